This design comes from an exercise in tuning for small area on the open sky130 flow, not from production work. Where RTL was checked, it was by simulation tests only, not by an equivalence proof against the original. The runs stand in the order in which they began. Some may have run side by side, so a run need not build on the results above it, and the first need not be the original design. Some runs may be left out. An edit can pass the tests and still lose a function that they never use. Only the layout flow was run in runs 1, 3 and 4; the RTL was not checked for function there. No driver is modelled on the clock port, so clocking that relies on it looks cheaper here than on a real chip. Power figures rest on the tool's default switching activity, not on a simulated workload.

[flow/config.mk]
export PLATFORM = sky130hd
export DESIGN_NAME = pong
export DESIGN_NICKNAME = pong
export VERILOG_FILES = /design/flow/design.v
export SDC_FILE = /design/flow/constraint.sdc
export NUM_CORES = 4
export LEC_CHECK = 0
export CAP_MARGIN = 20
export CORE_MARGIN = 2
export CORE_UTILIZATION = 40
export SLEW_MARGIN = 20
[flow/constraint.sdc]
create_clock -name core_clock -period 10.0 [get_ports {i_Clk}]
set_input_delay 2.0000 -clock core_clock [delete_from_list [all_inputs] [get_ports {i_Clk}]]
set_output_delay 2.0000 -clock core_clock [all_outputs]
set_load 0.01 [all_outputs]
[flow/design.v]
module bin_to_7seg
  (
    input  [7:0] i_bin,
    output o_Segment1_A,
    output o_Segment1_B,
    output o_Segment1_C,
    output o_Segment1_D,
    output o_Segment1_E,
    output o_Segment1_F,
    output o_Segment1_G,
    output o_Segment2_A,
    output o_Segment2_B,
    output o_Segment2_C,
    output o_Segment2_D,
    output o_Segment2_E,
    output o_Segment2_F,
    output o_Segment2_G
  );
  wire [6:0] w_Segment1;
  wire [6:0] w_Segment2;
  assign o_Segment1_A = w_Segment1[6];
  assign o_Segment1_B = w_Segment1[5];
  assign o_Segment1_C = w_Segment1[4];
  assign o_Segment1_D = w_Segment1[3];
  assign o_Segment1_E = w_Segment1[2];
  assign o_Segment1_F = w_Segment1[1];
  assign o_Segment1_G = w_Segment1[0];
  assign o_Segment2_A = w_Segment2[6];
  assign o_Segment2_B = w_Segment2[5];
  assign o_Segment2_C = w_Segment2[4];
  assign o_Segment2_D = w_Segment2[3];
  assign o_Segment2_E = w_Segment2[2];
  assign o_Segment2_F = w_Segment2[1];
  assign o_Segment2_G = w_Segment2[0];
  assign w_Segment1 = encode(i_bin[7:4]);
  assign w_Segment2 = encode(i_bin[3:0]);
	function [6:0] encode;
		input [3:0] i_bin_val;
		encode =	(i_bin_val[3:0] == 4'b0000) ? ~7'b1111110 :
					(i_bin_val[3:0] == 4'b0001) ? ~7'b0110000 :
					(i_bin_val[3:0] == 4'b0010) ? ~7'b1101101 :
					(i_bin_val[3:0] == 4'b0011) ? ~7'b1111001 :
					(i_bin_val[3:0] == 4'b0100) ? ~7'b0110011 :
					(i_bin_val[3:0] == 4'b0101) ? ~7'b1011011 :
					(i_bin_val[3:0] == 4'b0110) ? ~7'b1011111 :
					(i_bin_val[3:0] == 4'b0111) ? ~7'b1110000 :
					(i_bin_val[3:0] == 4'b1000) ? ~7'b1111111 :
					(i_bin_val[3:0] == 4'b1001) ? ~7'b1111011 :
					(i_bin_val[3:0] == 4'b1010) ? ~7'b1110111 :
					(i_bin_val[3:0] == 4'b1011) ? ~7'b0011111 :
					(i_bin_val[3:0] == 4'b1100) ? ~7'b1001110 :
					(i_bin_val[3:0] == 4'b1101) ? ~7'b0111101 :
					(i_bin_val[3:0] == 4'b1110) ? ~7'b1001111 :
					(i_bin_val[3:0] == 4'b1111) ? ~7'b1000111 :
											      ~7'b0000000;
	endfunction
endmodule
module LFSR (
	input i_Clk,
	input i_Rst,
	input [1:0] i_state,
	output [8:0] o_reg
);
	parameter seed =	9'b1_0110_1001;
	parameter DELAY_COUNT = 10000000;
	parameter INITIAL_VAL = 9'b1_1010_1110;
	reg	[8:0] r_reg;
	reg [31:0] delay_counter;
	assign o_reg = r_reg;
	always @(posedge i_Clk) begin
		if (i_Rst) begin
			r_reg <= INITIAL_VAL;
			delay_counter <= DELAY_COUNT;
		end else if (i_state == 0) begin
			r_reg <= INITIAL_VAL;
		end else begin
			if (delay_counter == 0) begin
				delay_counter <= DELAY_COUNT;
				r_reg[0] <= r_reg[8];
				r_reg[1] <= seed[7] ? r_reg[0] ^ r_reg[8] : r_reg[0];
				r_reg[2] <= seed[6] ? r_reg[1] ^ r_reg[8] : r_reg[1];
				r_reg[3] <= seed[5] ? r_reg[2] ^ r_reg[8] : r_reg[2];
				r_reg[4] <= seed[4] ? r_reg[3] ^ r_reg[8] : r_reg[3];
				r_reg[5] <= seed[3] ? r_reg[4] ^ r_reg[8] : r_reg[4];
				r_reg[6] <= seed[2] ? r_reg[5] ^ r_reg[8] : r_reg[5];
				r_reg[7] <= seed[1] ? r_reg[6] ^ r_reg[8] : r_reg[6];
				r_reg[8] <= seed[0] ? r_reg[7] ^ r_reg[8] : r_reg[7];
			end else begin
				delay_counter <= delay_counter - 1;
			end
		end
	end
endmodule
module paddle 
	#( parameter
	SCREEN_HEIGHT = 480,
	SCREEN_WIDTH = 640,
	PADDLE_HEIGHT = 80,
	PADDLE_WIDTH = 10,
	SW_STEP_COUNT = 52000,	 
	X_center = SCREEN_HEIGHT/2
	)
	(
	input i_Clk,
	input i_Rst,
	input i_up,
	input i_down,
	input i_enable,
	output reg o1,
	output reg o2,
	output [9:0] o_left,
	output [9:0] o_right,
	output [9:0] o_top,
	output [9:0] o_bottom
	);
	reg [31:0] r_up_sw_counter;	 
	reg [31:0] r_down_sw_counter;
	wire [9:0] X_START = X_center - PADDLE_WIDTH/2;
	wire [9:0] X_END   = X_center + PADDLE_WIDTH/2;
	reg [9:0] Y_start;
	reg [9:0] Y_end;
	assign o_left	= X_START;
	assign o_right	= X_END;
	assign o_top	= Y_start;
	assign o_bottom	= Y_end;
	always @(posedge i_Clk) begin
		if (i_Rst) begin
			r_up_sw_counter <= 0;
			r_down_sw_counter <= 0;
			o1 <= 1'b0;
			o2 <= 1'b0;
			Y_start <= (SCREEN_HEIGHT - PADDLE_HEIGHT)/2;
			Y_end	<= (SCREEN_HEIGHT + PADDLE_HEIGHT)/2;
		end else if (i_enable == 1) begin
			if (i_up == 1'b1 && i_down == 1'b0) begin
				r_up_sw_counter <= r_up_sw_counter + 1;
				if (r_up_sw_counter == SW_STEP_COUNT) begin
					r_up_sw_counter <= 0;
					if (Y_start != 0) begin
						Y_start <= Y_start - 1;
						Y_end	<= Y_end - 1;
					end
				end else begin
					o1 <= 1'b1;
				end
			end else if (i_up == 1'b0 && i_down == 1'b1) begin
				r_down_sw_counter <= r_down_sw_counter + 1;
				if (r_down_sw_counter == SW_STEP_COUNT) begin
					r_down_sw_counter <= 0;
					if (Y_end != SCREEN_HEIGHT - 1) begin
						Y_start <= Y_start + 1;
						Y_end	<= Y_end + 1;
					end
				end else begin
					o2 <= 1'b1;
				end
			end else begin
				r_up_sw_counter <= 0;
				r_down_sw_counter <= 0;
				o1 <= 1'b0;
				o2 <= 1'b0;
				Y_start <= Y_start;
				Y_end	<= Y_end;
			end	
		end else begin
			Y_start <= (SCREEN_HEIGHT - PADDLE_HEIGHT)/2;
			Y_end	<= (SCREEN_HEIGHT + PADDLE_HEIGHT)/2;
		end
	end
endmodule
module ball 
	#( parameter
		SIZE = 10,
		DEFAULT_SPEED = 100000,
		SCREEN_HEIGHT = 480,
		SCREEN_WIDTH = 640,
		BALL_SPEED_UP = 2000
	)
	(
	input i_Clk,
	input i_Rst,
	input i_enable,
	input i_P1_sw_up,
	input i_P1_sw_down,
	input i_P2_sw_up,
	input i_P2_sw_down,
	input [9:0] i_P1_top,
	input [9:0] i_P1_right,
	input [9:0] i_P1_bottom,
	input [9:0] i_P2_top,
	input [9:0] i_P2_left,
	input [9:0] i_P2_bottom,
	output [9:0] o_left,
	output [9:0] o_right,
	output [9:0] o_top,
	output [9:0] o_bottom,
	output reg [1:0] o_game_result  
    );
	parameter 	DEFAULT_TOP		= (SCREEN_HEIGHT - SIZE)/2,
				DEFAULT_BOTTOM	= (SCREEN_HEIGHT + SIZE)/2,
				DEFAULT_LEFT	= (SCREEN_WIDTH - SIZE)/2,
				DEFAULT_RIGHT	= (SCREEN_WIDTH + SIZE)/2;
	reg [31:0] ball_X_speed_count;
	reg [31:0] ball_X_speed;
	reg ball_X_direction;  
	reg [1:0]  ball_Y_direction;  
	reg last_win;  
	reg [9:0] ball_top;
	reg [9:0] ball_bottom;
	reg [9:0] ball_left;
	reg [9:0] ball_right;
	assign o_left	= ball_left;
	assign o_right	= ball_right;
	assign o_top	= ball_top;
	assign o_bottom	= ball_bottom;
	always @(posedge i_Clk) begin
		if (i_Rst) begin
			ball_top	<= DEFAULT_TOP;
			ball_bottom	<= DEFAULT_BOTTOM;
			ball_left	<= DEFAULT_LEFT;
			ball_right	<= DEFAULT_RIGHT;
			ball_X_speed_count 	<= DEFAULT_SPEED;
			ball_X_speed		<= DEFAULT_SPEED;
			ball_X_direction	<= 0;
			ball_Y_direction	<= 0;
			last_win			<= 0;
			o_game_result		<= 0;
		end else if (i_enable == 1) begin
			ball_X_speed_count <= ball_X_speed_count - 1;
			if (ball_X_speed_count == 0) begin
				ball_X_speed_count <= ball_X_speed;
				if (ball_X_direction == 0) begin
					ball_left <= ball_left - 1;
					ball_right <= ball_right - 1;
					if (ball_left == i_P1_right && (ball_top < i_P1_bottom) && (ball_bottom > i_P1_top)) begin	 
						if (i_P1_sw_up ^ i_P1_sw_down) begin
							if (i_P1_sw_up) begin
								if (ball_Y_direction == 0) begin
									ball_Y_direction <= 1;
								end else if (ball_Y_direction == 2) begin
									ball_Y_direction <= 0;
								end
							end else begin
								if (ball_Y_direction == 0) begin
									ball_Y_direction <= 2;
								end else if (ball_Y_direction == 1) begin
									ball_Y_direction <= 0;
								end					
							end
						end
						ball_X_direction <= 1;
						if (ball_X_speed > BALL_SPEED_UP) ball_X_speed <= ball_X_speed - BALL_SPEED_UP;
					end
					if (ball_left == 0) begin
						last_win <= 1;
						o_game_result <= 2;
					end
				end else begin
					ball_left <= ball_left + 1;
					ball_right <= ball_right + 1;
					if (ball_right == i_P2_left && (ball_top < i_P2_bottom) && (ball_bottom > i_P2_top)) begin	 
						if (i_P2_sw_up ^ i_P2_sw_down) begin
							if (i_P2_sw_up) begin
								if (ball_Y_direction == 0) begin
									ball_Y_direction <= 1;
								end else if (ball_Y_direction == 2) begin
									ball_Y_direction <= 0;
								end
							end else begin
								if (ball_Y_direction == 0) begin
									ball_Y_direction <= 2;
								end else if (ball_Y_direction == 1) begin
									ball_Y_direction <= 0;
								end					
							end
						end
						ball_X_direction <= 0;
						if (ball_X_speed > BALL_SPEED_UP) ball_X_speed <= ball_X_speed - BALL_SPEED_UP;
					end
					if (ball_right == SCREEN_WIDTH - 1) begin
						last_win <= 0;
						o_game_result <= 1;
					end
				end
				if (ball_Y_direction == 1) begin
					ball_top <= ball_top - 1;
					ball_bottom <= ball_bottom- 1;
					if (ball_top == 0) begin	 
						ball_Y_direction <= 2;  
					end
				end else if (ball_Y_direction == 2) begin
					ball_top <= ball_top + 1;
					ball_bottom <= ball_bottom + 1;
					if (ball_bottom == SCREEN_HEIGHT - 1) begin	 
						ball_Y_direction <= 1;
					end
				end else begin
					ball_top <= ball_top;
					ball_bottom <= ball_bottom;
				end
			end
		end else begin
			ball_top	<= DEFAULT_TOP;
			ball_bottom	<= DEFAULT_BOTTOM;
			ball_left	<= DEFAULT_LEFT;
			ball_right	<= DEFAULT_RIGHT;
			ball_X_speed_count 	<= DEFAULT_SPEED;
			ball_X_speed		<= DEFAULT_SPEED;
			ball_Y_direction	<= 0;
			if (last_win == 1)
				ball_X_direction <= 0;
			else
				ball_X_direction <= 1;
			o_game_result <= 0;
		end
	end
endmodule
module sync_pulse_generator
 #(parameter total_col = 800,
             total_row = 525,
             active_col = 640,
             active_row = 480)
  (input i_Clk,
   input i_Rst,
   output o_H_Sync,
   output o_V_Sync,
   output [9:0] o_X_Cursor,
   output [9:0] o_Y_Cursor
  );
  reg [9:0] r_X_Cursor;
  reg [9:0] r_Y_Cursor;
  always @ (posedge i_Clk) begin
   if (i_Rst) begin
    r_X_Cursor <= 0;
    r_Y_Cursor <= 0;
   end else begin
    r_X_Cursor <= r_X_Cursor + 1;
    if (r_X_Cursor == total_col - 1) begin
      r_X_Cursor <= 0;
      r_Y_Cursor <= r_Y_Cursor + 1;
    end
    if (r_Y_Cursor == total_row - 1 && r_X_Cursor == total_col - 1) begin
      r_Y_Cursor <= 0;
    end
   end
  end
  assign o_H_Sync = (r_X_Cursor < active_col) ? 1 : 0;
  assign o_V_Sync = (r_Y_Cursor < active_row) ? 1 : 0;
  assign o_X_Cursor = r_X_Cursor;
  assign o_Y_Cursor = r_Y_Cursor;
endmodule
module vga_sync_porch
 #(parameter total_col = 800,
             total_row = 525,
             active_col = 640,
             active_row = 480,
             H_F_Porch = 18,
             H_B_Porch = 50,
             V_F_Porch = 10,
             V_B_Porch = 33
  )
  (
   input [9:0] i_X_Cursor,
   input [9:0] i_Y_Cursor,
   output o_H_Sync,
   output o_V_Sync
  );
  assign o_H_Sync = (i_X_Cursor < active_col + H_F_Porch || i_X_Cursor > total_col - H_B_Porch) ? 1 : 0;
  assign o_V_Sync = (i_Y_Cursor < active_row + V_F_Porch || i_Y_Cursor > total_row - V_B_Porch) ? 1 : 0;
endmodule
module display_to_screen #(parameter LFSR_DELAY = 10000000) (
	input i_Clk,
	input i_Rst,
	input [1:0] i_device_state,
	input [5:0] i_p1_score,
	input [5:0] i_p2_score,
	input [9:0] i_P1_left,
	input [9:0] i_P1_right,
	input [9:0] i_P1_top,
	input [9:0] i_P1_bottom,
	input [9:0] i_P2_left,
	input [9:0] i_P2_right,
	input [9:0] i_P2_top,
	input [9:0] i_P2_bottom,
	input [9:0] i_B_left,
	input [9:0] i_B_right,
	input [9:0] i_B_top,
	input [9:0] i_B_bottom,
	input [9:0] i_X_cursor,
	input [9:0] i_Y_cursor,
	output [2:0] o_VGA_Red,
	output [2:0] o_VGA_Grn,
	output [2:0] o_VGA_Blu
);
	parameter 	w_w = 46, 	 
				s_w = 4,	 
				u_h = 46,	 
				b_h = 23,	 
				ste = 8,	 
				X_OFFSET = (640-(5*w_w+4*s_w))/2,
				Y_OFFSET = (480-(2*u_h+b_h))/2;
	wire [8:0] start_output;
	reg start_output_flag;
	assign start_output = (start_output_flag == 1) ? 9'b111111111 : 9'b000000000;  
	wire [8:0] game_output;
	wire [8:0] score_output;
	wire [8:0] p1_score;
	wire [8:0] p2_score;
	wire [8:0] finish_output;
	reg finish_output_flag;
	wire [8:0] w_rand_RGB;
	LFSR #(.DELAY_COUNT(LFSR_DELAY)) rand_RGB (.i_Clk(i_Clk), .i_Rst(i_Rst), .i_state(i_device_state), .o_reg(w_rand_RGB));
	assign finish_output = (finish_output_flag == 1) ? w_rand_RGB : 9'b000000000;
	assign {o_VGA_Red, o_VGA_Grn, o_VGA_Blu} = 	
		(i_device_state == 0) ? start_output :
		(i_device_state == 1) ? game_output :
		(i_device_state == 2) ? score_output :
		(i_device_state == 3) ? finish_output :
		0;
	always @(posedge i_Clk) begin  
		if (i_Rst)
			start_output_flag <= 0;
		else if (
			(i_Y_cursor>Y_OFFSET+0 && i_Y_cursor<=Y_OFFSET+u_h) && (i_X_cursor == X_OFFSET+4*w_w+3*s_w-ste || i_X_cursor == X_OFFSET+4*w_w+3*s_w)			 
			||(i_Y_cursor>Y_OFFSET+u_h/2 && i_Y_cursor<=Y_OFFSET+u_h/2+ste) && (i_X_cursor == X_OFFSET+2*w_w+2*s_w+ste || i_X_cursor == X_OFFSET+3*w_w+2*s_w)	 
			||(i_Y_cursor>Y_OFFSET+u_h/2+ste && i_Y_cursor<=Y_OFFSET+u_h) && (i_X_cursor == X_OFFSET+3*w_w+2*s_w-ste || i_X_cursor == X_OFFSET+3*w_w+2*s_w)
			||(i_Y_cursor>Y_OFFSET+u_h && i_Y_cursor<=Y_OFFSET+u_h+ste) && (i_X_cursor == X_OFFSET+0 || i_X_cursor == X_OFFSET+w_w || i_X_cursor == X_OFFSET+w_w+s_w || 			 
				i_X_cursor == X_OFFSET+2*w_w+s_w || i_X_cursor == X_OFFSET+2*w_w+2*s_w || i_X_cursor == X_OFFSET+3*w_w+2*s_w || i_X_cursor == X_OFFSET+3*w_w+3*s_w || 
				i_X_cursor == X_OFFSET+4*w_w+3*s_w || i_X_cursor == X_OFFSET+4*w_w+4*s_w || i_X_cursor == X_OFFSET+4*w_w+4*s_w+ste || i_X_cursor == X_OFFSET+5*w_w+4*s_w-ste ||
				i_X_cursor == X_OFFSET+5*w_w+4*s_w )
			||(i_Y_cursor>Y_OFFSET+u_h+ste && i_Y_cursor<=Y_OFFSET+u_h+b_h-ste/2) && (i_X_cursor == X_OFFSET+0 || i_X_cursor == X_OFFSET+ste || i_X_cursor == X_OFFSET+w_w+s_w || 
				i_X_cursor == X_OFFSET+w_w+s_w+ste || i_X_cursor == X_OFFSET+2*w_w+s_w-ste || i_X_cursor == X_OFFSET+2*w_w+s_w || i_X_cursor == X_OFFSET+2*w_w+2*s_w || 
				i_X_cursor == X_OFFSET+2*w_w+2*s_w+ste || i_X_cursor == X_OFFSET+3*w_w+2*s_w-ste || i_X_cursor == X_OFFSET+3*w_w+2*s_w || i_X_cursor == X_OFFSET+3*w_w+3*s_w || 
				i_X_cursor == X_OFFSET+3*w_w+3*s_w+ste || i_X_cursor == X_OFFSET+4*w_w+3*s_w-ste || i_X_cursor == X_OFFSET+4*w_w+3*s_w || i_X_cursor == X_OFFSET+4*w_w+4*s_w || 
				i_X_cursor == X_OFFSET+4*w_w+4*s_w+ste || i_X_cursor == X_OFFSET+5*w_w+4*s_w-ste || i_X_cursor == X_OFFSET+5*w_w+4*s_w )
			||(i_Y_cursor>Y_OFFSET+u_h+b_h-ste/2 && i_Y_cursor<=Y_OFFSET+u_h+b_h+ste/2) && (i_X_cursor == X_OFFSET+0 || i_X_cursor == X_OFFSET+ste || i_X_cursor == X_OFFSET+w_w+s_w || 
				i_X_cursor == X_OFFSET+2*w_w+s_w || i_X_cursor == X_OFFSET+2*w_w+2*s_w || i_X_cursor == X_OFFSET+2*w_w+2*s_w+ste || i_X_cursor == X_OFFSET+3*w_w+2*s_w-ste || 
				i_X_cursor == X_OFFSET+3*w_w+2*s_w || i_X_cursor == X_OFFSET+3*w_w+3*s_w || i_X_cursor == X_OFFSET+3*w_w+3*s_w+ste || i_X_cursor == X_OFFSET+4*w_w+3*s_w-ste || 
				i_X_cursor == X_OFFSET+4*w_w+3*s_w || i_X_cursor == X_OFFSET+4*w_w+4*s_w || i_X_cursor == X_OFFSET+4*w_w+4*s_w+ste || i_X_cursor == X_OFFSET+5*w_w+4*s_w-ste || 
				i_X_cursor == X_OFFSET+5*w_w+4*s_w )
			||(i_Y_cursor>Y_OFFSET+u_h+b_h+ste/2 && i_Y_cursor<=Y_OFFSET+2*u_h-ste) && (i_X_cursor == X_OFFSET+0 || i_X_cursor == X_OFFSET+ste || i_X_cursor == X_OFFSET+w_w+s_w || 
				i_X_cursor == X_OFFSET+w_w+s_w+ste || i_X_cursor == X_OFFSET+2*w_w+2*s_w || 
				i_X_cursor == X_OFFSET+2*w_w+2*s_w+ste || i_X_cursor == X_OFFSET+3*w_w+2*s_w-ste || i_X_cursor == X_OFFSET+3*w_w+2*s_w || i_X_cursor == X_OFFSET+3*w_w+3*s_w || 
				i_X_cursor == X_OFFSET+3*w_w+3*s_w+ste || i_X_cursor == X_OFFSET+4*w_w+3*s_w-ste || i_X_cursor == X_OFFSET+4*w_w+3*s_w || i_X_cursor == X_OFFSET+4*w_w+4*s_w || 
				i_X_cursor == X_OFFSET+4*w_w+4*s_w+ste || i_X_cursor == X_OFFSET+5*w_w+4*s_w-ste || i_X_cursor == X_OFFSET+5*w_w+4*s_w )								
			||(i_Y_cursor>Y_OFFSET+2*u_h-ste && i_Y_cursor<=Y_OFFSET+2*u_h) && (i_X_cursor == X_OFFSET+0 || i_X_cursor == X_OFFSET+ste || i_X_cursor == X_OFFSET+w_w+s_w || 
				i_X_cursor == X_OFFSET+2*w_w+s_w || i_X_cursor == X_OFFSET+2*w_w+2*s_w || i_X_cursor == X_OFFSET+3*w_w+2*s_w || i_X_cursor == X_OFFSET+3*w_w+3*s_w || 
				i_X_cursor == X_OFFSET+4*w_w+3*s_w || i_X_cursor == X_OFFSET+4*w_w+4*s_w || i_X_cursor == X_OFFSET+5*w_w+4*s_w )
			||(i_Y_cursor>Y_OFFSET+2*u_h && i_Y_cursor<=Y_OFFSET+2*u_h+b_h-ste) && (i_X_cursor == X_OFFSET+5*w_w+4*s_w-ste || i_X_cursor == X_OFFSET+5*w_w+4*s_w)	 
			||(i_Y_cursor>Y_OFFSET+2*u_h+b_h-ste && i_Y_cursor<=Y_OFFSET+2*u_h+b_h) && (i_X_cursor == X_OFFSET+4*w_w+4*s_w || i_X_cursor == X_OFFSET+5*w_w+4*s_w) 	
		) 
			start_output_flag <= ~start_output_flag;
		else
			start_output_flag <= start_output_flag;
	    end
	assign game_output = ((i_X_cursor > i_P1_left && i_X_cursor < i_P1_right && i_Y_cursor > i_P1_top && i_Y_cursor < i_P1_bottom) ||
						  (i_X_cursor > i_P2_left && i_X_cursor < i_P2_right && i_Y_cursor > i_P2_top && i_Y_cursor < i_P2_bottom) ||
						  (i_X_cursor > i_B_left && i_X_cursor < i_B_right && i_Y_cursor > i_B_top && i_Y_cursor < i_B_bottom)
							) ? 9'b111111111 : 9'b000000000;
	assign score_output = game_output | p1_score | p2_score;
	print_score #(.X_OFFSET((640-(3*w_w+2*s_w))/2), .Y_OFFSET((480-(2*u_h))/2)) player_1 
		(.i_Clk(i_Clk), .i_Rst(i_Rst), .i_score_val(i_p1_score), .i_X_cursor(i_X_cursor), .i_Y_cursor(i_Y_cursor), .o_score_RGB(p1_score));
	print_score #(.X_OFFSET((640-(3*w_w+2*s_w))/2+2*w_w+2*s_w), .Y_OFFSET((480-(2*u_h))/2)) player_2
		(.i_Clk(i_Clk), .i_Rst(i_Rst), .i_score_val(i_p2_score), .i_X_cursor(i_X_cursor), .i_Y_cursor(i_Y_cursor), .o_score_RGB(p2_score));
	always @(posedge i_Clk) begin  
		if (i_Rst)
		finish_output_flag <= 0;
	else if (
			(i_Y_cursor>Y_OFFSET+0 && i_Y_cursor<=Y_OFFSET+ste) && (i_X_cursor == X_OFFSET+0 || i_X_cursor == X_OFFSET+w_w)			 
			||(i_Y_cursor>Y_OFFSET+ste && i_Y_cursor<=Y_OFFSET+u_h) && (i_X_cursor == X_OFFSET+0 || i_X_cursor == X_OFFSET+ste || i_X_cursor == X_OFFSET+w_w-ste || i_X_cursor == X_OFFSET+w_w)
			||(i_Y_cursor>Y_OFFSET+u_h && i_Y_cursor<=Y_OFFSET+u_h+ste) && (i_X_cursor == X_OFFSET+0 || i_X_cursor == X_OFFSET+w_w || 
				i_X_cursor == X_OFFSET+3*w_w+3*s_w || i_X_cursor == X_OFFSET+3*w_w+3*s_w+ste || i_X_cursor == X_OFFSET+3*w_w+3*s_w+w_w/2-ste/2 || i_X_cursor == X_OFFSET+3*w_w+3*s_w+w_w/2+ste/2 ||
				i_X_cursor == X_OFFSET+4*w_w+3*s_w-ste || i_X_cursor == X_OFFSET+4*w_w+3*s_w || i_X_cursor == X_OFFSET+4*w_w+4*s_w || i_X_cursor == X_OFFSET+5*w_w+4*s_w ||
				i_X_cursor == X_OFFSET+5*w_w+5*s_w || i_X_cursor == X_OFFSET+6*w_w+5*s_w)
			||(i_Y_cursor>Y_OFFSET+u_h+ste && i_Y_cursor<=Y_OFFSET+2*u_h-ste) && (i_X_cursor == X_OFFSET+0 || i_X_cursor == X_OFFSET+ste || 
				i_X_cursor == X_OFFSET+3*w_w+3*s_w || i_X_cursor == X_OFFSET+3*w_w+3*s_w+ste || i_X_cursor == X_OFFSET+3*w_w+3*s_w+w_w/2-ste/2 || i_X_cursor == X_OFFSET+3*w_w+3*s_w+w_w/2+ste/2 ||
				i_X_cursor == X_OFFSET+4*w_w+3*s_w-ste || i_X_cursor == X_OFFSET+4*w_w+3*s_w || i_X_cursor == X_OFFSET+4*w_w+4*s_w || i_X_cursor == X_OFFSET+4*w_w+4*s_w+ste ||
				i_X_cursor == X_OFFSET+5*w_w+4*s_w-ste ||i_X_cursor == X_OFFSET+5*w_w+4*s_w || i_X_cursor == X_OFFSET+5*w_w+5*s_w || i_X_cursor == X_OFFSET+5*w_w+5*s_w+ste || 
				i_X_cursor == X_OFFSET+6*w_w+5*s_w-ste || i_X_cursor == X_OFFSET+6*w_w+5*s_w)
			||(i_Y_cursor>Y_OFFSET+2*u_h-ste && i_Y_cursor<=Y_OFFSET+2*u_h) && (i_X_cursor == X_OFFSET+0 || i_X_cursor == X_OFFSET+ste || 
				i_X_cursor == X_OFFSET+3*w_w+3*s_w || i_X_cursor == X_OFFSET+4*w_w+3*s_w || i_X_cursor == X_OFFSET+4*w_w+4*s_w || i_X_cursor == X_OFFSET+5*w_w+4*s_w || 
				i_X_cursor == X_OFFSET+5*w_w+5*s_w || i_X_cursor == X_OFFSET+5*w_w+5*s_w+ste || i_X_cursor == X_OFFSET+6*w_w+5*s_w-ste || i_X_cursor == X_OFFSET+6*w_w+5*s_w)
			|| ((i_p1_score > i_p2_score) && ((i_Y_cursor>Y_OFFSET+0 && i_Y_cursor<=Y_OFFSET+2*u_h) && (i_X_cursor==X_OFFSET+2*w_w+s_w-ste || i_X_cursor==X_OFFSET+2*w_w+s_w)))	 
			|| ((i_p1_score < i_p2_score) && ((i_Y_cursor>Y_OFFSET+0 && i_Y_cursor<=Y_OFFSET+ste) && (i_X_cursor==X_OFFSET+w_w+s_w+0 || i_X_cursor==X_OFFSET+w_w+s_w+w_w)		 
				|| (i_Y_cursor>Y_OFFSET+ste && i_Y_cursor<=Y_OFFSET+u_h-ste/2) && (i_X_cursor==X_OFFSET+w_w+s_w+w_w-ste || i_X_cursor==X_OFFSET+w_w+s_w+w_w)
				|| (i_Y_cursor>Y_OFFSET+u_h-ste/2 && i_Y_cursor<=Y_OFFSET+u_h+ste/2) && (i_X_cursor==X_OFFSET+w_w+s_w+0 || i_X_cursor==X_OFFSET+w_w+s_w+w_w)
				|| (i_Y_cursor>Y_OFFSET+u_h+ste/2 && i_Y_cursor<=Y_OFFSET+2*u_h-ste) && (i_X_cursor==X_OFFSET+w_w+s_w+0 || i_X_cursor==X_OFFSET+w_w+s_w+ste)
				|| (i_Y_cursor>Y_OFFSET+2*u_h-ste && i_Y_cursor<=Y_OFFSET+2*u_h) && (i_X_cursor==X_OFFSET+w_w+s_w+0 || i_X_cursor==X_OFFSET+w_w+s_w+w_w)))
		) 
		finish_output_flag <= ~finish_output_flag;
	else
		finish_output_flag <= finish_output_flag;
	end
endmodule
module print_score #(
	parameter	X_OFFSET = 0,
				Y_OFFSET = 0,
				w_w = 46, 	 
				s_w = 4,	 
				u_h = 46,	 
				b_h = 23,	 
				ste = 8	 
	)
	(
	input i_Clk,
	input i_Rst,
	input [5:0] i_score_val,
	input [9:0] i_X_cursor,
	input [9:0] i_Y_cursor,
	output [8:0] o_score_RGB
	);
	reg score_flag;
	assign o_score_RGB = (score_flag == 1) ? 9'b111111111 : 9'b000000000;
	always @(posedge i_Clk) begin
		if (i_Rst) score_flag <= 0;
		else
		case(i_score_val)
			0: score_flag <= ((i_Y_cursor>Y_OFFSET+0 && i_Y_cursor<=Y_OFFSET+ste) && (i_X_cursor==X_OFFSET+0 || i_X_cursor==X_OFFSET+w_w)
	|| (i_Y_cursor>Y_OFFSET+ste && i_Y_cursor<=Y_OFFSET+2*u_h-ste) && (i_X_cursor==X_OFFSET+0 || i_X_cursor==X_OFFSET+ste || i_X_cursor==X_OFFSET+w_w-ste || i_X_cursor==X_OFFSET+w_w)
	|| (i_Y_cursor>Y_OFFSET+2*u_h-ste && i_Y_cursor<=Y_OFFSET+2*u_h) && (i_X_cursor==X_OFFSET+0 || i_X_cursor==X_OFFSET+w_w)) ? ~score_flag : score_flag;
			1: score_flag <= ((i_Y_cursor>Y_OFFSET+0 && i_Y_cursor<=Y_OFFSET+2*u_h) && (i_X_cursor==X_OFFSET+w_w-ste || i_X_cursor==X_OFFSET+w_w)) ? ~score_flag : score_flag;
			2: score_flag <= ((i_Y_cursor>Y_OFFSET+0 && i_Y_cursor<=Y_OFFSET+ste) && (i_X_cursor==X_OFFSET+0 || i_X_cursor==X_OFFSET+w_w)
	|| (i_Y_cursor>Y_OFFSET+ste && i_Y_cursor<=Y_OFFSET+u_h-ste/2) && (i_X_cursor==X_OFFSET+w_w-ste || i_X_cursor==X_OFFSET+w_w)
	|| (i_Y_cursor>Y_OFFSET+u_h-ste/2 && i_Y_cursor<=Y_OFFSET+u_h+ste/2) && (i_X_cursor==X_OFFSET+0 || i_X_cursor==X_OFFSET+w_w)
	|| (i_Y_cursor>Y_OFFSET+u_h+ste/2 && i_Y_cursor<=Y_OFFSET+2*u_h-ste) && (i_X_cursor==X_OFFSET+0 || i_X_cursor==X_OFFSET+ste)
	|| (i_Y_cursor>Y_OFFSET+2*u_h-ste && i_Y_cursor<=Y_OFFSET+2*u_h) && (i_X_cursor==X_OFFSET+0 || i_X_cursor==X_OFFSET+w_w)) ? ~score_flag : score_flag;
			3: score_flag <= ((i_Y_cursor>Y_OFFSET+0 && i_Y_cursor<=Y_OFFSET+ste) && (i_X_cursor==X_OFFSET+0 || i_X_cursor==X_OFFSET+w_w)
	|| (i_Y_cursor>Y_OFFSET+ste && i_Y_cursor<=Y_OFFSET+u_h-ste/2) && (i_X_cursor==X_OFFSET+w_w-ste || i_X_cursor==X_OFFSET+w_w)
	|| (i_Y_cursor>Y_OFFSET+u_h-ste/2 && i_Y_cursor<=Y_OFFSET+u_h+ste/2) && (i_X_cursor==X_OFFSET+0 || i_X_cursor==X_OFFSET+w_w)
	|| (i_Y_cursor>Y_OFFSET+u_h+ste/2 && i_Y_cursor<=Y_OFFSET+2*u_h-ste) && (i_X_cursor==X_OFFSET+w_w-ste || i_X_cursor==X_OFFSET+w_w)
	|| (i_Y_cursor>Y_OFFSET+2*u_h-ste && i_Y_cursor<=Y_OFFSET+2*u_h) && (i_X_cursor==X_OFFSET+0 || i_X_cursor==X_OFFSET+w_w)) ? ~score_flag : score_flag; 
			4: score_flag <= ((i_Y_cursor>Y_OFFSET+0 && i_Y_cursor<=Y_OFFSET+u_h-ste/2) && (i_X_cursor==X_OFFSET+0 || i_X_cursor==X_OFFSET+ste || i_X_cursor==X_OFFSET+w_w-ste || i_X_cursor==X_OFFSET+w_w)
	|| (i_Y_cursor>Y_OFFSET+u_h-ste/2 && i_Y_cursor<=Y_OFFSET+u_h+ste/2) && (i_X_cursor==X_OFFSET+0 || i_X_cursor==X_OFFSET+w_w)
	|| (i_Y_cursor>Y_OFFSET+u_h+ste/2 && i_Y_cursor<=Y_OFFSET+2*u_h) && (i_X_cursor==X_OFFSET+w_w-ste || i_X_cursor==X_OFFSET+w_w)) ? ~score_flag : score_flag;
			5: score_flag <= ((i_Y_cursor>Y_OFFSET+0 && i_Y_cursor<=Y_OFFSET+ste) && (i_X_cursor==X_OFFSET+0 || i_X_cursor==X_OFFSET+w_w)
	|| (i_Y_cursor>Y_OFFSET+ste && i_Y_cursor<=Y_OFFSET+u_h-ste/2) && (i_X_cursor==X_OFFSET+0 || i_X_cursor==X_OFFSET+ste)
	|| (i_Y_cursor>Y_OFFSET+u_h-ste/2 && i_Y_cursor<=Y_OFFSET+u_h+ste/2) && (i_X_cursor==X_OFFSET+0 || i_X_cursor==X_OFFSET+w_w)
	|| (i_Y_cursor>Y_OFFSET+u_h+ste/2 && i_Y_cursor<=Y_OFFSET+2*u_h-ste) && (i_X_cursor==X_OFFSET+w_w-ste || i_X_cursor==X_OFFSET+w_w)
	|| (i_Y_cursor>Y_OFFSET+2*u_h-ste && i_Y_cursor<=Y_OFFSET+2*u_h) && (i_X_cursor==X_OFFSET+0 || i_X_cursor==X_OFFSET+w_w)) ? ~score_flag : score_flag;
			6: score_flag <= ((i_Y_cursor>Y_OFFSET+0 && i_Y_cursor<=Y_OFFSET+ste) && (i_X_cursor==X_OFFSET+0 || i_X_cursor==X_OFFSET+w_w)
	|| (i_Y_cursor>Y_OFFSET+ste && i_Y_cursor<=Y_OFFSET+u_h-ste/2) && (i_X_cursor==X_OFFSET+0 || i_X_cursor==X_OFFSET+ste)
	|| (i_Y_cursor>Y_OFFSET+u_h-ste/2 && i_Y_cursor<=Y_OFFSET+u_h+ste/2) && (i_X_cursor==X_OFFSET+0 || i_X_cursor==X_OFFSET+w_w)
	|| (i_Y_cursor>Y_OFFSET+u_h+ste/2 && i_Y_cursor<=Y_OFFSET+2*u_h-ste) && (i_X_cursor==X_OFFSET+0 || i_X_cursor==X_OFFSET+ste || i_X_cursor==X_OFFSET+w_w-ste || i_X_cursor==X_OFFSET+w_w)
	|| (i_Y_cursor>Y_OFFSET+2*u_h-ste && i_Y_cursor<=Y_OFFSET+2*u_h) && (i_X_cursor==X_OFFSET+0 || i_X_cursor==X_OFFSET+w_w)) ? ~score_flag : score_flag;
			7: score_flag <= ((i_Y_cursor>Y_OFFSET+0 && i_Y_cursor<=Y_OFFSET+ste) && (i_X_cursor==X_OFFSET+0 || i_X_cursor==X_OFFSET+w_w)
	|| (i_Y_cursor>Y_OFFSET+ste && i_Y_cursor<=Y_OFFSET+2*u_h) && (i_X_cursor==X_OFFSET+w_w-ste || i_X_cursor==X_OFFSET+w_w)) ? ~score_flag : score_flag;
			8: score_flag <= ((i_Y_cursor>Y_OFFSET+0 && i_Y_cursor<=Y_OFFSET+ste) && (i_X_cursor==X_OFFSET+0 || i_X_cursor==X_OFFSET+w_w)
	|| (i_Y_cursor>Y_OFFSET+ste && i_Y_cursor<=Y_OFFSET+u_h-ste/2) && (i_X_cursor==X_OFFSET+0 || i_X_cursor==X_OFFSET+ste || i_X_cursor==X_OFFSET+w_w-ste || i_X_cursor==X_OFFSET+w_w)
	|| (i_Y_cursor>Y_OFFSET+u_h-ste/2 && i_Y_cursor<=Y_OFFSET+u_h+ste/2) && (i_X_cursor==X_OFFSET+0 || i_X_cursor==X_OFFSET+w_w)
	|| (i_Y_cursor>Y_OFFSET+u_h+ste/2 && i_Y_cursor<=Y_OFFSET+2*u_h-ste) && (i_X_cursor==X_OFFSET+0 || i_X_cursor==X_OFFSET+ste || i_X_cursor==X_OFFSET+w_w-ste || i_X_cursor==X_OFFSET+w_w)
	|| (i_Y_cursor>Y_OFFSET+2*u_h-ste && i_Y_cursor<=Y_OFFSET+2*u_h) && (i_X_cursor==X_OFFSET+0 || i_X_cursor==X_OFFSET+w_w)) ? ~score_flag : score_flag;
			9: score_flag <= ((i_Y_cursor>Y_OFFSET+0 && i_Y_cursor<=Y_OFFSET+ste) && (i_X_cursor==X_OFFSET+0 || i_X_cursor==X_OFFSET+w_w)
	|| (i_Y_cursor>Y_OFFSET+ste && i_Y_cursor<=Y_OFFSET+u_h-ste/2) && (i_X_cursor==X_OFFSET+0 || i_X_cursor==X_OFFSET+ste || i_X_cursor==X_OFFSET+w_w-ste || i_X_cursor==X_OFFSET+w_w)
	|| (i_Y_cursor>Y_OFFSET+u_h-ste/2 && i_Y_cursor<=Y_OFFSET+u_h+ste/2) && (i_X_cursor==X_OFFSET+0 || i_X_cursor==X_OFFSET+w_w)
	|| (i_Y_cursor>Y_OFFSET+u_h+ste/2 && i_Y_cursor<=Y_OFFSET+2*u_h-ste) && (i_X_cursor==X_OFFSET+w_w-ste || i_X_cursor==X_OFFSET+w_w)
	|| (i_Y_cursor>Y_OFFSET+2*u_h-ste && i_Y_cursor<=Y_OFFSET+2*u_h) && (i_X_cursor==X_OFFSET+0 || i_X_cursor==X_OFFSET+w_w)) ? ~score_flag : score_flag;
			default: score_flag <= score_flag;
		endcase
	end
endmodule
module pong (
  input i_Clk,
  input i_Rst,
  input i_Switch_1,
  input i_Switch_2,
  input i_Switch_3,
  input i_Switch_4,
  output o_LED_1,
  output o_LED_2,
  output o_LED_3,
  output o_LED_4,
  output o_Segment1_A,
  output o_Segment1_B,
  output o_Segment1_C,
  output o_Segment1_D,
  output o_Segment1_E,
  output o_Segment1_F,
  output o_Segment1_G,
  output o_Segment2_A,
  output o_Segment2_B,
  output o_Segment2_C,
  output o_Segment2_D,
  output o_Segment2_E,
  output o_Segment2_F,
  output o_Segment2_G,
  output o_VGA_Red_0,
  output o_VGA_Red_1,
  output o_VGA_Red_2,
  output o_VGA_Grn_0,
  output o_VGA_Grn_1,
  output o_VGA_Grn_2,
  output o_VGA_Blu_0,
  output o_VGA_Blu_1,
  output o_VGA_Blu_2,
  output o_VGA_HSync,
  output o_VGA_VSync
  );
  parameter total_col = 800,
            total_row = 525,
            active_col = 640,
            active_row = 480;
  wire [9:0] w_X_Cursor;
  wire [9:0] w_Y_Cursor;
  wire [9:0] w_P1_left;
  wire [9:0] w_P1_right;
  wire [9:0] w_P1_top;
  wire [9:0] w_P1_bottom;
  wire [9:0] w_P2_left;
  wire [9:0] w_P2_right;
  wire [9:0] w_P2_top;
  wire [9:0] w_P2_bottom;
  wire [9:0] w_B_left;
  wire [9:0] w_B_right;
  wire [9:0] w_B_top;
  wire [9:0] w_B_bottom;
  wire [1:0] game_result;
  localparam BALL_DEFAULT_SPEED = 200,
             BALL_SPEED_STEP    = 10,
             PADDLE_STEP_COUNT  = 16,
             LFSR_DELAY         = 100000;
  reg [1:0] device_state;	 
  reg r_en;
  reg [5:0] r_p1_score;
  reg [5:0] r_p2_score;
	always @(posedge i_Clk) begin
		if (i_Rst) begin
			device_state <= 0;
			r_en <= 0;
			r_p1_score <= 0;
			r_p2_score <= 0;
		end else if (device_state == 0) begin
			if (i_Switch_1 == 1 || i_Switch_2 == 1 || i_Switch_3 == 1 || i_Switch_4 == 1 || r_en == 1)begin
				device_state <= 1;
				r_en <= 1;
			end
		end else if (device_state == 1) begin
			if (game_result != 0) begin
				if (game_result == 1) begin
					r_p1_score <= r_p1_score + 1;
				end else if (game_result == 2) begin
					r_p2_score <= r_p2_score + 1;
				end
				if (r_p1_score == 9 || r_p2_score == 9) begin
					device_state <= 3;
				end else begin
					device_state <= 2;
				end
				r_en <= 0;
			end
		end else if (device_state == 2) begin
			if (i_Switch_1 == 1 || i_Switch_2 == 1 || i_Switch_3 == 1 || i_Switch_4 == 1 || r_en == 1)begin
				device_state <= 1;
				r_en <= 1;
			end
		end else begin
			if (i_Switch_1 == 1 || i_Switch_2 == 1 || i_Switch_3 == 1 || i_Switch_4 == 1 || r_en == 1)begin
				r_p1_score <= 0;
				r_p2_score <= 0;
				device_state <= 1;
				r_en <= 1;
			end
		end
	end
  bin_to_7seg U_BIN2SEG(
    .i_bin({r_p1_score[3:0], r_p2_score[3:0]}),
    .o_Segment1_A(o_Segment1_A),
    .o_Segment1_B(o_Segment1_B),
    .o_Segment1_C(o_Segment1_C),
    .o_Segment1_D(o_Segment1_D),
    .o_Segment1_E(o_Segment1_E),
    .o_Segment1_F(o_Segment1_F),
    .o_Segment1_G(o_Segment1_G),
    .o_Segment2_A(o_Segment2_A),
    .o_Segment2_B(o_Segment2_B),
    .o_Segment2_C(o_Segment2_C),
    .o_Segment2_D(o_Segment2_D),
    .o_Segment2_E(o_Segment2_E),
    .o_Segment2_F(o_Segment2_F),
    .o_Segment2_G(o_Segment2_G)
    );
  paddle #(.X_center(49), .SW_STEP_COUNT(PADDLE_STEP_COUNT)) Paddle1 (
		.i_Clk(i_Clk),
		.i_Rst(i_Rst),
		.i_up(i_Switch_1),
		.i_down(i_Switch_2),
		.i_enable(r_en),
		.o1(o_LED_1),
		.o2(o_LED_2),
		.o_left(w_P1_left),
		.o_right(w_P1_right),
		.o_top(w_P1_top),
		.o_bottom(w_P1_bottom)
    );
  paddle #(.X_center(active_col-49), .SW_STEP_COUNT(PADDLE_STEP_COUNT)) Paddle2 (
		.i_Clk(i_Clk),
		.i_Rst(i_Rst),
		.i_up(i_Switch_3),
		.i_down(i_Switch_4),
		.i_enable(r_en),
		.o1(o_LED_3),
		.o2(o_LED_4),
		.o_left(w_P2_left),
		.o_right(w_P2_right),
		.o_top(w_P2_top),
		.o_bottom(w_P2_bottom)
    );
  ball #(.DEFAULT_SPEED(BALL_DEFAULT_SPEED), .BALL_SPEED_UP(BALL_SPEED_STEP)) Ball_Unit (
	.i_Clk(i_Clk),
	.i_Rst(i_Rst),
	.i_P1_sw_up(i_Switch_1),
	.i_P1_sw_down(i_Switch_2),
	.i_P2_sw_up(i_Switch_3),
	.i_P2_sw_down(i_Switch_4),
	.i_P1_top(w_P1_top),
	.i_P1_right(w_P1_right),
	.i_P1_bottom(w_P1_bottom),
	.i_P2_top(w_P2_top),
	.i_P2_left(w_P2_left),
	.i_P2_bottom(w_P2_bottom),
	.i_enable(r_en),
	.o_game_result(game_result),
	.o_left(w_B_left),
	.o_right(w_B_right),
	.o_top(w_B_top),
	.o_bottom(w_B_bottom)
  );
  sync_pulse_generator SPG1 (
    .i_Clk(i_Clk),
    .i_Rst(i_Rst),
    .o_H_Sync(),
    .o_V_Sync(),
    .o_X_Cursor(w_X_Cursor),
    .o_Y_Cursor(w_Y_Cursor)
  );
  vga_sync_porch VSP1 (
    .i_X_Cursor(w_X_Cursor),
    .i_Y_Cursor(w_Y_Cursor),
    .o_H_Sync(o_VGA_HSync),
    .o_V_Sync(o_VGA_VSync)
  );
	display_to_screen #(.LFSR_DELAY(LFSR_DELAY)) Display1 (
		.i_Clk(i_Clk),
		.i_Rst(i_Rst),
		.i_device_state(device_state),
		.i_p1_score(r_p1_score),
		.i_p2_score(r_p2_score),
	  .i_P1_left(w_P1_left),
	  .i_P1_right(w_P1_right),
	  .i_P1_top(w_P1_top),
	  .i_P1_bottom(w_P1_bottom),
	  .i_P2_left(w_P2_left),
	  .i_P2_right(w_P2_right),
	  .i_P2_top(w_P2_top),
	  .i_P2_bottom(w_P2_bottom),	  
	  .i_B_left(w_B_left),
	  .i_B_right(w_B_right),
	  .i_B_top(w_B_top),
	  .i_B_bottom(w_B_bottom),
	  .i_X_cursor(w_X_Cursor),
	  .i_Y_cursor(w_Y_Cursor),
	  .o_VGA_Red({o_VGA_Red_2, o_VGA_Red_1, o_VGA_Red_0}),
	  .o_VGA_Grn({o_VGA_Grn_2, o_VGA_Grn_1, o_VGA_Grn_0}),
	  .o_VGA_Blu({o_VGA_Blu_2, o_VGA_Blu_1, o_VGA_Blu_0})
	);
endmodule
[flow/run.sh]
#!/bin/bash
# synth_recipe.tcl (not shown) runs the flow's synth.tcl, then flattens the netlist and writes it again
# the make line also repeats each setting of config.mk as NAME=value (left out here)
make -C /OpenROAD-flow-scripts/flow DESIGN_CONFIG=/design/flow/config.mk WORK_HOME=/design/flow/orfs CLKGATE_MAP_FILE= SYNTH_SCRIPT=/design/flow/synth_recipe.tcl finish
==> results of run 1 <==
[area by class of cell]
type	instances	area, um2
Sequential cell	361	7230
Clock buffer	62	1250
Timing Repair Buffer	56	503
Inverter	172	646
Clock inverter	12	128
Multi-Input combinational cell	2530	16500
Fill cell	6198	34300
Tap cell	837	1050
[where the power goes]
group / leakage (nW) / internal (mW) / switching, mW / total [mW]
Combinational: 6.85 / 0.0747 / 0.130 / 0.205
Sequential: 2.91 / 1.45 / 0.0160 / 1.47
Clock: 0.677 / 0.893 / 0.650 / 1.54
[cells in the mapped netlist (73+ instances only)]
cell	number
nor3_1	113
a21oi_1	225
xor2_1	87
xnor2_1	93
nor4_1	73
nand2_1	296
inv_1	170
nor2_1	380
dfxtp_1	361
clkbuf_1	132
nand3_1	105
o21ai_0	142
ha_1	219
[stage by stage]
step                      hold WS [ns]  utilization
after floorplan                  0.419            -
after global placement           0.438        0.420
after detailed placement         0.442        0.420
after CTS                        0.458        0.442
after global routing             0.473        0.442
final                            0.457        0.442
[worst register-to-register path: cells and delay by family (launching register included)]
kind                     cells  cell delay [ns]
buffers and inverters        1             0.06
AO/OA/AOI/OAI                1             0.14
adder cells (fa/ha/maj)      1             0.19
AND/OR/NAND/NOR              6             3.05
flip-flops                   1             0.32
[per-layer routing]
layer / vias to the layer above / routed length [um]
li1: 11567 / -
met1: 10588 / 32600
met2: 465 / 28600
met3: 75 / 2980
met4: 0 / 1440
met5: - / 0
[logic make-up after synthesis]
family | share of synthesized area
AND/OR/NAND/NOR | 0.266
flip-flops | 0.291
multiplexers | 0.0145
adder cells (fa/ha/maj) | 0.117
buffers and inverters | 0.0487
XOR/XNOR | 0.0635
AO/OA/AOI/OAI | 0.200
[worst paths after layout]
check	start	endpoint	slack, ns
max	SPG1.r_Y_Cursor[9]	o_VGA_Blu_2	3.27
min	Paddle1.Y_end[9]	Paddle1.Y_end[9]	0.46
max reg2reg	Ball_Unit.ball_X_speed_count[0]	Ball_Unit.ball_X_speed[17]	6.18
min reg2reg	Paddle1.Y_end[9]	Paddle1.Y_end[9]	0.46
==> run notes, run 1 <==
Hold Path Class register to register; max_slew headroom 0.232; asr flop ratio synth 0; area delta synth->final 9.69%; root buffer cell clkbuf_16; total power 3.21 mW; core area around 60000 um2; number of cells on the critical path 10; synth warn 10; largest net degree at the start of global routing 70; total number of vias about 23000; via/cell ratio 5.63; Setup CP Type register to primary output; Crit path largest cell delay about 0.75 ns; CTS tree done; synthesized area between 20000 and 25000 um2; LEAKAGE 10.4 nW; ys flop type dfxtp_1; hold path cells 2; Cell variety after synth 90; number of port buffers 34; total track usage 0.201; routing usage on met2 0.319; commonest non-fill, non-tap cell in the layout nor2_1; Sink Count between 300 and 400; Slew Limit Fails 0; worst skew pair latency roughly 0.58 ns; nets about 3400; Max Freq 0.149 GHz; worst vdd ir 108 uV; layout cells sized above 1 0.0435; DIE WIDTH 253 um; Critical Path Slowest Stage Cell dfxtp_1; sequential area share after synthesis 0.291; met1 Usage GRT 0.288; unrepaired setup endpoints after global routing no; I/O pins 35; CP dominant cell by count o211ai_1; total gr overflow 0; die footprint 64100 um2; DRT Pass-1 Iters 6; CP max FO 18; number of instances in the placed design 3956; Final WS setup roughly 3.3 ns; data arrival time of the critical path 4.73 ns; crit share post-route 0.673; n_diodes 0; Setup-failing EPs final 0; fin crit period 6.73 ns; worst-case clock buffer depth 3; clock slew at reported path FFs around 0.060 ns; initial antenna violation count 0; EDFF count, synth 0; routability cong. a little over 0.9; CP Launch Type register; #FFs+latches synth 361; Hold Vio Cnt, Final 0; cell area after layout approximately 27000 um2; Die Ht 253 um; most frequent cells in the layout nor2_1, dfxtp_1, nand2_1; DP HPWL 46300 um; top-area cell type share of the netlist area 0.291; R2R depth 9; CP cell instances ha_1 > a211oi_1 > o211ai_1 > nor3_1 > o211ai_1 > o41a_1 > o31ai_2 > o21bai_1 > a31oi_1 > clkdlybuf4s50_1; dpl ws 3.95 ns; GR peak layer met2; # resized after CTS 0; wirelength, routed 65600 um; syn_nets 3443; Yosys top cell by area dfxtp_1; CTS Buf Count between 40 and 50; clock skew 0.0174 ns; DR iter-0 viols roughly 1700; Mapped Cells around 3200; critical path data required time approximately 8 ns; Worst Path Buf+Inv 1; max-cap violations 0; Fin Setup TNS 0 ns; hold buffers post-CTS 0; non-filler cells, final between 4000 and 5000; global routing usage on met3 0.0242; Initial Util 0.403; top cell family by delay on the critical path compound AO/OA/AOI/OAI gates; mean post-synth cell area around 7.7 um2; routed length per placed instance 16.3 um; synth top area cells dfxtp_1, ha_1, nor2_1; Power Dens Cells 118 nW/um2; status complete, no violations; CTS H-tree lvls 2; vias in the first global route about 21000; first-pass GRT wire length 108000 um; # rows 91; Cell Area, Placed 25900 um2; ANT nets after route 0; setup bufs post-CTS 0; Setup crit end kind primary output; drt drc 0; Worst Tran Pin Value about 1.1 ns
==> inputs of run 2 (changes only) <==
--- a/flow/design.v
+++ b/flow/design.v
@@ -58,49 +58,29 @@
 module LFSR (
 	input i_Clk,
 	input i_Rst,
-	input [1:0] i_state,
-	output [8:0] o_reg
+	input i_run,
+	output reg [8:0] o_reg
 );
-	parameter seed =	9'b1_0110_1001;
-	parameter DELAY_COUNT = 10000000;
-	parameter INITIAL_VAL = 9'b1_1010_1110;
-	reg	[8:0] r_reg;
-	reg [31:0] delay_counter;
-	assign o_reg = r_reg;
+	localparam [8:0]  INITIAL_VAL = 9'b1_1010_1110;
+	localparam [16:0] DLY_START = 17'h1FFFF,
+	                  DLY_END   = 17'h15728;
+	reg [16:0] r_dly;
+	wire w_end = (r_dly == DLY_END);
 	always @(posedge i_Clk) begin
-		if (i_Rst) begin
-			r_reg <= INITIAL_VAL;
-			delay_counter <= DELAY_COUNT;
-		end else if (i_state == 0) begin
-			r_reg <= INITIAL_VAL;
-		end else begin
-			if (delay_counter == 0) begin
-				delay_counter <= DELAY_COUNT;
-				r_reg[0] <= r_reg[8];
-				r_reg[1] <= seed[7] ? r_reg[0] ^ r_reg[8] : r_reg[0];
-				r_reg[2] <= seed[6] ? r_reg[1] ^ r_reg[8] : r_reg[1];
-				r_reg[3] <= seed[5] ? r_reg[2] ^ r_reg[8] : r_reg[2];
-				r_reg[4] <= seed[4] ? r_reg[3] ^ r_reg[8] : r_reg[3];
-				r_reg[5] <= seed[3] ? r_reg[4] ^ r_reg[8] : r_reg[4];
-				r_reg[6] <= seed[2] ? r_reg[5] ^ r_reg[8] : r_reg[5];
-				r_reg[7] <= seed[1] ? r_reg[6] ^ r_reg[8] : r_reg[6];
-				r_reg[8] <= seed[0] ? r_reg[7] ^ r_reg[8] : r_reg[7];
-			end else begin
-				delay_counter <= delay_counter - 1;
-			end
-		end
+		if (i_Rst || (i_run && w_end))
+			r_dly <= DLY_START;
+		else if (i_run)
+			r_dly <= {r_dly[15:0], r_dly[16] ^ r_dly[13]};
+	end
+	always @(posedge i_Clk) begin
+		if (i_Rst || !i_run)
+			o_reg <= INITIAL_VAL;
+		else if (w_end)
+			o_reg <= {o_reg[7] ^ o_reg[8], o_reg[6:5], o_reg[4] ^ o_reg[8],
+			          o_reg[3], o_reg[2] ^ o_reg[8], o_reg[1] ^ o_reg[8], o_reg[0], o_reg[8]};
 	end
 endmodule
-module paddle 
-	#( parameter
-	SCREEN_HEIGHT = 480,
-	SCREEN_WIDTH = 640,
-	PADDLE_HEIGHT = 80,
-	PADDLE_WIDTH = 10,
-	SW_STEP_COUNT = 52000,	 
-	X_center = SCREEN_HEIGHT/2
-	)
-	(
+module paddle #(parameter SW_STEP_COUNT = 16) (
 	input i_Clk,
 	input i_Rst,
 	input i_up,
@@ -108,75 +88,46 @@
 	input i_enable,
 	output reg o1,
 	output reg o2,
-	output [9:0] o_left,
-	output [9:0] o_right,
-	output [9:0] o_top,
-	output [9:0] o_bottom
+	output reg [8:0] o_top	 
 	);
-	reg [31:0] r_up_sw_counter;	 
-	reg [31:0] r_down_sw_counter;
-	wire [9:0] X_START = X_center - PADDLE_WIDTH/2;
-	wire [9:0] X_END   = X_center + PADDLE_WIDTH/2;
-	reg [9:0] Y_start;
-	reg [9:0] Y_end;
-	assign o_left	= X_START;
-	assign o_right	= X_END;
-	assign o_top	= Y_start;
-	assign o_bottom	= Y_end;
+	reg [4:0] r_up_cnt;
+	reg [4:0] r_dn_cnt;
 	always @(posedge i_Clk) begin
 		if (i_Rst) begin
-			r_up_sw_counter <= 0;
-			r_down_sw_counter <= 0;
+			r_up_cnt <= 0;
+			r_dn_cnt <= 0;
 			o1 <= 1'b0;
 			o2 <= 1'b0;
-			Y_start <= (SCREEN_HEIGHT - PADDLE_HEIGHT)/2;
-			Y_end	<= (SCREEN_HEIGHT + PADDLE_HEIGHT)/2;
-		end else if (i_enable == 1) begin
-			if (i_up == 1'b1 && i_down == 1'b0) begin
-				r_up_sw_counter <= r_up_sw_counter + 1;
-				if (r_up_sw_counter == SW_STEP_COUNT) begin
-					r_up_sw_counter <= 0;
-					if (Y_start != 0) begin
-						Y_start <= Y_start - 1;
-						Y_end	<= Y_end - 1;
-					end
+			o_top <= 9'd200;
+		end else if (i_enable) begin
+			if (i_up && !i_down) begin
+				if (r_up_cnt[4]) begin
+					r_up_cnt <= 0;
+					if (o_top != 0) o_top <= o_top - 1'b1;
 				end else begin
+					r_up_cnt <= r_up_cnt + 1'b1;
 					o1 <= 1'b1;
 				end
-			end else if (i_up == 1'b0 && i_down == 1'b1) begin
-				r_down_sw_counter <= r_down_sw_counter + 1;
-				if (r_down_sw_counter == SW_STEP_COUNT) begin
-					r_down_sw_counter <= 0;
-					if (Y_end != SCREEN_HEIGHT - 1) begin
-						Y_start <= Y_start + 1;
-						Y_end	<= Y_end + 1;
-					end
+			end else if (!i_up && i_down) begin
+				if (r_dn_cnt[4]) begin
+					r_dn_cnt <= 0;
+					if (o_top != 9'd399) o_top <= o_top + 1'b1;
 				end else begin
+					r_dn_cnt <= r_dn_cnt + 1'b1;
 					o2 <= 1'b1;
 				end
 			end else begin
-				r_up_sw_counter <= 0;
-				r_down_sw_counter <= 0;
+				r_up_cnt <= 0;
+				r_dn_cnt <= 0;
 				o1 <= 1'b0;
 				o2 <= 1'b0;
-				Y_start <= Y_start;
-				Y_end	<= Y_end;
-			end	
+			end
 		end else begin
-			Y_start <= (SCREEN_HEIGHT - PADDLE_HEIGHT)/2;
-			Y_end	<= (SCREEN_HEIGHT + PADDLE_HEIGHT)/2;
+			o_top <= 9'd200;
 		end
 	end
 endmodule
-module ball 
-	#( parameter
-		SIZE = 10,
-		DEFAULT_SPEED = 100000,
-		SCREEN_HEIGHT = 480,
-		SCREEN_WIDTH = 640,
-		BALL_SPEED_UP = 2000
-	)
-	(
+module ball (
 	input i_Clk,
 	input i_Rst,
 	input i_enable,
@@ -184,208 +135,98 @@
 	input i_P1_sw_down,
 	input i_P2_sw_up,
 	input i_P2_sw_down,
-	input [9:0] i_P1_top,
-	input [9:0] i_P1_right,
-	input [9:0] i_P1_bottom,
-	input [9:0] i_P2_top,
-	input [9:0] i_P2_left,
-	input [9:0] i_P2_bottom,
-	output [9:0] o_left,
-	output [9:0] o_right,
-	output [9:0] o_top,
-	output [9:0] o_bottom,
-	output reg [1:0] o_game_result  
-    );
-	parameter 	DEFAULT_TOP		= (SCREEN_HEIGHT - SIZE)/2,
-				DEFAULT_BOTTOM	= (SCREEN_HEIGHT + SIZE)/2,
-				DEFAULT_LEFT	= (SCREEN_WIDTH - SIZE)/2,
-				DEFAULT_RIGHT	= (SCREEN_WIDTH + SIZE)/2;
-	reg [31:0] ball_X_speed_count;
-	reg [31:0] ball_X_speed;
-	reg ball_X_direction;  
-	reg [1:0]  ball_Y_direction;  
-	reg last_win;  
-	reg [9:0] ball_top;
-	reg [9:0] ball_bottom;
-	reg [9:0] ball_left;
-	reg [9:0] ball_right;
-	assign o_left	= ball_left;
-	assign o_right	= ball_right;
-	assign o_top	= ball_top;
-	assign o_bottom	= ball_bottom;
+	input [8:0] i_P1_top,
+	input [8:0] i_P2_top,
+	output reg [9:0] o_left,	 
+	output reg [9:0] o_top		 
+	);
+	reg [4:0] r_speed;
+	reg [4:0] r_hi;
+	reg [3:0] r_lo;
+	reg r_xdir;			 
+	reg [1:0] r_ydir;	 
+	wire [9:0] w_bottom = o_top + 10'd10;
+	wire w_step = (r_hi == 0) && (r_lo == 0);
+	wire w_hit1 = (o_left == 10'd54) && (o_top < {1'b0, i_P1_top} + 10'd80) && (w_bottom > {1'b0, i_P1_top});
+	wire w_hit2 = (o_left == 10'd576) && (o_top < {1'b0, i_P2_top} + 10'd80) && (w_bottom > {1'b0, i_P2_top});
+	wire w_hit = r_xdir ? w_hit2 : w_hit1;
+	wire w_up = r_xdir ? i_P2_sw_up : i_P1_sw_up;
+	wire w_dn = r_xdir ? i_P2_sw_down : i_P1_sw_down;
 	always @(posedge i_Clk) begin
-		if (i_Rst) begin
-			ball_top	<= DEFAULT_TOP;
-			ball_bottom	<= DEFAULT_BOTTOM;
-			ball_left	<= DEFAULT_LEFT;
-			ball_right	<= DEFAULT_RIGHT;
-			ball_X_speed_count 	<= DEFAULT_SPEED;
-			ball_X_speed		<= DEFAULT_SPEED;
-			ball_X_direction	<= 0;
-			ball_Y_direction	<= 0;
-			last_win			<= 0;
-			o_game_result		<= 0;
-		end else if (i_enable == 1) begin
-			ball_X_speed_count <= ball_X_speed_count - 1;
-			if (ball_X_speed_count == 0) begin
-				ball_X_speed_count <= ball_X_speed;
-				if (ball_X_direction == 0) begin
-					ball_left <= ball_left - 1;
-					ball_right <= ball_right - 1;
-					if (ball_left == i_P1_right && (ball_top < i_P1_bottom) && (ball_bottom > i_P1_top)) begin	 
-						if (i_P1_sw_up ^ i_P1_sw_down) begin
-							if (i_P1_sw_up) begin
-								if (ball_Y_direction == 0) begin
-									ball_Y_direction <= 1;
-								end else if (ball_Y_direction == 2) begin
-									ball_Y_direction <= 0;
-								end
-							end else begin
-								if (ball_Y_direction == 0) begin
-									ball_Y_direction <= 2;
-								end else if (ball_Y_direction == 1) begin
-									ball_Y_direction <= 0;
-								end					
-							end
-						end
-						ball_X_direction <= 1;
-						if (ball_X_speed > BALL_SPEED_UP) ball_X_speed <= ball_X_speed - BALL_SPEED_UP;
-					end
-					if (ball_left == 0) begin
-						last_win <= 1;
-						o_game_result <= 2;
-					end
-				end else begin
-					ball_left <= ball_left + 1;
-					ball_right <= ball_right + 1;
-					if (ball_right == i_P2_left && (ball_top < i_P2_bottom) && (ball_bottom > i_P2_top)) begin	 
-						if (i_P2_sw_up ^ i_P2_sw_down) begin
-							if (i_P2_sw_up) begin
-								if (ball_Y_direction == 0) begin
-									ball_Y_direction <= 1;
-								end else if (ball_Y_direction == 2) begin
-									ball_Y_direction <= 0;
-								end
-							end else begin
-								if (ball_Y_direction == 0) begin
-									ball_Y_direction <= 2;
-								end else if (ball_Y_direction == 1) begin
-									ball_Y_direction <= 0;
-								end					
-							end
-						end
-						ball_X_direction <= 0;
-						if (ball_X_speed > BALL_SPEED_UP) ball_X_speed <= ball_X_speed - BALL_SPEED_UP;
-					end
-					if (ball_right == SCREEN_WIDTH - 1) begin
-						last_win <= 0;
-						o_game_result <= 1;
-					end
-				end
-				if (ball_Y_direction == 1) begin
-					ball_top <= ball_top - 1;
-					ball_bottom <= ball_bottom- 1;
-					if (ball_top == 0) begin	 
-						ball_Y_direction <= 2;  
-					end
-				end else if (ball_Y_direction == 2) begin
-					ball_top <= ball_top + 1;
-					ball_bottom <= ball_bottom + 1;
-					if (ball_bottom == SCREEN_HEIGHT - 1) begin	 
-						ball_Y_direction <= 1;
-					end
-				end else begin
-					ball_top <= ball_top;
-					ball_bottom <= ball_bottom;
+		if (i_Rst || !i_enable) begin
+			o_left <= 10'd315;
+			o_top <= 10'd235;
+			r_speed <= 5'd20;
+			r_hi <= 5'd20;
+			r_lo <= 0;
+			r_ydir <= 0;
+			if (i_Rst) r_xdir <= 1'b1;
+		end else if (w_step) begin
+			r_hi <= r_speed;
+			o_left <= r_xdir ? o_left + 1'b1 : o_left - 1'b1;
+			if (w_hit) begin
+				r_xdir <= ~r_xdir;
+				if (r_speed != 5'd1) r_speed <= r_speed - 1'b1;
+				if (w_up && !w_dn) begin
+					if (r_ydir == 0) r_ydir <= 1;
+					else if (r_ydir == 2) r_ydir <= 0;
+				end else if (!w_up && w_dn) begin
+					if (r_ydir == 0) r_ydir <= 2;
+					else if (r_ydir == 1) r_ydir <= 0;
 				end
 			end
+			if (r_ydir == 1) begin
+				o_top <= o_top - 1'b1;
+				if (o_top == 0) r_ydir <= 2;
+			end else if (r_ydir == 2) begin
+				o_top <= o_top + 1'b1;
+				if (o_top == 10'd469) r_ydir <= 1;
+			end
+		end else if (r_lo == 0) begin
+			r_lo <= 4'd9;
+			r_hi <= r_hi - 1'b1;
 		end else begin
-			ball_top	<= DEFAULT_TOP;
-			ball_bottom	<= DEFAULT_BOTTOM;
-			ball_left	<= DEFAULT_LEFT;
-			ball_right	<= DEFAULT_RIGHT;
-			ball_X_speed_count 	<= DEFAULT_SPEED;
-			ball_X_speed		<= DEFAULT_SPEED;
-			ball_Y_direction	<= 0;
-			if (last_win == 1)
-				ball_X_direction <= 0;
-			else
-				ball_X_direction <= 1;
-			o_game_result <= 0;
+			r_lo <= r_lo - 1'b1;
 		end
 	end
 endmodule
-module sync_pulse_generator
- #(parameter total_col = 800,
-             total_row = 525,
-             active_col = 640,
-             active_row = 480)
-  (input i_Clk,
-   input i_Rst,
-   output o_H_Sync,
-   output o_V_Sync,
-   output [9:0] o_X_Cursor,
-   output [9:0] o_Y_Cursor
-  );
-  reg [9:0] r_X_Cursor;
-  reg [9:0] r_Y_Cursor;
-  always @ (posedge i_Clk) begin
-   if (i_Rst) begin
-    r_X_Cursor <= 0;
-    r_Y_Cursor <= 0;
-   end else begin
-    r_X_Cursor <= r_X_Cursor + 1;
-    if (r_X_Cursor == total_col - 1) begin
-      r_X_Cursor <= 0;
-      r_Y_Cursor <= r_Y_Cursor + 1;
-    end
-    if (r_Y_Cursor == total_row - 1 && r_X_Cursor == total_col - 1) begin
-      r_Y_Cursor <= 0;
-    end
-   end
-  end
-  assign o_H_Sync = (r_X_Cursor < active_col) ? 1 : 0;
-  assign o_V_Sync = (r_Y_Cursor < active_row) ? 1 : 0;
-  assign o_X_Cursor = r_X_Cursor;
-  assign o_Y_Cursor = r_Y_Cursor;
+module sync_pulse_generator (
+	input i_Clk,
+	input i_Rst,
+	output reg [9:0] o_X_Cursor,
+	output reg [9:0] o_Y_Cursor
+	);
+	always @(posedge i_Clk) begin
+		if (i_Rst) begin
+			o_X_Cursor <= 0;
+			o_Y_Cursor <= 0;
+		end else if (o_X_Cursor == 10'd799) begin
+			o_X_Cursor <= 0;
+			o_Y_Cursor <= (o_Y_Cursor == 10'd524) ? 10'd0 : o_Y_Cursor + 1'b1;
+		end else begin
+			o_X_Cursor <= o_X_Cursor + 1'b1;
+		end
+	end
 endmodule
-module vga_sync_porch
- #(parameter total_col = 800,
-             total_row = 525,
-             active_col = 640,
-             active_row = 480,
-             H_F_Porch = 18,
-             H_B_Porch = 50,
-             V_F_Porch = 10,
-             V_B_Porch = 33
-  )
-  (
-   input [9:0] i_X_Cursor,
-   input [9:0] i_Y_Cursor,
-   output o_H_Sync,
-   output o_V_Sync
-  );
-  assign o_H_Sync = (i_X_Cursor < active_col + H_F_Porch || i_X_Cursor > total_col - H_B_Porch) ? 1 : 0;
-  assign o_V_Sync = (i_Y_Cursor < active_row + V_F_Porch || i_Y_Cursor > total_row - V_B_Porch) ? 1 : 0;
+module vga_sync_porch (
+	input [9:0] i_X_Cursor,
+	input [9:0] i_Y_Cursor,
+	output o_H_Sync,
+	output o_V_Sync
+	);
+	assign o_H_Sync = (i_X_Cursor < 10'd658) || (i_X_Cursor > 10'd750);
+	assign o_V_Sync = (i_Y_Cursor < 10'd490) || (i_Y_Cursor > 10'd492);
 endmodule
-module display_to_screen #(parameter LFSR_DELAY = 10000000) (
+module display_to_screen (
 	input i_Clk,
 	input i_Rst,
 	input [1:0] i_device_state,
-	input [5:0] i_p1_score,
-	input [5:0] i_p2_score,
-	input [9:0] i_P1_left,
-	input [9:0] i_P1_right,
-	input [9:0] i_P1_top,
-	input [9:0] i_P1_bottom,
-	input [9:0] i_P2_left,
-	input [9:0] i_P2_right,
-	input [9:0] i_P2_top,
-	input [9:0] i_P2_bottom,
+	input [3:0] i_p1_score,
+	input [3:0] i_p2_score,
+	input [8:0] i_P1_top,
+	input [8:0] i_P2_top,
 	input [9:0] i_B_left,
-	input [9:0] i_B_right,
 	input [9:0] i_B_top,
-	input [9:0] i_B_bottom,
 	input [9:0] i_X_cursor,
 	input [9:0] i_Y_cursor,
 	output [2:0] o_VGA_Red,
@@ -409,7 +250,7 @@
 	wire [8:0] finish_output;
 	reg finish_output_flag;
 	wire [8:0] w_rand_RGB;
-	LFSR #(.DELAY_COUNT(LFSR_DELAY)) rand_RGB (.i_Clk(i_Clk), .i_Rst(i_Rst), .i_state(i_device_state), .o_reg(w_rand_RGB));
+	LFSR rand_RGB (.i_Clk(i_Clk), .i_Rst(i_Rst), .i_run(i_device_state != 0), .o_reg(w_rand_RGB));
 	assign finish_output = (finish_output_flag == 1) ? w_rand_RGB : 9'b000000000;
 	assign {o_VGA_Red, o_VGA_Grn, o_VGA_Blu} = 	
 		(i_device_state == 0) ? start_output :
@@ -453,9 +294,11 @@
 		else
 			start_output_flag <= start_output_flag;
 	    end
-	assign game_output = ((i_X_cursor > i_P1_left && i_X_cursor < i_P1_right && i_Y_cursor > i_P1_top && i_Y_cursor < i_P1_bottom) ||
-						  (i_X_cursor > i_P2_left && i_X_cursor < i_P2_right && i_Y_cursor > i_P2_top && i_Y_cursor < i_P2_bottom) ||
-						  (i_X_cursor > i_B_left && i_X_cursor < i_B_right && i_Y_cursor > i_B_top && i_Y_cursor < i_B_bottom)
+	wire [9:0] w_B_right = i_B_left + 10'd10;
+	wire [9:0] w_B_bottom = i_B_top + 10'd10;
+	assign game_output = ((i_X_cursor > 10'd44 && i_X_cursor < 10'd54 && i_Y_cursor > {1'b0, i_P1_top} && i_Y_cursor < {1'b0, i_P1_top} + 10'd80) ||
+						  (i_X_cursor > 10'd586 && i_X_cursor < 10'd596 && i_Y_cursor > {1'b0, i_P2_top} && i_Y_cursor < {1'b0, i_P2_top} + 10'd80) ||
+						  (i_X_cursor > i_B_left && i_X_cursor < w_B_right && i_Y_cursor > i_B_top && i_Y_cursor < w_B_bottom)
 							) ? 9'b111111111 : 9'b000000000;
 	assign score_output = game_output | p1_score | p2_score;
 	print_score #(.X_OFFSET((640-(3*w_w+2*s_w))/2), .Y_OFFSET((480-(2*u_h))/2)) player_1 
@@ -504,7 +347,7 @@
 	(
 	input i_Clk,
 	input i_Rst,
-	input [5:0] i_score_val,
+	input [3:0] i_score_val,
 	input [9:0] i_X_cursor,
 	input [9:0] i_Y_cursor,
 	output [8:0] o_score_RGB
@@ -595,74 +438,40 @@
   output o_VGA_HSync,
   output o_VGA_VSync
   );
-  parameter total_col = 800,
-            total_row = 525,
-            active_col = 640,
-            active_row = 480;
   wire [9:0] w_X_Cursor;
   wire [9:0] w_Y_Cursor;
-  wire [9:0] w_P1_left;
-  wire [9:0] w_P1_right;
-  wire [9:0] w_P1_top;
-  wire [9:0] w_P1_bottom;
-  wire [9:0] w_P2_left;
-  wire [9:0] w_P2_right;
-  wire [9:0] w_P2_top;
-  wire [9:0] w_P2_bottom;
+  wire [8:0] w_P1_top;
+  wire [8:0] w_P2_top;
   wire [9:0] w_B_left;
-  wire [9:0] w_B_right;
   wire [9:0] w_B_top;
-  wire [9:0] w_B_bottom;
-  wire [1:0] game_result;
-  localparam BALL_DEFAULT_SPEED = 200,
-             BALL_SPEED_STEP    = 10,
-             PADDLE_STEP_COUNT  = 16,
-             LFSR_DELAY         = 100000;
   reg [1:0] device_state;	 
-  reg r_en;
-  reg [5:0] r_p1_score;
-  reg [5:0] r_p2_score;
-	always @(posedge i_Clk) begin
-		if (i_Rst) begin
-			device_state <= 0;
-			r_en <= 0;
-			r_p1_score <= 0;
-			r_p2_score <= 0;
-		end else if (device_state == 0) begin
-			if (i_Switch_1 == 1 || i_Switch_2 == 1 || i_Switch_3 == 1 || i_Switch_4 == 1 || r_en == 1)begin
-				device_state <= 1;
-				r_en <= 1;
-			end
-		end else if (device_state == 1) begin
-			if (game_result != 0) begin
-				if (game_result == 1) begin
-					r_p1_score <= r_p1_score + 1;
-				end else if (game_result == 2) begin
-					r_p2_score <= r_p2_score + 1;
-				end
-				if (r_p1_score == 9 || r_p2_score == 9) begin
-					device_state <= 3;
-				end else begin
-					device_state <= 2;
-				end
-				r_en <= 0;
-			end
-		end else if (device_state == 2) begin
-			if (i_Switch_1 == 1 || i_Switch_2 == 1 || i_Switch_3 == 1 || i_Switch_4 == 1 || r_en == 1)begin
-				device_state <= 1;
-				r_en <= 1;
-			end
-		end else begin
-			if (i_Switch_1 == 1 || i_Switch_2 == 1 || i_Switch_3 == 1 || i_Switch_4 == 1 || r_en == 1)begin
-				r_p1_score <= 0;
-				r_p2_score <= 0;
-				device_state <= 1;
-				r_en <= 1;
-			end
-		end
-	end
+  reg [3:0] r_p1_score;	 
+  reg [3:0] r_p2_score;
+  wire w_en = (device_state == 2'd1);
+  wire w_any_sw = i_Switch_1 | i_Switch_2 | i_Switch_3 | i_Switch_4;
+  wire w_p1_point = (w_B_left == 10'd630);
+  wire w_p2_point = (w_B_left == 10'd1023);
+  always @(posedge i_Clk) begin
+    if (i_Rst) begin
+      device_state <= 0;
+      r_p1_score <= 0;
+      r_p2_score <= 0;
+    end else if (device_state == 2'd1) begin
+      if (w_p1_point || w_p2_point) begin
+        if (w_p1_point) r_p1_score <= r_p1_score + 1'b1;
+        else r_p2_score <= r_p2_score + 1'b1;
+        device_state <= (r_p1_score == 4'd9 || r_p2_score == 4'd9) ? 2'd3 : 2'd2;
+      end
+    end else if (w_any_sw) begin
+      if (device_state == 2'd3) begin
+        r_p1_score <= 0;
+        r_p2_score <= 0;
+      end
+      device_state <= 2'd1;
+    end
+  end
   bin_to_7seg U_BIN2SEG(
-    .i_bin({r_p1_score[3:0], r_p2_score[3:0]}),
+    .i_bin({r_p1_score, r_p2_score}),
     .o_Segment1_A(o_Segment1_A),
     .o_Segment1_B(o_Segment1_B),
     .o_Segment1_C(o_Segment1_C),
@@ -678,88 +487,65 @@
     .o_Segment2_F(o_Segment2_F),
     .o_Segment2_G(o_Segment2_G)
     );
-  paddle #(.X_center(49), .SW_STEP_COUNT(PADDLE_STEP_COUNT)) Paddle1 (
-		.i_Clk(i_Clk),
-		.i_Rst(i_Rst),
-		.i_up(i_Switch_1),
-		.i_down(i_Switch_2),
-		.i_enable(r_en),
-		.o1(o_LED_1),
-		.o2(o_LED_2),
-		.o_left(w_P1_left),
-		.o_right(w_P1_right),
-		.o_top(w_P1_top),
-		.o_bottom(w_P1_bottom)
+  paddle Paddle1 (
+    .i_Clk(i_Clk),
+    .i_Rst(i_Rst),
+    .i_up(i_Switch_1),
+    .i_down(i_Switch_2),
+    .i_enable(w_en),
+    .o1(o_LED_1),
+    .o2(o_LED_2),
+    .o_top(w_P1_top)
     );
-  paddle #(.X_center(active_col-49), .SW_STEP_COUNT(PADDLE_STEP_COUNT)) Paddle2 (
-		.i_Clk(i_Clk),
-		.i_Rst(i_Rst),
-		.i_up(i_Switch_3),
-		.i_down(i_Switch_4),
-		.i_enable(r_en),
-		.o1(o_LED_3),
-		.o2(o_LED_4),
-		.o_left(w_P2_left),
-		.o_right(w_P2_right),
-		.o_top(w_P2_top),
-		.o_bottom(w_P2_bottom)
+  paddle Paddle2 (
+    .i_Clk(i_Clk),
+    .i_Rst(i_Rst),
+    .i_up(i_Switch_3),
+    .i_down(i_Switch_4),
+    .i_enable(w_en),
+    .o1(o_LED_3),
+    .o2(o_LED_4),
+    .o_top(w_P2_top)
+    );
+  ball Ball_Unit (
+    .i_Clk(i_Clk),
+    .i_Rst(i_Rst),
+    .i_enable(w_en),
+    .i_P1_sw_up(i_Switch_1),
+    .i_P1_sw_down(i_Switch_2),
+    .i_P2_sw_up(i_Switch_3),
+    .i_P2_sw_down(i_Switch_4),
+    .i_P1_top(w_P1_top),
+    .i_P2_top(w_P2_top),
+    .o_left(w_B_left),
+    .o_top(w_B_top)
     );
-  ball #(.DEFAULT_SPEED(BALL_DEFAULT_SPEED), .BALL_SPEED_UP(BALL_SPEED_STEP)) Ball_Unit (
-	.i_Clk(i_Clk),
-	.i_Rst(i_Rst),
-	.i_P1_sw_up(i_Switch_1),
-	.i_P1_sw_down(i_Switch_2),
-	.i_P2_sw_up(i_Switch_3),
-	.i_P2_sw_down(i_Switch_4),
-	.i_P1_top(w_P1_top),
-	.i_P1_right(w_P1_right),
-	.i_P1_bottom(w_P1_bottom),
-	.i_P2_top(w_P2_top),
-	.i_P2_left(w_P2_left),
-	.i_P2_bottom(w_P2_bottom),
-	.i_enable(r_en),
-	.o_game_result(game_result),
-	.o_left(w_B_left),
-	.o_right(w_B_right),
-	.o_top(w_B_top),
-	.o_bottom(w_B_bottom)
-  );
   sync_pulse_generator SPG1 (
     .i_Clk(i_Clk),
     .i_Rst(i_Rst),
-    .o_H_Sync(),
-    .o_V_Sync(),
     .o_X_Cursor(w_X_Cursor),
     .o_Y_Cursor(w_Y_Cursor)
-  );
+    );
   vga_sync_porch VSP1 (
     .i_X_Cursor(w_X_Cursor),
     .i_Y_Cursor(w_Y_Cursor),
     .o_H_Sync(o_VGA_HSync),
     .o_V_Sync(o_VGA_VSync)
-  );
-	display_to_screen #(.LFSR_DELAY(LFSR_DELAY)) Display1 (
-		.i_Clk(i_Clk),
-		.i_Rst(i_Rst),
-		.i_device_state(device_state),
-		.i_p1_score(r_p1_score),
-		.i_p2_score(r_p2_score),
-	  .i_P1_left(w_P1_left),
-	  .i_P1_right(w_P1_right),
-	  .i_P1_top(w_P1_top),
-	  .i_P1_bottom(w_P1_bottom),
-	  .i_P2_left(w_P2_left),
-	  .i_P2_right(w_P2_right),
-	  .i_P2_top(w_P2_top),
-	  .i_P2_bottom(w_P2_bottom),	  
-	  .i_B_left(w_B_left),
-	  .i_B_right(w_B_right),
-	  .i_B_top(w_B_top),
-	  .i_B_bottom(w_B_bottom),
-	  .i_X_cursor(w_X_Cursor),
-	  .i_Y_cursor(w_Y_Cursor),
-	  .o_VGA_Red({o_VGA_Red_2, o_VGA_Red_1, o_VGA_Red_0}),
-	  .o_VGA_Grn({o_VGA_Grn_2, o_VGA_Grn_1, o_VGA_Grn_0}),
-	  .o_VGA_Blu({o_VGA_Blu_2, o_VGA_Blu_1, o_VGA_Blu_0})
-	);
+    );
+  display_to_screen Display1 (
+    .i_Clk(i_Clk),
+    .i_Rst(i_Rst),
+    .i_device_state(device_state),
+    .i_p1_score(r_p1_score),
+    .i_p2_score(r_p2_score),
+    .i_P1_top(w_P1_top),
+    .i_P2_top(w_P2_top),
+    .i_B_left(w_B_left),
+    .i_B_top(w_B_top),
+    .i_X_cursor(w_X_Cursor),
+    .i_Y_cursor(w_Y_Cursor),
+    .o_VGA_Red({o_VGA_Red_2, o_VGA_Red_1, o_VGA_Red_0}),
+    .o_VGA_Grn({o_VGA_Grn_2, o_VGA_Grn_1, o_VGA_Grn_0}),
+    .o_VGA_Blu({o_VGA_Blu_2, o_VGA_Blu_1, o_VGA_Blu_0})
+    );
 endmodule
==> run 2 against run 1 <==
  * Synthesized cell count down 47%
  * Clock-buffer cell count decreased by 45
  * Largest cell class unchanged
  * Flip-flop and latch count decreased by 222
  * Still clean
  * First-iteration DRC count shrank 36%
  * Critical path type unchanged
  * Worst setup slack improved by 0.33 ns
  * Via count fell by 46%
  * Critical path depth up 4
  * Utilization up 0.087 points
  * Combinational power decreased by 52%
  * Sequential share of layout area fell by 6.5 points
  * Highest routed layer unchanged
==> run notes, run 2 <==
FF-to-FF Start Ball_Unit.o_top[2]; Largest register FFs 17; #FFs+latches synth 139 (-61%); asr flop ratio synth 0 (unchanged); commonest non-fill, non-tap cell in the layout nand2_1; sw frac 0.287 (+0.0397); most frequent cells in the layout nand2_1, ha_1, nor2_1; hold slack 0.468 ns (+0.0118 ns); Hold Path End Ball_Unit.r_hi[1]; EDFF count, synth 1 (+1); data arrival time of the critical path 4.40 ns (-0.33 ns); CTS H-tree lvls 4 (+2); Setup-failing EPs final 0 (unchanged); n_diodes 0 (unchanged); critical path data required time 8.00 ns (about the same); Slew Limit Fails 0 (unchanged); R2R depth 11 (+2); most common cell in the netlist nand2_1; initial antenna violation count 0 (unchanged); ys flop type dfxtp_1; total number of vias 12262 (-46%); via/cell ratio 5.84 (+3.7%); LEAKAGE 5.76 nW (-45%); DR iter-0 viols 1091 (-36%); syn_nets 1880 (-45%); Hold Path Origin Ball_Unit.r_hi[1]; Sink Count 139 (-61%); DP HPWL 26300 um (-43%); synthesized area 12800 um2 (-49%); ANT nets after route 0 (unchanged); vias in the first global route 11189 (-46%); sequential area share after synthesis 0.219 (-0.0719); FILL cells 3091 (-50%); hold path cells 2 (unchanged); Die Ht 183 um (-28%); Power Dens Cells 94.0 nW/um2 (-20%); Hold Path Class register to register; Net Switching 377 uW (-53%); synth warn 9 (-1); DRT Pass-1 Iters 6 (unchanged); mean post-synth cell area 7.51 um2 (-3.0%); clock skew 0.00966 ns (-0.00769 ns); hold buffers post-CTS 0 (unchanged); DIE WIDTH 183 um (-28%); sequential power share 0.439 (-0.017); # rows 65 (-29%); worst-case clock buffer depth 2 (-1); crit share post-route 0.640 (-0.0331); Yosys top cell by area dfxtp_1; first-pass GRT wire length 58700 um (-46%); total power 1.31 mW (-59%); Biggest register Display1.rand_RGB.r_dly; routability cong. 0.948 (+2.7%); Setup CP Type register to primary output; max-cap violations 0 (unchanged); routed length per placed instance 17.1 um (+5.0%); CP Launch Type register; CTS tree done; Mapped Cells 1699 (-47%); unrepaired setup endpoints after global routing no; Initial Util 0.405 (+0.00186); synth cell count leaders nand2_1, ha_1, nor2_1, dfxtp_1, a21oi_1; Hold Vio Cnt, Final 0 (unchanged); core area 31500 um2 (-49%); status complete, no violations; Fin Setup TNS 0 ns (unchanged); I/O pins 35 (unchanged); clock share of power 0.486 (+0.006); die footprint 33300 um2 (-48%); # resized after CTS 0 (unchanged); Comb power frac 0.075 (+0.011); Worst Tran Pin Value 1.01 ns (-0.138 ns); number of port buffers 34 (unchanged); root buffer cell clkbuf_16; worst skew pair latency 0.46 ns (-0.12 ns); CTS Buf Count 17 (-60%); synth top area cells dfxtp_1, ha_1, nand2_1; area delta synth->final 9.40%; max_slew headroom 0.321 (+0.0885); total gr overflow 0 (unchanged); drt drc 0 (unchanged); CP max FO 9 (-9); nets 1866 (-45%); clock slew at reported path FFs 0.07 ns (about the same); layout cells sized above 1 0.0453 (+0.00181); P_int 934 uW (-61%); Setup crit end kind primary output; worst vdd ir 127 uV (+18%); wirelength, routed 35900 um (-45%); top-area cell type share of the netlist area 0.217 (-0.0743); R2R setup slack 6.56 ns (+0.38 ns); setup bufs post-CTS 0 (unchanged); Cell variety after synth 88 (-2.2%); total track usage 0.216 (+0.0151); critical path launch point Ball_Unit.o_top[2]; Max Freq 0.156 GHz (+5.2%); worst r2r dst Ball_Unit.r_speed[0]; largest net degree at the start of global routing 52 (-26%); fin crit period 6.40 ns (-0.331 ns)
-- run 2: changes by cell type in the layout (fill, tap and decap cells not counted), sizes merged, moves of 37 or more --
| cell | previous run | this run |
|---|---|---|
| a21oi | 225 | 120 |
| and3 | 50 | 8 |
| clkbuf | 62 | 18 |
| dfxtp | 361 | 138 |
| ha | 219 | 171 |
| inv | 172 | 101 |
| nand2 | 296 | 206 |
| nand3 | 105 | 68 |
| nor2 | 381 | 149 |
| nor3 | 113 | 46 |
| nor4 | 75 | 22 |
| o21ai | 145 | 96 |
| xnor2 | 93 | 56 |
| xor2 | 87 | 18 |
-- run 2: logic make-up after synthesis --
kind of cell    count (synthesis)  synth area share
flops                         139             0.219
simple gates                  683             0.265
fa+ha+maj                     175             0.174
compound gates                431             0.221
buf+inv                       177            0.0550
xor+xnor                       74            0.0508
mux                            20            0.0160
-- run 2: cell type report --
| type | count | area, um2 | share of cell area |
|---|---|---|---|
| multi-input combinational | 1383 | 9260 | 0.664 |
| sequential | 139 | 2790 | 0.200 |
| tap | 402 | 503 | 0.0361 |
| timing repair buffer | 52 | 468 | 0.0335 |
| clock buffer | 17 | 425 | 0.0305 |
| inverter | 92 | 345 | 0.0248 |
| clock inverter | 15 | 156 | 0.0112 |
-- run 2: through the flow --
step | worst slack, ns | cell area, um2 | instances | utilization
floorplan | 5.43 | 12800 | 1699 | -
global placement | 4.17 | 13400 | 2066 | 0.424
detailed placement | 4.06 | 13400 | 2067 | 0.425
CTS | 3.56 | 13900 | 2099 | 0.443
global route | 3.42 | 14000 | 2100 | 0.443
finish | 3.60 | 14000 | 2100 | 0.443
-- run 2: power by group through the flow --
stage | combinational (mW) | clock [mW] | sequential (mW)
3_5_place_dp | 0.0976 | 0 | 0.588
5_1_grt | 0.110 | 0.675 | 0.577
2_1_floorplan | 0.0718 | 0 | 0.584
6_report | 0.0980 | 0.637 | 0.576
4_1_cts | 0.0981 | 0.655 | 0.575
3_3_place_gp | 0.0961 | 0 | 0.588
-- run 2: layer usage --
layer	wire length, um	up-vias	GRT usage
met4	532	0	0.0590
met1	17200	5702	0.302
met2	16300	367	0.348
met3	1890	41	0.0311
met5	0	-	0
li1	-	6152	-
-- run 2: worst max-delay path, stage by stage (launching register included) --
cell and delay (ns):
dfxtp_1 0.54, ha_1 0.28, o2111ai_1 0.18, xnor2_1 0.31
inv_1 0.08, ha_1 0.30, a21oi_1 0.17, nor2b_1 0.06
o21ai_0 0.17, nand4_1 0.10, a2111oi_0 0.68, a221oi_1 0.26
clkbuf_2 0.23, nand2_1 0.08, clkdlybuf4s50_1 0.53
-- run 2: worst max-delay path by stage --
stage | endpoint | slack (ns) | depth (start not counted)
global route | o_VGA_Red_1 | 3.42 | 14
floorplan | o_VGA_Blu_0 | 5.43 | 11
finish | o_VGA_Red_1 | 3.60 | 14
detailed placement | o_VGA_Red_1 | 4.06 | 13
global placement | o_VGA_Red_1 | 4.17 | 13
CTS | o_VGA_Red_1 | 3.56 | 13
==> inputs of run 3 (changes only) <==
==> flow/design.v (replaced) <==
module bin_to_7seg
  (
    input  [7:0] i_bin,
    output o_Segment1_A,
    output o_Segment1_B,
    output o_Segment1_C,
    output o_Segment1_D,
    output o_Segment1_E,
    output o_Segment1_F,
    output o_Segment1_G,
    output o_Segment2_A,
    output o_Segment2_B,
    output o_Segment2_C,
    output o_Segment2_D,
    output o_Segment2_E,
    output o_Segment2_F,
    output o_Segment2_G
  );
  wire [6:0] w_Segment1;
  wire [6:0] w_Segment2;
  assign o_Segment1_A = w_Segment1[6];
  assign o_Segment1_B = w_Segment1[5];
  assign o_Segment1_C = w_Segment1[4];
  assign o_Segment1_D = w_Segment1[3];
  assign o_Segment1_E = w_Segment1[2];
  assign o_Segment1_F = w_Segment1[1];
  assign o_Segment1_G = w_Segment1[0];
  assign o_Segment2_A = w_Segment2[6];
  assign o_Segment2_B = w_Segment2[5];
  assign o_Segment2_C = w_Segment2[4];
  assign o_Segment2_D = w_Segment2[3];
  assign o_Segment2_E = w_Segment2[2];
  assign o_Segment2_F = w_Segment2[1];
  assign o_Segment2_G = w_Segment2[0];
  assign w_Segment1 = encode(i_bin[7:4]);
  assign w_Segment2 = encode(i_bin[3:0]);
	function [6:0] encode;
		input [3:0] i_bin_val;
		encode =	(i_bin_val[3:0] == 4'b0000) ? ~7'b1111110 :
					(i_bin_val[3:0] == 4'b0001) ? ~7'b0110000 :
					(i_bin_val[3:0] == 4'b0010) ? ~7'b1101101 :
					(i_bin_val[3:0] == 4'b0011) ? ~7'b1111001 :
					(i_bin_val[3:0] == 4'b0100) ? ~7'b0110011 :
					(i_bin_val[3:0] == 4'b0101) ? ~7'b1011011 :
					(i_bin_val[3:0] == 4'b0110) ? ~7'b1011111 :
					(i_bin_val[3:0] == 4'b0111) ? ~7'b1110000 :
					(i_bin_val[3:0] == 4'b1000) ? ~7'b1111111 :
					(i_bin_val[3:0] == 4'b1001) ? ~7'b1111011 :
					(i_bin_val[3:0] == 4'b1010) ? ~7'b1110111 :
					(i_bin_val[3:0] == 4'b1011) ? ~7'b0011111 :
					(i_bin_val[3:0] == 4'b1100) ? ~7'b1001110 :
					(i_bin_val[3:0] == 4'b1101) ? ~7'b0111101 :
					(i_bin_val[3:0] == 4'b1110) ? ~7'b1001111 :
					(i_bin_val[3:0] == 4'b1111) ? ~7'b1000111 :
											      ~7'b0000000;
	endfunction
endmodule
module LFSR (
	input i_Clk,
	input i_Rst,
	input i_run,
	output reg [8:0] o_reg
);
	localparam [8:0]  INITIAL_VAL = 9'b1_1010_1110;
	localparam [16:0] DLY_START = 17'h1FFFF,
	                  DLY_END   = 17'h15728;
	reg [16:0] r_dly;
	wire w_end = (r_dly == DLY_END);
	always @(posedge i_Clk) begin
		if (i_Rst || (i_run && w_end))
			r_dly <= DLY_START;
		else if (i_run)
			r_dly <= {r_dly[15:0], r_dly[16] ^ r_dly[13]};
	end
	always @(posedge i_Clk) begin
		if (i_Rst || !i_run)
			o_reg <= INITIAL_VAL;
		else if (w_end)
			o_reg <= {o_reg[7] ^ o_reg[8], o_reg[6:5], o_reg[4] ^ o_reg[8],
			          o_reg[3], o_reg[2] ^ o_reg[8], o_reg[1] ^ o_reg[8], o_reg[0], o_reg[8]};
	end
endmodule
module paddle #(parameter SW_STEP_COUNT = 16) (
	input i_Clk,
	input i_Rst,
	input i_up,
	input i_down,
	input i_enable,
	output reg o1,
	output reg o2,
	output reg [8:0] o_top	 
	);
	reg [4:0] r_up_cnt;
	reg [4:0] r_dn_cnt;
	always @(posedge i_Clk) begin
		if (i_Rst) begin
			r_up_cnt <= 0;
			r_dn_cnt <= 0;
			o1 <= 1'b0;
			o2 <= 1'b0;
			o_top <= 9'd200;
		end else if (i_enable) begin
			if (i_up && !i_down) begin
				if (r_up_cnt[4]) begin
					r_up_cnt <= 0;
					if (o_top != 0) o_top <= o_top - 1'b1;
				end else begin
					r_up_cnt <= r_up_cnt + 1'b1;
					o1 <= 1'b1;
				end
			end else if (!i_up && i_down) begin
				if (r_dn_cnt[4]) begin
					r_dn_cnt <= 0;
					if (o_top != 9'd399) o_top <= o_top + 1'b1;
				end else begin
					r_dn_cnt <= r_dn_cnt + 1'b1;
					o2 <= 1'b1;
				end
			end else begin
				r_up_cnt <= 0;
				r_dn_cnt <= 0;
				o1 <= 1'b0;
				o2 <= 1'b0;
			end
		end else begin
			o_top <= 9'd200;
		end
	end
endmodule
module ball (
	input i_Clk,
	input i_Rst,
	input i_enable,
	input i_P1_sw_up,
	input i_P1_sw_down,
	input i_P2_sw_up,
	input i_P2_sw_down,
	input [8:0] i_P1_top,
	input [8:0] i_P2_top,
	output reg [9:0] o_left,	 
	output reg [9:0] o_top		 
	);
	reg [4:0] r_speed;
	reg [4:0] r_hi;
	reg [3:0] r_lo;
	reg r_xdir;			 
	reg [1:0] r_ydir;	 
	wire [9:0] w_bottom = o_top + 10'd10;
	wire w_step = (r_hi == 0) && (r_lo == 0);
	wire w_hit1 = (o_left == 10'd54) && (o_top < {1'b0, i_P1_top} + 10'd80) && (w_bottom > {1'b0, i_P1_top});
	wire w_hit2 = (o_left == 10'd576) && (o_top < {1'b0, i_P2_top} + 10'd80) && (w_bottom > {1'b0, i_P2_top});
	wire w_hit = r_xdir ? w_hit2 : w_hit1;
	wire w_up = r_xdir ? i_P2_sw_up : i_P1_sw_up;
	wire w_dn = r_xdir ? i_P2_sw_down : i_P1_sw_down;
	always @(posedge i_Clk) begin
		if (i_Rst || !i_enable) begin
			o_left <= 10'd315;
			o_top <= 10'd235;
			r_speed <= 5'd20;
			r_hi <= 5'd20;
			r_lo <= 0;
			r_ydir <= 0;
			if (i_Rst) r_xdir <= 1'b1;
		end else if (w_step) begin
			r_hi <= r_speed;
			o_left <= r_xdir ? o_left + 1'b1 : o_left - 1'b1;
			if (w_hit) begin
				r_xdir <= ~r_xdir;
				if (r_speed != 5'd1) r_speed <= r_speed - 1'b1;
				if (w_up && !w_dn) begin
					if (r_ydir == 0) r_ydir <= 1;
					else if (r_ydir == 2) r_ydir <= 0;
				end else if (!w_up && w_dn) begin
					if (r_ydir == 0) r_ydir <= 2;
					else if (r_ydir == 1) r_ydir <= 0;
				end
			end
			if (r_ydir == 1) begin
				o_top <= o_top - 1'b1;
				if (o_top == 0) r_ydir <= 2;
			end else if (r_ydir == 2) begin
				o_top <= o_top + 1'b1;
				if (o_top == 10'd469) r_ydir <= 1;
			end
		end else if (r_lo == 0) begin
			r_lo <= 4'd9;
			r_hi <= r_hi - 1'b1;
		end else begin
			r_lo <= r_lo - 1'b1;
		end
	end
endmodule
module sync_pulse_generator (
	input i_Clk,
	input i_Rst,
	output reg [9:0] o_X_Cursor,
	output reg [9:0] o_Y_Cursor
	);
	always @(posedge i_Clk) begin
		if (i_Rst) begin
			o_X_Cursor <= 0;
			o_Y_Cursor <= 0;
		end else if (o_X_Cursor == 10'd799) begin
			o_X_Cursor <= 0;
			o_Y_Cursor <= (o_Y_Cursor == 10'd524) ? 10'd0 : o_Y_Cursor + 1'b1;
		end else begin
			o_X_Cursor <= o_X_Cursor + 1'b1;
		end
	end
endmodule
module vga_sync_porch (
	input [9:0] i_X_Cursor,
	input [9:0] i_Y_Cursor,
	output o_H_Sync,
	output o_V_Sync
	);
	assign o_H_Sync = (i_X_Cursor < 10'd658) || (i_X_Cursor > 10'd750);
	assign o_V_Sync = (i_Y_Cursor < 10'd490) || (i_Y_Cursor > 10'd492);
endmodule
module display_to_screen (
	input i_Clk,
	input i_Rst,
	input [1:0] i_device_state,
	input [3:0] i_p1_score,
	input [3:0] i_p2_score,
	input [8:0] i_P1_top,
	input [8:0] i_P2_top,
	input [9:0] i_B_left,
	input [9:0] i_B_top,
	input [9:0] i_X_cursor,
	input [9:0] i_Y_cursor,
	output [2:0] o_VGA_Red,
	output [2:0] o_VGA_Grn,
	output [2:0] o_VGA_Blu
);
	wire w_x197 = (i_X_cursor == 10'd197);
	wire w_x205 = (i_X_cursor == 10'd205);
	wire w_x235 = (i_X_cursor == 10'd235);
	wire w_x243 = (i_X_cursor == 10'd243);
	wire w_x247 = (i_X_cursor == 10'd247);
	wire w_x255 = (i_X_cursor == 10'd255);
	wire w_x285 = (i_X_cursor == 10'd285);
	wire w_x293 = (i_X_cursor == 10'd293);
	wire w_x297 = (i_X_cursor == 10'd297);
	wire w_x305 = (i_X_cursor == 10'd305);
	wire w_x335 = (i_X_cursor == 10'd335);
	wire w_x343 = (i_X_cursor == 10'd343);
	wire w_x347 = (i_X_cursor == 10'd347);
	wire w_x355 = (i_X_cursor == 10'd355);
	wire w_x366 = (i_X_cursor == 10'd366);
	wire w_x374 = (i_X_cursor == 10'd374);
	wire w_x385 = (i_X_cursor == 10'd385);
	wire w_x393 = (i_X_cursor == 10'd393);
	wire w_x397 = (i_X_cursor == 10'd397);
	wire w_x405 = (i_X_cursor == 10'd405);
	wire w_x435 = (i_X_cursor == 10'd435);
	wire w_x443 = (i_X_cursor == 10'd443);
	wire w_x447 = (i_X_cursor == 10'd447);
	wire w_x455 = (i_X_cursor == 10'd455);
	wire w_x485 = (i_X_cursor == 10'd485);
	wire w_x493 = (i_X_cursor == 10'd493);
	wire w_ge183 = (i_Y_cursor >= 10'd183);
	wire w_ge191 = (i_Y_cursor >= 10'd191);
	wire w_ge195 = (i_Y_cursor >= 10'd195);
	wire w_ge203 = (i_Y_cursor >= 10'd203);
	wire w_ge206 = (i_Y_cursor >= 10'd206);
	wire w_ge214 = (i_Y_cursor >= 10'd214);
	wire w_ge225 = (i_Y_cursor >= 10'd225);
	wire w_ge229 = (i_Y_cursor >= 10'd229);
	wire w_ge233 = (i_Y_cursor >= 10'd233);
	wire w_ge237 = (i_Y_cursor >= 10'd237);
	wire w_ge245 = (i_Y_cursor >= 10'd245);
	wire w_ge248 = (i_Y_cursor >= 10'd248);
	wire w_ge256 = (i_Y_cursor >= 10'd256);
	wire w_ge267 = (i_Y_cursor >= 10'd267);
	wire w_ge275 = (i_Y_cursor >= 10'd275);
	wire w_ge279 = (i_Y_cursor >= 10'd279);
	wire w_ge287 = (i_Y_cursor >= 10'd287);
	wire w_ge290 = (i_Y_cursor >= 10'd290);
	wire w_ge298 = (i_Y_cursor >= 10'd298);
	reg w_s1_0;
	always @(*) begin
		case (i_p1_score)
			4'd0: w_s1_0 = (w_ge195 & ~w_ge287);
			4'd1: w_s1_0 = 1'b0;
			4'd2: w_s1_0 = (w_ge195 & ~w_ge203) | (w_ge237 & ~w_ge287);
			4'd3: w_s1_0 = (w_ge195 & ~w_ge203) | (w_ge237 & ~w_ge245) | (w_ge279 & ~w_ge287);
			4'd4: w_s1_0 = (w_ge195 & ~w_ge245);
			4'd5: w_s1_0 = (w_ge195 & ~w_ge245) | (w_ge279 & ~w_ge287);
			4'd6: w_s1_0 = (w_ge195 & ~w_ge287);
			4'd7: w_s1_0 = (w_ge195 & ~w_ge203);
			4'd8: w_s1_0 = (w_ge195 & ~w_ge287);
			4'd9: w_s1_0 = (w_ge195 & ~w_ge245) | (w_ge279 & ~w_ge287);
			default: w_s1_0 = 1'b0;
		endcase
	end
	reg w_s2_0;
	always @(*) begin
		case (i_p2_score)
			4'd0: w_s2_0 = (w_ge195 & ~w_ge287);
			4'd1: w_s2_0 = 1'b0;
			4'd2: w_s2_0 = (w_ge195 & ~w_ge203) | (w_ge237 & ~w_ge287);
			4'd3: w_s2_0 = (w_ge195 & ~w_ge203) | (w_ge237 & ~w_ge245) | (w_ge279 & ~w_ge287);
			4'd4: w_s2_0 = (w_ge195 & ~w_ge245);
			4'd5: w_s2_0 = (w_ge195 & ~w_ge245) | (w_ge279 & ~w_ge287);
			4'd6: w_s2_0 = (w_ge195 & ~w_ge287);
			4'd7: w_s2_0 = (w_ge195 & ~w_ge203);
			4'd8: w_s2_0 = (w_ge195 & ~w_ge287);
			4'd9: w_s2_0 = (w_ge195 & ~w_ge245) | (w_ge279 & ~w_ge287);
			default: w_s2_0 = 1'b0;
		endcase
	end
	reg w_s1_8;
	always @(*) begin
		case (i_p1_score)
			4'd0: w_s1_8 = (w_ge203 & ~w_ge279);
			4'd1: w_s1_8 = 1'b0;
			4'd2: w_s1_8 = (w_ge245 & ~w_ge279);
			4'd3: w_s1_8 = 1'b0;
			4'd4: w_s1_8 = (w_ge195 & ~w_ge237);
			4'd5: w_s1_8 = (w_ge203 & ~w_ge237);
			4'd6: w_s1_8 = (w_ge203 & ~w_ge237) | (w_ge245 & ~w_ge279);
			4'd7: w_s1_8 = 1'b0;
			4'd8: w_s1_8 = (w_ge203 & ~w_ge237) | (w_ge245 & ~w_ge279);
			4'd9: w_s1_8 = (w_ge203 & ~w_ge237);
			default: w_s1_8 = 1'b0;
		endcase
	end
	reg w_s2_8;
	always @(*) begin
		case (i_p2_score)
			4'd0: w_s2_8 = (w_ge203 & ~w_ge279);
			4'd1: w_s2_8 = 1'b0;
			4'd2: w_s2_8 = (w_ge245 & ~w_ge279);
			4'd3: w_s2_8 = 1'b0;
			4'd4: w_s2_8 = (w_ge195 & ~w_ge237);
			4'd5: w_s2_8 = (w_ge203 & ~w_ge237);
			4'd6: w_s2_8 = (w_ge203 & ~w_ge237) | (w_ge245 & ~w_ge279);
			4'd7: w_s2_8 = 1'b0;
			4'd8: w_s2_8 = (w_ge203 & ~w_ge237) | (w_ge245 & ~w_ge279);
			4'd9: w_s2_8 = (w_ge203 & ~w_ge237);
			default: w_s2_8 = 1'b0;
		endcase
	end
	reg w_s1_38;
	always @(*) begin
		case (i_p1_score)
			4'd0: w_s1_38 = (w_ge203 & ~w_ge279);
			4'd1: w_s1_38 = (w_ge195 & ~w_ge287);
			4'd2: w_s1_38 = (w_ge203 & ~w_ge237);
			4'd3: w_s1_38 = (w_ge203 & ~w_ge237) | (w_ge245 & ~w_ge279);
			4'd4: w_s1_38 = (w_ge195 & ~w_ge237) | (w_ge245 & ~w_ge287);
			4'd5: w_s1_38 = (w_ge245 & ~w_ge279);
			4'd6: w_s1_38 = (w_ge245 & ~w_ge279);
			4'd7: w_s1_38 = (w_ge203 & ~w_ge287);
			4'd8: w_s1_38 = (w_ge203 & ~w_ge237) | (w_ge245 & ~w_ge279);
			4'd9: w_s1_38 = (w_ge203 & ~w_ge237) | (w_ge245 & ~w_ge279);
			default: w_s1_38 = 1'b0;
		endcase
	end
	reg w_s2_38;
	always @(*) begin
		case (i_p2_score)
			4'd0: w_s2_38 = (w_ge203 & ~w_ge279);
			4'd1: w_s2_38 = (w_ge195 & ~w_ge287);
			4'd2: w_s2_38 = (w_ge203 & ~w_ge237);
			4'd3: w_s2_38 = (w_ge203 & ~w_ge237) | (w_ge245 & ~w_ge279);
			4'd4: w_s2_38 = (w_ge195 & ~w_ge237) | (w_ge245 & ~w_ge287);
			4'd5: w_s2_38 = (w_ge245 & ~w_ge279);
			4'd6: w_s2_38 = (w_ge245 & ~w_ge279);
			4'd7: w_s2_38 = (w_ge203 & ~w_ge287);
			4'd8: w_s2_38 = (w_ge203 & ~w_ge237) | (w_ge245 & ~w_ge279);
			4'd9: w_s2_38 = (w_ge203 & ~w_ge237) | (w_ge245 & ~w_ge279);
			default: w_s2_38 = 1'b0;
		endcase
	end
	reg w_s1_46;
	always @(*) begin
		case (i_p1_score)
			4'd0: w_s1_46 = (w_ge195 & ~w_ge287);
			4'd1: w_s1_46 = (w_ge195 & ~w_ge287);
			4'd2: w_s1_46 = (w_ge195 & ~w_ge245) | (w_ge279 & ~w_ge287);
			4'd3: w_s1_46 = (w_ge195 & ~w_ge287);
			4'd4: w_s1_46 = (w_ge195 & ~w_ge287);
			4'd5: w_s1_46 = (w_ge195 & ~w_ge203) | (w_ge237 & ~w_ge287);
			4'd6: w_s1_46 = (w_ge195 & ~w_ge203) | (w_ge237 & ~w_ge287);
			4'd7: w_s1_46 = (w_ge195 & ~w_ge287);
			4'd8: w_s1_46 = (w_ge195 & ~w_ge287);
			4'd9: w_s1_46 = (w_ge195 & ~w_ge287);
			default: w_s1_46 = 1'b0;
		endcase
	end
	reg w_s2_46;
	always @(*) begin
		case (i_p2_score)
			4'd0: w_s2_46 = (w_ge195 & ~w_ge287);
			4'd1: w_s2_46 = (w_ge195 & ~w_ge287);
			4'd2: w_s2_46 = (w_ge195 & ~w_ge245) | (w_ge279 & ~w_ge287);
			4'd3: w_s2_46 = (w_ge195 & ~w_ge287);
			4'd4: w_s2_46 = (w_ge195 & ~w_ge287);
			4'd5: w_s2_46 = (w_ge195 & ~w_ge203) | (w_ge237 & ~w_ge287);
			4'd6: w_s2_46 = (w_ge195 & ~w_ge203) | (w_ge237 & ~w_ge287);
			4'd7: w_s2_46 = (w_ge195 & ~w_ge287);
			4'd8: w_s2_46 = (w_ge195 & ~w_ge287);
			4'd9: w_s2_46 = (w_ge195 & ~w_ge287);
			default: w_s2_46 = 1'b0;
		endcase
	end
	wire w_tog_ready = w_x197 & ((w_ge229 & ~w_ge275))
		| w_x205 & ((w_ge237 & ~w_ge275))
		| w_x243 & ((w_ge229 & ~w_ge237))
		| w_x247 & ((w_ge229 & ~w_ge275))
		| w_x255 & ((w_ge237 & ~w_ge248) | (w_ge256 & ~w_ge267))
		| w_x285 & ((w_ge237 & ~w_ge248))
		| w_x293 & ((w_ge229 & ~w_ge256) | (w_ge267 & ~w_ge275))
		| w_x297 & ((w_ge229 & ~w_ge275))
		| w_x305 & ((w_ge206 & ~w_ge214) | (w_ge237 & ~w_ge267))
		| w_x335 & ((w_ge214 & ~w_ge229) | (w_ge237 & ~w_ge267))
		| w_x343 & ((w_ge206 & ~w_ge275))
		| w_x347 & ((w_ge229 & ~w_ge275))
		| w_x355 & ((w_ge237 & ~w_ge267))
		| w_x385 & ((w_ge183 & ~w_ge229) | (w_ge237 & ~w_ge267))
		| w_x393 & ((w_ge183 & ~w_ge275))
		| w_x397 & ((w_ge229 & ~w_ge275) | (w_ge290 & ~w_ge298))
		| w_x405 & ((w_ge229 & ~w_ge267))
		| w_x435 & ((w_ge229 & ~w_ge267) | (w_ge275 & ~w_ge290))
		| w_x443 & ((w_ge229 & ~w_ge298));
	wire w_tog_fin = w_x197 & ((w_ge183 & ~w_ge275))
		| w_x205 & ((w_ge191 & ~w_ge229) | (w_ge237 & ~w_ge275))
		| w_x235 & ((w_ge191 & ~w_ge229))
		| w_x243 & ((w_ge183 & ~w_ge237))
		| w_x347 & ((w_ge229 & ~w_ge275))
		| w_x355 & ((w_ge229 & ~w_ge267))
		| w_x366 & ((w_ge229 & ~w_ge267))
		| w_x374 & ((w_ge229 & ~w_ge267))
		| w_x385 & ((w_ge229 & ~w_ge267))
		| w_x393 & ((w_ge229 & ~w_ge275))
		| w_x397 & ((w_ge229 & ~w_ge275))
		| w_x405 & ((w_ge237 & ~w_ge267))
		| w_x435 & ((w_ge237 & ~w_ge267))
		| w_x443 & ((w_ge229 & ~w_ge275))
		| w_x447 & ((w_ge229 & ~w_ge275))
		| w_x455 & ((w_ge237 & ~w_ge275))
		| w_x485 & ((w_ge237 & ~w_ge275))
		| w_x493 & ((w_ge229 & ~w_ge275))
		| (i_p1_score > i_p2_score) & (w_x285 & ((w_ge183 & ~w_ge275))
			| w_x293 & ((w_ge183 & ~w_ge275)))
		| (i_p1_score < i_p2_score) & (w_x247 & ((w_ge183 & ~w_ge191) | (w_ge225 & ~w_ge275))
			| w_x255 & ((w_ge233 & ~w_ge267))
			| w_x285 & ((w_ge191 & ~w_ge225))
			| w_x293 & ((w_ge183 & ~w_ge233) | (w_ge267 & ~w_ge275)));
	wire w_tog_s1 = w_x247 & w_s1_0 | w_x255 & w_s1_8 | w_x285 & w_s1_38 | w_x293 & w_s1_46;
	wire w_tog_s2 = w_x347 & w_s2_0 | w_x355 & w_s2_8 | w_x385 & w_s2_38 | w_x393 & w_s2_46;
	reg r_ready_flag, r_fin_flag, r_s1_flag, r_s2_flag;
	always @(posedge i_Clk) begin
		if (i_Rst) begin
			r_ready_flag <= 0;
			r_fin_flag <= 0;
			r_s1_flag <= 0;
			r_s2_flag <= 0;
		end else begin
			r_ready_flag <= r_ready_flag ^ w_tog_ready;
			r_fin_flag <= r_fin_flag ^ w_tog_fin;
			r_s1_flag <= r_s1_flag ^ w_tog_s1;
			r_s2_flag <= r_s2_flag ^ w_tog_s2;
		end
	end
	wire [8:0] w_rand_RGB;
	LFSR rand_RGB (.i_Clk(i_Clk), .i_Rst(i_Rst), .i_run(i_device_state != 0), .o_reg(w_rand_RGB));
	wire [9:0] w_B_right = i_B_left + 10'd10;
	wire [9:0] w_B_bottom = i_B_top + 10'd10;
	wire w_game = (i_X_cursor > 10'd44 && i_X_cursor < 10'd54 && i_Y_cursor > {1'b0, i_P1_top} && i_Y_cursor < {1'b0, i_P1_top} + 10'd80) ||
	              (i_X_cursor > 10'd586 && i_X_cursor < 10'd596 && i_Y_cursor > {1'b0, i_P2_top} && i_Y_cursor < {1'b0, i_P2_top} + 10'd80) ||
	              (i_X_cursor > i_B_left && i_X_cursor < w_B_right && i_Y_cursor > i_B_top && i_Y_cursor < w_B_bottom);
	assign {o_VGA_Red, o_VGA_Grn, o_VGA_Blu} =
		(i_device_state == 2'd0) ? {9{r_ready_flag}} :
		(i_device_state == 2'd1) ? {9{w_game}} :
		(i_device_state == 2'd2) ? {9{w_game | r_s1_flag | r_s2_flag}} :
		(r_fin_flag ? w_rand_RGB : 9'd0);
endmodule
module pong (
  input i_Clk,
  input i_Rst,
  input i_Switch_1,
  input i_Switch_2,
  input i_Switch_3,
  input i_Switch_4,
  output o_LED_1,
  output o_LED_2,
  output o_LED_3,
  output o_LED_4,
  output o_Segment1_A,
  output o_Segment1_B,
  output o_Segment1_C,
  output o_Segment1_D,
  output o_Segment1_E,
  output o_Segment1_F,
  output o_Segment1_G,
  output o_Segment2_A,
  output o_Segment2_B,
  output o_Segment2_C,
  output o_Segment2_D,
  output o_Segment2_E,
  output o_Segment2_F,
  output o_Segment2_G,
  output o_VGA_Red_0,
  output o_VGA_Red_1,
  output o_VGA_Red_2,
  output o_VGA_Grn_0,
  output o_VGA_Grn_1,
  output o_VGA_Grn_2,
  output o_VGA_Blu_0,
  output o_VGA_Blu_1,
  output o_VGA_Blu_2,
  output o_VGA_HSync,
  output o_VGA_VSync
  );
  wire [9:0] w_X_Cursor;
  wire [9:0] w_Y_Cursor;
  wire [8:0] w_P1_top;
  wire [8:0] w_P2_top;
  wire [9:0] w_B_left;
  wire [9:0] w_B_top;
  reg [1:0] device_state;	 
  reg [3:0] r_p1_score;	 
  reg [3:0] r_p2_score;
  wire w_en = (device_state == 2'd1);
  wire w_any_sw = i_Switch_1 | i_Switch_2 | i_Switch_3 | i_Switch_4;
  wire w_p1_point = (w_B_left == 10'd630);
  wire w_p2_point = (w_B_left == 10'd1023);
  always @(posedge i_Clk) begin
    if (i_Rst) begin
      device_state <= 0;
      r_p1_score <= 0;
      r_p2_score <= 0;
    end else if (device_state == 2'd1) begin
      if (w_p1_point || w_p2_point) begin
        if (w_p1_point) r_p1_score <= r_p1_score + 1'b1;
        else r_p2_score <= r_p2_score + 1'b1;
        device_state <= (r_p1_score == 4'd9 || r_p2_score == 4'd9) ? 2'd3 : 2'd2;
      end
    end else if (w_any_sw) begin
      if (device_state == 2'd3) begin
        r_p1_score <= 0;
        r_p2_score <= 0;
      end
      device_state <= 2'd1;
    end
  end
  bin_to_7seg U_BIN2SEG(
    .i_bin({r_p1_score, r_p2_score}),
    .o_Segment1_A(o_Segment1_A),
    .o_Segment1_B(o_Segment1_B),
    .o_Segment1_C(o_Segment1_C),
    .o_Segment1_D(o_Segment1_D),
    .o_Segment1_E(o_Segment1_E),
    .o_Segment1_F(o_Segment1_F),
    .o_Segment1_G(o_Segment1_G),
    .o_Segment2_A(o_Segment2_A),
    .o_Segment2_B(o_Segment2_B),
    .o_Segment2_C(o_Segment2_C),
    .o_Segment2_D(o_Segment2_D),
    .o_Segment2_E(o_Segment2_E),
    .o_Segment2_F(o_Segment2_F),
    .o_Segment2_G(o_Segment2_G)
    );
  paddle Paddle1 (
    .i_Clk(i_Clk),
    .i_Rst(i_Rst),
    .i_up(i_Switch_1),
    .i_down(i_Switch_2),
    .i_enable(w_en),
    .o1(o_LED_1),
    .o2(o_LED_2),
    .o_top(w_P1_top)
    );
  paddle Paddle2 (
    .i_Clk(i_Clk),
    .i_Rst(i_Rst),
    .i_up(i_Switch_3),
    .i_down(i_Switch_4),
    .i_enable(w_en),
    .o1(o_LED_3),
    .o2(o_LED_4),
    .o_top(w_P2_top)
    );
  ball Ball_Unit (
    .i_Clk(i_Clk),
    .i_Rst(i_Rst),
    .i_enable(w_en),
    .i_P1_sw_up(i_Switch_1),
    .i_P1_sw_down(i_Switch_2),
    .i_P2_sw_up(i_Switch_3),
    .i_P2_sw_down(i_Switch_4),
    .i_P1_top(w_P1_top),
    .i_P2_top(w_P2_top),
    .o_left(w_B_left),
    .o_top(w_B_top)
    );
  sync_pulse_generator SPG1 (
    .i_Clk(i_Clk),
    .i_Rst(i_Rst),
    .o_X_Cursor(w_X_Cursor),
    .o_Y_Cursor(w_Y_Cursor)
    );
  vga_sync_porch VSP1 (
    .i_X_Cursor(w_X_Cursor),
    .i_Y_Cursor(w_Y_Cursor),
    .o_H_Sync(o_VGA_HSync),
    .o_V_Sync(o_VGA_VSync)
    );
  display_to_screen Display1 (
    .i_Clk(i_Clk),
    .i_Rst(i_Rst),
    .i_device_state(device_state),
    .i_p1_score(r_p1_score),
    .i_p2_score(r_p2_score),
    .i_P1_top(w_P1_top),
    .i_P2_top(w_P2_top),
    .i_B_left(w_B_left),
    .i_B_top(w_B_top),
    .i_X_cursor(w_X_Cursor),
    .i_Y_cursor(w_Y_Cursor),
    .o_VGA_Red({o_VGA_Red_2, o_VGA_Red_1, o_VGA_Red_0}),
    .o_VGA_Grn({o_VGA_Grn_2, o_VGA_Grn_1, o_VGA_Grn_0}),
    .o_VGA_Blu({o_VGA_Blu_2, o_VGA_Blu_1, o_VGA_Blu_0})
    );
endmodule
--- a/flow/config.mk
+++ b/flow/config.mk
@@ -7,5 +7,5 @@
 export LEC_CHECK = 0
 export CAP_MARGIN = 20
 export CORE_MARGIN = 2
-export CORE_UTILIZATION = 40
+export CORE_UTILIZATION = 75
 export SLEW_MARGIN = 20
==> run 3 against run 2 <==
  * First-iteration DRC count increased by 89%
  * Worst hold slack improved by 0.0070 ns
  * Critical path type unchanged
  * Clock skew increased by 0.0046 ns
  * Cell count decreased by 7.9%
  * Die area decreased by 45%
  * Non-clock buffer count decreased by 8
  * Critical path depth increased by 2
  * Worst setup slack got worse by 0.75 ns
  * Via count increased by 8.4%
  * Largest cell class unchanged
  * Still clean
==> run notes, run 3 <==
LEAKAGE 5.53 nW (-4.0%); status complete, no violations; CTS Buf Count 17 (unchanged); total gr overflow 0 (unchanged); initial antenna violation count 0 (unchanged); number of port buffers 34 (unchanged); asr flop ratio synth 0 (unchanged); synth cell count leaders nand2_1, ha_1, nor2_1, dfxtp_1, a21oi_1; max-cap violations 0 (unchanged); # resized after CTS 0 (unchanged); DR iter-0 viols 2060 (+89%); Crit path largest cell delay 0.64 ns (-0.04 ns); dpl ws 3.56 ns (-0.502 ns); sequential area share after synthesis 0.216 (-0.00257); nets 1882 (+0.86%); I/O pins 35 (unchanged); Yosys top cell by area dfxtp_1; Slew Limit Fails 0 (unchanged); top-area cell type share of the netlist area 0.214 (-0.00254); Sink Count 139 (unchanged); EDFF count, synth 1 (unchanged); Mapped Cells 1729 (+1.8%); n_diodes 0 (unchanged); Initial Util 0.773 (+0.367); CTS H-tree lvls 4 (unchanged); Hold Vio Cnt, Final 0 (unchanged); unrepaired setup endpoints after global routing no; CP Launch Type register; Setup CP Type register to primary output; Biggest register Display1.rand_RGB.r_dly; Die Ht 135 um (-26%); Worst Tran Pin Value 0.967 ns (-0.0428 ns); mean post-synth cell area 7.46 um2 (-0.57%); wirelength, routed 36600 um (+2.1%); drt drc 0 (unchanged); setup bufs post-CTS 0 (unchanged); DIE WIDTH 135 um (-26%); clock slew at reported path FFs 0.07 ns (about the same); Setup-failing EPs final 0 (unchanged); Largest register FFs 17 (unchanged); DRT Pass-1 Iters 8 (+2); commonest non-fill, non-tap cell in the layout nand2_1; total number of vias 13292 (+8.4%); hold slack 0.475 ns (+0.00695 ns); Max Freq 0.140 GHz (-11%); ANT nets after route 0 (unchanged); fin crit period 7.16 ns (+0.755 ns); syn_nets 1909 (+1.5%); worst vdd ir 123 uV (-3.2%); data arrival time of the critical path 5.16 ns (+0.76 ns); layout cells sized above 1 0.0484 (+0.00305); Final WS setup 2.84 ns (-0.755 ns); crit share post-route 0.716 (+0.0755); synth warn 7 (-2); worst-case clock buffer depth 2 (unchanged); ys flop type dfxtp_1; critical path data required time 8.00 ns (about the same); routed length per placed instance 18.9 um (+11%); Fin Setup TNS 0 ns (unchanged); largest net degree at the start of global routing 52 (unchanged); Cell variety after synth 87 (-1.1%); Hold Path Class register to register; most frequent cells in the layout nand2_1, ha_1, nor2_1; synthesized area 12900 um2 (+1.2%); most common cell in the netlist nand2_1; root buffer cell clkbuf_16; FILL cells 1085 (-65%); first-pass GRT wire length 59100 um (+0.65%); core area 16700 um2 (-47%); # rows 47 (-28%); routability cong. 0.994 (+4.9%); die footprint 18300 um2 (-45%); worst skew pair latency 0.44 ns (-0.02 ns); area delta synth->final 7.22%; synth top area cells dfxtp_1, ha_1, a21oi_1; CP max FO 10 (+1); Critical Path Slowest Stage Cell clkdlybuf4s50_1; CTS tree done; max_slew headroom 0.354 (+0.0337); vias in the first global route 12184 (+8.9%); clock skew 0.0142 ns (+0.00456 ns); Setup crit end kind primary output; Power Dens Cells 103 nW/um2 (+9.3%); DP HPWL 25900 um (-1.6%); hold buffers post-CTS 0 (unchanged); CP cell instances inv_1 > nor2_1 > nand3_1 > o21bai_1 > xnor2_1 > ha_1 > a211oi_1 > o221ai_1 > a311o_1 > nor4b_1 > o311ai_0 > nand3b_1 > o311ai_2 > nor3b_2 > nor4_1 > clkdlybuf4s50_1; total track usage 0.396 (+0.179); via/cell ratio 6.87 (+18%); #FFs+latches synth 139 (unchanged)
==> run 3: cell types whose count changed in the layout (fill, tap and decap cells not counted), moves of 9 or more <==
cell	delta
nand2_1	-31
nor2_1	+16
nor3_1	+15
a21oi_1	+11
o21ai_0	+10
and3_1	+9
nand2b_1	-9
nand4_1	-9
==> run 3: logic make-up (layout without fill, tap and decap cells) <==
logic type                 after synthesis  after routing  synth area share
adders and majority gates              174            174             0.171
and+or+nand+nor                        676            676             0.260
muxes                                   23             23            0.0186
DFF                                    139            139             0.216
AOI/OAI and AO/OA                      458            458             0.228
xor gates and xnor gates                73             73            0.0495
buffers and inverters                  186            172            0.0561
==> run 3: final timing paths <==
path	end	slack [ns]	start	depth (start not counted)
max	o_VGA_Blu_2	2.84	Ball_Unit.o_left[6]	16
min	Display1.rand_RGB.r_dly[6]	0.48	Display1.rand_RGB.r_dly[5]	2
max reg2reg	Display1.r_ready_flag	6.25	SPG1.o_Y_Cursor[9]	9
min reg2reg	Display1.rand_RGB.r_dly[6]	0.48	Display1.rand_RGB.r_dly[5]	2
==> run 3: layer usage <==
metal / wire [um] / track usage / vias up / part of all wire
met1: 15500 / 0.528 / 6100 / 0.42
met3: 3410 / 0.0744 / 125 / 0.093
met4: 1220 / 0.159 / 0 / 0.033
met2: 16500 / 0.633 / 787 / 0.45
li1: - / - / 6280 / -
met5: 0 / 0 / - / 0
==> run 3: power breakdown <==
| part | switching, mW | leakage [nW] | internal (mW) | total [mW] |
|---|---|---|---|---|
| Clock | 0.287 | 0.286 | 0.360 | 0.647 |
| Combinational | 0.113 | 4.12 | 0.0716 | 0.184 |
| Sequential | 0.0198 | 1.13 | 0.570 | 0.590 |
==> run 3: critical path: cells and delay by family, from the launching register on <==
family | cells | cell delay, ns
buffers and inverters | 2 | 0.78
and+or+nand+nor | 6 | 1.63
xor gates and xnor gates | 1 | 0.15
DFF | 1 | 0.42
adders and majority gates | 1 | 0.33
AOI/OAI and AO/OA | 6 | 1.42
==> run 3: layout make-up <==
cell class                 instances  area, um2  share of cell area
sequential                       139       2790               0.202
inverter                          96        360              0.0260
tap                              220        275              0.0199
multi-input combinational       1404       9410               0.680
clock inverter                    14        149              0.0108
timing repair buffer              44        410              0.0297
clock buffer                      18        439              0.0317
==> run 3: metrics by stage <==
step                      std cells   util  power [mW]  area (um2)
after floorplan                1729      -       0.721       12900
after global placement         1903  0.793       0.771       13200
after detailed placement       1903  0.793       0.778       13200
after CTS                      1935  0.828        1.41       13800
after global routing           1935  0.829        1.46       13800
final                          1935  0.829        1.42       13800
==> inputs of run 4 (changes only) <==
--- a/flow/config.mk
+++ b/flow/config.mk
@@ -7,5 +7,5 @@
 export LEC_CHECK = 0
 export CAP_MARGIN = 20
 export CORE_MARGIN = 2
-export CORE_UTILIZATION = 75
+export CORE_UTILIZATION = 40
 export SLEW_MARGIN = 20
==> run 4 against run 3 <==
  * Still clean on timing, DRC and antenna
  * Via count fell by 6.0%
  * Non-clock buffer count rose by 2
  * Area after synthesis did not move
  * Fmax rose by 4.5%
  * Sequential power barely moved
  * Synthesized cell count did not move
  * Worst setup slack improved by 0.31 ns
  * Wire length rose by 0.10%
  * Sequential share of layout area fell by 0.41 points
  * Die area rose by 85%
  * Final area rose by 2.1%
  * Critical path type unchanged
  * Largest cell class unchanged
==> run notes, run 4 <==
FF-to-FF Start Ball_Unit.o_top[1]; clock skew 0.0127 ns (-0.00149 ns); vias in the first global route 11573 (-5.0%); CTS H-tree lvls 4 (unchanged); wirelength, routed 36700 um (+0.10%); #FFs+latches synth 139 (unchanged); initial antenna violation count 0 (unchanged); DR iter-0 viols 1008 (-51%); hold buffers post-CTS 0 (unchanged); Die Ht 184 um (+36%); hold path cells 2 (unchanged); die footprint 33700 um2 (+85%); mean post-synth cell area 7.46 um2 (unchanged); total gr overflow 0 (unchanged); nets 1884 (+0.11%); Worst Tran Pin Value 0.940 ns (-0.0269 ns); Hold Vio Cnt, Final 0 (unchanged); n_diodes 0 (unchanged); Net Switching 431 uW (+2.8%); non-filler cells, final 2119 (+9.5%); DRT Pass-1 Iters 6 (-2); crit share post-route 0.685 (-0.0307); ANT nets after route 0 (unchanged); number of port buffers 34 (unchanged); commonest non-fill, non-tap cell in the layout nand2_1; worst r2r dst Ball_Unit.r_xdir; # rows 65 (+38%); P_int 1.00 mW (+0.21%); CP max FO 10 (unchanged); routability cong. 0.938 (-5.7%); Synth Area in Adders 0.171 (unchanged); Core Util, Final 0.446 (-0.382); Slew Limit Fails 0 (unchanged); Hold Path End Ball_Unit.r_hi[1]; Fin Setup TNS 0 ns (unchanged); xor-xnor portion of the synthesized cell area 0.0495 (unchanged); area delta synth->final 9.43%; Power Dens Cells 102 nW/um2 (-1.1%); most frequent cells in the layout nand2_1, ha_1, nor2_1; routed length per placed instance 17.3 um (-8.6%); R2R depth 10 (+1); R2R setup slack 6.21 ns (-0.04 ns); layout cells sized above 1 0.0495 (+0.00111); via/cell ratio 5.90 (-14%); data arrival time of the critical path 4.85 ns (-0.31 ns); CTS Buf Count 17 (unchanged); max_slew headroom 0.372 (+0.0180); first-pass GRT wire length 60300 um (+2.0%); synthesized area 12900 um2 (unchanged); syn_nets 1909 (unchanged); top-area cell type share of the netlist area 0.214 (unchanged); Post-Synth Simple-Gate Area 0.260 (unchanged); total number of vias 12493 (-6.0%); largest net degree at the start of global routing 52 (unchanged); max-cap violations 0 (unchanged); core area 31600 um2 (+89%); CTS tree done; sw frac 0.300 (+0.00541); worst vdd ir 94.9 uV (-23%); Hold Path Class register to register; unrepaired setup endpoints after global routing no; Hold Path Origin Ball_Unit.r_hi[1]; Synth Area in Compound Gates 0.228 (unchanged); EDFF count, synth 1 (unchanged); Largest register FFs 17 (unchanged); synth top area cells dfxtp_1, ha_1, a21oi_1; Biggest register Display1.rand_RGB.r_dly; Mapped Cells 1729 (unchanged); number of instances in the placed design 2087 (+9.7%); mux contribution to synthesized area 0.0186 (unchanged); ys flop type dfxtp_1; Max Freq 0.146 GHz (+4.5%); Comb power frac 0.125 (-0.005); worst skew pair latency 0.44 ns (about the same); DIE WIDTH 184 um (+36%); DP HPWL 27200 um (+5.3%); worst-case clock buffer depth 2 (unchanged); critical path data required time 8.00 ns (about the same); I/O pins 35 (unchanged); status complete, no violations; Setup-failing EPs final 0 (unchanged); Cell variety after synth 87 (unchanged); Sink Count 139 (unchanged); synth cell count leaders nand2_1, ha_1, nor2_1, dfxtp_1, a21oi_1; drt drc 0 (unchanged); synth warn 7 (unchanged); Setup CP Type register to primary output; sequential power share 0.411 (-0.004); # resized after CTS 0 (unchanged); most common cell in the netlist nand2_1; Setup crit end kind primary output; root buffer cell clkbuf_16; Initial Util 0.408 (-0.365); sequential area share after synthesis 0.216 (unchanged); fin crit period 6.85 ns (-0.307 ns); total track usage 0.219 (-0.176); CP Launch Type register; clock slew at reported path FFs 0.07 ns (about the same); largest family of logic cells by synthesized area simple AND/OR/NAND/NOR gates; Yosys top cell by area dfxtp_1; LEAKAGE 5.56 nW (+0.48%); asr flop ratio synth 0 (unchanged); clock share of power 0.464 (+0.009); setup bufs post-CTS 0 (unchanged)
-- run 4: cell counts after synthesis --
Identical to the previous run, type by type.
-- run 4: cells by family (layout without fill, tap and decap cells) --
| family | Yosys count | count (layout) |
|---|---|---|
| buffers and inverters | 186 | 174 |
| flip-flops | 139 | 139 |
| AND/OR/NAND/NOR | 676 | 676 |
| adder cells (fa/ha/maj) | 174 | 174 |
| multiplexers | 23 | 23 |
| XOR/XNOR | 73 | 73 |
| AO/OA/AOI/OAI | 458 | 458 |
-- run 4: through the flow --
step                      setup WS (ns)  hold WS (ns)  cell area, um2  power (mW)
after floorplan                    4.63         0.441           12900       0.721
after detailed placement           3.64         0.455           13500       0.781
after global placement             3.79         0.457           13500       0.778
final                              3.15         0.462           14100        1.43
after CTS                          3.15         0.462           14100        1.45
after global routing               2.68         0.495           14100        1.50
-- run 4: power by group through the flow --
stage	registers, mW	clock network [mW]	logic, mW
6_report	0.590	0.665	0.180
5_1_grt	0.593	0.703	0.202
4_1_cts	0.590	0.683	0.180
3_5_place_dp	0.602	0	0.179
3_3_place_gp	0.601	0	0.177
2_1_floorplan	0.594	0	0.128
-- run 4: worst max path at each step --
stage          cells after the start           startpoint          end
2_1_floorplan                     15  Ball_Unit.o_left[6]  o_VGA_Blu_0
3_3_place_gp                      15   Ball_Unit.o_top[1]  o_VGA_Grn_1
3_5_place_dp                      15   Ball_Unit.o_top[1]  o_VGA_Grn_1
4_1_cts                           15   Ball_Unit.o_top[1]  o_VGA_Grn_1
5_1_grt                           16  Ball_Unit.o_left[1]  o_VGA_Grn_1
6_report                          15   Ball_Unit.o_top[1]  o_VGA_Grn_1
-- run 4: worst max-delay path: stages, from the launching register on --
cell and delay, ns:
dfxtp_1 0.56, ha_1 0.28, o2111ai_2 0.17, nor3_2 0.17, xnor2_1 0.14, ha_1 0.23, a211oi_1 0.22, o221ai_1 0.14
a311o_1 0.34, nor4b_1 0.31, o311ai_0 0.19, nand3b_1 0.22, o311ai_2 0.26, nor3b_2 0.24, nor4_1 0.33, clkdlybuf4s50_1 0.60
-- run 4: final cells by class --
cell class / instances / area [um2]
fill: 3105 / 17500
multi-input combinational: 1404 / 9420
sequential: 139 / 2790
tap: 402 / 503
clock buffer: 17 / 425
timing repair buffer: 46 / 425
inverter: 96 / 360
clock inverter: 15 / 196
-- run 4: per-layer routing --
metal,GRT usage,share of wire,up-vias
met5,0,0,-
met4,0.0771,0.023,0
met3,0.0242,0.051,41
met2,0.355,0.45,339
met1,0.302,0.48,5827
li1,-,-,6286
==> inputs of run 5 (changes only) <==
==> flow/design.v: back to that of run 2 <==
==> flow/flow/run.sh (new file) <==
#!/bin/bash
# Own layout flow: the standard synthesis, then an area-oriented re-mapping of the
# combinational logic (registers untouched: same cells, same names), then the standard
# layout from floorplan to finish.
set -euo pipefail
W=$(pwd)
R=$W/orfs/results/${FLOW_PLATFORM}/pong/base
YOSYS=yosys
[[ -x $FLOW_HOME/../tools/install/yosys/bin/yosys ]] && YOSYS=$FLOW_HOME/../tools/install/yosys/bin/yosys

# 1. standard synthesis
bash standard.sh synth > $W/1_standard_synth.log 2>&1

# 2. re-map the logic between the registers for area
cp $R/1_2_yosys.v $W/synth_standard.v
LIB=$FLOW_HOME/platforms/${FLOW_PLATFORM}/lib/sky130_fd_sc_hd__tt_025C_1v80.lib
sed -e "s#@LIB@#$LIB#g" -e "s#@IN@#$W/synth_standard.v#g" -e "s#@OUT@#$W/synth_remapped.v#g" \
    -e "s#@ABC@#$W/flow/area.abc#g" -e "s#@TOP@#$FLOW_TOP#g" $W/flow/remap.ys > $W/remap.ys
$YOSYS -s $W/remap.ys > $W/2_remap.log 2>&1
cp $W/synth_remapped.v $R/1_2_yosys.v
touch $R/1_2_yosys.v

# 3. standard layout on the re-mapped netlist
bash standard.sh finish > $W/3_standard_layout.log 2>&1
==> flow/flow/area.abc (new file) <==
strash; &get -n; &deepsyn -T 60; &put; dch -f; amap
==> flow/flow/remap.ys (new file) <==
read_liberty -ignore_miss_func @LIB@
read_verilog @IN@
hierarchy -top @TOP@
blackbox sky130_fd_sc_hd__dfxtp_1 sky130_fd_sc_hd__dfxtp_2 sky130_fd_sc_hd__dfxtp_4 sky130_fd_sc_hd__edfxtp_1 sky130_fd_sc_hd__conb_1
flatten
opt_clean -purge
abc -liberty @LIB@ -dont_use *lpflow* -dont_use *probe* -dont_use *__ha_* -dont_use *__fa_* -script @ABC@
opt_clean -purge
hilomap -singleton -hicell sky130_fd_sc_hd__conb_1 HI -locell sky130_fd_sc_hd__conb_1 LO
splitnets
opt_clean -purge
insbuf -buf sky130_fd_sc_hd__buf_4 A X
stat -liberty @LIB@
write_verilog -noattr -nohex -nodec @OUT@
==> flow/standard.sh (new file) <==
#!/bin/bash
# synth_recipe.tcl (not shown) runs the flow's synth.tcl, then flattens the netlist and writes it again
# the make line also repeats each setting of config.mk as NAME=value (left out here)
make -C /OpenROAD-flow-scripts/flow DESIGN_CONFIG=/design/flow/config.mk WORK_HOME=/design/flow/orfs CLKGATE_MAP_FILE= SYNTH_SCRIPT=/design/flow/synth_recipe.tcl "${@:-finish}"
removed: flow/run.sh
==> run 5 against run 4 <==
  * Clock-buffer cell count did not move
  * Clock power decreased by 2%
  * Die area decreased by 33%
  * Still clean
  * Combinational power decreased by about 70%
==> run notes, run 5 <==
hold buffers post-CTS 0 (unchanged); fin crit period 6.50 ns (-0.354 ns); Biggest register Display1.rand_RGB.r_dly; routed length per placed instance 18.1 um (+4.5%); multi-input logic area 5080 um2 (-46%); Hold Path Origin Ball_Unit.r_lo[0]; # resized after CTS 0 (unchanged); hold path cells 1 (-1); CP max FO 9 (-1); max_slew headroom 0.378 (+0.00559); Die Ht 150 um (-18%); Power Dens Cells 129 nW/um2 (+27%); worst-case clock buffer depth 2 (unchanged); CP Launch Type register; critical path launch point Paddle1.o_top[4]; commonest non-fill, non-tap cell in the layout nor2_1; I/O pins 35 (unchanged); total power 1.27 mW (-11%); crit share post-route 0.650 (-0.0354); FF-to-FF Start Ball_Unit.o_top[2]; Setup-failing EPs final 0 (unchanged); layout cells sized above 1 0.0269 (-0.0226); Mapped Cells 1267 (-27%); Sink Count 139 (unchanged); synth warn 9 (+2); clock skew 0.00853 ns (-0.00420 ns); nets 1329 (-29%); n_diodes 0 (unchanged); ANT nets after route 0 (unchanged); number of port buffers 34 (unchanged); total number of vias 9709 (-22%); # rows 53 (-18%); clock slew at reported path FFs 0.07 ns (about the same); Fin Setup TNS 0 ns (unchanged); via/cell ratio 6.03 (+2.2%); DR iter-0 viols 1088 (+7.9%); LEAKAGE 3.22 nW (-42%); R2R depth 20 (+10); worst skew pair latency 0.43 ns (about the same); data arrival time of the critical path 4.50 ns (-0.35 ns); total gr overflow 0 (unchanged); FF/Latch Area 2790 um2 (unchanged); Initial Util 0.407 (-0.000816); CTS tree done; Setup crit end kind primary output; wirelength, routed 29100 um (-21%); core area 21000 um2 (-34%); die footprint 22500 um2 (-33%); vias in the first global route 8882 (-23%); DRT Pass-1 Iters 6 (unchanged); initial antenna violation count 0 (unchanged); Max Freq 0.154 GHz (+5.4%); total track usage 0.262 (+0.0427); Hold Path Class register to register; root buffer cell clkbuf_16; area delta synth->final 15.3%; DIE WIDTH 150 um (-18%); unrepaired setup endpoints after global routing no; drt drc 0 (unchanged); Slew Limit Fails 0 (unchanged); CTS Buf Count 17 (unchanged); Largest register FFs 17 (unchanged); Setup CP Type register to primary output; Hold Vio Cnt, Final 0 (unchanged); CTS H-tree lvls 4 (unchanged); routability cong. 0.993 (+5.9%); worst vdd ir 108 uV (+14%); most frequent cells in the layout nor2_1, clkinv_1, dfxtp_1; first-pass GRT wire length 46700 um (-23%); status complete, no violations; syn_nets 1273 (-33%); Worst Tran Pin Value 0.921 ns (-0.0190 ns); largest net degree at the start of global routing 41 (-21%); setup bufs post-CTS 0 (unchanged); critical path data required time 8.00 ns (about the same); FILL cells 2191 (-29%); DP HPWL 22000 um (-19%); max-cap violations 0 (unchanged); synthesized area 8530 um2 (-34%); mean post-synth cell area 6.73 um2 (-9.8%)
[run 5: final timing paths]
| check | slack, ns | endpoint |
|---|---|---|
| min reg2reg | 0.44 | Ball_Unit.r_lo[0] |
| max | 3.50 | o_VGA_Red_0 |
| min | 0.44 | Ball_Unit.r_lo[0] |
| max reg2reg | 5.49 | Ball_Unit.r_speed[3] |
[run 5: layout make-up]
cell class	instances	area share
timing repair buffer	37	0.0369
sequential	139	0.284
inverter	175	0.0668
tap	275	0.0350
multi-input combinational	953	0.517
clock buffer	17	0.0432
clock inverter	15	0.0174
[run 5: layer usage]
metal / vias up / share of wire / routed length, um / track usage
li1: 4755 / - / - / -
met1: 4443 / 0.46 / 13300 / 0.361
met2: 431 / 0.42 / 12100 / 0.386
met3: 80 / 0.094 / 2750 / 0.0753
met4: 0 / 0.031 / 913 / 0.100
met5: - / 0 / 0 / 0
[run 5: metrics by stage]
stage / instance area, um2 / utilization / std cells / setup slack [ns] / hold WS, ns
2_1_floorplan: 8530 / - / 1267 / 5.42 / 0.413
3_3_place_gp: 9240 / 0.441 / 1579 / 4.30 / 0.428
4_1_cts: 9840 / 0.469 / 1611 / 3.61 / 0.447
3_5_place_dp: 9240 / 0.441 / 1579 / 4.09 / 0.436
5_1_grt: 9840 / 0.469 / 1611 / 3.07 / 0.461
6_report: 9840 / 0.469 / 1611 / 3.50 / 0.443
[run 5: power by group]
part	switching (mW)	total (mW)	internal [mW]
Clock	0.294	0.652	0.358
Sequential	0.00558	0.566	0.560
Combinational	0.0361	0.0540	0.0178
[run 5: worst max-delay path, stage by stage (launching register included)]
cell and delay (ns):
dfxtp_1 0.44, clkinv_1 0.24, nor2_1 0.42, nor2_1 0.20
nor2_1 0.19, clkinv_1 0.14, o221ai_1 0.18, a31oi_1 0.08
o311ai_0 0.36, o21ai_0 0.14, nor2_1 0.13, nor3_1 0.07
a41oi_1 0.72, o21ai_0 0.22, clkdlybuf4s50_1 0.54
==> inputs of run 6 (changes only) <==
--- a/flow/flow/run.sh
+++ b/flow/flow/run.sh
@@ -20,5 +20,6 @@
 cp $W/synth_remapped.v $R/1_2_yosys.v
 touch $R/1_2_yosys.v
 
-# 3. standard layout on the re-mapped netlist
+# 3. standard layout on the re-mapped netlist; ports get the smallest buffer
+export BUFFER_PORTS_ARGS="-buffer_cell sky130_fd_sc_hd__buf_1"
 bash standard.sh finish > $W/3_standard_layout.log 2>&1
==> flow/flow/area.abc (replaced) <==
strash; &get -n; &deepsyn -J 100 -T 400; &put; dch -f; amap
--- a/flow/config.mk
+++ b/flow/config.mk
@@ -7,5 +7,6 @@
 export LEC_CHECK = 0
 export CAP_MARGIN = 20
 export CORE_MARGIN = 2
-export CORE_UTILIZATION = 40
+export CORE_UTILIZATION = 65
+export CTS_BUF_LIST = sky130_fd_sc_hd__clkbuf_8
 export SLEW_MARGIN = 20
==> run 6 against run 5 <==
  * Area after synthesis decreased by 3.3%
  * Critical path depth stayed put
  * Via count down 2.2%
  * Largest power group is now registers
==> run notes, run 6 <==
ANT nets after route 0 (unchanged); Fin Setup TNS 0 ns (unchanged); clock skew 0.0114 ns (+0.00287 ns); die footprint 13600 um2 (-40%); Max Freq 0.179 GHz (+16%); area delta synth->final 9.12%; status complete, no violations; routed length per placed instance 17.0 um (-5.7%); Hold Path Class register to register; Die Ht 117 um (-22%); worst-case clock buffer depth 2 (unchanged); root buffer cell clkbuf_8; unrepaired setup endpoints after global routing no; layout cells sized above 1 0.0272 (+0.000249); number of port buffers 34 (unchanged); number of instances in the placed design 1427 (-9.6%); vias in the first global route 8233 (-7.3%); total gr overflow 0 (unchanged); Critical Path Slowest Stage Cell dfxtp_1; Sink Count 139 (unchanged); total number of vias 9496 (-2.2%); Biggest register Display1.rand_RGB.r_dly; fin crit period 5.59 ns (-0.901 ns); Worst Tran Pin Value 1.12 ns (+0.197 ns); crit share post-route 0.559 (-0.0901); mean post-synth cell area 6.77 um2 (+0.56%); first-pass GRT wire length 39900 um (-15%); CTS H-tree lvls 4 (unchanged); worst vdd ir 198 uV (+84%); clock slew at reported path FFs 0.08 ns (about the same); nets 1280 (-3.7%); synth warn 9 (unchanged); max-cap violations 0 (unchanged); DP HPWL 18300 um (-17%); Crit path largest cell delay 0.66 ns (-0.06 ns); Mapped Cells 1218 (-3.9%); dpl ws 4.94 ns (+0.848 ns); DR iter-0 viols 1072 (-1.5%); Hold Vio Cnt, Final 0 (unchanged); worst skew pair latency 0.47 ns (+0.04 ns); DRT Pass-1 Iters 8 (+2); DIE WIDTH 117 um (-22%); Setup crit end kind primary output; critical path data required time 8.00 ns (about the same); LEAKAGE 2.86 nW (-11%); Hold Path Origin Ball_Unit.r_lo[0]; Slew Limit Fails 0 (unchanged); routability cong. 1.02 (+3.1%); largest net degree at the start of global routing 34 (-17%); data arrival time of the critical path 3.59 ns (-0.91 ns); Final WS setup 4.41 ns (+0.901 ns); CP Launch Type register; CTS tree done; Power Dens Cells 120 nW/um2 (-7.5%); Largest register FFs 17 (unchanged); most frequent cells in the layout nor2_1, clkinv_1, dfxtp_1; core area 12500 um2 (-40%); I/O pins 35 (unchanged); setup bufs post-CTS 0 (unchanged); syn_nets 1224 (-3.8%); FILL cells 1119 (-49%); Setup CP Type register to primary output; CP cell instances clkinv_1 > o22ai_1 > nor2_1 > a21oi_1 > a31oi_1 > o41a_1 > nor4_1 > nor2_1 > nor2_1 > nor2_1 > nor2_1 > o21ai_0 > o21ai_0 > buf_1; initial antenna violation count 0 (unchanged); Initial Util 0.659 (+0.252); n_diodes 0 (unchanged); total track usage 0.370 (+0.108); Setup-failing EPs final 0 (unchanged); CP max FO 15 (+6); FF-to-FF Start Ball_Unit.r_lo[1]; critical path launch point SPG1.o_Y_Cursor[3]; non-filler cells, final 1459 (-9.4%); # resized after CTS 0 (unchanged); commonest non-fill, non-tap cell in the layout nor2_1; CP dominant cell by count nor2_1; max_slew headroom 0.248 (-0.130); hold buffers post-CTS 0 (unchanged); via/cell ratio 6.51 (+8.0%); drt drc 0 (unchanged); synthesized area 8250 um2 (-3.3%); # rows 41 (-23%); CTS Buf Count 17 (unchanged); wirelength, routed 24900 um (-15%)
run 6: through the flow:
| stage | total power, mW | area, um2 | utilization | hold WS (ns) |
|---|---|---|---|---|
| global route | 1.11 | 9000 | 0.719 | 0.465 |
| detailed placement | 0.626 | 8610 | 0.688 | 0.426 |
| floorplan | 0.609 | 8250 | - | 0.407 |
| global placement | 0.625 | 8610 | 0.688 | 0.423 |
| CTS | 1.08 | 9000 | 0.719 | 0.445 |
| finish | 1.08 | 9000 | 0.719 | 0.448 |
run 6: worst paths after layout:
| kind | cells after the start | slack, ns | to |
|---|---|---|---|
| setup / recovery | 14 | 4.41 | o_VGA_Red_2 |
| hold / removal | 1 | 0.45 | Ball_Unit.r_lo[0] |
| setup reg to reg | 19 | 6.01 | Ball_Unit.o_top[7] |
| hold reg to reg | 1 | 0.45 | Ball_Unit.r_lo[0] |
run 6: critical path: cells and delay by family, from the launching register on:
family,cells,cell delay (ns)
AOI/OAI and AO/OA,6,1.28
buffers and inverters,2,0.55
DFF,1,0.66
and+or+nand+nor,6,0.63
run 6: layout make-up:
cell class,instances,area (um2),area share
sequential,139,2790,0.310
timing repair buffer,37,150,0.0167
clock inverter,15,153,0.0170
multi-input combinational,917,4850,0.539
clock buffer,17,234,0.0260
tap,172,215,0.0239
inverter,162,608,0.0676
run 6: routing by layer:
metal  wire length [um]  GRT usage  up-vias  part of all wire
met4                915      0.141        0             0.037
met2              11000      0.580      548              0.44
met3               2640     0.0887      105              0.11
met1              10400      0.497     4288              0.42
met5                  0          0        -                 0
li1                   -          -     4555                 -
run 6: power by group:
part / total [mW] / switching [mW] / internal, mW
Clock: 0.463 / 0.257 / 0.205
Sequential: 0.567 / 0.00691 / 0.560
Combinational: 0.0473 / 0.0341 / 0.0132
Total: 1.08 / 0.298 / 0.779
==> inputs of run 7 (changes only) <==
--- a/flow/design.v
+++ b/flow/design.v
@@ -147,9 +147,9 @@
 	reg [1:0] r_ydir;	 
 	wire [9:0] w_bottom = o_top + 10'd10;
 	wire w_step = (r_hi == 0) && (r_lo == 0);
-	wire w_hit1 = (o_left == 10'd54) && (o_top < {1'b0, i_P1_top} + 10'd80) && (w_bottom > {1'b0, i_P1_top});
-	wire w_hit2 = (o_left == 10'd576) && (o_top < {1'b0, i_P2_top} + 10'd80) && (w_bottom > {1'b0, i_P2_top});
-	wire w_hit = r_xdir ? w_hit2 : w_hit1;
+	wire [9:0] w_pt = {1'b0, r_xdir ? i_P2_top : i_P1_top};
+	wire [10:0] w_e = {1'b0, o_top} + 11'd9 - {1'b0, w_pt};
+	wire w_hit = (o_left == (r_xdir ? 10'd576 : 10'd54)) && !w_e[10] && (w_e[9:0] <= 10'd88);
 	wire w_up = r_xdir ? i_P2_sw_up : i_P1_sw_up;
 	wire w_dn = r_xdir ? i_P2_sw_down : i_P1_sw_down;
 	always @(posedge i_Clk) begin
@@ -294,12 +294,12 @@
 		else
 			start_output_flag <= start_output_flag;
 	    end
-	wire [9:0] w_B_right = i_B_left + 10'd10;
-	wire [9:0] w_B_bottom = i_B_top + 10'd10;
-	assign game_output = ((i_X_cursor > 10'd44 && i_X_cursor < 10'd54 && i_Y_cursor > {1'b0, i_P1_top} && i_Y_cursor < {1'b0, i_P1_top} + 10'd80) ||
-						  (i_X_cursor > 10'd586 && i_X_cursor < 10'd596 && i_Y_cursor > {1'b0, i_P2_top} && i_Y_cursor < {1'b0, i_P2_top} + 10'd80) ||
-						  (i_X_cursor > i_B_left && i_X_cursor < w_B_right && i_Y_cursor > i_B_top && i_Y_cursor < w_B_bottom)
-							) ? 9'b111111111 : 9'b000000000;
+	wire [10:0] w_dx = {1'b0, i_X_cursor} - {1'b0, i_B_left} - 11'd1;
+	wire [10:0] w_dy = {1'b0, i_Y_cursor} - {1'b0, i_B_top} - 11'd1;
+	wire w_pad_col = (i_X_cursor > 10'd44 && i_X_cursor < 10'd54) || (i_X_cursor > 10'd586 && i_X_cursor < 10'd596);
+	wire [8:0] w_pt = i_X_cursor[9] ? i_P2_top : i_P1_top;
+	wire [10:0] w_dp = {1'b0, i_Y_cursor} - {2'b0, w_pt} - 11'd1;
+	assign game_output = ((w_pad_col && w_dp <= 11'd78) || (w_dx <= 11'd8 && w_dy <= 11'd8)) ? 9'b111111111 : 9'b000000000;
 	assign score_output = game_output | p1_score | p2_score;
 	print_score #(.X_OFFSET((640-(3*w_w+2*s_w))/2), .Y_OFFSET((480-(2*u_h))/2)) player_1 
 		(.i_Clk(i_Clk), .i_Rst(i_Rst), .i_score_val(i_p1_score), .i_X_cursor(i_X_cursor), .i_Y_cursor(i_Y_cursor), .o_score_RGB(p1_score));
--- a/flow/config.mk
+++ b/flow/config.mk
@@ -7,6 +7,6 @@
 export LEC_CHECK = 0
 export CAP_MARGIN = 20
 export CORE_MARGIN = 2
-export CORE_UTILIZATION = 65
+export CORE_UTILIZATION = 45
 export CTS_BUF_LIST = sky130_fd_sc_hd__clkbuf_8
 export SLEW_MARGIN = 20
==> run 7 against run 6 <==
  * Still clean on timing, DRC and antenna
  * Clock skew up 0.0057 ns
  * Sequential share of layout area up 0.75 points
  * Register-to-register slack worse by 0.30 ns
  * Cell count down 1.7%
  * Wire length down 7.2%
  * Total power up 4.8%
  * Critical path depth down 4
  * Largest power group unchanged
==> run notes, run 7 <==
number of port buffers 34 (unchanged); synthesized area 7920 um2 (-4.0%); Biggest register Display1.rand_RGB.r_dly; Worst Path Buf+Inv 2 (unchanged); data arrival time of the critical path 3.93 ns (+0.34 ns); Die Ht 137 um (+17%); FF-to-FF Start Ball_Unit.r_xdir; setup bufs post-CTS 0 (unchanged); crit share post-route 0.593 (+0.0333); Slew Limit Fails 0 (unchanged); core area 17200 um2 (+38%); clock skew 0.0171 ns (+0.00572 ns); R2R depth 11 (-8); Power Dens Cells 128 nW/um2 (+7.3%); via/cell ratio 5.85 (-10%); CP Launch Type register; first-pass GRT wire length 37200 um (-6.8%); total number of vias 8383 (-12%); R2R setup slack 5.71 ns (-0.30 ns); drt drc 0 (unchanged); worst vdd ir 78.4 uV (-60%); Sink Count 139 (unchanged); fin crit period 5.93 ns (+0.333 ns); worst r2r dst Ball_Unit.r_speed[3]; I/O pins 35 (unchanged); CP max FO 18 (+3); # resized after CTS 0 (unchanged); CTS H-tree lvls 4 (unchanged); CTS Buf Count 17 (unchanged); non-filler cells, final 1434 (-1.7%); cell area after layout 8790 um2 (-2.4%); number of cells on the critical path 10 (-4); LEAKAGE 2.81 nW (-1.7%); number of instances in the placed design 1402 (-1.8%); status complete, no violations; commonest non-fill, non-tap cell in the layout nor2_1; hold buffers post-CTS 0 (unchanged); Hold Vio Cnt, Final 0 (unchanged); Hold Path Origin Ball_Unit.r_lo[0]; # rows 48 (+17%); Hold Path Class register to register; CP dominant cell by count o21ai_0; worst-case clock buffer depth 2 (unchanged); Initial Util 0.459 (-0.199); CTS tree done; nets 1202 (-6.1%); CP cell instances clkinv_1 > o22ai_1 > o21ai_0 > or2_0 > o32a_1 > o311a_1 > nor2_1 > o21ai_0 > o21ai_0 > buf_1; max-cap violations 0 (unchanged); largest net degree at the start of global routing 28 (-18%); Worst Tran Pin Value 0.994 ns (-0.124 ns); die footprint 18700 um2 (+37%); vias in the first global route 7351 (-11%); DRT Pass-1 Iters 5 (-3); hold slack 0.444 ns (-0.00435 ns); DIE WIDTH 137 um (+17%); DP HPWL 17300 um (-5.2%); hold path cells 1 (unchanged); syn_nets 1146 (-6.4%); layout cells sized above 1 0.0289 (+0.00175); wirelength, routed 23100 um (-7.2%); Setup CP Type register to primary output; Fin Setup TNS 0 ns (unchanged); critical path data required time 8.00 ns (about the same); Setup-failing EPs final 0 (unchanged); worst skew pair latency 0.48 ns (about the same); Max Freq 0.169 GHz (-5.6%); top cell family by delay on the critical path compound AO/OA/AOI/OAI gates; routed length per placed instance 16.1 um (-5.6%); Largest register FFs 17 (unchanged); total gr overflow 0 (unchanged); max_slew headroom 0.331 (+0.0832); routability cong. 0.944 (-7.8%); unrepaired setup endpoints after global routing no; DR iter-0 viols 592 (-45%); ANT nets after route 0 (unchanged); Critical Path Slowest Stage Cell dfxtp_1; Cell Area, Placed 8350 um2 (-3.1%); Hold Path End Ball_Unit.r_lo[0]; most frequent cells in the layout nor2_1, dfxtp_1, clkinv_1; root buffer cell clkbuf_8; n_diodes 0 (unchanged); synth warn 9 (unchanged); initial antenna violation count 0 (unchanged); area delta synth->final 11.0%; Mapped Cells 1140 (-6.4%); mean post-synth cell area 6.95 um2 (+2.6%); clock slew at reported path FFs 0.09 ns (about the same); total track usage 0.251 (-0.120); Setup crit end kind primary output; Crit path largest cell delay 0.71 ns (+0.05 ns)
==> run 7: worst max-delay path by stage <==
stage	from	end	slack (ns)
final	SPG1.o_X_Cursor[9]	o_VGA_Red_1	4.07
after global routing	SPG1.o_X_Cursor[9]	o_VGA_Red_2	3.73
after CTS	SPG1.o_X_Cursor[9]	o_VGA_Blu_2	4.12
after detailed placement	SPG1.o_X_Cursor[9]	o_VGA_Blu_2	4.65
after global placement	SPG1.o_X_Cursor[9]	o_VGA_Blu_1	4.78
after floorplan	SPG1.o_X_Cursor[9]	o_VGA_Blu_0	5.39
==> run 7: area by class of cell <==
type                            instances  area, um2
Tap cell                              225        282
Clock inverter                         15        203
Fill cell                            1723       8450
Timing Repair Buffer                   37        150
Multi-Input combinational cell        870       4630
Inverter                              131        492
Clock buffer                           17        234
Sequential cell                       139       2790
==> run 7: per-layer routing <==
layer	vias up	wire length (um)	track usage
li1	4288	-	-
met1	3819	11300	0.348
met2	235	10200	0.387
met3	41	1030	0.0441
met4	0	584	0.0961
met5	-	0	0
==> run 7: per-stage QoR <==
stage | total power, mW | utilization | setup slack, ns
after floorplan | 0.615 | - | 5.39
after CTS | 1.14 | 0.510 | 4.12
after global routing | 1.17 | 0.510 | 3.73
after global placement | 0.636 | 0.484 | 4.78
final | 1.13 | 0.510 | 4.07
after detailed placement | 0.636 | 0.484 | 4.65
==> run 7: report_power, final <==
part           total [mW]  switching [mW]  internal [mW]
Sequential          0.569         0.00763          0.561
Clock               0.505           0.269          0.236
Combinational      0.0547          0.0387         0.0160
==> inputs of run 8 (changes only) <==
--- a/flow/config.mk
+++ b/flow/config.mk
@@ -8,5 +8,6 @@
 export CAP_MARGIN = 20
 export CORE_MARGIN = 2
 export CORE_UTILIZATION = 45
-export CTS_BUF_LIST = sky130_fd_sc_hd__clkbuf_8
+export CTS_BUF_LIST = sky130_fd_sc_hd__clkbuf_4 sky130_fd_sc_hd__clkbuf_16
+export CTS_CLUSTER_SIZE = 8
 export SLEW_MARGIN = 20
==> run 8 against run 7 <==
  * Still clean on timing, DRC and antenna
  * Register-to-register slack improved by 0.02 ns
  * Synthesized cell count unchanged
  * Fmax increased by 1.2%
  * Critical endpoint unchanged
==> run notes, run 8 <==
status complete, no violations; Hold Path Origin Ball_Unit.r_lo[0]; Setup crit end kind primary output; synth warn 9 (unchanged); CTS tree done; DRT Pass-1 Iters 5 (unchanged); Fin Setup TNS 0 ns (unchanged); setup bufs post-CTS 0 (unchanged); data arrival time of the critical path 3.85 ns (-0.08 ns); # rows 48 (unchanged); # resized after CTS 0 (unchanged); Hold Path Class register to register; sw frac 0.258 (-0.0214); total number of vias 8353 (-0.36%); syn_nets 1146 (unchanged); P_int 960 uW (+18%); nets 1202 (unchanged); R2R depth 11 (unchanged); dpl ws 4.65 ns (unchanged); Critical Path Slowest Stage Cell dfxtp_1; worst r2r dst Ball_Unit.r_speed[3]; Power Dens Cells 144 nW/um2 (+12%); Initial Util 0.459 (unchanged); worst vdd ir 116 uV (+48%); worst skew pair latency 0.44 ns (-0.04 ns); Core Util, Final 0.521 (+0.0111); DR iter-0 viols 600 (+1.4%); n_diodes 0 (unchanged); core area 17200 um2 (unchanged); mean post-synth cell area 6.95 um2 (unchanged); DIE WIDTH 137 um (unchanged); R2R setup slack 5.73 ns (+0.02 ns); worst-case clock buffer depth 2 (unchanged); initial antenna violation count 0 (unchanged); FILL cells 1702 (-1.2%); wirelength, routed 23000 um (-0.37%); FF-to-FF Start Ball_Unit.r_xdir; vias in the first global route 7382 (+0.42%); drt drc 0 (unchanged); crit share post-route 0.585 (-0.00731); via/cell ratio 5.82 (-0.36%); unrepaired setup endpoints after global routing no; CTS H-tree lvls 4 (unchanged); CP cell instances clkinv_1 > o22ai_1 > o21ai_0 > or2_0 > o32a_1 > o311a_1 > nor2_1 > o21ai_0 > o21ai_0 > buf_1; Worst Path Buf+Inv 2 (unchanged); ANT nets after route 0 (unchanged); max-cap violations 0 (unchanged); clock share of power 0.518 (+0.071); Final WS setup 4.15 ns (+0.0731 ns); Biggest register Display1.rand_RGB.r_dly; largest net degree at the start of global routing 28 (unchanged); Largest register FFs 17 (unchanged); Setup CP Type register to primary output; synthesized area 7920 um2 (unchanged); total gr overflow 0 (unchanged); area delta synth->final 13.4%; total track usage 0.250 (-0.000549); Mapped Cells 1140 (unchanged); routed length per placed instance 16.0 um (-0.37%); die footprint 18700 um2 (unchanged); Crit path largest cell delay 0.69 ns (-0.02 ns); Net Switching 333 uW (+5.8%); I/O pins 35 (unchanged); Slew Limit Fails 0 (unchanged); CP Launch Type register; fin crit period 5.85 ns (-0.0731 ns); number of port buffers 34 (unchanged); first-pass GRT wire length 37100 um (-0.24%); max_slew headroom 0.311 (-0.0197); commonest non-fill, non-tap cell in the layout nor2_1; top cell family by delay on the critical path compound AO/OA/AOI/OAI gates; LEAKAGE 2.90 nW (+3.1%); critical path data required time 8.00 ns (about the same); CP max FO 18 (unchanged); hold buffers post-CTS 0 (unchanged); Setup-failing EPs final 0 (unchanged); Hold Vio Cnt, Final 0 (unchanged); Hold Path End Ball_Unit.r_lo[0]; CP dominant cell by count o21ai_0; routability cong. 0.944 (unchanged); layout cells sized above 1 0.0289 (unchanged); clock skew 0.0111 ns (-0.00599 ns); root buffer cell clkbuf_16; Worst Tran Pin Value 1.02 ns (+0.0292 ns); sequential power share 0.440 (-0.064); most frequent cells in the layout nor2_1, dfxtp_1, clkinv_1; CTS Buf Count 17 (unchanged); clock slew at reported path FFs 0.06 ns (-0.03 ns); Die Ht 137 um (unchanged); Max Freq 0.171 GHz (+1.2%); Sink Count 139 (unchanged); DP HPWL 17300 um (unchanged); Comb power frac 0.042 (-0.006); hold path cells 1 (unchanged)
==> run 8: changes by cell type in the layout (fill, tap and decap cells not counted) <==
| cell | change |
|---|---|
| clkbuf_16 | +17 |
| clkbuf_8 | -17 |
==> run 8: layout make-up <==
cell class	instances	area, um2	share of cell area
inverters	131	492	0.0548
well taps	225	282	0.0314
clock inverters	15	203	0.0226
multi-input cells	870	4630	0.516
flip-flops and latches	139	2790	0.311
clock buffers	17	425	0.0474
repair buffers	37	150	0.0167
==> run 8: per-stage QoR <==
step | power, mW | instance area [um2] | hold WS [ns] | std cells
2_1_floorplan | 0.615 | 7920 | 0.415 | 1140
3_3_place_gp | 0.636 | 8350 | 0.433 | 1402
3_5_place_dp | 0.636 | 8350 | 0.431 | 1402
4_1_cts | 1.30 | 8980 | 0.440 | 1434
5_1_grt | 1.33 | 8980 | 0.471 | 1434
6_report | 1.29 | 8980 | 0.441 | 1434
==> run 8: worst max-delay path by stage <==
stage               depth (start not counted)          startpoint  slack [ns]     endpoint
finish                                     10  SPG1.o_X_Cursor[9]        4.15  o_VGA_Red_1
global route                               10  SPG1.o_X_Cursor[9]        3.79  o_VGA_Red_2
CTS                                        10  SPG1.o_X_Cursor[9]        4.17  o_VGA_Blu_2
detailed placement                         10  SPG1.o_X_Cursor[9]        4.65  o_VGA_Blu_2
global placement                           10  SPG1.o_X_Cursor[9]        4.78  o_VGA_Blu_1
floorplan                                   9  SPG1.o_X_Cursor[9]        5.39  o_VGA_Blu_0
==> run 8: power groups by stage <==
stage	registers (mW)	logic, mW	clock network (mW)
CTS	0.569	0.0546	0.680
global route	0.570	0.0615	0.703
detailed placement	0.581	0.0544	0
floorplan	0.580	0.0355	0
global placement	0.582	0.0541	0
finish	0.569	0.0545	0.669
==> run 8: layer usage <==
layer / global-route usage / vias up / part of all wire
met4: 0.110 / 0 / 0.031
met3: 0.0363 / 40 / 0.041
met1: 0.348 / 3818 / 0.49
met2: 0.383 / 204 / 0.44
li1: - / 4291 / -
met5: 0 / - / 0
==> inputs of run 9 (changes only) <==
==> flow/flow/area.abc (replaced) <==
strash; &get -n; &deepsyn -J 20 -T 300; &put; dch -f; amap -F 4 -A 8
==> flow/config.mk (replaced) <==
export PLATFORM = sky130hd
export DESIGN_NAME = pong
export DESIGN_NICKNAME = pong
export VERILOG_FILES = /design/flow/design.v
export SDC_FILE = /design/flow/constraint.sdc
export NUM_CORES = 4
export LEC_CHECK = 0
export CAP_MARGIN = 0
export CORE_MARGIN = 2
export CORE_UTILIZATION = 45
export CTS_BUF_LIST = sky130_fd_sc_hd__clkbuf_8
export CTS_CLUSTER_SIZE = 30
export SLEW_MARGIN = 0
==> run 9 against run 8 <==
  * Via count increased by 4.8%
  * First-iteration DRC count increased by 20%
  * Largest power group is now registers
  * Non-clock buffer count increased by 2
  * Critical path type unchanged
  * Sequential share of layout area increased by 0.16 points
  * Largest cell class unchanged
  * Still clean
  * Worst setup slack got worse by 0.23 ns
  * Fmax decreased by 3.7%
  * Worst hold slack got worse by 0.0030 ns
  * Area after synthesis increased by 2.3%
  * Clock-buffer cell count unchanged
==> run notes, run 9 <==
Setup crit end kind primary output; worst vdd ir 118 uV (+1.7%); core area 17800 um2 (+3.5%); # resized after CTS 0 (unchanged); ANT nets after route 0 (unchanged); top cell family by delay on the critical path compound AO/OA/AOI/OAI gates; CTS H-tree lvls 4 (unchanged); nets 1225 (+1.9%); crit share post-route 0.608 (+0.0227); routed length per placed instance 16.7 um (+4.0%); Setup CP Type register to primary output; synthesized area 8100 um2 (+2.3%); largest net degree at the start of global routing 45 (+61%); status complete, no violations; # rows 49 (+2.1%); hold buffers post-CTS 0 (unchanged); non-filler cells, final 1461 (+1.9%); CP max FO 17 (-1); number of instances in the placed design 1429 (+1.9%); CP Launch Type register; Initial Util 0.454 (-0.00532); Max Freq 0.164 GHz (-3.7%); via/cell ratio 5.99 (+2.9%); initial antenna violation count 0 (unchanged); Fin Setup TNS 0 ns (unchanged); area delta synth->final 10.3%; syn_nets 1167 (+1.8%); critical path data required time 8.00 ns (about the same); DP HPWL 18400 um (+6.4%); first-pass GRT wire length 40300 um (+8.5%); Critical Path Slowest Stage Cell dfxtp_1; clock slew at reported path FFs 0.10 ns (+0.04 ns); Sink Count 139 (unchanged); wirelength, routed 24400 um (+5.9%); Crit path largest cell delay 0.73 ns (+0.04 ns); mean post-synth cell area 6.98 um2 (+0.46%); max-cap violations 0 (unchanged); drt drc 0 (unchanged); total power 1.07 mW (-17%); Worst Tran Pin Value 0.997 ns (-0.0264 ns); DR iter-0 viols 722 (+20%); most frequent cells in the layout nor2_1, clkinv_1, dfxtp_1; total track usage 0.255 (+0.00461); unrepaired setup endpoints after global routing no; critical path launch point SPG1.o_X_Cursor[9]; I/O pins 35 (unchanged); CP cell instances clkinv_1 > o22ai_1 > nor2b_1 > nor2_1 > nor2_1 > nor2_1 > o311a_1 > a211oi_1 > a21oi_1 > a211oi_1 > o21ai_0 > buf_1; fin crit period 6.08 ns (+0.227 ns); Die Ht 138 um (+1.1%); LEAKAGE 2.75 nW (-5.2%); worst skew pair latency 0.46 ns (+0.02 ns); CTS Buf Count 17 (unchanged); root buffer cell clkbuf_8; total gr overflow 0 (unchanged); Hold Vio Cnt, Final 0 (unchanged); Cell Area, Placed 8550 um2 (+2.4%); max_slew headroom 0.329 (+0.0177); CP dominant cell by count nor2_1; DRT Pass-1 Iters 6 (+1); clock skew 0.0117 ns (+0.000570 ns); die footprint 19100 um2 (+2.2%); data arrival time of the critical path 4.08 ns (+0.23 ns); DIE WIDTH 138 um (+1.1%); routability cong. 0.911 (-3.5%); layout cells sized above 1 0.0300 (+0.00108); Core Util, Final 0.501 (-0.0202); number of port buffers 34 (unchanged); Mapped Cells 1161 (+1.8%); synth warn 9 (unchanged); Power Dens Cells 120 nW/um2 (-17%); setup bufs post-CTS 0 (unchanged); Biggest register Display1.rand_RGB.r_dly; vias in the first global route 7999 (+8.4%); FF-to-FF Start Ball_Unit.r_xdir; CTS tree done; Hold Path Class register to register; Setup-failing EPs final 0 (unchanged); commonest non-fill, non-tap cell in the layout nor2_1; Slew Limit Fails 0 (unchanged); n_diodes 0 (unchanged); cell area after layout 8930 um2 (-0.52%); Largest register FFs 17 (unchanged); Worst Path Buf+Inv 2 (unchanged); total number of vias 8754 (+4.8%); Hold Path Origin Ball_Unit.r_lo[0]; worst-case clock buffer depth 2 (unchanged)
run 9: path summary, 6_finish.rpt:
path	end	cells after the start	slack, ns
worst max register to register	Ball_Unit.r_speed[4]	16	5.40
worst min-delay path	Ball_Unit.r_lo[0]	1	0.44
worst min register to register	Ball_Unit.r_lo[0]	1	0.44
worst max-delay path	o_VGA_Red_2	12	3.92
run 9: final cells by class:
cell class	count	area [um2]
Tap cell	229	287
Inverter	165	619
Fill cell	1816	8910
Timing Repair Buffer	39	165
Sequential cell	139	2790
Clock buffer	17	234
Multi-Input combinational cell	857	4690
Clock inverter	15	145
run 9: routing by layer:
| layer | up-vias | share of wire | global-route usage |
|---|---|---|---|
| li1 | 4401 | - | - |
| met1 | 4031 | 0.48 | 0.347 |
| met2 | 282 | 0.45 | 0.413 |
| met3 | 40 | 0.058 | 0.0513 |
| met4 | 0 | 0.016 | 0.0704 |
| met5 | - | 0 | 0 |
run 9: where the power goes:
group          internal (mW)  leakage (nW)  switching, mW  total, mW
combinational         0.0164          1.43         0.0367     0.0531
clock                  0.185         0.190          0.265      0.450
sequential             0.563          1.13        0.00718      0.570
total                  0.765          2.75          0.309       1.07
run 9: stage by stage:
step	setup slack, ns	hold slack [ns]
finish	3.92	0.438
floorplan	5.30	0.412
CTS	3.94	0.441
global placement	4.51	0.422
global route	3.47	0.453
detailed placement	4.44	0.425
run 9: worst register-to-register path, delay by kind of cell (launching register included):
| family | cells | cell delay [ns] |
|---|---|---|
| buffers and inverters | 4 | 1.07 |
| and+or+nand+nor | 5 | 1.07 |
| DFF | 1 | 0.73 |
| AOI/OAI and AO/OA | 7 | 1.62 |
==> inputs of run 10 (changes only) <==
--- a/flow/design.v
+++ b/flow/design.v
@@ -47,11 +47,11 @@
 					(i_bin_val[3:0] == 4'b1000) ? ~7'b1111111 :
 					(i_bin_val[3:0] == 4'b1001) ? ~7'b1111011 :
 					(i_bin_val[3:0] == 4'b1010) ? ~7'b1110111 :
-					(i_bin_val[3:0] == 4'b1011) ? ~7'b0011111 :
-					(i_bin_val[3:0] == 4'b1100) ? ~7'b1001110 :
-					(i_bin_val[3:0] == 4'b1101) ? ~7'b0111101 :
-					(i_bin_val[3:0] == 4'b1110) ? ~7'b1001111 :
-					(i_bin_val[3:0] == 4'b1111) ? ~7'b1000111 :
+					(i_bin_val[3:0] == 4'b1011) ? 7'b0001110 :
+					(i_bin_val[3:0] == 4'b1100) ? 7'b0000100 :
+					(i_bin_val[3:0] == 4'b1101) ? 7'b0100100 :
+					(i_bin_val[3:0] == 4'b1110) ? 7'b0101000 :
+					(i_bin_val[3:0] == 4'b1111) ? 7'b0001111 :
 											      ~7'b0000000;
 	endfunction
 endmodule
@@ -111,7 +111,7 @@
 			end else if (!i_up && i_down) begin
 				if (r_dn_cnt[4]) begin
 					r_dn_cnt <= 0;
-					if (o_top != 9'd399) o_top <= o_top + 1'b1;
+					if (!(o_top[8:7] == 2'b11 && o_top[3:0] == 4'b1111)) o_top <= o_top + 1'b1;	 
 				end else begin
 					r_dn_cnt <= r_dn_cnt + 1'b1;
 					o2 <= 1'b1;
@@ -200,9 +200,9 @@
 		if (i_Rst) begin
 			o_X_Cursor <= 0;
 			o_Y_Cursor <= 0;
-		end else if (o_X_Cursor == 10'd799) begin
+		end else if (o_X_Cursor[9:8] == 2'b11 && o_X_Cursor[4:0] == 5'b11111) begin	 
 			o_X_Cursor <= 0;
-			o_Y_Cursor <= (o_Y_Cursor == 10'd524) ? 10'd0 : o_Y_Cursor + 1'b1;
+			o_Y_Cursor <= (o_Y_Cursor[9] && o_Y_Cursor[3:2] == 2'b11) ? 10'd0 : o_Y_Cursor + 1'b1;	 
 		end else begin
 			o_X_Cursor <= o_X_Cursor + 1'b1;
 		end
@@ -449,8 +449,8 @@
   reg [3:0] r_p2_score;
   wire w_en = (device_state == 2'd1);
   wire w_any_sw = i_Switch_1 | i_Switch_2 | i_Switch_3 | i_Switch_4;
-  wire w_p1_point = (w_B_left == 10'd630);
-  wire w_p2_point = (w_B_left == 10'd1023);
+  wire w_p1_point = w_B_left[9] && (w_B_left[6:0] == 7'b1110110);	 
+  wire w_p2_point = (w_B_left[9:8] == 2'b11);	 
   always @(posedge i_Clk) begin
     if (i_Rst) begin
       device_state <= 0;
==> flow/flow/run.sh (replaced) <==
#!/bin/bash
# Own layout flow: the standard synthesis, then an area-oriented re-mapping of the
# logic between the registers (registers untouched: same cells, same names), then the standard flow's
# standard layout from floorplan to finish with smaller port and clock buffers.
set -euo pipefail
W=$(pwd)
R=$W/orfs/results/${FLOW_PLATFORM}/pong/base
YOSYS=yosys
[[ -x $FLOW_HOME/../tools/install/yosys/bin/yosys ]] && YOSYS=$FLOW_HOME/../tools/install/yosys/bin/yosys
LIB=$FLOW_HOME/platforms/${FLOW_PLATFORM}/lib/sky130_fd_sc_hd__tt_025C_1v80.lib

# 1. standard synthesis
bash standard.sh synth > $W/1_standard_synth.log 2>&1
cp $R/1_2_yosys.v $W/synth_standard.v

# 2. re-map the logic for area: ABC deepsyn with several seeds in parallel, keep the smallest
SEEDS="1 2 3 4"
for S in $SEEDS; do
  sed -e "s#@SEED@#$S#g" $W/flow/area.abc > $W/area_$S.abc
  sed -e "s#@LIB@#$LIB#g" -e "s#@IN@#$W/synth_standard.v#g" -e "s#@OUT@#$W/synth_remapped_$S.v#g" \
      -e "s#@ABC@#$W/area_$S.abc#g" -e "s#@TOP@#$FLOW_TOP#g" $W/flow/remap.ys > $W/remap_$S.ys
  $YOSYS -s $W/remap_$S.ys > $W/2_remap_$S.log 2>&1 &
done
wait || true
BEST=""; BEST_AREA=""
for S in $SEEDS; do
  A=$(grep -a "Chip area for module" $W/2_remap_$S.log | tail -1 | sed 's/.*: //') || true
  [[ -s $W/synth_remapped_$S.v && -n "$A" ]] || continue
  if [[ -z "$BEST" ]] || awk "BEGIN {exit !($A < $BEST_AREA)}"; then BEST=$S; BEST_AREA=$A; fi
done
echo "remap seeds: best $BEST area $BEST_AREA" > $W/2_remap_choice.log
for S in $SEEDS; do echo "seed $S: $(grep -a 'Chip area for module' $W/2_remap_$S.log | tail -1)" >> $W/2_remap_choice.log; done
[[ -n "$BEST" ]]
cp $W/synth_remapped_$BEST.v $R/1_2_yosys.v
touch $R/1_2_yosys.v

# 3. standard layout on the re-mapped netlist; ports get the smallest buffer, the clock tree
#    small buffers and no dummy loads
export BUFFER_PORTS_ARGS="-buffer_cell sky130_fd_sc_hd__buf_1"
export CTS_ARGS="-sink_clustering_enable -repair_clock_nets -root_buf sky130_fd_sc_hd__clkbuf_8 -buf_list sky130_fd_sc_hd__clkbuf_8 -dont_use_dummy_load"
bash standard.sh finish > $W/3_standard_layout.log 2>&1
==> flow/flow/area.abc (replaced) <==
strash; &get -n; &deepsyn -J 100 -T 500 -S @SEED@; &put; dch -f; amap -F 4 -A 8
--- a/flow/flow/remap.ys
+++ b/flow/flow/remap.ys
@@ -1,7 +1,7 @@
 read_liberty -ignore_miss_func @LIB@
 read_verilog @IN@
 hierarchy -top @TOP@
-blackbox sky130_fd_sc_hd__dfxtp_1 sky130_fd_sc_hd__dfxtp_2 sky130_fd_sc_hd__dfxtp_4 sky130_fd_sc_hd__edfxtp_1 sky130_fd_sc_hd__conb_1
+blackbox sky130_fd_sc_hd__*df* sky130_fd_sc_hd__*dl* sky130_fd_sc_hd__conb_1
 flatten
 opt_clean -purge
 abc -liberty @LIB@ -dont_use *lpflow* -dont_use *probe* -dont_use *__ha_* -dont_use *__fa_* -script @ABC@
--- a/flow/config.mk
+++ b/flow/config.mk
@@ -8,6 +8,4 @@
 export CAP_MARGIN = 0
 export CORE_MARGIN = 2
 export CORE_UTILIZATION = 45
-export CTS_BUF_LIST = sky130_fd_sc_hd__clkbuf_8
-export CTS_CLUSTER_SIZE = 30
 export SLEW_MARGIN = 0
==> run 10 against run 9 <==
  * Worst setup slack gained 0.31 ns
  * Still clean on timing, DRC and antenna
  * Worst hold slack worse by 0.0068 ns
  * Non-clock buffer count down 2
  * Global-route usage is 0.24 points lower
  * First-iteration DRC count increased by 8.7%
  * Fmax rose by 5.3%
  * Critical path depth rose by 4
  * Highest routed layer unchanged
  * Critical path type unchanged
  * Clock skew grew 0.022 ns
==> run notes, run 10 <==
largest net degree at the start of global routing 44 (-2.2%); wirelength, routed 22900 um (-6.1%); number of instances in the placed design 1364 (-4.5%); root buffer cell clkbuf_8; n_diodes 0 (unchanged); Largest register FFs 17 (unchanged); hold path cells 1 (unchanged); clock slew at reported path FFs 0.07 ns (-0.03 ns); DR iter-0 viols 785 (+8.7%); R2R setup slack 5.53 ns (+0.13 ns); LEAKAGE 2.67 nW (-2.8%); total power 957 uW (-11%); hold buffers post-CTS 0 (unchanged); data arrival time of the critical path 3.77 ns (-0.31 ns); unrepaired setup endpoints after global routing no; status complete, no violations; Setup crit end kind primary output; clock skew 0.0338 ns (+0.0221 ns); # resized after CTS 0 (unchanged); total gr overflow 0 (unchanged); initial antenna violation count 0 (unchanged); DRT Pass-1 Iters 6 (unchanged); Slew Limit Fails 0 (unchanged); CTS H-tree lvls 4 (unchanged); # rows 48 (-2.0%); layout cells sized above 1 0.0173 (-0.0127); Final WS setup 4.23 ns (+0.307 ns); total track usage 0.252 (-0.00240); Setup CP Type register to primary output; Sink Count 139 (unchanged); Worst Tran Pin Value 0.843 ns (-0.154 ns); CTS Buf Count 17 (unchanged); syn_nets 1108 (-5.1%); ANT nets after route 0 (unchanged); Max Freq 0.173 GHz (+5.3%); Cell Area, Placed 8230 um2 (-3.8%); total number of vias 8318 (-5.0%); worst vdd ir 74.8 uV (-36%); R2R depth 14 (-2); non-filler cells, final 1381 (-5.5%); FILL cells 1803 (-0.72%); worst r2r dst Ball_Unit.r_speed[4]; most frequent cells in the layout nor2_1, clkinv_1, dfxtp_1; Biggest register Display1.rand_RGB.r_dly; setup bufs post-CTS 0 (unchanged); dpl ws 4.76 ns (+0.320 ns); Hold Path Origin Ball_Unit.r_lo[0]; synthesized area 7790 um2 (-3.8%); drt drc 0 (unchanged); DIE WIDTH 136 um (-1.9%); Hold Path Class register to register; Mapped Cells 1102 (-5.1%); Hold Path End Ball_Unit.r_lo[0]; Hold Vio Cnt, Final 0 (unchanged); first-pass GRT wire length 37300 um (-7.4%); synth warn 9 (unchanged); Setup-failing EPs final 0 (unchanged); critical path data required time 8.00 ns (about the same); number of port buffers 34 (unchanged); CTS tree done; max-cap violations 0 (unchanged); fin crit period 5.77 ns (-0.307 ns); Power Dens Cells 113 nW/um2 (-5.9%); routed length per placed instance 16.6 um (-0.70%); FF-to-FF Start Ball_Unit.r_xdir; Initial Util 0.455 (+0.00131); cell area after layout 8460 um2 (-5.3%); CP Launch Type register; core area 17100 um2 (-4.1%); crit share post-route 0.577 (-0.0307); Die Ht 136 um (-1.9%); worst-case clock buffer depth 2 (unchanged); DP HPWL 17200 um (-6.8%); hold slack 0.431 ns (-0.00684 ns); area delta synth->final 8.54%; die footprint 18400 um2 (-3.7%); I/O pins 35 (unchanged); worst skew pair latency 0.46 ns (about the same); vias in the first global route 7431 (-7.1%); Core Util, Final 0.494 (-0.00637); CP max FO 15 (-2); nets 1164 (-5.0%); Fin Setup TNS 0 ns (unchanged); via/cell ratio 6.02 (+0.52%); max_slew headroom 0.433 (+0.103); commonest non-fill, non-tap cell in the layout nor2_1; mean post-synth cell area 7.07 um2 (+1.4%); routability cong. 0.920 (+0.98%)
[run 10: power by group]
group	internal, mW	total [mW]	switching [mW]
clock	0.149	0.335	0.186
sequential	0.561	0.567	0.00647
combinational	0.0157	0.0546	0.0389
total	0.726	0.957	0.231
[run 10: cell type report]
cell class,instances,area (um2),share of cell area
well taps,225,282,0.0333
flip-flops and latches,139,2790,0.330
inverters,157,589,0.0697
repair buffers,37,150,0.0177
clock buffers,17,234,0.0277
multi-input cells,806,4410,0.522
[run 10: worst max-delay path by stage]
stage,cells past startpoint,end,slack [ns],startpoint
6_report,16,o_VGA_Red_0,4.23,SPG1.o_X_Cursor[3]
5_1_grt,16,o_VGA_Grn_1,3.73,SPG1.o_X_Cursor[3]
4_1_cts,17,o_VGA_Red_0,4.28,SPG1.o_X_Cursor[9]
3_5_place_dp,17,o_VGA_Red_0,4.76,SPG1.o_X_Cursor[9]
3_3_place_gp,16,o_VGA_Red_0,4.80,SPG1.o_X_Cursor[3]
2_1_floorplan,16,o_VGA_Blu_0,5.32,SPG1.o_X_Cursor[9]
[run 10: critical path, cell delays in order, from the launching register on]
cell,delay (ns)
dfxtp_1,0.68
clkinv_1,0.49
nand2_1,0.20
o21ai_0,0.10
o221ai_1,0.09
o221ai_1,0.14
o21a_1,0.13
nor4_1,0.28
nand4_1,0.13
nor2_1,0.11
o2111ai_1,0.13
nand2b_1,0.15
o21bai_1,0.12
and2_0,0.13
o31ai_1,0.17
o21ai_0,0.13
buf_1,0.17
[run 10: per-layer routing]
| metal | routed length (um) | global-route usage |
|---|---|---|
| met5 | 0 | 0 |
| met4 | 533 | 0.0822 |
| met3 | 1260 | 0.0449 |
| met2 | 10200 | 0.397 |
| met1 | 10800 | 0.350 |
==> inputs of run 11 (changes only) <==
--- a/flow/flow/run.sh
+++ b/flow/flow/run.sh
@@ -1,7 +1,8 @@
 #!/bin/bash
 # Own layout flow: the standard synthesis, then an area-oriented re-mapping of the
 # logic between the registers (registers untouched: same cells, same names), then the standard flow's
-# standard layout from floorplan to finish with smaller port and clock buffers.
+# standard layout from floorplan to finish with smaller port and clock buffers, the clock
+# buffers that drive too slow a clock edge made one size larger.
 set -euo pipefail
 W=$(pwd)
 R=$W/orfs/results/${FLOW_PLATFORM}/pong/base
@@ -14,7 +15,7 @@
 cp $R/1_2_yosys.v $W/synth_standard.v
 
 # 2. re-map the logic for area: ABC deepsyn with several seeds in parallel, keep the smallest
-SEEDS="1 2 3 4"
+SEEDS="1 2"
 for S in $SEEDS; do
   sed -e "s#@SEED@#$S#g" $W/flow/area.abc > $W/area_$S.abc
   sed -e "s#@LIB@#$LIB#g" -e "s#@IN@#$W/synth_standard.v#g" -e "s#@OUT@#$W/synth_remapped_$S.v#g" \
@@ -37,5 +38,15 @@
 # 3. standard layout on the re-mapped netlist; ports get the smallest buffer, the clock tree
 #    small buffers and no dummy loads
 export BUFFER_PORTS_ARGS="-buffer_cell sky130_fd_sc_hd__buf_1"
-export CTS_ARGS="-sink_clustering_enable -repair_clock_nets -root_buf sky130_fd_sc_hd__clkbuf_8 -buf_list sky130_fd_sc_hd__clkbuf_8 -dont_use_dummy_load"
-bash standard.sh finish > $W/3_standard_layout.log 2>&1
+export CTS_ARGS="-sink_clustering_enable -repair_clock_nets -root_buf sky130_fd_sc_hd__clkbuf_8 -buf_list sky130_fd_sc_hd__clkbuf_4 -dont_use_dummy_load"
+bash standard.sh cts > $W/3_standard_to_cts.log 2>&1
+
+# 4. clock buffers that leave a flip-flop clock pin slow get the next size up
+cp $R/4_cts.odb $W/4_cts_standard.odb
+FIX_LIB=$LIB FIX_IN_ODB=$W/4_cts_standard.odb FIX_IN_SDC=$R/4_cts.sdc FIX_OUT_ODB=$R/4_cts.odb \
+  FIX_SLEW_PS=100 FIX_BUF=sky130_fd_sc_hd__clkbuf_8 \
+  openroad -no_init -exit $W/flow/cts_fix.tcl > $W/4_cts_fix.log 2>&1
+touch $R/4_cts.odb
+
+# 5. standard layout from global routing to finish
+bash standard.sh finish > $W/5_standard_layout.log 2>&1
==> flow/flow/area.abc (replaced) <==
strash; &get -n; &deepsyn -J 20 -T 300 -S @SEED@; &put; dch -f; amap -F 4 -A 8
==> flow/flow/cts_fix.tcl (new file) <==
# After CTS: give each clock buffer whose flip-flop clock pins see a slow slew the next
# larger clock buffer, then legalise the placement again.
read_liberty $::env(FIX_LIB)
read_db $::env(FIX_IN_ODB)
read_sdc $::env(FIX_IN_SDC)
source $::env(FLOW_HOME)/platforms/$::env(FLOW_PLATFORM)/setRC.tcl
estimate_parasitics -placement
set limit $::env(FIX_SLEW_PS)
set bigger $::env(FIX_BUF)
set todo [dict create]
foreach pin [all_registers -clock_pins -edge_triggered] {
  set worst 0
  foreach edge {rise fall} {
    foreach analysis {min max} {
      set s [get_property $pin slew_${analysis}_$edge]
      set ps [expr {[sta::time_ui_sta $s] * 1e12}]
      if {$ps > $worst} { set worst $ps }
    }
  }
  if {$worst > $limit} {
    foreach drv [get_pins -of_objects [get_nets -of_objects $pin] -filter "direction == output"] {
      set cell [get_cells -of_objects $drv]
      dict set todo [get_full_name $cell] $worst
    }
  }
}
foreach inst [dict keys $todo] {
  set c [get_cells $inst]
  set ref [get_property $c ref_name]
  if {$ref ne $bigger} {
    puts "upsizing $inst ($ref, clock pin slew [format %.1f [dict get $todo $inst]] ps) to $bigger"
    replace_cell $c $bigger
  }
}
detailed_placement
check_placement -verbose
write_db $::env(FIX_OUT_ODB)
==> run 11 against run 10 <==
  * Still clean on timing, DRC and antenna
  * Clock power down 13%
  * Clock skew decreased by 0.011 ns
  * Global-route usage grew 1.0 points
  * Worst hold slack better by 0.0051 ns
  * Register-to-register slack gained 0.11 ns
  * Critical endpoint is now o_VGA_Red_1
  * Largest power group unchanged
==> run notes, run 11 <==
status complete, no violations; total power 911 uW (-4.8%); Setup CP Type register to primary output; Fin Setup TNS 0 ns (unchanged); hold buffers post-CTS 0 (unchanged); Cell Area, Placed 8300 um2 (+0.91%); cell area after layout 8480 um2 (+0.22%); # resized after CTS 0 (unchanged); total gr overflow 0 (unchanged); DP HPWL 17900 um (+4.2%); die footprint 18500 um2 (+0.75%); vias in the first global route 7654 (+3.0%); Hold Path Class register to register; Power Dens Cells 107 nW/um2 (-5.0%); CTS H-tree lvls 4 (unchanged); initial antenna violation count 0 (unchanged); non-filler cells, final 1384 (+0.22%); Slew Limit Fails 0 (unchanged); layout cells sized above 1 0.0190 (+0.00168); FF/Latch Area 2790 um2 (unchanged); commonest non-fill, non-tap cell in the layout nor2_1; CP Launch Type register; LEAKAGE 2.63 nW (-1.5%); fin crit period 5.87 ns (+0.0998 ns); max_slew headroom 0.223 (-0.210); CTS tree done; most frequent cells in the layout nor2_1, clkinv_1, dfxtp_1; number of instances in the placed design 1367 (+0.22%); multi-input logic area 4450 um2 (+0.85%); area delta synth->final 7.95%; Die Ht 136 um (+0.37%); CP max FO 16 (+1); worst skew pair latency 0.43 ns (-0.03 ns); wirelength, routed 23700 um (+3.5%); crit share post-route 0.587 (+0.00998); core area 17200 um2 (+0.35%); Setup crit end kind primary output; synth warn 9 (unchanged); Worst Tran Pin Value 1.15 ns (+0.308 ns); clock slew at reported path FFs 0.07 ns (about the same); Sink Count 139 (unchanged); DIE WIDTH 136 um (+0.37%); via/cell ratio 6.17 (+2.4%); I/O pins 35 (unchanged); max-cap violations 0 (unchanged); CTS Buf Count 17 (unchanged); synthesized area 7850 um2 (+0.77%); FILL cells 1830 (+1.5%); Hold Vio Cnt, Final 0 (unchanged); syn_nets 1109 (+0.090%); mean post-synth cell area 7.12 um2 (+0.68%); drt drc 0 (unchanged); worst-case clock buffer depth 2 (unchanged); routability cong. 0.995 (+8.1%); first-pass GRT wire length 39000 um (+4.4%); Biggest register Display1.rand_RGB.r_dly; total number of vias 8536 (+2.6%); setup bufs post-CTS 0 (unchanged); critical path data required time 8.00 ns (about the same); root buffer cell clkbuf_8; n_diodes 0 (unchanged); routed length per placed instance 17.1 um (+3.3%); Mapped Cells 1103 (+0.091%); largest net degree at the start of global routing 42 (-4.5%); data arrival time of the critical path 3.87 ns (+0.10 ns); Max Freq 0.170 GHz (-1.7%); worst vdd ir 68.2 uV (-8.9%); nets 1167 (+0.26%); number of port buffers 34 (unchanged); unrepaired setup endpoints after global routing no; clock skew 0.0224 ns (-0.0113 ns); total track usage 0.263 (+0.0105); DRT Pass-1 Iters 5 (-1); Setup-failing EPs final 0 (unchanged); # rows 48 (unchanged); DR iter-0 viols 612 (-22%); Initial Util 0.457 (+0.00190); ANT nets after route 0 (unchanged); Largest register FFs 17 (unchanged)
## run 11: area by class of cell
| class | count | area share |
|---|---|---|
| Clock buffer | 17 | 0.0210 |
| Inverter | 163 | 0.0722 |
| Multi-Input combinational cell | 801 | 0.525 |
| Sequential cell | 139 | 0.329 |
| Tap cell | 225 | 0.0332 |
| Timing Repair Buffer | 39 | 0.0195 |
## run 11: worst max-delay path: stages (launching register included)
cell,delay [ns]
dfxtp_1,0.64
clkinv_1,0.50
o22ai_1,0.39
clkinv_1,0.12
a22oi_1,0.22
a31oi_1,0.06
a2111oi_0,0.35
o311ai_0,0.22
nand3b_1,0.19
o311ai_0,0.39
o21ai_0,0.20
buf_1,0.18
## run 11: per-layer routing
| layer | global-route usage | vias up | routed length [um] |
|---|---|---|---|
| met4 | 0.100 | 0 | 533 |
| met2 | 0.406 | 293 | 10600 |
| met5 | 0 | - | 0 |
| met3 | 0.0466 | 43 | 1360 |
| li1 | - | 4226 | - |
| met1 | 0.365 | 3974 | 11200 |
## run 11: through the flow
| step | setup slack (ns) | hold WS, ns | util |
|---|---|---|---|
| after floorplan | 5.44 | 0.406 | - |
| after global placement | 4.74 | 0.419 | 0.483 |
| after detailed placement | 4.64 | 0.426 | 0.483 |
| after CTS | 4.18 | 0.442 | 0.491 |
| after global routing | 3.75 | 0.465 | 0.494 |
| final | 4.13 | 0.436 | 0.494 |
## run 11: worst paths after layout
path,from,to,slack [ns],cells past startpoint
max,SPG1.o_X_Cursor[9],o_VGA_Red_1,4.13,11
min reg2reg,Ball_Unit.r_lo[0],Ball_Unit.r_lo[0],0.44,1
max reg2reg,Ball_Unit.r_xdir,Ball_Unit.r_speed[4],5.64,15
min,Ball_Unit.r_lo[0],Ball_Unit.r_lo[0],0.44,1
## run 11: where the power goes
group | switching, mW | internal, mW | total (mW)
clock | 0.179 | 0.113 | 0.292
sequential | 0.00559 | 0.560 | 0.566
combinational | 0.0375 | 0.0154 | 0.0528
total | 0.222 | 0.688 | 0.911
==> inputs of run 12 (changes only) <==
--- a/flow/flow/run.sh
+++ b/flow/flow/run.sh
@@ -15,7 +15,7 @@
 cp $R/1_2_yosys.v $W/synth_standard.v
 
 # 2. re-map the logic for area: ABC deepsyn with several seeds in parallel, keep the smallest
-SEEDS="1 2"
+SEEDS="1 2 3 4"
 for S in $SEEDS; do
   sed -e "s#@SEED@#$S#g" $W/flow/area.abc > $W/area_$S.abc
   sed -e "s#@LIB@#$LIB#g" -e "s#@IN@#$W/synth_standard.v#g" -e "s#@OUT@#$W/synth_remapped_$S.v#g" \
==> flow/flow/area.abc (replaced) <==
strash; &get -n; &deepsyn -J 100 -T 500 -S @SEED@; &put; dch -f; amap -F 4 -A 8
==> run 12 against run 11 <==
  * Still clean
  * Utilization shrank 0.27 points
  * Synthesized cell count is essentially flat
  * Cell count shrank 0.22%
  * Total power grew 0.31%
  * Flip-flop and latch count is the same
  * Sequential share of layout area grew 0.29 points
  * Largest power group unchanged
==> run notes, run 12 <==
status complete, no violations; Setup crit end kind primary output; core area 17100 um2 (-0.35%); total number of vias 8387 (-1.7%); Slew Limit Fails 0 (unchanged); die footprint 18400 um2 (-0.74%); syn_nets 1108 (-0.090%); ANT nets after route 0 (unchanged); Worst Tran Pin Value 0.865 ns (-0.287 ns); Max Freq 0.173 GHz (+1.4%); Die Ht 136 um (-0.37%); first-pass GRT wire length 37300 um (-4.2%); fin crit period 5.79 ns (-0.0839 ns); drt drc 0 (unchanged); clock share of power 0.320 (about the same); Sink Count 139 (unchanged); non-filler cells, final 1381 (-0.22%); unrepaired setup endpoints after global routing no; routed length per placed instance 16.7 um (-2.6%); # rows 48 (unchanged); LEAKAGE 2.64 nW (+0.68%); synth warn 9 (unchanged); number of instances in the placed design 1364 (-0.22%); Setup CP Type register to primary output; number of port buffers 34 (unchanged); DRT Pass-1 Iters 6 (+1); total track usage 0.252 (-0.0106); max-cap violations 0 (unchanged); Biggest register Display1.rand_RGB.r_dly; critical path data required time 8.00 ns (about the same); clock slew at reported path FFs 0.08 ns (about the same); FILL cells 1810 (-1.1%); I/O pins 35 (unchanged); Power Dens Cells 109 nW/um2 (+1.2%); Setup-failing EPs final 0 (unchanged); DP HPWL 17200 um (-4.0%); FF/Latch Area 2790 um2 (unchanged); data arrival time of the critical path 3.79 ns (-0.08 ns); # resized after CTS 0 (unchanged); n_diodes 0 (unchanged); Largest register FFs 17 (unchanged); via/cell ratio 6.07 (-1.5%); Mapped Cells 1102 (-0.091%); routability cong. 0.920 (-7.5%); hold buffers post-CTS 0 (unchanged); sequential power share 0.620 (about the same); worst vdd ir 73.2 uV (+7.3%); Initial Util 0.455 (-0.00190); setup bufs post-CTS 0 (unchanged); wirelength, routed 23000 um (-2.8%); layout cells sized above 1 0.0173 (-0.00168); Hold Path Origin Ball_Unit.r_lo[0]; DR iter-0 viols 745 (+22%); Comb power frac 0.060 (+0.002); commonest non-fill, non-tap cell in the layout nor2_1; crit share post-route 0.579 (-0.00839); mean post-synth cell area 7.07 um2 (-0.67%); worst-case clock buffer depth 2 (unchanged); critical path launch point SPG1.o_X_Cursor[9]; max_slew headroom 0.418 (+0.195); clock skew 0.0267 ns (+0.00433 ns); initial antenna violation count 0 (unchanged); Fin Setup TNS 0 ns (unchanged); CP Launch Type register; vias in the first global route 7440 (-2.8%); P_int 688 uW (about the same); area delta synth->final 7.82%; multi-input logic area 4410 um2 (-0.84%); FF-to-FF Start Ball_Unit.r_xdir; CTS tree done; Hold Path Class register to register; Hold Vio Cnt, Final 0 (unchanged); DIE WIDTH 136 um (-0.37%); largest net degree at the start of global routing 44 (+4.8%); most frequent cells in the layout nor2_1, clkinv_1, dfxtp_1; CTS H-tree lvls 4 (unchanged); Net Switching 225 uW (+1.1%); worst skew pair latency 0.43 ns (about the same); nets 1164 (-0.26%); CP max FO 16 (unchanged); total gr overflow 0 (unchanged); root buffer cell clkbuf_8; CTS Buf Count 17 (unchanged); sw frac 0.246 (+0.00203); synthesized area 7790 um2 (-0.76%)
-- run 12: cell type report --
type	instances	area share
Timing Repair Buffer	37	0.0179
Clock buffer	17	0.0211
Sequential cell	139	0.332
Tap cell	225	0.0335
Inverter	157	0.0701
Multi-Input combinational cell	806	0.525
-- run 12: power groups by stage --
stage | clock, mW | sequential (mW) | combinational [mW]
floorplan | 0 | 0.578 | 0.0364
global placement | 0 | 0.579 | 0.0539
detailed placement | 0 | 0.579 | 0.0545
CTS | 0.269 | 0.567 | 0.0548
global route | 0.325 | 0.568 | 0.0620
finish | 0.292 | 0.567 | 0.0548
-- run 12: final timing paths --
| check | slack [ns] | cells after the start | endpoint |
|---|---|---|---|
| max | 4.21 | 17 | o_VGA_Red_0 |
| min | 0.43 | 1 | Ball_Unit.r_lo[0] |
| max reg2reg | 5.52 | 14 | Ball_Unit.r_speed[4] |
| min reg2reg | 0.43 | 1 | Ball_Unit.r_lo[0] |
-- run 12: worst max-delay path, stage by stage, from the launching register on --
cell and delay, ns:
dfxtp_1 0.54, clkinv_1 0.51, o22ai_1 0.38, o22ai_1 0.10, a31oi_1 0.15, o22ai_1 0.11
clkinv_1 0.06, o21a_1 0.11, nor2_1 0.03, nor2_1 0.13, o21a_1 0.14, nor4_1 0.04
nand2b_1 0.18, o21bai_1 0.17, and2_0 0.15, o31ai_1 0.20, o21ai_0 0.19, buf_1 0.17
-- run 12: layer usage --
metal / vias up / part of all wire / wire length, um / GRT usage
met5: - / 0 / 0 / 0
met4: 0 / 0.024 / 549 / 0.0833
met3: 43 / 0.055 / 1260 / 0.0498
met2: 293 / 0.44 / 10200 / 0.397
met1: 3850 / 0.48 / 11000 / 0.347
li1: 4201 / - / - / -
-- run 12: per-stage QoR --
step / hold WS [ns] / utilization / total power, mW / instance area [um2] / setup slack (ns)
2_1_floorplan: 0.406 / - / 0.614 / 7790 / 5.32
3_3_place_gp: 0.421 / 0.481 / 0.633 / 8230 / 4.80
3_5_place_dp: 0.420 / 0.481 / 0.634 / 8230 / 4.76
4_1_cts: 0.435 / 0.488 / 0.890 / 8360 / 4.30
5_1_grt: 0.448 / 0.491 / 0.955 / 8400 / 3.73
6_report: 0.431 / 0.491 / 0.913 / 8400 / 4.21
==> inputs of run 13 (changes only) <==
==> flow/flow/area.abc (replaced) <==
strash; &get -n; &deepsyn -J 500 -T 900 -S @SEED@; &put; dch -f; amap -F 4 -A 8
==> run 13 against run 12 <==
  * Flip-flop and latch count unchanged
  * Sequential share of layout area up 0.37 points
  * Non-clock buffer count up 3
  * Critical path type unchanged
  * Critical endpoint is now o_VGA_Red_2
  * Largest power group unchanged
==> run notes, run 13 <==
CP max FO 10 (-6); clock skew 0.0289 ns (+0.00217 ns); most frequent cells in the layout nor2_1, clkinv_1, dfxtp_1; number of port buffers 34 (unchanged); synth warn 9 (unchanged); layout cells sized above 1 0.0205 (+0.00316); syn_nets 1073 (-3.2%); DP HPWL 17200 um (+0.17%); Sink Count 139 (unchanged); Initial Util 0.461 (+0.00613); Core Util, Final 0.499 (+0.00850); # rows 47 (-2.1%); via/cell ratio 6.13 (+0.89%); Max Freq 0.171 GHz (-1.2%); Power Dens Cells 112 nW/um2 (+2.8%); FILL cells 1698 (-6.2%); drt drc 0 (unchanged); Largest register FFs 17 (unchanged); Die Ht 135 um (-0.71%); Hold Path Class register to register; total gr overflow 0 (unchanged); Hold Vio Cnt, Final 0 (unchanged); routability cong. 1.00 (+9.0%); largest net degree at the start of global routing 33 (-25%); mean post-synth cell area 7.20 um2 (+1.8%); CP Launch Type register; critical path data required time 8.00 ns (about the same); crit share post-route 0.586 (+0.00724); max_slew headroom 0.448 (+0.0296); Setup crit end kind primary output; hold slack 0.435 ns (+0.00365 ns); core area 16600 um2 (-2.8%); unrepaired setup endpoints after global routing no; Worst Tran Pin Value 0.821 ns (-0.0440 ns); nets 1132 (-2.7%); Biggest register Display1.rand_RGB.r_dly; root buffer cell clkbuf_8; worst vdd ir 88.6 uV (+21%); Setup-failing EPs final 0 (unchanged); first-pass GRT wire length 37400 um (+0.33%); vias in the first global route 7351 (-1.2%); CTS tree done; clock slew at reported path FFs 0.08 ns (about the same); # resized after CTS 0 (unchanged); CTS Buf Count 17 (unchanged); DR iter-0 viols 662 (-11%); Fin Setup TNS 0 ns (unchanged); die footprint 18100 um2 (-1.4%); worst skew pair latency 0.44 ns (about the same); ANT nets after route 0 (unchanged); hold buffers post-CTS 0 (unchanged); CTS H-tree lvls 4 (unchanged); hold path cells 1 (unchanged); R2R depth 11 (-3); initial antenna violation count 0 (unchanged); worst-case clock buffer depth 2 (unchanged); fin crit period 5.86 ns (+0.0724 ns); max-cap violations 0 (unchanged); Mapped Cells 1067 (-3.2%); synthesized area 7680 um2 (-1.5%); routed length per placed instance 17.1 um (+2.9%); Setup CP Type register to primary output; DIE WIDTH 135 um (-0.71%); total track usage 0.256 (+0.00428); setup bufs post-CTS 0 (unchanged); total number of vias 8235 (-1.8%); I/O pins 35 (unchanged); area delta synth->final 8.23%; LEAKAGE 2.67 nW (+0.85%); n_diodes 0 (unchanged); DRT Pass-1 Iters 8 (+2); status complete, no violations; Slew Limit Fails 0 (unchanged); data arrival time of the critical path 3.86 ns (+0.07 ns); wirelength, routed 23000 um (+0.18%); commonest non-fill, non-tap cell in the layout nor2_1
[run 13: cell types whose count changed in the layout (fill, tap and decap cells not counted), moves of 6 or more]
cell      before  now
nor2_1       194  171
nor3_1        64   45
a31oi_1       21   10
a211oi_1      33   26
a21oi_1       69   75
[run 13: path summary, 6_finish.rpt]
check                                            to  slack (ns)               start
worst max-delay path                    o_VGA_Red_2        4.14  SPG1.o_Y_Cursor[3]
worst min-delay path              Ball_Unit.r_lo[0]        0.43   Ball_Unit.r_lo[0]
worst max register to register  Ball_Unit.r_ydir[1]        5.67    Ball_Unit.r_xdir
worst min register to register    Ball_Unit.r_lo[0]        0.43   Ball_Unit.r_lo[0]
[run 13: where the power goes]
group	internal, mW	leakage, nW	total (mW)	switching (mW)
logic	0.0166	1.44	0.0563	0.0397
clock network	0.117	0.102	0.305	0.188
registers	0.561	1.13	0.568	0.00714
[run 13: metal layers]
metal	vias to the layer above	GRT usage	wire, um
met1	3822	0.369	11400
met4	0	0.0819	405
met5	-	0	0
met3	43	0.0413	1180
li1	4122	-	-
met2	248	0.393	10000
[run 13: worst max-delay path, stage by stage, from the launching register on]
cell and delay [ns]:
dfxtp_1 0.53, clkinv_1 0.34, nor2_1 0.25, nor3_1 0.06, nor2_1 0.14, a2111oi_0 0.09, or4_1 0.49, or3_1 0.30
or4_1 0.41, o21ai_0 0.09, nor2_1 0.11, a21oi_1 0.13, o31ai_1 0.18, o21ai_0 0.13, buf_1 0.17
[run 13: layout make-up]
type,instances,area [um2],share of cell area
Multi-Input combinational cell,773,4310,0.518
Sequential cell,139,2790,0.336
Inverter,155,582,0.0700
Tap cell,220,275,0.0331
Clock buffer,17,184,0.0221
Timing Repair Buffer,40,173,0.0208
[run 13: per-stage QoR]
step | instance area (um2) | total power, mW | instances | worst slack, ns
global placement | 8130 | 0.637 | 1327 | 4.73
finish | 8310 | 0.929 | 1344 | 4.14
CTS | 8260 | 0.898 | 1344 | 4.16
global route | 8310 | 0.964 | 1344 | 3.70
floorplan | 7680 | 0.617 | 1067 | 5.16
detailed placement | 8130 | 0.637 | 1327 | 4.62
==> inputs of run 14 (changes only) <==
--- a/flow/flow/run.sh
+++ b/flow/flow/run.sh
@@ -15,7 +15,7 @@
 cp $R/1_2_yosys.v $W/synth_standard.v
 
 # 2. re-map the logic for area: ABC deepsyn with several seeds in parallel, keep the smallest
-SEEDS="1 2 3 4"
+SEEDS="1 5 6 7 8 9 10 11"
 for S in $SEEDS; do
   sed -e "s#@SEED@#$S#g" $W/flow/area.abc > $W/area_$S.abc
   sed -e "s#@LIB@#$LIB#g" -e "s#@IN@#$W/synth_standard.v#g" -e "s#@OUT@#$W/synth_remapped_$S.v#g" \
==> flow/flow/area.abc (replaced) <==
strash; &get -n; &deepsyn -J 500 -T 1500 -S @SEED@; &put; dch -f; amap -F 4 -A 8
--- a/flow/config.mk
+++ b/flow/config.mk
@@ -8,4 +8,5 @@
 export CAP_MARGIN = 0
 export CORE_MARGIN = 2
 export CORE_UTILIZATION = 45
+export GPL_TIMING_DRIVEN = 0
 export SLEW_MARGIN = 0
==> run 14 against run 13 <==
  * Still clean
  * Total power barely moved
  * Fmax fell by 14%
  * Sequential power barely moved
  * Clock skew fell by 0.0012 ns
  * Sequential share of layout area rose by 0.16 points
  * Final area fell by 0.47%
  * Clock-buffer cell count did not move
  * Cell count fell by 0.45%
  * Global-route usage fell by 1.1 points
  * Critical path type unchanged
  * Critical endpoint is now o_VGA_Red_1
==> run notes, run 14 <==
mean post-synth cell area 7.19 um2 (about the same); CP max FO 18 (+8); Hold Vio Cnt, Final 0 (unchanged); setup bufs post-CTS 0 (unchanged); CTS tree done; max_slew headroom 0.103 (-0.345); CP cell instances clkinv_1 > o22ai_1 > nor2b_1 > nor2_1 > o21a_1 > nor2_1 > nor2_1 > a2111oi_0 > nor3_1 > a211oi_1 > a21oi_1 > o31ai_1 > o21ai_0 > buf_1; fin crit period 6.81 ns (+0.948 ns); clock slew at reported path FFs 0.08 ns (about the same); syn_nets 1073 (unchanged); critical path data required time 8.00 ns (about the same); total track usage 0.245 (-0.0113); via/cell ratio 5.96 (-2.8%); # rows 47 (unchanged); unrepaired setup endpoints after global routing no; CP dominant cell by count nor2_1; R2R depth 14 (+3); n_diodes 0 (unchanged); worst r2r dst Ball_Unit.r_ydir[0]; crit share post-route 0.681 (+0.0948); routed length per placed instance 16.4 um (-4.3%); Biggest register Display1.rand_RGB.r_dly; drt drc 0 (unchanged); LEAKAGE 2.61 nW (-2.1%); Critical Path Slowest Stage Cell a2111oi_0; vias in the first global route 6948 (-5.5%); Sink Count 139 (unchanged); # resized after CTS 0 (unchanged); nets 1126 (-0.53%); Hold Path End Ball_Unit.r_lo[0]; Fin Setup TNS 0 ns (unchanged); worst skew pair latency 0.44 ns (about the same); DRT Pass-1 Iters 5 (-3); Crit path largest cell delay 0.81 ns (+0.28 ns); total gr overflow 0 (unchanged); Worst Tran Pin Value 1.34 ns (+0.521 ns); hold buffers post-CTS 0 (unchanged); worst vdd ir 91.4 uV (+3.1%); initial antenna violation count 0 (unchanged); synthesized area 7670 um2 (about the same); commonest non-fill, non-tap cell in the layout nor2_1; top cell family by delay on the critical path compound AO/OA/AOI/OAI gates; I/O pins 35 (unchanged); Max Freq 0.147 GHz (-14%); Setup-failing EPs final 0 (unchanged); data arrival time of the critical path 4.81 ns (+0.95 ns); Worst Path Buf+Inv 2 (unchanged); CP Launch Type register; Mapped Cells 1067 (unchanged); total number of vias 7968 (-3.2%); core area 16600 um2 (unchanged); Largest register FFs 17 (unchanged); ANT nets after route 0 (unchanged); first-pass GRT wire length 35800 um (-4.3%); Slew Limit Fails 0 (unchanged); DR iter-0 viols 560 (-15%); R2R setup slack 5.75 ns (+0.08 ns); Hold Path Origin Ball_Unit.r_lo[0]; CTS Buf Count 17 (unchanged); Die Ht 135 um (about the same); Initial Util 0.461 (about the same); Cell Area, Placed 8080 um2 (-0.55%); cell area after layout 8270 um2 (-0.47%); DP HPWL 16400 um (-4.5%); Setup CP Type register to primary output; most frequent cells in the layout nor2_1, clkinv_1, dfxtp_1; Setup crit end kind primary output; root buffer cell clkbuf_8; layout cells sized above 1 0.0170 (-0.00347); wirelength, routed 21900 um (-4.8%); max-cap violations 0 (unchanged); die footprint 18100 um2 (about the same); synth warn 9 (unchanged); Hold Path Class register to register; CTS H-tree lvls 4 (unchanged); routability cong. 0.987 (-1.5%); Power Dens Cells 112 nW/um2 (+0.43%); DIE WIDTH 135 um (about the same); hold path cells 1 (unchanged); largest net degree at the start of global routing 43 (+30%); clock skew 0.0277 ns (-0.00117 ns); number of port buffers 34 (unchanged); area delta synth->final 7.83%; FF-to-FF Start Ball_Unit.r_xdir; status complete, no violations; worst-case clock buffer depth 2 (unchanged)
-- run 14: report_power, final --
group / total, mW / internal, mW / leakage (nW) / switching (mW)
sequential: 0.567 / 0.560 / 1.13 / 0.00707
combinational: 0.0539 / 0.0156 / 1.38 / 0.0383
clock: 0.307 / 0.121 / 0.104 / 0.187
total: 0.929 / 0.697 / 2.61 / 0.232
-- run 14: area by class of cell --
type,count,area (um2)
Tap cell,220,275
Multi-Input combinational cell,776,4320
Inverter,152,571
Fill cell,1701,8370
Timing Repair Buffer,34,128
Sequential cell,139,2790
Clock buffer,17,190
-- run 14: worst reg2reg max path: stages, from the launching register on --
cell	delay, ns
edfxtp_1	0.74
clkinv_1	0.55
o22ai_1	0.34
or2_0	0.21
nor2_1	0.08
o21a_1	0.20
o21bai_1	0.15
a22oi_1	0.20
nor2_1	0.07
a2111oi_0	0.74
or3_1	0.30
nor2_1	0.07
nor3_1	0.20
o21ai_0	0.12
a31oi_1	0.18
-- run 14: per-stage QoR --
stage	hold WS (ns)	power [mW]	setup slack, ns	util	cells
after CTS	0.439	0.892	3.33	0.494	1338
final	0.427	0.929	3.19	0.497	1338
after detailed placement	0.423	0.634	3.79	0.486	1321
after floorplan	0.406	0.614	5.29	-	1067
after global routing	0.448	0.962	2.87	0.497	1338
after global placement	0.420	0.633	3.75	0.485	1321
-- run 14: worst max-delay path by stage --
stage	start	end	slack [ns]	cells after the start
5_1_grt	SPG1.o_X_Cursor[9]	o_VGA_Red_1	2.87	14
4_1_cts	SPG1.o_X_Cursor[9]	o_VGA_Red_1	3.33	14
3_5_place_dp	SPG1.o_X_Cursor[9]	o_VGA_Red_1	3.79	14
6_report	SPG1.o_X_Cursor[9]	o_VGA_Red_1	3.19	14
2_1_floorplan	SPG1.o_X_Cursor[9]	o_VGA_Blu_0	5.29	13
3_3_place_gp	SPG1.o_X_Cursor[9]	o_VGA_Red_1	3.75	14
-- run 14: metal layers --
| layer | vias to the layer above | wire length [um] | track usage | share of wire |
|---|---|---|---|---|
| met5 | - | 0 | 0 | 0 |
| met4 | 0 | 319 | 0.0602 | 0.015 |
| met3 | 28 | 1170 | 0.0458 | 0.053 |
| met2 | 238 | 9330 | 0.374 | 0.43 |
| met1 | 3648 | 11100 | 0.358 | 0.51 |
| li1 | 4054 | - | - | - |

static timing again, ports no longer ideal:
Ports are ideal in the flow. The routed layouts listed here were re-timed in OpenROAD.
Step 1 assumes that a clkbuf_16 drives the clock port and a buf_2 every other input.
Step 2 adds t to the input delays and takes it off the output delays; t is the mean of the earliest and latest rising clock arrival at the registers after step 1. Input paths then give back, and output paths get back, about the clock's delay inside the block.
Slacks: no drivers / after step 1 / after step 2; pairs: no drivers / after step 1.
| run | t (ns) | slack for setup (ns) | latest minus earliest clock arrival (ns) | slew at the worst register clock pin (ns) |
|---|---|---|---|---|
| run 1 | 0.635 | 3.267 / 3.205 / 3.840 | 0.020 / 0.021 | 0.06 / 0.06 |
| run 2 | 0.497 | 3.598 / 3.552 / 4.049 | 0.010 / 0.010 | 0.07 / 0.07 |
| run 3 | 0.484 | 2.844 / 2.797 / 3.281 | 0.014 / 0.014 | 0.07 / 0.07 |
| run 4 | 0.479 | 3.151 / 3.104 / 3.584 | 0.014 / 0.015 | 0.08 / 0.08 |
| run 5 | 0.472 | 3.505 / 3.456 / 3.928 | 0.010 / 0.010 | 0.07 / 0.07 |
| run 6 | 0.500 | 4.405 / 4.367 / 4.867 | 0.012 / 0.011 | 0.09 / 0.09 |
| run 7 | 0.508 | 4.072 / 4.034 / 4.542 | 0.017 / 0.018 | 0.10 / 0.10 |
| run 8 | 0.475 | 4.145 / 4.100 / 4.575 | 0.012 / 0.012 | 0.07 / 0.07 |
| run 9 | 0.496 | 3.919 / 3.878 / 4.374 | 0.012 / 0.012 | 0.10 / 0.10 |
| run 10 | 0.476 | 4.226 / 4.188 / 4.663 | 0.035 / 0.035 | 0.09 / 0.09 |
| run 11 | 0.461 | 4.126 / 4.086 / 4.546 | 0.023 / 0.023 | 0.10 / 0.10 |
| run 12 | 0.458 | 4.210 / 4.172 / 4.629 | 0.027 / 0.027 | 0.09 / 0.09 |
| run 13 | 0.470 | 4.137 / 4.098 / 4.567 | 0.029 / 0.029 | 0.10 / 0.10 |
| run 14 | 0.471 | 3.190 / 3.149 / 3.619 | 0.027 / 0.027 | 0.09 / 0.09 |
After both steps every run listed still meets setup and hold.
